Background: an optimization exercise with open tools, aiming at small area. Do not read the settings as production practice. In this exercise RTL edits were held to simulation tests only and were not proved equivalent to the original. The runs stand in the order in which they began. Some may have run side by side, so a run need not build on the results above it, and the first need not be the original design. The series may have gaps, and a smaller design here may also do less where the tests do not look. The clock port is modelled as an ideal driver; clocking choices that lean on that would not hold on a real chip. Power figures rest on the tool's default switching activity, not on a simulated workload.

--- design.v ---
`timescale 1ns / 1ps
module clk_divider(
	input wire clk,
	input wire rst,
	output wire segtick,
	output wire randclk
	);
	reg [9:0] s;
	reg [1:0] hi;
	wire z9 = (s[8:0] == 9'd0);
	wire fb = s[9] ^ s[6] ^ z9;
	always @(posedge clk)
		if (rst) begin s <= 0; hi <= 0; end
		else begin
			s <= {s[8:0], fb};
			if (segtick) hi <= hi + 1;
		end
	assign segtick = s[9] & z9;
	assign randclk = (hi == 2'd0) && (s == 10'd1);
endmodule
module seg_display(
	input clk,
	input rst,
	input segtick,
	input [1:0] state,
	input [15:0] bcd,
	output reg [7:0] seg,
	output [3:0] an
    );
	reg started;
	reg [1:0] cur;
	wire [1:0] digit = started ? cur + 2'd1 : 2'd0;
	reg [3:0] num;
	reg [7:0] nxt;
	function [7:0] seg_val;
		input [3:0] n;
		case (n)
			0: seg_val = 8'b11000000;
			1: seg_val = 8'b11111001;
			2: seg_val = 8'b10100100;
			3: seg_val = 8'b10110000;
			4: seg_val = 8'b10011001;
			5: seg_val = 8'b10010010;
			6: seg_val = 8'b10000010;
			7: seg_val = 8'b11111000;
			8: seg_val = 8'b10000000;
			default: seg_val = 8'b10010000;
		endcase
	endfunction
	always @* begin
		case (digit)
			2'd0: num = bcd[15:12];
			2'd1: num = bcd[11:8];
			2'd2: num = bcd[7:4];
			default: num = bcd[3:0];
		endcase
		case (state)
			2'd0: case (digit)
				2'd0: nxt = 8'b11000110;
				2'd1: nxt = 8'b11000001;
				2'd2: nxt = 8'b10000000;
				default: nxt = 8'b10000110;
			endcase
			2'd1: nxt = 8'b01111111;
			2'd2: nxt = seg_val(num);
			default: case (digit)
				2'd0: nxt = 8'b10100001;
				2'd1: nxt = 8'b11000000;
				2'd2: nxt = 8'b11001000;
				default: nxt = 8'b10000110;
			endcase
		endcase
	end
	always @(posedge clk)
		if (rst) begin
			started <= 0;
			cur <= 0;
			seg <= 8'hff;
		end
		else if (segtick) begin
			started <= 1;
			cur <= digit;
			seg <= nxt;
		end
	assign an = started ? ~(4'b1000 >> cur) : 4'b1111;
endmodule
`timescale 1ns / 1ps
module debouncing(
	input clk,
	input rst,
	input btn,
	output press
    );
	reg [4:0] r;
	reg fb;
	always @* begin
		case ({r[4], r[3], r[2], r[0]})
			4'd0: fb = 1'b1;   4'd1: fb = 1'b0;   4'd2: fb = 1'b1;   4'd3: fb = 1'b0;
			4'd4: fb = 1'b1;   4'd5: fb = 1'b0;   4'd6: fb = 1'b1;   4'd7: fb = 1'b1;
			4'd8: fb = 1'b0;   4'd9: fb = 1'b1;   4'd10: fb = 1'b0;  4'd11: fb = 1'b1;
			4'd12: fb = 1'b0;  4'd13: fb = 1'b1;  4'd14: fb = 1'b1;  default: fb = 1'b1;
		endcase
	end
	always @(posedge clk)
		if (rst || !btn) r <= 5'b00000;
		else r <= {r[3:0], fb};
	assign press = ~r[4] & r[3] & r[2] & r[0];
endmodule
module lfsr    (
	input clk,
	input rst,
	output [3:0] out
	);
	reg [3:0] sr;
	wire linear_feedback = ~(sr[3] ^ sr[2]);
	always @(posedge clk)
		if (rst) sr <= 0;
		else sr <= {sr[2:0], linear_feedback};
	assign out = (sr[3] & sr[2]) ? {3'b011, sr[1] | sr[0]} : sr;
endmodule
`timescale 1ns / 1ps
module logic_and_vga(
	input clk,
	input rst,
	input randclk,
	input [7:0] sw,
	input btn_reset,
	input cw_press,
	input ccw_press,
	input hrot_press,
	input vrot_press,
	input [3:0] rand_num,
	output reg [1:0] state,		 
	output reg [15:0] bcd,
	output hsync,
	output vsync,
	output [2:0] red,
	output [2:0] green,
	output [1:0] blue
    );
	reg [2:0] hg, vg;
	reg [6:0] hw, vw;
	wire line_end = (hg == 3'd7) && (hw == 7'd15);
	wire frame_end = (vg == 3'd4) && (vw == 7'd89);
	always @(posedge clk)
		if (rst) begin
			hg <= 0; hw <= 56; vg <= 0; vw <= 49;
		end
		else if (line_end) begin
			hg <= 0; hw <= 56;
			if (frame_end) begin vg <= 0; vw <= 49; end
			else if (vw == 7'd119) begin vg <= vg + 1; vw <= 0; end
			else vw <= vw + 1;
		end
		else if (hw == 7'd119) begin hg <= hg + 1; hw <= 0; end
		else hw <= hw + 1;
	assign hsync = ~(hg == 0 || (hg == 1 && hw < 32));	 
	assign vsync = ~(vg == 0 && vw < 51);			 
	wire clr = rst | btn_reset;
	wire scramble = sw[0] & randclk;
	wire turn = cw_press | ccw_press;
	wire onehot = (sw[7:2] == 6'b100000) | (sw[7:2] == 6'b010000) | (sw[7:2] == 6'b001000) |
	              (sw[7:2] == 6'b000100) | (sw[7:2] == 6'b000010) | (sw[7:2] == 6'b000001);
	wire [5:0] face_sel = {sw[2], sw[3], sw[4], sw[5], sw[6], sw[7]};	 
	reg [11:0] tsel;
	integer k;
	always @* begin
		tsel = 12'b0;
		if (clr) tsel = 12'b0;
		else if (scramble) begin
			for (k = 0; k < 12; k = k + 1)
				tsel[k] = (rand_num == k);
		end
		else if (cw_press) begin
			if (onehot) tsel[5:0] = face_sel;
		end
		else if (ccw_press) begin
			if (onehot) tsel[11:6] = face_sel;
		end
	end
	wire [143:0] stk;
	wire [8:0] cul;
	wire [17:0] ctr;
	wire solved;
	cube_state cube_state(
		.clk(clk), .clr(clr), .hrot(hrot_press), .vrot(vrot_press),
		.tsel(tsel), .stk(stk), .cul(cul), .ctr(ctr));
	solved_check solved_check(.stk(stk), .ctr(ctr), .solved(solved));
	reg [1:0] st_q;
	always @* state = (st_q == 2 && solved) ? 2'd3 : st_q;
	always @(posedge clk)
		if (clr) st_q <= 0;
		else if (scramble) st_q <= 1;
		else if (turn && state == 1) st_q <= 2;
		else st_q <= state;
	wire counted = ~clr & ~scramble & turn & onehot;
	wire [3:0] d0 = bcd[3:0], d1 = bcd[7:4], d2 = bcd[11:8], d3 = bcd[15:12];
	wire wrap = (bcd == 16'h8191);
	wire c0 = (d0 == 9), c1 = c0 & (d1 == 9), c2 = c1 & (d2 == 9);
	always @(posedge clk) begin
		if (clr | scramble | (counted & wrap)) bcd <= 0;
		else if (counted) begin
			bcd[3:0] <= c0 ? 4'd0 : d0 + 1;
			bcd[7:4] <= c0 ? (c1 ? 4'd0 : d1 + 1) : d1;
			bcd[11:8] <= c1 ? (c2 ? 4'd0 : d2 + 1) : d2;
			bcd[15:12] <= c2 ? d3 + 1 : d3;
		end
	end
	wire [2:0] hcell = {hw >= 70 && hw < 100, hw >= 35 && hw < 65, hw < 30};
	wire [2:0] vcell = {vw >= 70 && vw < 100, vw >= 35 && vw < 65, vw < 30};
	wire [5:0] lcol;
	assign lcol[0] = hg == 5 && hw >= 60 && hw < 70;
	assign lcol[1] = hg == 5 && hw >= 80 && hw < 90;
	assign lcol[2] = hg == 5 && hw >= 100 && hw < 110;
	assign lcol[3] = hg == 6 && hw < 10;
	assign lcol[4] = hg == 6 && hw >= 20 && hw < 30;
	assign lcol[5] = hg == 6 && hw >= 40 && hw < 50;
	wire [11:0] ch;
	wire [9:0] rh;
	genvar g, c;
	generate for (g = 0; g < 4; g = g + 1) begin: cg
		for (c = 0; c < 3; c = c + 1) begin: cc
			assign ch[3*g+c] = (hg == g+2 && hcell[c]);
		end
	end endgenerate
	generate for (g = 0; g < 3; g = g + 1) begin: rg
		for (c = 0; c < 3; c = c + 1) begin: rc
			assign rh[3*g+c] = (vg == g+1 && vcell[c]);
		end
	end endgenerate
	assign rh[9] = vg == 4 && vw >= 20 && vw < 30;
	wire [2:0] scol;
	sticker_pick sticker_pick(.rh(rh), .ch(ch), .lcol(lcol), .stk(stk), .ctr(ctr), .color(scol));
	reg [2:0] pix;
	always @(posedge clk)
		if (rst) pix <= 3'b000;
		else pix <= scol;
	reg [7:0] rgb;
	always @* begin
		case (pix)
			3'b001: rgb = 8'b111_111_11;	 
			3'b010: rgb = 8'b111_100_00;	 
			3'b011: rgb = 8'b000_111_00;	 
			3'b100: rgb = 8'b001_001_11;	 
			3'b101: rgb = 8'b111_000_00;	 
			3'b110: rgb = 8'b111_111_00;	 
			default: rgb = 8'b000_000_00;	 
		endcase
	end
	assign {red, green, blue} = rgb;
endmodule
module cube_state(
	input clk,
	input clr,             
	input hrot,            
	input vrot,            
	input [11:0] tsel,     
	output reg [143:0] stk,
	output reg [8:0] cul,   
	output [17:0] ctr       
	);
	assign ctr = {~cul[2:0], ~cul[8:6], ~cul[5:3], cul};
	wire [143:0] r1, r2, nx;
	assign r1[2:0] = hrot ? stk[17:15] : stk[2:0];
	assign r1[5:3] = hrot ? stk[11:9] : stk[5:3];
	assign r1[8:6] = hrot ? stk[2:0] : stk[8:6];
	assign r1[11:9] = hrot ? stk[20:18] : stk[11:9];
	assign r1[14:12] = hrot ? stk[5:3] : stk[14:12];
	assign r1[17:15] = hrot ? stk[23:21] : stk[17:15];
	assign r1[20:18] = hrot ? stk[14:12] : stk[20:18];
	assign r1[23:21] = hrot ? stk[8:6] : stk[23:21];
	assign r1[26:24] = hrot ? stk[50:48] : stk[26:24];
	assign r1[29:27] = hrot ? stk[53:51] : stk[29:27];
	assign r1[32:30] = hrot ? stk[56:54] : stk[32:30];
	assign r1[35:33] = hrot ? stk[59:57] : stk[35:33];
	assign r1[38:36] = hrot ? stk[62:60] : stk[38:36];
	assign r1[41:39] = hrot ? stk[65:63] : stk[41:39];
	assign r1[44:42] = hrot ? stk[68:66] : stk[44:42];
	assign r1[47:45] = hrot ? stk[71:69] : stk[47:45];
	assign r1[50:48] = hrot ? stk[74:72] : stk[50:48];
	assign r1[53:51] = hrot ? stk[77:75] : stk[53:51];
	assign r1[56:54] = hrot ? stk[80:78] : stk[56:54];
	assign r1[59:57] = hrot ? stk[83:81] : stk[59:57];
	assign r1[62:60] = hrot ? stk[86:84] : stk[62:60];
	assign r1[65:63] = hrot ? stk[89:87] : stk[65:63];
	assign r1[68:66] = hrot ? stk[92:90] : stk[68:66];
	assign r1[71:69] = hrot ? stk[95:93] : stk[71:69];
	assign r1[74:72] = hrot ? stk[98:96] : stk[74:72];
	assign r1[77:75] = hrot ? stk[101:99] : stk[77:75];
	assign r1[80:78] = hrot ? stk[104:102] : stk[80:78];
	assign r1[83:81] = hrot ? stk[107:105] : stk[83:81];
	assign r1[86:84] = hrot ? stk[110:108] : stk[86:84];
	assign r1[89:87] = hrot ? stk[113:111] : stk[89:87];
	assign r1[92:90] = hrot ? stk[116:114] : stk[92:90];
	assign r1[95:93] = hrot ? stk[119:117] : stk[95:93];
	assign r1[98:96] = hrot ? stk[26:24] : stk[98:96];
	assign r1[101:99] = hrot ? stk[29:27] : stk[101:99];
	assign r1[104:102] = hrot ? stk[32:30] : stk[104:102];
	assign r1[107:105] = hrot ? stk[35:33] : stk[107:105];
	assign r1[110:108] = hrot ? stk[38:36] : stk[110:108];
	assign r1[113:111] = hrot ? stk[41:39] : stk[113:111];
	assign r1[116:114] = hrot ? stk[44:42] : stk[116:114];
	assign r1[119:117] = hrot ? stk[47:45] : stk[119:117];
	assign r1[122:120] = hrot ? stk[128:126] : stk[122:120];
	assign r1[125:123] = hrot ? stk[134:132] : stk[125:123];
	assign r1[128:126] = hrot ? stk[143:141] : stk[128:126];
	assign r1[131:129] = hrot ? stk[125:123] : stk[131:129];
	assign r1[134:132] = hrot ? stk[140:138] : stk[134:132];
	assign r1[137:135] = hrot ? stk[122:120] : stk[137:135];
	assign r1[140:138] = hrot ? stk[131:129] : stk[140:138];
	assign r1[143:141] = hrot ? stk[137:135] : stk[143:141];
	assign r2[2:0] = vrot ? r1[50:48] : r1[2:0];
	assign r2[5:3] = vrot ? r1[53:51] : r1[5:3];
	assign r2[8:6] = vrot ? r1[56:54] : r1[8:6];
	assign r2[11:9] = vrot ? r1[59:57] : r1[11:9];
	assign r2[14:12] = vrot ? r1[62:60] : r1[14:12];
	assign r2[17:15] = vrot ? r1[65:63] : r1[17:15];
	assign r2[20:18] = vrot ? r1[68:66] : r1[20:18];
	assign r2[23:21] = vrot ? r1[71:69] : r1[23:21];
	assign r2[26:24] = vrot ? r1[32:30] : r1[26:24];
	assign r2[29:27] = vrot ? r1[38:36] : r1[29:27];
	assign r2[32:30] = vrot ? r1[47:45] : r1[32:30];
	assign r2[35:33] = vrot ? r1[29:27] : r1[35:33];
	assign r2[38:36] = vrot ? r1[44:42] : r1[38:36];
	assign r2[41:39] = vrot ? r1[26:24] : r1[41:39];
	assign r2[44:42] = vrot ? r1[35:33] : r1[44:42];
	assign r2[47:45] = vrot ? r1[41:39] : r1[47:45];
	assign r2[50:48] = vrot ? r1[122:120] : r1[50:48];
	assign r2[53:51] = vrot ? r1[125:123] : r1[53:51];
	assign r2[56:54] = vrot ? r1[128:126] : r1[56:54];
	assign r2[59:57] = vrot ? r1[131:129] : r1[59:57];
	assign r2[62:60] = vrot ? r1[134:132] : r1[62:60];
	assign r2[65:63] = vrot ? r1[137:135] : r1[65:63];
	assign r2[68:66] = vrot ? r1[140:138] : r1[68:66];
	assign r2[71:69] = vrot ? r1[143:141] : r1[71:69];
	assign r2[74:72] = vrot ? r1[89:87] : r1[74:72];
	assign r2[77:75] = vrot ? r1[83:81] : r1[77:75];
	assign r2[80:78] = vrot ? r1[74:72] : r1[80:78];
	assign r2[83:81] = vrot ? r1[92:90] : r1[83:81];
	assign r2[86:84] = vrot ? r1[77:75] : r1[86:84];
	assign r2[89:87] = vrot ? r1[95:93] : r1[89:87];
	assign r2[92:90] = vrot ? r1[86:84] : r1[92:90];
	assign r2[95:93] = vrot ? r1[80:78] : r1[95:93];
	assign r2[98:96] = vrot ? r1[2:0] : r1[98:96];
	assign r2[101:99] = vrot ? r1[5:3] : r1[101:99];
	assign r2[104:102] = vrot ? r1[8:6] : r1[104:102];
	assign r2[107:105] = vrot ? r1[11:9] : r1[107:105];
	assign r2[110:108] = vrot ? r1[14:12] : r1[110:108];
	assign r2[113:111] = vrot ? r1[17:15] : r1[113:111];
	assign r2[116:114] = vrot ? r1[20:18] : r1[116:114];
	assign r2[119:117] = vrot ? r1[23:21] : r1[119:117];
	assign r2[122:120] = vrot ? r1[98:96] : r1[122:120];
	assign r2[125:123] = vrot ? r1[101:99] : r1[125:123];
	assign r2[128:126] = vrot ? r1[104:102] : r1[128:126];
	assign r2[131:129] = vrot ? r1[107:105] : r1[131:129];
	assign r2[134:132] = vrot ? r1[110:108] : r1[134:132];
	assign r2[137:135] = vrot ? r1[113:111] : r1[137:135];
	assign r2[140:138] = vrot ? r1[116:114] : r1[140:138];
	assign r2[143:141] = vrot ? r1[119:117] : r1[143:141];
	assign nx[2:0] = ({3{tsel[6]}} & r2[8:6]) | ({3{tsel[0]}} & r2[17:15]) | ({3{tsel[10]}} & r2[41:39]) | ({3{tsel[7]}} & r2[50:48]) | ({3{tsel[4]}} & r2[80:78]) | ({3{tsel[1]}} & r2[119:117]) | ({3{~(clr | tsel[0] | tsel[1] | tsel[4] | tsel[6] | tsel[7] | tsel[10])}} & r2[2:0]);
	assign nx[5:3] = ({3{tsel[0]}} & r2[11:9]) | ({3{tsel[6]}} & r2[14:12]) | ({3{tsel[10]}} & r2[35:33]) | ({3{tsel[4]}} & r2[86:84]) | ({3{~(clr | tsel[0] | tsel[4] | tsel[6] | tsel[10])}} & r2[5:3]);
	assign nx[8:6] = ({3{tsel[0]}} & r2[2:0]) | ({3{tsel[6]}} & r2[23:21]) | ({3{tsel[10]}} & r2[26:24]) | ({3{tsel[3]}} & r2[56:54]) | ({3{tsel[4]}} & r2[95:93]) | ({3{tsel[9]}} & r2[113:111]) | ({3{~(clr | tsel[0] | tsel[3] | tsel[4] | tsel[6] | tsel[9] | tsel[10])}} & r2[8:6]);
	assign nx[11:9] = ({3{tsel[6]}} & r2[5:3]) | ({3{tsel[0]}} & r2[20:18]) | ({3{tsel[7]}} & r2[59:57]) | ({3{tsel[1]}} & r2[110:108]) | ({3{~(clr | tsel[0] | tsel[1] | tsel[6] | tsel[7])}} & r2[11:9]);
	assign nx[14:12] = ({3{tsel[0]}} & r2[5:3]) | ({3{tsel[6]}} & r2[20:18]) | ({3{tsel[3]}} & r2[62:60]) | ({3{tsel[9]}} & r2[107:105]) | ({3{~(clr | tsel[0] | tsel[3] | tsel[6] | tsel[9])}} & r2[14:12]);
	assign nx[17:15] = ({3{tsel[6]}} & r2[2:0]) | ({3{tsel[0]}} & r2[23:21]) | ({3{tsel[2]}} & r2[47:45]) | ({3{tsel[7]}} & r2[65:63]) | ({3{tsel[8]}} & r2[74:72]) | ({3{tsel[1]}} & r2[104:102]) | ({3{~(clr | tsel[0] | tsel[1] | tsel[2] | tsel[6] | tsel[7] | tsel[8])}} & r2[17:15]);
	assign nx[20:18] = ({3{tsel[6]}} & r2[11:9]) | ({3{tsel[0]}} & r2[14:12]) | ({3{tsel[2]}} & r2[38:36]) | ({3{tsel[8]}} & r2[83:81]) | ({3{~(clr | tsel[0] | tsel[2] | tsel[6] | tsel[8])}} & r2[20:18]);
	assign nx[23:21] = ({3{tsel[0]}} & r2[8:6]) | ({3{tsel[6]}} & r2[17:15]) | ({3{tsel[2]}} & r2[32:30]) | ({3{tsel[3]}} & r2[71:69]) | ({3{tsel[8]}} & r2[89:87]) | ({3{tsel[9]}} & r2[98:96]) | ({3{~(clr | tsel[0] | tsel[2] | tsel[3] | tsel[6] | tsel[8] | tsel[9])}} & r2[23:21]);
	assign nx[26:24] = ({3{tsel[4]}} & r2[8:6]) | ({3{tsel[7]}} & r2[32:30]) | ({3{tsel[1]}} & r2[41:39]) | ({3{tsel[0]}} & r2[50:48]) | ({3{tsel[6]}} & r2[98:96]) | ({3{tsel[10]}} & r2[137:135]) | ({3{~(clr | tsel[0] | tsel[1] | tsel[4] | tsel[6] | tsel[7] | tsel[10])}} & r2[26:24]);
	assign nx[29:27] = ({3{tsel[1]}} & r2[35:33]) | ({3{tsel[7]}} & r2[38:36]) | ({3{tsel[0]}} & r2[53:51]) | ({3{tsel[6]}} & r2[101:99]) | ({3{~(clr | tsel[0] | tsel[1] | tsel[6] | tsel[7])}} & r2[29:27]);
	assign nx[32:30] = ({3{tsel[8]}} & r2[23:21]) | ({3{tsel[1]}} & r2[26:24]) | ({3{tsel[7]}} & r2[47:45]) | ({3{tsel[0]}} & r2[56:54]) | ({3{tsel[6]}} & r2[104:102]) | ({3{tsel[2]}} & r2[122:120]) | ({3{~(clr | tsel[0] | tsel[1] | tsel[2] | tsel[6] | tsel[7] | tsel[8])}} & r2[32:30]);
	assign nx[35:33] = ({3{tsel[4]}} & r2[5:3]) | ({3{tsel[7]}} & r2[29:27]) | ({3{tsel[1]}} & r2[44:42]) | ({3{tsel[10]}} & r2[140:138]) | ({3{~(clr | tsel[1] | tsel[4] | tsel[7] | tsel[10])}} & r2[35:33]);
	assign nx[38:36] = ({3{tsel[8]}} & r2[20:18]) | ({3{tsel[1]}} & r2[29:27]) | ({3{tsel[7]}} & r2[44:42]) | ({3{tsel[2]}} & r2[125:123]) | ({3{~(clr | tsel[1] | tsel[2] | tsel[7] | tsel[8])}} & r2[38:36]);
	assign nx[41:39] = ({3{tsel[4]}} & r2[2:0]) | ({3{tsel[7]}} & r2[26:24]) | ({3{tsel[1]}} & r2[47:45]) | ({3{tsel[11]}} & r2[65:63]) | ({3{tsel[5]}} & r2[113:111]) | ({3{tsel[10]}} & r2[143:141]) | ({3{~(clr | tsel[1] | tsel[4] | tsel[5] | tsel[7] | tsel[10] | tsel[11])}} & r2[41:39]);
	assign nx[44:42] = ({3{tsel[7]}} & r2[35:33]) | ({3{tsel[1]}} & r2[38:36]) | ({3{tsel[11]}} & r2[68:66]) | ({3{tsel[5]}} & r2[116:114]) | ({3{~(clr | tsel[1] | tsel[5] | tsel[7] | tsel[11])}} & r2[44:42]);
	assign nx[47:45] = ({3{tsel[8]}} & r2[17:15]) | ({3{tsel[1]}} & r2[32:30]) | ({3{tsel[7]}} & r2[41:39]) | ({3{tsel[11]}} & r2[71:69]) | ({3{tsel[5]}} & r2[119:117]) | ({3{tsel[2]}} & r2[128:126]) | ({3{~(clr | tsel[1] | tsel[2] | tsel[5] | tsel[7] | tsel[8] | tsel[11])}} & r2[47:45]);
	assign nx[50:48] = ({3{tsel[1]}} & r2[2:0]) | ({3{tsel[6]}} & r2[26:24]) | ({3{tsel[8]}} & r2[56:54]) | ({3{tsel[2]}} & r2[65:63]) | ({3{tsel[0]}} & r2[74:72]) | ({3{tsel[7]}} & r2[122:120]) | ({3{~(clr | tsel[0] | tsel[1] | tsel[2] | tsel[6] | tsel[7] | tsel[8])}} & r2[50:48]);
	assign nx[53:51] = ({3{tsel[6]}} & r2[29:27]) | ({3{tsel[2]}} & r2[59:57]) | ({3{tsel[8]}} & r2[62:60]) | ({3{tsel[0]}} & r2[77:75]) | ({3{~(clr | tsel[0] | tsel[2] | tsel[6] | tsel[8])}} & r2[53:51]);
	assign nx[56:54] = ({3{tsel[9]}} & r2[8:6]) | ({3{tsel[6]}} & r2[32:30]) | ({3{tsel[2]}} & r2[50:48]) | ({3{tsel[8]}} & r2[71:69]) | ({3{tsel[0]}} & r2[80:78]) | ({3{tsel[3]}} & r2[128:126]) | ({3{~(clr | tsel[0] | tsel[2] | tsel[3] | tsel[6] | tsel[8] | tsel[9])}} & r2[56:54]);
	assign nx[59:57] = ({3{tsel[1]}} & r2[11:9]) | ({3{tsel[8]}} & r2[53:51]) | ({3{tsel[2]}} & r2[68:66]) | ({3{tsel[7]}} & r2[131:129]) | ({3{~(clr | tsel[1] | tsel[2] | tsel[7] | tsel[8])}} & r2[59:57]);
	assign nx[62:60] = ({3{tsel[9]}} & r2[14:12]) | ({3{tsel[2]}} & r2[53:51]) | ({3{tsel[8]}} & r2[68:66]) | ({3{tsel[3]}} & r2[134:132]) | ({3{~(clr | tsel[2] | tsel[3] | tsel[8] | tsel[9])}} & r2[62:60]);
	assign nx[65:63] = ({3{tsel[1]}} & r2[17:15]) | ({3{tsel[5]}} & r2[41:39]) | ({3{tsel[8]}} & r2[50:48]) | ({3{tsel[2]}} & r2[71:69]) | ({3{tsel[11]}} & r2[89:87]) | ({3{tsel[7]}} & r2[137:135]) | ({3{~(clr | tsel[1] | tsel[2] | tsel[5] | tsel[7] | tsel[8] | tsel[11])}} & r2[65:63]);
	assign nx[68:66] = ({3{tsel[5]}} & r2[44:42]) | ({3{tsel[8]}} & r2[59:57]) | ({3{tsel[2]}} & r2[62:60]) | ({3{tsel[11]}} & r2[92:90]) | ({3{~(clr | tsel[2] | tsel[5] | tsel[8] | tsel[11])}} & r2[68:66]);
	assign nx[71:69] = ({3{tsel[9]}} & r2[23:21]) | ({3{tsel[5]}} & r2[47:45]) | ({3{tsel[2]}} & r2[56:54]) | ({3{tsel[8]}} & r2[65:63]) | ({3{tsel[11]}} & r2[95:93]) | ({3{tsel[3]}} & r2[143:141]) | ({3{~(clr | tsel[2] | tsel[3] | tsel[5] | tsel[8] | tsel[9] | tsel[11])}} & r2[71:69]);
	assign nx[74:72] = ({3{tsel[2]}} & r2[17:15]) | ({3{tsel[6]}} & r2[50:48]) | ({3{tsel[9]}} & r2[80:78]) | ({3{tsel[3]}} & r2[89:87]) | ({3{tsel[0]}} & r2[98:96]) | ({3{tsel[8]}} & r2[128:126]) | ({3{~(clr | tsel[0] | tsel[2] | tsel[3] | tsel[6] | tsel[8] | tsel[9])}} & r2[74:72]);
	assign nx[77:75] = ({3{tsel[6]}} & r2[53:51]) | ({3{tsel[3]}} & r2[83:81]) | ({3{tsel[9]}} & r2[86:84]) | ({3{tsel[0]}} & r2[101:99]) | ({3{~(clr | tsel[0] | tsel[3] | tsel[6] | tsel[9])}} & r2[77:75]);
	assign nx[80:78] = ({3{tsel[10]}} & r2[2:0]) | ({3{tsel[6]}} & r2[56:54]) | ({3{tsel[3]}} & r2[74:72]) | ({3{tsel[9]}} & r2[95:93]) | ({3{tsel[0]}} & r2[104:102]) | ({3{tsel[4]}} & r2[143:141]) | ({3{~(clr | tsel[0] | tsel[3] | tsel[4] | tsel[6] | tsel[9] | tsel[10])}} & r2[80:78]);
	assign nx[83:81] = ({3{tsel[2]}} & r2[20:18]) | ({3{tsel[9]}} & r2[77:75]) | ({3{tsel[3]}} & r2[92:90]) | ({3{tsel[8]}} & r2[125:123]) | ({3{~(clr | tsel[2] | tsel[3] | tsel[8] | tsel[9])}} & r2[83:81]);
	assign nx[86:84] = ({3{tsel[10]}} & r2[5:3]) | ({3{tsel[3]}} & r2[77:75]) | ({3{tsel[9]}} & r2[92:90]) | ({3{tsel[4]}} & r2[140:138]) | ({3{~(clr | tsel[3] | tsel[4] | tsel[9] | tsel[10])}} & r2[86:84]);
	assign nx[89:87] = ({3{tsel[2]}} & r2[23:21]) | ({3{tsel[5]}} & r2[65:63]) | ({3{tsel[9]}} & r2[74:72]) | ({3{tsel[3]}} & r2[95:93]) | ({3{tsel[11]}} & r2[113:111]) | ({3{tsel[8]}} & r2[122:120]) | ({3{~(clr | tsel[2] | tsel[3] | tsel[5] | tsel[8] | tsel[9] | tsel[11])}} & r2[89:87]);
	assign nx[92:90] = ({3{tsel[5]}} & r2[68:66]) | ({3{tsel[9]}} & r2[83:81]) | ({3{tsel[3]}} & r2[86:84]) | ({3{tsel[11]}} & r2[116:114]) | ({3{~(clr | tsel[3] | tsel[5] | tsel[9] | tsel[11])}} & r2[92:90]);
	assign nx[95:93] = ({3{tsel[10]}} & r2[8:6]) | ({3{tsel[5]}} & r2[71:69]) | ({3{tsel[3]}} & r2[80:78]) | ({3{tsel[9]}} & r2[89:87]) | ({3{tsel[11]}} & r2[119:117]) | ({3{tsel[4]}} & r2[137:135]) | ({3{~(clr | tsel[3] | tsel[4] | tsel[5] | tsel[9] | tsel[10] | tsel[11])}} & r2[95:93]);
	assign nx[98:96] = ({3{tsel[3]}} & r2[23:21]) | ({3{tsel[0]}} & r2[26:24]) | ({3{tsel[6]}} & r2[74:72]) | ({3{tsel[10]}} & r2[104:102]) | ({3{tsel[4]}} & r2[113:111]) | ({3{tsel[9]}} & r2[143:141]) | ({3{~(clr | tsel[0] | tsel[3] | tsel[4] | tsel[6] | tsel[9] | tsel[10])}} & r2[98:96]);
	assign nx[101:99] = ({3{tsel[0]}} & r2[29:27]) | ({3{tsel[6]}} & r2[77:75]) | ({3{tsel[4]}} & r2[107:105]) | ({3{tsel[10]}} & r2[110:108]) | ({3{~(clr | tsel[0] | tsel[4] | tsel[6] | tsel[10])}} & r2[101:99]);
	assign nx[104:102] = ({3{tsel[7]}} & r2[17:15]) | ({3{tsel[0]}} & r2[32:30]) | ({3{tsel[6]}} & r2[80:78]) | ({3{tsel[4]}} & r2[98:96]) | ({3{tsel[10]}} & r2[119:117]) | ({3{tsel[1]}} & r2[137:135]) | ({3{~(clr | tsel[0] | tsel[1] | tsel[4] | tsel[6] | tsel[7] | tsel[10])}} & r2[104:102]);
	assign nx[107:105] = ({3{tsel[3]}} & r2[14:12]) | ({3{tsel[10]}} & r2[101:99]) | ({3{tsel[4]}} & r2[116:114]) | ({3{tsel[9]}} & r2[134:132]) | ({3{~(clr | tsel[3] | tsel[4] | tsel[9] | tsel[10])}} & r2[107:105]);
	assign nx[110:108] = ({3{tsel[7]}} & r2[11:9]) | ({3{tsel[4]}} & r2[101:99]) | ({3{tsel[10]}} & r2[116:114]) | ({3{tsel[1]}} & r2[131:129]) | ({3{~(clr | tsel[1] | tsel[4] | tsel[7] | tsel[10])}} & r2[110:108]);
	assign nx[113:111] = ({3{tsel[3]}} & r2[8:6]) | ({3{tsel[11]}} & r2[41:39]) | ({3{tsel[5]}} & r2[89:87]) | ({3{tsel[10]}} & r2[98:96]) | ({3{tsel[4]}} & r2[119:117]) | ({3{tsel[9]}} & r2[128:126]) | ({3{~(clr | tsel[3] | tsel[4] | tsel[5] | tsel[9] | tsel[10] | tsel[11])}} & r2[113:111]);
	assign nx[116:114] = ({3{tsel[11]}} & r2[44:42]) | ({3{tsel[5]}} & r2[92:90]) | ({3{tsel[10]}} & r2[107:105]) | ({3{tsel[4]}} & r2[110:108]) | ({3{~(clr | tsel[4] | tsel[5] | tsel[10] | tsel[11])}} & r2[116:114]);
	assign nx[119:117] = ({3{tsel[7]}} & r2[2:0]) | ({3{tsel[11]}} & r2[47:45]) | ({3{tsel[5]}} & r2[95:93]) | ({3{tsel[4]}} & r2[104:102]) | ({3{tsel[10]}} & r2[113:111]) | ({3{tsel[1]}} & r2[122:120]) | ({3{~(clr | tsel[1] | tsel[4] | tsel[5] | tsel[7] | tsel[10] | tsel[11])}} & r2[119:117]);
	assign nx[122:120] = ({3{tsel[8]}} & r2[32:30]) | ({3{tsel[1]}} & r2[50:48]) | ({3{tsel[2]}} & r2[89:87]) | ({3{tsel[7]}} & r2[119:117]) | ({3{tsel[11]}} & r2[128:126]) | ({3{tsel[5]}} & r2[137:135]) | ({3{~(clr | tsel[1] | tsel[2] | tsel[5] | tsel[7] | tsel[8] | tsel[11])}} & r2[122:120]);
	assign nx[125:123] = ({3{tsel[8]}} & r2[38:36]) | ({3{tsel[2]}} & r2[83:81]) | ({3{tsel[5]}} & r2[131:129]) | ({3{tsel[11]}} & r2[134:132]) | ({3{~(clr | tsel[2] | tsel[5] | tsel[8] | tsel[11])}} & r2[125:123]);
	assign nx[128:126] = ({3{tsel[8]}} & r2[47:45]) | ({3{tsel[9]}} & r2[56:54]) | ({3{tsel[2]}} & r2[74:72]) | ({3{tsel[3]}} & r2[113:111]) | ({3{tsel[5]}} & r2[122:120]) | ({3{tsel[11]}} & r2[143:141]) | ({3{~(clr | tsel[2] | tsel[3] | tsel[5] | tsel[8] | tsel[9] | tsel[11])}} & r2[128:126]);
	assign nx[131:129] = ({3{tsel[1]}} & r2[59:57]) | ({3{tsel[7]}} & r2[110:108]) | ({3{tsel[11]}} & r2[125:123]) | ({3{tsel[5]}} & r2[140:138]) | ({3{~(clr | tsel[1] | tsel[5] | tsel[7] | tsel[11])}} & r2[131:129]);
	assign nx[134:132] = ({3{tsel[9]}} & r2[62:60]) | ({3{tsel[3]}} & r2[107:105]) | ({3{tsel[5]}} & r2[125:123]) | ({3{tsel[11]}} & r2[140:138]) | ({3{~(clr | tsel[3] | tsel[5] | tsel[9] | tsel[11])}} & r2[134:132]);
	assign nx[137:135] = ({3{tsel[4]}} & r2[26:24]) | ({3{tsel[1]}} & r2[65:63]) | ({3{tsel[10]}} & r2[95:93]) | ({3{tsel[7]}} & r2[104:102]) | ({3{tsel[11]}} & r2[122:120]) | ({3{tsel[5]}} & r2[143:141]) | ({3{~(clr | tsel[1] | tsel[4] | tsel[5] | tsel[7] | tsel[10] | tsel[11])}} & r2[137:135]);
	assign nx[140:138] = ({3{tsel[4]}} & r2[35:33]) | ({3{tsel[10]}} & r2[86:84]) | ({3{tsel[11]}} & r2[131:129]) | ({3{tsel[5]}} & r2[134:132]) | ({3{~(clr | tsel[4] | tsel[5] | tsel[10] | tsel[11])}} & r2[140:138]);
	assign nx[143:141] = ({3{tsel[4]}} & r2[41:39]) | ({3{tsel[9]}} & r2[71:69]) | ({3{tsel[10]}} & r2[80:78]) | ({3{tsel[3]}} & r2[98:96]) | ({3{tsel[5]}} & r2[128:126]) | ({3{tsel[11]}} & r2[137:135]) | ({3{~(clr | tsel[3] | tsel[4] | tsel[5] | tsel[9] | tsel[10] | tsel[11])}} & r2[143:141]);
	wire [8:0] c1, c2;
	assign c1[2:0] = hrot ? cul[2:0] : cul[2:0];
	assign c1[5:3] = hrot ? cul[8:6] : cul[5:3];
	assign c1[8:6] = hrot ? ~cul[5:3] : cul[8:6];
	assign c2[2:0] = vrot ? c1[8:6] : c1[2:0];
	assign c2[5:3] = vrot ? c1[5:3] : c1[5:3];
	assign c2[8:6] = vrot ? ~c1[2:0] : c1[8:6];
	always @(posedge clk)
		if (clr) begin
			stk <= nx | 144'b110110110110110110110110100100100100100100100100101101101101101101101101011011011011011011011011010010010010010010010010001001001001001001001001;
			cul <= 9'b011010001;
		end
		else begin
			stk <= nx;
			cul <= c2;
		end
endmodule
module solved_check(
	input [143:0] stk,
	input [17:0] ctr,
	output solved
	);
	wire u0_0 = ctr[0] ? (&{stk[0], stk[3], stk[6], stk[9], stk[12], stk[15], stk[18], stk[21]}) : ~(|{stk[0], stk[3], stk[6], stk[9], stk[12], stk[15], stk[18], stk[21]});
	wire u0_1 = ctr[1] ? (&{stk[1], stk[4], stk[7], stk[10], stk[13], stk[16], stk[19], stk[22]}) : ~(|{stk[1], stk[4], stk[7], stk[10], stk[13], stk[16], stk[19], stk[22]});
	wire u0_2 = ctr[2] ? (&{stk[2], stk[5], stk[8], stk[11], stk[14], stk[17], stk[20], stk[23]}) : ~(|{stk[2], stk[5], stk[8], stk[11], stk[14], stk[17], stk[20], stk[23]});
	wire u1_0 = ctr[3] ? (&{stk[24], stk[27], stk[30], stk[33], stk[36], stk[39], stk[42], stk[45]}) : ~(|{stk[24], stk[27], stk[30], stk[33], stk[36], stk[39], stk[42], stk[45]});
	wire u1_1 = ctr[4] ? (&{stk[25], stk[28], stk[31], stk[34], stk[37], stk[40], stk[43], stk[46]}) : ~(|{stk[25], stk[28], stk[31], stk[34], stk[37], stk[40], stk[43], stk[46]});
	wire u1_2 = ctr[5] ? (&{stk[26], stk[29], stk[32], stk[35], stk[38], stk[41], stk[44], stk[47]}) : ~(|{stk[26], stk[29], stk[32], stk[35], stk[38], stk[41], stk[44], stk[47]});
	wire u2_0 = ctr[6] ? (&{stk[48], stk[51], stk[54], stk[57], stk[60], stk[63], stk[66], stk[69]}) : ~(|{stk[48], stk[51], stk[54], stk[57], stk[60], stk[63], stk[66], stk[69]});
	wire u2_1 = ctr[7] ? (&{stk[49], stk[52], stk[55], stk[58], stk[61], stk[64], stk[67], stk[70]}) : ~(|{stk[49], stk[52], stk[55], stk[58], stk[61], stk[64], stk[67], stk[70]});
	wire u2_2 = ctr[8] ? (&{stk[50], stk[53], stk[56], stk[59], stk[62], stk[65], stk[68], stk[71]}) : ~(|{stk[50], stk[53], stk[56], stk[59], stk[62], stk[65], stk[68], stk[71]});
	wire u3_0 = ctr[9] ? (&{stk[72], stk[75], stk[78], stk[81], stk[84], stk[87], stk[90], stk[93]}) : ~(|{stk[72], stk[75], stk[78], stk[81], stk[84], stk[87], stk[90], stk[93]});
	wire u3_1 = ctr[10] ? (&{stk[73], stk[76], stk[79], stk[82], stk[85], stk[88], stk[91], stk[94]}) : ~(|{stk[73], stk[76], stk[79], stk[82], stk[85], stk[88], stk[91], stk[94]});
	wire u3_2 = ctr[11] ? (&{stk[74], stk[77], stk[80], stk[83], stk[86], stk[89], stk[92], stk[95]}) : ~(|{stk[74], stk[77], stk[80], stk[83], stk[86], stk[89], stk[92], stk[95]});
	wire u4_0 = ctr[12] ? (&{stk[96], stk[99], stk[102], stk[105], stk[108], stk[111], stk[114], stk[117]}) : ~(|{stk[96], stk[99], stk[102], stk[105], stk[108], stk[111], stk[114], stk[117]});
	wire u4_1 = ctr[13] ? (&{stk[97], stk[100], stk[103], stk[106], stk[109], stk[112], stk[115], stk[118]}) : ~(|{stk[97], stk[100], stk[103], stk[106], stk[109], stk[112], stk[115], stk[118]});
	wire u4_2 = ctr[14] ? (&{stk[98], stk[101], stk[104], stk[107], stk[110], stk[113], stk[116], stk[119]}) : ~(|{stk[98], stk[101], stk[104], stk[107], stk[110], stk[113], stk[116], stk[119]});
	assign solved = u0_0 & u0_1 & u0_2 & u1_0 & u1_1 & u1_2 & u2_0 & u2_1 & u2_2 & u3_0 & u3_1 & u3_2 & u4_0 & u4_1 & u4_2;
endmodule
module sticker_pick(
	input [9:0] rh,
	input [11:0] ch,
	input [5:0] lcol,
	input [143:0] stk,
	input [17:0] ctr,
	output [2:0] color
	);
	wire [2:0] rv0 = ({3{ch[3]}} & stk[2:0]) | ({3{ch[4]}} & stk[5:3]) | ({3{ch[5]}} & stk[8:6]);
	wire [2:0] rv1 = ({3{ch[3]}} & stk[11:9]) | ({3{ch[4]}} & ctr[2:0]) | ({3{ch[5]}} & stk[14:12]);
	wire [2:0] rv2 = ({3{ch[3]}} & stk[17:15]) | ({3{ch[4]}} & stk[20:18]) | ({3{ch[5]}} & stk[23:21]);
	wire [2:0] rv3 = ({3{ch[0]}} & stk[26:24]) | ({3{ch[1]}} & stk[29:27]) | ({3{ch[2]}} & stk[32:30]) | ({3{ch[3]}} & stk[50:48]) | ({3{ch[4]}} & stk[53:51]) | ({3{ch[5]}} & stk[56:54]) | ({3{ch[6]}} & stk[74:72]) | ({3{ch[7]}} & stk[77:75]) | ({3{ch[8]}} & stk[80:78]) | ({3{ch[9]}} & stk[98:96]) | ({3{ch[10]}} & stk[101:99]) | ({3{ch[11]}} & stk[104:102]);
	wire [2:0] rv4 = ({3{ch[0]}} & stk[35:33]) | ({3{ch[1]}} & ctr[5:3]) | ({3{ch[2]}} & stk[38:36]) | ({3{ch[3]}} & stk[59:57]) | ({3{ch[4]}} & ctr[8:6]) | ({3{ch[5]}} & stk[62:60]) | ({3{ch[6]}} & stk[83:81]) | ({3{ch[7]}} & ctr[11:9]) | ({3{ch[8]}} & stk[86:84]) | ({3{ch[9]}} & stk[107:105]) | ({3{ch[10]}} & ctr[14:12]) | ({3{ch[11]}} & stk[110:108]);
	wire [2:0] rv5 = ({3{ch[0]}} & stk[41:39]) | ({3{ch[1]}} & stk[44:42]) | ({3{ch[2]}} & stk[47:45]) | ({3{ch[3]}} & stk[65:63]) | ({3{ch[4]}} & stk[68:66]) | ({3{ch[5]}} & stk[71:69]) | ({3{ch[6]}} & stk[89:87]) | ({3{ch[7]}} & stk[92:90]) | ({3{ch[8]}} & stk[95:93]) | ({3{ch[9]}} & stk[113:111]) | ({3{ch[10]}} & stk[116:114]) | ({3{ch[11]}} & stk[119:117]);
	wire [2:0] rv6 = ({3{ch[3]}} & stk[122:120]) | ({3{ch[4]}} & stk[125:123]) | ({3{ch[5]}} & stk[128:126]);
	wire [2:0] rv7 = ({3{ch[3]}} & stk[131:129]) | ({3{ch[4]}} & ctr[17:15]) | ({3{ch[5]}} & stk[134:132]);
	wire [2:0] rv8 = ({3{ch[3]}} & stk[137:135]) | ({3{ch[4]}} & stk[140:138]) | ({3{ch[5]}} & stk[143:141]);
	wire [2:0] rv9 = ({3{lcol[0]}} & ctr[2:0]) | ({3{lcol[1]}} & ctr[5:3]) | ({3{lcol[2]}} & ctr[8:6]) | ({3{lcol[3]}} & ctr[11:9]) | ({3{lcol[4]}} & ctr[14:12]) | ({3{lcol[5]}} & ctr[17:15]);
	assign color = ({3{rh[0]}} & rv0) | ({3{rh[1]}} & rv1) | ({3{rh[2]}} & rv2) | ({3{rh[3]}} & rv3) | ({3{rh[4]}} & rv4) | ({3{rh[5]}} & rv5) | ({3{rh[6]}} & rv6) | ({3{rh[7]}} & rv7) | ({3{rh[8]}} & rv8) | ({3{rh[9]}} & rv9);
endmodule
`timescale 1ns / 1ps
module cube_top( 
	input clk, 
	input rst,
	input [7:0] sw, 
	input btn_reset, 
	input btn_ccw, 
	input btn_cw,
	input btn_hrot, 
	input btn_vrot,
	output [7:0] seg, 
	output [3:0] an,
	output hsync,			 
	output vsync,			 
	output [2:0] red,		 
	output [2:0] green,	 
	output [1:0] blue		 
    );
	wire segtick;
	wire randclk;
	wire cw_press, ccw_press, hrot_press, vrot_press;
	wire [1:0] state;	 
	wire [15:0] bcd;	 
	wire [3:0] rand_num;	 
	clk_divider clk_divider(.clk(clk), .rst(rst), .segtick(segtick), .randclk(randclk));
	seg_display seg_display(.clk(clk), .rst(rst), .segtick(segtick), .state(state),
		.bcd(bcd), .seg(seg), .an(an));
	debouncing d1(.clk(clk), .rst(rst), .btn(btn_cw), .press(cw_press));
	debouncing d2(.clk(clk), .rst(rst), .btn(btn_ccw), .press(ccw_press));
	debouncing d3(.clk(clk), .rst(rst), .btn(btn_hrot), .press(hrot_press));
	debouncing d4(.clk(clk), .rst(rst), .btn(btn_vrot), .press(vrot_press));
	lfsr lfsr(.clk(clk), .rst(rst), .out(rand_num));
	logic_and_vga logic_and_vga(
		.clk(clk), .rst(rst), .randclk(randclk), .sw(sw), .btn_reset(btn_reset),
		.cw_press(cw_press), .ccw_press(ccw_press),
		.hrot_press(hrot_press), .vrot_press(vrot_press),
		.rand_num(rand_num), .state(state), .bcd(bcd),
		.hsync(hsync), .vsync(vsync), .red(red), .green(green), .blue(blue));
endmodule
--- run.sh ---
#!/bin/bash
# synth_recipe.tcl (not shown) runs the flow's synth.tcl, then flattens the netlist and writes it again
# the make line also repeats each setting of config.mk as NAME=value (left out here)
make -C /OpenROAD-flow-scripts/flow DESIGN_CONFIG=/design/flow/config.mk WORK_HOME=/design/flow/orfs CLKGATE_MAP_FILE= SYNTH_SCRIPT=/design/flow/synth_recipe.tcl finish
--- config.mk ---
export PLATFORM = sky130hd
export DESIGN_NAME = cube_top
export DESIGN_NICKNAME = cube_top
export VERILOG_FILES = /design/flow/design.v
export SDC_FILE = /design/flow/constraint.sdc
export NUM_CORES = 8
export LEC_CHECK = 0
export CAP_MARGIN = 20
export CORE_MARGIN = 2
export CORE_UTILIZATION = 25
export SLEW_MARGIN = 20
--- constraint.sdc ---
create_clock -name core_clock -period 12.0 [get_ports {clk}]
set_input_delay 2.4000 -clock core_clock [delete_from_list [all_inputs] [get_ports {clk}]]
set_output_delay 2.4000 -clock core_clock [all_outputs]
set_load 0.01 [all_outputs]
==> metrics.log, run 1 <==
INFO  metric drive_gt1_share = 6.30%
INFO  metric post_synthesis_cell_area = 18,200 µm²
INFO  metric antenna-diode-count = 0
INFO  metric postSynth.topFlopCell = sky130_fd_sc_hd__dfxtp_1
INFO  metric die_height = 274 µm
INFO  metric worst_pin_slew = 1.17 ns
INFO  metric r2r-end = logic_and_vga.cube_state.stk[88]
INFO  metric regToRegStartpoint = clk_divider.s[4]
INFO  metric setup.worst_path.class = in2reg
INFO  metric net_count_final = 2,191
INFO  metric placeableCoreArea = 71,700 µm²
INFO  metric core.rowCount = 98
INFO  metric drt-pass1-iter-count = 13
INFO  metric worst_setup_path_start_kind = input pin
INFO  metric area.growth.synth_to_final = 12.1%
INFO  metric setup-tns-final = 0 ns
INFO  metric finalClockSkew = 0.0327 ns
INFO  metric post_synth_inst_count = 2,210
INFO  metric ant_nets = 0
INFO  metric max_freq = 0.178 GHz
INFO  metric period_share = 46.9%
INFO  metric global_route_wire_length_before_repair = 116,000 µm
INFO  metric buffers_inserted_during_post_cts_setup_optimization = 0
INFO  metric grt_start_max_net_pins = 152
INFO  metric critPathCaptureType = register
INFO  metric whs_path_depth = 1
INFO  metric critical_path_rt = 12.43 ns
INFO  metric postSynthNetCount = 2,263
INFO  metric rsz0062_at_grt = no
INFO  metric num-fill-cells = 7,685
INFO  metric dpl.cell_count = 3,056
INFO  metric synth_edf_count = 0
INFO  metric final_hold_viol_count = 0
INFO  metric hold_buffers = 0
INFO  metric final.min_clock_period = 5.63 ns
INFO  metric worstPathMaxFanout = 36
INFO  metric total_leakage_power = 8.29 nW
INFO  metric rr_worst_depth = 11
INFO  metric tritoncts.num_buffers = 30
INFO  metric detailedRoute.firstIterationViolations = 3,494
INFO  metric synthDominantAreaCellType = sky130_fd_sc_hd__dfxtp_1
INFO  metric hp-class = reg2reg
INFO  metric numPortBuffers = 35
INFO  metric register_bit_count_reported_by_yosys = 241
INFO  metric synthDominantCellAreaShare = 26.6%
INFO  metric grt_pass1_vias = 18,800
INFO  metric power.total = 0.00197 W
INFO  metric number_of_setup_violations_in_the_final_report = 0
INFO  metric globalRoute.totalOverflow = 0
INFO  metric power.density_cell_area = 97.0 nW/µm²
INFO  metric worst-r2r-setup-slack = 7.79 ns
INFO  metric synth_top_cells_by_area = sky130_fd_sc_hd__dfxtp_1, sky130_fd_sc_hd__mux2i_1, sky130_fd_sc_hd__a22oi_1
INFO  metric max-slew-margin-rel = 21.8%
INFO  metric met2_wl_post_dr = 31,500 µm
INFO  metric hold_end = d2.r[2]
INFO  metric max_cap_viol_count = 0
INFO  metric wl_per_cell = 24.8 µm
INFO  metric cts_tree = done
INFO  metric m1WireLength = 29,700 µm
INFO  metric ys_seq_area_share = 26.6%
INFO  metric most_frequently_used_cell_type_in_the_post_synthesis_netlist = sky130_fd_sc_hd__mux2i_1
INFO  metric worst_skew_pair.late_latency = 0.60 ns
INFO  metric post_synth_num_cell_types = 80
INFO  metric io_pins = 37
INFO  metric worst_setup_hold_path_clk_slew = 0.06 ns
INFO  metric die-width = 274 µm
INFO  metric via_count = 19,700
INFO  metric place.gp.congestion = 1.01
INFO  metric grt_antenna_before_repair = 1
INFO  metric total_die_area = 74,800 µm²
INFO  metric drc = 0
INFO  metric worst_ep_arrival_time = 6.06 ns
INFO  metric cts_num_sinks = 241
INFO  metric global_route_total_usage_across_every_layer = 19.7%
INFO  metric wirelength = 77,100 µm
INFO  metric cts.htree.levels = 1
INFO  metric timing_max_transition_violations_final = 0
INFO  metric synthArstFlopShare = 0%
INFO  metric route.top_layer_used = met4
INFO  metric final-instance-count-excl-fill = 3,108
INFO  metric ys_warn_count = 6
INFO  metric initial_core_util = 25.3%
INFO  metric route.detailed.vias_per_inst = 6.34
INFO  metric outcome = complete, no violations
INFO  metric cts_resized = 0
INFO  metric hp-start = d2.r[1]
INFO  metric clk_path_buf_depth = 3
INFO  metric place.detailed.hpwl = 50,400 µm
INFO  metric cts_root_buffer = sky130_fd_sc_hd__clkbuf_16
INFO  metric met3_wirelength = 10,800 µm
INFO  metric vdd.ir_drop.worst = 0.102 mV
INFO  metric synth.avg_cell_area = 8.22 µm²
INFO  metric synthTopCellsByCount = sky130_fd_sc_hd__mux2i_1, sky130_fd_sc_hd__nand2_1, sky130_fd_sc_hd__dfxtp_1
## worst max-delay path, cell delays in order
cell and delay [ns]:
sky130_fd_sc_hd__clkdlybuf4s50_1 0.46, sky130_fd_sc_hd__nand4b_1 0.07, sky130_fd_sc_hd__or3_1 0.33, sky130_fd_sc_hd__buf_4 0.26, sky130_fd_sc_hd__mux2i_4 0.21, sky130_fd_sc_hd__buf_4 0.48, sky130_fd_sc_hd__and2_1 0.77, sky130_fd_sc_hd__buf_4 0.45
sky130_fd_sc_hd__nor4_2 0.09, sky130_fd_sc_hd__buf_4 0.23, sky130_fd_sc_hd__nand2_1 0.08, sky130_fd_sc_hd__nand4_1 0.12
## cell usage in the layout (no fill, tap or decap), types with 39 or more instances in the layout
| cell type | netlist | layout |
|---|---|---|
| sky130_fd_sc_hd__a21oi_1 | 83 | 83 |
| sky130_fd_sc_hd__a221oi_1 | 62 | 62 |
| sky130_fd_sc_hd__a222oi_1 | 88 | 88 |
| sky130_fd_sc_hd__a22oi_1 | 184 | 184 |
| sky130_fd_sc_hd__buf_4 | 6 | 49 |
| sky130_fd_sc_hd__dfxtp_1 | 241 | 241 |
| sky130_fd_sc_hd__inv_1 | 39 | 39 |
| sky130_fd_sc_hd__mux2i_1 | 307 | 303 |
| sky130_fd_sc_hd__nand2_1 | 261 | 261 |
| sky130_fd_sc_hd__nand3_1 | 136 | 136 |
| sky130_fd_sc_hd__nand4_1 | 70 | 70 |
| sky130_fd_sc_hd__nor2_1 | 88 | 87 |
## through the flow
step | hold WS (ns) | setup slack, ns | area, µm² | util, %
after floorplan | 0.406 | 7.32 | 18200 | -
after global placement | 0.407 | 5.95 | 19400 | 27.0
after detailed placement | 0.412 | 5.97 | 19400 | 27.0
after CTS | 0.421 | 6.53 | 20400 | 28.4
after global routing | 0.449 | 6.41 | 20400 | 28.4
final | 0.418 | 6.37 | 20400 | 28.4
## flip-flops by register name (all words and copies together), names as in the netlist
register,count
logic_and_vga.st_q,2
logic_and_vga.vg,3
lfsr.sr,4
d4.r,5
clk_divider.hi,2
clk_divider.s,10
seg_display.started,1
seg_display.cur,2
logic_and_vga.hg,3
logic_and_vga.hw,7
seg_display.seg,8
logic_and_vga.vw,7
d3.r,5
logic_and_vga.cube_state.stk,144
logic_and_vga.bcd,16
logic_and_vga.pix,3
d1.r,5
logic_and_vga.cube_state.cul,9
d2.r,5
## kinds of logic after synthesis
| group | count (synthesis) | share of synthesized area [%] |
|---|---|---|
| simple gates | 778 | 21.9 |
| fa+ha+maj | 39 | 2.67 |
| flops | 241 | 26.6 |
| xor+xnor | 21 | 1.01 |
| mux | 317 | 17.8 |
| compound gates | 585 | 24.7 |
| buf+inv | 229 | 5.33 |
## routing by layer
metal / global-route usage [%] / vias to the layer above
met4: 11.1 / 0
met1: 25.3 / 9183
met3: 6.46 / 424
met5: 0 / -
met2: 28.7 / 1609
li1: - / 8493
## report_power, final
group          switching (W)  internal, W  total [W]
registers          0.0000346     0.000821   0.000856
clock network       0.000380     0.000557   0.000938
logic               0.000125    0.0000562   0.000181
## area by class of cell
cell class	instances	area, µm²	share of cell area [%]
clock buffer	41	852	4.18
clock inverter	11	153	0.750
inverter	39	146	0.719
multi-input combinational	1740	12500	61.2
sequential	241	4820	23.7
tap	950	1190	5.84
timing repair buffer	86	738	3.63
## how the worst max path moves through the flow
stage,depth (start not counted),end,slack [ns],start
after global placement,12,logic_and_vga.cube_state.stk[89],5.95,sw[0]
after detailed placement,12,logic_and_vga.cube_state.stk[88],5.97,sw[0]
after CTS,12,logic_and_vga.cube_state.stk[88],6.53,sw[0]
final,12,logic_and_vga.cube_state.stk[88],6.37,sw[0]
after global routing,12,logic_and_vga.cube_state.stk[88],6.41,sw[0]
after floorplan,10,logic_and_vga.cube_state.stk[69],7.32,sw[0]
==> run 2, diff against run 1 <==
==> design.v (replaced) <==
`timescale 1ns / 1ps
module clk_divider(
	input wire clk,
	input wire rst,
	output wire segtick,
	output wire randclk,
	output reg [1:0] hi	 
	);
	reg [9:0] s;
	wire z9 = (s[8:0] == 9'd0);
	wire fb = s[9] ^ s[6] ^ z9;
	always @(posedge clk)
		if (rst) begin s <= 0; hi <= 0; end
		else begin
			s <= {s[8:0], fb};
			if (segtick) hi <= hi + 1;
		end
	assign segtick = s[9] & z9;
	assign randclk = (hi == 2'd0) && (s == 10'd1);
endmodule
`timescale 1ns / 1ps
module seg_display(
	input clk,
	input rst,
	input segtick,
	input [1:0] digit,		 
	input [1:0] state,
	input [15:0] bcd,
	output reg [7:0] seg,
	output [3:0] an
    );
	reg started;			 
	wire [1:0] cur = digit - 2'd1;	 
	reg [3:0] num;
	reg [7:0] nxt;
	function [7:0] seg_val;
		input [3:0] n;
		case (n)
			0: seg_val = 8'b11000000;
			1: seg_val = 8'b11111001;
			2: seg_val = 8'b10100100;
			3: seg_val = 8'b10110000;
			4: seg_val = 8'b10011001;
			5: seg_val = 8'b10010010;
			6: seg_val = 8'b10000010;
			7: seg_val = 8'b11111000;
			8: seg_val = 8'b10000000;
			default: seg_val = 8'b10010000;
		endcase
	endfunction
	always @* begin
		case (digit)
			2'd0: num = bcd[15:12];
			2'd1: num = bcd[11:8];
			2'd2: num = bcd[7:4];
			default: num = bcd[3:0];
		endcase
		case (state)
			2'd0: case (digit)
				2'd0: nxt = 8'b11000110;
				2'd1: nxt = 8'b11000001;
				2'd2: nxt = 8'b10000000;
				default: nxt = 8'b10000110;
			endcase
			2'd1: nxt = 8'b01111111;
			2'd2: nxt = seg_val(num);
			default: case (digit)
				2'd0: nxt = 8'b10100001;
				2'd1: nxt = 8'b11000000;
				2'd2: nxt = 8'b11001000;
				default: nxt = 8'b10000110;
			endcase
		endcase
	end
	always @(posedge clk)
		if (rst) begin
			started <= 0;
			seg <= 8'hff;
		end
		else if (segtick) begin
			started <= 1;
			seg <= nxt;
		end
	assign an = started ? ~(4'b1000 >> cur) : 4'b1111;
endmodule
`timescale 1ns / 1ps
module debouncing(
	input clk,
	input rst,
	input btn,
	output press
    );
	reg [4:0] r;
	reg fb;
	always @* begin
		case ({r[4], r[3], r[2], r[0]})
			4'd0: fb = 1'b1;   4'd1: fb = 1'b0;   4'd2: fb = 1'b1;   4'd3: fb = 1'b0;
			4'd4: fb = 1'b1;   4'd5: fb = 1'b0;   4'd6: fb = 1'b1;   4'd7: fb = 1'b1;
			4'd8: fb = 1'b0;   4'd9: fb = 1'b1;   4'd10: fb = 1'b0;  4'd11: fb = 1'b1;
			4'd12: fb = 1'b0;  4'd13: fb = 1'b1;  4'd14: fb = 1'b1;  default: fb = 1'b1;
		endcase
	end
	always @(posedge clk)
		if (rst || !btn) r <= 5'b00000;
		else r <= {r[3:0], fb};
	assign press = ~r[4] & r[3] & r[2] & r[0];
endmodule
module lfsr    (
	input clk,
	input rst,
	output [3:0] out
	);
	reg [3:0] sr;
	wire linear_feedback = ~(sr[3] ^ sr[2]);
	always @(posedge clk)
		if (rst) sr <= 0;
		else sr <= {sr[2:0], linear_feedback};
	assign out = (sr[3] & sr[2]) ? {3'b011, sr[1] | sr[0]} : sr;
endmodule
`timescale 1ns / 1ps
module logic_and_vga(
	input clk,
	input rst,
	input randclk,
	input [7:0] sw,
	input btn_reset,
	input cw_press,
	input ccw_press,
	input hrot_press,
	input vrot_press,
	input [3:0] rand_num,
	output reg [1:0] state,		 
	output reg [15:0] bcd,
	output hsync,
	output vsync,
	output [2:0] red,
	output [2:0] green,
	output [1:0] blue
    );
	reg [2:0] hg, vg;
	reg [6:0] hw, vw;
	wire line_end = (hg == 3'd7) && (hw == 7'd15);
	wire frame_end = (vg == 3'd4) && (vw == 7'd89);
	always @(posedge clk)
		if (rst) begin
			hg <= 0; hw <= 56; vg <= 0; vw <= 49;
		end
		else if (line_end) begin
			hg <= 0; hw <= 56;
			if (frame_end) begin vg <= 0; vw <= 49; end
			else if (vw == 7'd119) begin vg <= vg + 1; vw <= 0; end
			else vw <= vw + 1;
		end
		else if (hw == 7'd119) begin hg <= hg + 1; hw <= 0; end
		else hw <= hw + 1;
	assign hsync = ~(hg == 0 || (hg == 1 && hw < 32));	 
	assign vsync = ~(vg == 0 && vw < 51);			 
	wire clr = rst | btn_reset;
	wire scramble = sw[0] & randclk;
	wire turn = cw_press | ccw_press;
	wire onehot = (sw[7:2] == 6'b100000) | (sw[7:2] == 6'b010000) | (sw[7:2] == 6'b001000) |
	              (sw[7:2] == 6'b000100) | (sw[7:2] == 6'b000010) | (sw[7:2] == 6'b000001);
	reg [2:0] tface;
	reg tccw, tvalid;
	always @* begin
		tface = sw[7] ? 3'd0 : sw[6] ? 3'd1 : sw[5] ? 3'd2 : sw[4] ? 3'd3 : sw[3] ? 3'd4 : 3'd5;
		tccw = ccw_press & ~cw_press;
		tvalid = ~clr & (cw_press | ccw_press) & onehot;
		if (scramble) begin
			tface = (rand_num < 6) ? rand_num[2:0] : rand_num[2:0] - 3'd6;
			tccw = (rand_num >= 6);
			tvalid = ~clr;
		end
	end
	reg [9-1:0] p;
	wire [9-1:0] pn;
	wire [5:0] spin, tstore, dstore;
	wire [1:0] drot;
	wire [2:0] dface;
	orient orient(.p(p), .hrot(hrot_press), .vrot(vrot_press), .tface(tface), .dface(dface),
		.pn(pn), .spin(spin), .tstore(tstore), .dstore(dstore), .drot(drot));
	always @(posedge clk)
		if (clr) p <= 9'd209;
		else p <= pn;
	wire [11:0] ut = tvalid ? (tccw ? {tstore, 6'b0} : {6'b0, tstore}) : 12'b0;
	wire [143:0] stk;
	wire solved;
	cube_state cube_state(.clk(clk), .clr(clr), .spin(spin), .ut(ut), .stk(stk));
	solved_check solved_check(.stk(stk), .solved(solved));
	reg [1:0] st_q;
	always @* state = (st_q == 2 && solved) ? 2'd3 : st_q;
	always @(posedge clk)
		if (clr) st_q <= 0;
		else if (scramble) st_q <= 1;
		else if (turn && state == 1) st_q <= 2;
		else st_q <= state;
	wire counted = ~clr & ~scramble & turn & onehot;
	wire [3:0] d0 = bcd[3:0], d1 = bcd[7:4], d2 = bcd[11:8], d3 = bcd[15:12];
	wire wrap = (bcd == 16'h8191);
	wire c0 = (d0 == 9), c1 = c0 & (d1 == 9), c2 = c1 & (d2 == 9);
	always @(posedge clk) begin
		if (clr | scramble | (counted & wrap)) bcd <= 0;
		else if (counted) begin
			bcd[3:0] <= c0 ? 4'd0 : d0 + 1;
			bcd[7:4] <= c0 ? (c1 ? 4'd0 : d1 + 1) : d1;
			bcd[11:8] <= c1 ? (c2 ? 4'd0 : d2 + 1) : d2;
			bcd[15:12] <= c2 ? d3 + 1 : d3;
		end
	end
	wire [2:0] hcell = {hw >= 70 && hw < 100, hw >= 35 && hw < 65, hw < 30};
	wire [2:0] vcell = {vw >= 70 && vw < 100, vw >= 35 && vw < 65, vw < 30};
	wire [5:0] lcol;
	assign lcol[0] = hg == 5 && hw >= 60 && hw < 70;
	assign lcol[1] = hg == 5 && hw >= 80 && hw < 90;
	assign lcol[2] = hg == 5 && hw >= 100 && hw < 110;
	assign lcol[3] = hg == 6 && hw < 10;
	assign lcol[4] = hg == 6 && hw >= 20 && hw < 30;
	assign lcol[5] = hg == 6 && hw >= 40 && hw < 50;
	wire [2:0] hgrp = (hg == 2) ? 3'd0 : (hg == 3) ? 3'd1 : (hg == 4) ? 3'd2 : (hg == 5) ? 3'd3 : 3'd7;
	wire hin = |hcell && hgrp != 7;
	wire vin = |vcell && vg >= 1 && vg <= 3;
	wire legend = (vg == 4 && vw >= 20 && vw < 30) && |lcol;
	reg [2:0] face;
	always @* begin
		face = 3'd6;
		if (legend)
			face = lcol[0] ? 3'd0 : lcol[1] ? 3'd1 : lcol[2] ? 3'd2 : lcol[3] ? 3'd3 : lcol[4] ? 3'd4 : 3'd5;
		else if (hin && vin) begin
			if (vg == 2) face = hgrp + 3'd1;
			else if (hgrp == 1) face = (vg == 1) ? 3'd0 : 3'd5;
		end
	end
	assign dface = face;
	wire [2:0] dr = legend ? 3'b010 : vcell;
	wire [2:0] dc = legend ? 3'b010 : hcell;
	wire [2:0] sr, sc;
	face_rot face_rot(.n(drot), .r(dr), .c(dc), .rs(sr), .cs(sc));
	wire [2:0] scol;
	sticker_pick sticker_pick(.u(dstore), .r(sr), .c(sc), .stk(stk), .color(scol));
	reg [2:0] pix;
	always @(posedge clk)
		if (rst) pix <= 3'b000;
		else pix <= scol;
	reg [7:0] rgb;
	always @* begin
		case (pix)
			3'b001: rgb = 8'b111_111_11;	 
			3'b010: rgb = 8'b111_100_00;	 
			3'b011: rgb = 8'b000_111_00;	 
			3'b100: rgb = 8'b001_001_11;	 
			3'b101: rgb = 8'b111_000_00;	 
			3'b110: rgb = 8'b111_111_00;	 
			default: rgb = 8'b000_000_00;	 
		endcase
	end
	assign {red, green, blue} = rgb;
endmodule
module orient(
	input [8:0] p,
	input hrot,
	input vrot,
	input [2:0] tface,       
	input [2:0] dface,       
	output [8:0] pn,         
	output [5:0] spin,       
	output [5:0] tstore,     
	output [5:0] dstore,     
	output reg [1:0] drot    
	);
	wire [8:0] p1;
	assign p1[2:0] = hrot ? p[2:0] : p[2:0];
	assign p1[5:3] = hrot ? p[8:6] : p[5:3];
	assign p1[8:6] = hrot ? ~p[5:3] : p[8:6];
	assign pn[2:0] = vrot ? p1[8:6] : p1[2:0];
	assign pn[5:3] = vrot ? p1[5:3] : p1[5:3];
	assign pn[8:6] = vrot ? ~p1[2:0] : p1[8:6];
	wire [2:0] sv0 = p1[2:0], sv1 = ~p1[8:6];
	assign spin = vrot ? ({(sv0 == 3'b110), (sv0 == 3'b100), (sv0 == 3'b101), (sv0 == 3'b011), (sv0 == 3'b010), (sv0 == 3'b001)} | {(sv1 == 3'b110), (sv1 == 3'b100), (sv1 == 3'b101), (sv1 == 3'b011), (sv1 == 3'b010), (sv1 == 3'b001)}) : 6'b0;
	reg [2:0] tc, dc;
	always @* begin
		case (tface)
			3'd0: tc = pn[2:0];
			3'd1: tc = pn[5:3];
			3'd2: tc = pn[8:6];
			3'd3: tc = ~pn[5:3];
			3'd4: tc = ~pn[8:6];
			default: tc = ~pn[2:0];
		endcase
		case (dface)
			3'd0: dc = p[2:0];
			3'd1: dc = p[5:3];
			3'd2: dc = p[8:6];
			3'd3: dc = ~p[5:3];
			3'd4: dc = ~p[8:6];
			3'd5: dc = ~p[2:0];
			default: dc = 3'b000;
		endcase
	end
	assign tstore = {(tc == 3'b110), (tc == 3'b100), (tc == 3'b101), (tc == 3'b011), (tc == 3'b010), (tc == 3'b001)};
	assign dstore = {(dc == 3'b110), (dc == 3'b100), (dc == 3'b101), (dc == 3'b011), (dc == 3'b010), (dc == 3'b001)};
	reg [2:0] nc;
	always @* begin
		case (dface)
			3'd0: nc = ~p[8:6];
			3'd1: nc = p[2:0];
			3'd2: nc = p[2:0];
			3'd3: nc = p[2:0];
			3'd4: nc = p[2:0];
			3'd5: nc = p[8:6];
			default: nc = 3'b000;
		endcase
		case ({dc, nc})
			6'b001010: drot = 2'd3;
			6'b001011: drot = 2'd2;
			6'b001101: drot = 2'd1;
			6'b001100: drot = 2'd0;
			6'b010001: drot = 2'd0;
			6'b010011: drot = 2'd1;
			6'b010100: drot = 2'd3;
			6'b010110: drot = 2'd2;
			6'b011001: drot = 2'd0;
			6'b011010: drot = 2'd3;
			6'b011101: drot = 2'd1;
			6'b011110: drot = 2'd2;
			6'b101001: drot = 2'd0;
			6'b101011: drot = 2'd3;
			6'b101100: drot = 2'd1;
			6'b101110: drot = 2'd2;
			6'b100001: drot = 2'd0;
			6'b100010: drot = 2'd1;
			6'b100101: drot = 2'd3;
			6'b100110: drot = 2'd2;
			6'b110010: drot = 2'd3;
			6'b110011: drot = 2'd0;
			6'b110101: drot = 2'd1;
			6'b110100: drot = 2'd2;
			default: drot = 2'd0;
		endcase
	end
endmodule
module cube_state(
	input clk,
	input clr,              
	input [5:0] spin,       
	input [11:0] ut,        
	output reg [143:0] stk
	);
	wire [143:0] r, nx;
	assign r[2:0] = spin[0] ? stk[23:21] : stk[2:0];
	assign r[5:3] = spin[0] ? stk[20:18] : stk[5:3];
	assign r[8:6] = spin[0] ? stk[17:15] : stk[8:6];
	assign r[11:9] = spin[0] ? stk[14:12] : stk[11:9];
	assign r[14:12] = spin[0] ? stk[11:9] : stk[14:12];
	assign r[17:15] = spin[0] ? stk[8:6] : stk[17:15];
	assign r[20:18] = spin[0] ? stk[5:3] : stk[20:18];
	assign r[23:21] = spin[0] ? stk[2:0] : stk[23:21];
	assign r[26:24] = spin[1] ? stk[47:45] : stk[26:24];
	assign r[29:27] = spin[1] ? stk[44:42] : stk[29:27];
	assign r[32:30] = spin[1] ? stk[41:39] : stk[32:30];
	assign r[35:33] = spin[1] ? stk[38:36] : stk[35:33];
	assign r[38:36] = spin[1] ? stk[35:33] : stk[38:36];
	assign r[41:39] = spin[1] ? stk[32:30] : stk[41:39];
	assign r[44:42] = spin[1] ? stk[29:27] : stk[44:42];
	assign r[47:45] = spin[1] ? stk[26:24] : stk[47:45];
	assign r[50:48] = spin[2] ? stk[71:69] : stk[50:48];
	assign r[53:51] = spin[2] ? stk[68:66] : stk[53:51];
	assign r[56:54] = spin[2] ? stk[65:63] : stk[56:54];
	assign r[59:57] = spin[2] ? stk[62:60] : stk[59:57];
	assign r[62:60] = spin[2] ? stk[59:57] : stk[62:60];
	assign r[65:63] = spin[2] ? stk[56:54] : stk[65:63];
	assign r[68:66] = spin[2] ? stk[53:51] : stk[68:66];
	assign r[71:69] = spin[2] ? stk[50:48] : stk[71:69];
	assign r[74:72] = spin[3] ? stk[95:93] : stk[74:72];
	assign r[77:75] = spin[3] ? stk[92:90] : stk[77:75];
	assign r[80:78] = spin[3] ? stk[89:87] : stk[80:78];
	assign r[83:81] = spin[3] ? stk[86:84] : stk[83:81];
	assign r[86:84] = spin[3] ? stk[83:81] : stk[86:84];
	assign r[89:87] = spin[3] ? stk[80:78] : stk[89:87];
	assign r[92:90] = spin[3] ? stk[77:75] : stk[92:90];
	assign r[95:93] = spin[3] ? stk[74:72] : stk[95:93];
	assign r[98:96] = spin[4] ? stk[119:117] : stk[98:96];
	assign r[101:99] = spin[4] ? stk[116:114] : stk[101:99];
	assign r[104:102] = spin[4] ? stk[113:111] : stk[104:102];
	assign r[107:105] = spin[4] ? stk[110:108] : stk[107:105];
	assign r[110:108] = spin[4] ? stk[107:105] : stk[110:108];
	assign r[113:111] = spin[4] ? stk[104:102] : stk[113:111];
	assign r[116:114] = spin[4] ? stk[101:99] : stk[116:114];
	assign r[119:117] = spin[4] ? stk[98:96] : stk[119:117];
	assign r[122:120] = spin[5] ? stk[143:141] : stk[122:120];
	assign r[125:123] = spin[5] ? stk[140:138] : stk[125:123];
	assign r[128:126] = spin[5] ? stk[137:135] : stk[128:126];
	assign r[131:129] = spin[5] ? stk[134:132] : stk[131:129];
	assign r[134:132] = spin[5] ? stk[131:129] : stk[134:132];
	assign r[137:135] = spin[5] ? stk[128:126] : stk[137:135];
	assign r[140:138] = spin[5] ? stk[125:123] : stk[140:138];
	assign r[143:141] = spin[5] ? stk[122:120] : stk[143:141];
	assign nx[2:0] = ({3{ut[6]}} & r[8:6]) | ({3{ut[0]}} & r[17:15]) | ({3{ut[10]}} & r[41:39]) | ({3{ut[7]}} & r[50:48]) | ({3{ut[4]}} & r[80:78]) | ({3{ut[1]}} & r[119:117]) | ({3{~(clr | ut[0] | ut[1] | ut[4] | ut[6] | ut[7] | ut[10])}} & r[2:0]);
	assign nx[5:3] = ({3{ut[0]}} & r[11:9]) | ({3{ut[6]}} & r[14:12]) | ({3{ut[10]}} & r[35:33]) | ({3{ut[4]}} & r[86:84]) | ({3{~(clr | ut[0] | ut[4] | ut[6] | ut[10])}} & r[5:3]);
	assign nx[8:6] = ({3{ut[0]}} & r[2:0]) | ({3{ut[6]}} & r[23:21]) | ({3{ut[10]}} & r[26:24]) | ({3{ut[3]}} & r[56:54]) | ({3{ut[4]}} & r[95:93]) | ({3{ut[9]}} & r[113:111]) | ({3{~(clr | ut[0] | ut[3] | ut[4] | ut[6] | ut[9] | ut[10])}} & r[8:6]);
	assign nx[11:9] = ({3{ut[6]}} & r[5:3]) | ({3{ut[0]}} & r[20:18]) | ({3{ut[7]}} & r[59:57]) | ({3{ut[1]}} & r[110:108]) | ({3{~(clr | ut[0] | ut[1] | ut[6] | ut[7])}} & r[11:9]);
	assign nx[14:12] = ({3{ut[0]}} & r[5:3]) | ({3{ut[6]}} & r[20:18]) | ({3{ut[3]}} & r[62:60]) | ({3{ut[9]}} & r[107:105]) | ({3{~(clr | ut[0] | ut[3] | ut[6] | ut[9])}} & r[14:12]);
	assign nx[17:15] = ({3{ut[6]}} & r[2:0]) | ({3{ut[0]}} & r[23:21]) | ({3{ut[2]}} & r[47:45]) | ({3{ut[7]}} & r[65:63]) | ({3{ut[8]}} & r[74:72]) | ({3{ut[1]}} & r[104:102]) | ({3{~(clr | ut[0] | ut[1] | ut[2] | ut[6] | ut[7] | ut[8])}} & r[17:15]);
	assign nx[20:18] = ({3{ut[6]}} & r[11:9]) | ({3{ut[0]}} & r[14:12]) | ({3{ut[2]}} & r[38:36]) | ({3{ut[8]}} & r[83:81]) | ({3{~(clr | ut[0] | ut[2] | ut[6] | ut[8])}} & r[20:18]);
	assign nx[23:21] = ({3{ut[0]}} & r[8:6]) | ({3{ut[6]}} & r[17:15]) | ({3{ut[2]}} & r[32:30]) | ({3{ut[3]}} & r[71:69]) | ({3{ut[8]}} & r[89:87]) | ({3{ut[9]}} & r[98:96]) | ({3{~(clr | ut[0] | ut[2] | ut[3] | ut[6] | ut[8] | ut[9])}} & r[23:21]);
	assign nx[26:24] = ({3{ut[4]}} & r[8:6]) | ({3{ut[7]}} & r[32:30]) | ({3{ut[1]}} & r[41:39]) | ({3{ut[0]}} & r[50:48]) | ({3{ut[6]}} & r[98:96]) | ({3{ut[10]}} & r[137:135]) | ({3{~(clr | ut[0] | ut[1] | ut[4] | ut[6] | ut[7] | ut[10])}} & r[26:24]);
	assign nx[29:27] = ({3{ut[1]}} & r[35:33]) | ({3{ut[7]}} & r[38:36]) | ({3{ut[0]}} & r[53:51]) | ({3{ut[6]}} & r[101:99]) | ({3{~(clr | ut[0] | ut[1] | ut[6] | ut[7])}} & r[29:27]);
	assign nx[32:30] = ({3{ut[8]}} & r[23:21]) | ({3{ut[1]}} & r[26:24]) | ({3{ut[7]}} & r[47:45]) | ({3{ut[0]}} & r[56:54]) | ({3{ut[6]}} & r[104:102]) | ({3{ut[2]}} & r[122:120]) | ({3{~(clr | ut[0] | ut[1] | ut[2] | ut[6] | ut[7] | ut[8])}} & r[32:30]);
	assign nx[35:33] = ({3{ut[4]}} & r[5:3]) | ({3{ut[7]}} & r[29:27]) | ({3{ut[1]}} & r[44:42]) | ({3{ut[10]}} & r[140:138]) | ({3{~(clr | ut[1] | ut[4] | ut[7] | ut[10])}} & r[35:33]);
	assign nx[38:36] = ({3{ut[8]}} & r[20:18]) | ({3{ut[1]}} & r[29:27]) | ({3{ut[7]}} & r[44:42]) | ({3{ut[2]}} & r[125:123]) | ({3{~(clr | ut[1] | ut[2] | ut[7] | ut[8])}} & r[38:36]);
	assign nx[41:39] = ({3{ut[4]}} & r[2:0]) | ({3{ut[7]}} & r[26:24]) | ({3{ut[1]}} & r[47:45]) | ({3{ut[11]}} & r[65:63]) | ({3{ut[5]}} & r[113:111]) | ({3{ut[10]}} & r[143:141]) | ({3{~(clr | ut[1] | ut[4] | ut[5] | ut[7] | ut[10] | ut[11])}} & r[41:39]);
	assign nx[44:42] = ({3{ut[7]}} & r[35:33]) | ({3{ut[1]}} & r[38:36]) | ({3{ut[11]}} & r[68:66]) | ({3{ut[5]}} & r[116:114]) | ({3{~(clr | ut[1] | ut[5] | ut[7] | ut[11])}} & r[44:42]);
	assign nx[47:45] = ({3{ut[8]}} & r[17:15]) | ({3{ut[1]}} & r[32:30]) | ({3{ut[7]}} & r[41:39]) | ({3{ut[11]}} & r[71:69]) | ({3{ut[5]}} & r[119:117]) | ({3{ut[2]}} & r[128:126]) | ({3{~(clr | ut[1] | ut[2] | ut[5] | ut[7] | ut[8] | ut[11])}} & r[47:45]);
	assign nx[50:48] = ({3{ut[1]}} & r[2:0]) | ({3{ut[6]}} & r[26:24]) | ({3{ut[8]}} & r[56:54]) | ({3{ut[2]}} & r[65:63]) | ({3{ut[0]}} & r[74:72]) | ({3{ut[7]}} & r[122:120]) | ({3{~(clr | ut[0] | ut[1] | ut[2] | ut[6] | ut[7] | ut[8])}} & r[50:48]);
	assign nx[53:51] = ({3{ut[6]}} & r[29:27]) | ({3{ut[2]}} & r[59:57]) | ({3{ut[8]}} & r[62:60]) | ({3{ut[0]}} & r[77:75]) | ({3{~(clr | ut[0] | ut[2] | ut[6] | ut[8])}} & r[53:51]);
	assign nx[56:54] = ({3{ut[9]}} & r[8:6]) | ({3{ut[6]}} & r[32:30]) | ({3{ut[2]}} & r[50:48]) | ({3{ut[8]}} & r[71:69]) | ({3{ut[0]}} & r[80:78]) | ({3{ut[3]}} & r[128:126]) | ({3{~(clr | ut[0] | ut[2] | ut[3] | ut[6] | ut[8] | ut[9])}} & r[56:54]);
	assign nx[59:57] = ({3{ut[1]}} & r[11:9]) | ({3{ut[8]}} & r[53:51]) | ({3{ut[2]}} & r[68:66]) | ({3{ut[7]}} & r[131:129]) | ({3{~(clr | ut[1] | ut[2] | ut[7] | ut[8])}} & r[59:57]);
	assign nx[62:60] = ({3{ut[9]}} & r[14:12]) | ({3{ut[2]}} & r[53:51]) | ({3{ut[8]}} & r[68:66]) | ({3{ut[3]}} & r[134:132]) | ({3{~(clr | ut[2] | ut[3] | ut[8] | ut[9])}} & r[62:60]);
	assign nx[65:63] = ({3{ut[1]}} & r[17:15]) | ({3{ut[5]}} & r[41:39]) | ({3{ut[8]}} & r[50:48]) | ({3{ut[2]}} & r[71:69]) | ({3{ut[11]}} & r[89:87]) | ({3{ut[7]}} & r[137:135]) | ({3{~(clr | ut[1] | ut[2] | ut[5] | ut[7] | ut[8] | ut[11])}} & r[65:63]);
	assign nx[68:66] = ({3{ut[5]}} & r[44:42]) | ({3{ut[8]}} & r[59:57]) | ({3{ut[2]}} & r[62:60]) | ({3{ut[11]}} & r[92:90]) | ({3{~(clr | ut[2] | ut[5] | ut[8] | ut[11])}} & r[68:66]);
	assign nx[71:69] = ({3{ut[9]}} & r[23:21]) | ({3{ut[5]}} & r[47:45]) | ({3{ut[2]}} & r[56:54]) | ({3{ut[8]}} & r[65:63]) | ({3{ut[11]}} & r[95:93]) | ({3{ut[3]}} & r[143:141]) | ({3{~(clr | ut[2] | ut[3] | ut[5] | ut[8] | ut[9] | ut[11])}} & r[71:69]);
	assign nx[74:72] = ({3{ut[2]}} & r[17:15]) | ({3{ut[6]}} & r[50:48]) | ({3{ut[9]}} & r[80:78]) | ({3{ut[3]}} & r[89:87]) | ({3{ut[0]}} & r[98:96]) | ({3{ut[8]}} & r[128:126]) | ({3{~(clr | ut[0] | ut[2] | ut[3] | ut[6] | ut[8] | ut[9])}} & r[74:72]);
	assign nx[77:75] = ({3{ut[6]}} & r[53:51]) | ({3{ut[3]}} & r[83:81]) | ({3{ut[9]}} & r[86:84]) | ({3{ut[0]}} & r[101:99]) | ({3{~(clr | ut[0] | ut[3] | ut[6] | ut[9])}} & r[77:75]);
	assign nx[80:78] = ({3{ut[10]}} & r[2:0]) | ({3{ut[6]}} & r[56:54]) | ({3{ut[3]}} & r[74:72]) | ({3{ut[9]}} & r[95:93]) | ({3{ut[0]}} & r[104:102]) | ({3{ut[4]}} & r[143:141]) | ({3{~(clr | ut[0] | ut[3] | ut[4] | ut[6] | ut[9] | ut[10])}} & r[80:78]);
	assign nx[83:81] = ({3{ut[2]}} & r[20:18]) | ({3{ut[9]}} & r[77:75]) | ({3{ut[3]}} & r[92:90]) | ({3{ut[8]}} & r[125:123]) | ({3{~(clr | ut[2] | ut[3] | ut[8] | ut[9])}} & r[83:81]);
	assign nx[86:84] = ({3{ut[10]}} & r[5:3]) | ({3{ut[3]}} & r[77:75]) | ({3{ut[9]}} & r[92:90]) | ({3{ut[4]}} & r[140:138]) | ({3{~(clr | ut[3] | ut[4] | ut[9] | ut[10])}} & r[86:84]);
	assign nx[89:87] = ({3{ut[2]}} & r[23:21]) | ({3{ut[5]}} & r[65:63]) | ({3{ut[9]}} & r[74:72]) | ({3{ut[3]}} & r[95:93]) | ({3{ut[11]}} & r[113:111]) | ({3{ut[8]}} & r[122:120]) | ({3{~(clr | ut[2] | ut[3] | ut[5] | ut[8] | ut[9] | ut[11])}} & r[89:87]);
	assign nx[92:90] = ({3{ut[5]}} & r[68:66]) | ({3{ut[9]}} & r[83:81]) | ({3{ut[3]}} & r[86:84]) | ({3{ut[11]}} & r[116:114]) | ({3{~(clr | ut[3] | ut[5] | ut[9] | ut[11])}} & r[92:90]);
	assign nx[95:93] = ({3{ut[10]}} & r[8:6]) | ({3{ut[5]}} & r[71:69]) | ({3{ut[3]}} & r[80:78]) | ({3{ut[9]}} & r[89:87]) | ({3{ut[11]}} & r[119:117]) | ({3{ut[4]}} & r[137:135]) | ({3{~(clr | ut[3] | ut[4] | ut[5] | ut[9] | ut[10] | ut[11])}} & r[95:93]);
	assign nx[98:96] = ({3{ut[3]}} & r[23:21]) | ({3{ut[0]}} & r[26:24]) | ({3{ut[6]}} & r[74:72]) | ({3{ut[10]}} & r[104:102]) | ({3{ut[4]}} & r[113:111]) | ({3{ut[9]}} & r[143:141]) | ({3{~(clr | ut[0] | ut[3] | ut[4] | ut[6] | ut[9] | ut[10])}} & r[98:96]);
	assign nx[101:99] = ({3{ut[0]}} & r[29:27]) | ({3{ut[6]}} & r[77:75]) | ({3{ut[4]}} & r[107:105]) | ({3{ut[10]}} & r[110:108]) | ({3{~(clr | ut[0] | ut[4] | ut[6] | ut[10])}} & r[101:99]);
	assign nx[104:102] = ({3{ut[7]}} & r[17:15]) | ({3{ut[0]}} & r[32:30]) | ({3{ut[6]}} & r[80:78]) | ({3{ut[4]}} & r[98:96]) | ({3{ut[10]}} & r[119:117]) | ({3{ut[1]}} & r[137:135]) | ({3{~(clr | ut[0] | ut[1] | ut[4] | ut[6] | ut[7] | ut[10])}} & r[104:102]);
	assign nx[107:105] = ({3{ut[3]}} & r[14:12]) | ({3{ut[10]}} & r[101:99]) | ({3{ut[4]}} & r[116:114]) | ({3{ut[9]}} & r[134:132]) | ({3{~(clr | ut[3] | ut[4] | ut[9] | ut[10])}} & r[107:105]);
	assign nx[110:108] = ({3{ut[7]}} & r[11:9]) | ({3{ut[4]}} & r[101:99]) | ({3{ut[10]}} & r[116:114]) | ({3{ut[1]}} & r[131:129]) | ({3{~(clr | ut[1] | ut[4] | ut[7] | ut[10])}} & r[110:108]);
	assign nx[113:111] = ({3{ut[3]}} & r[8:6]) | ({3{ut[11]}} & r[41:39]) | ({3{ut[5]}} & r[89:87]) | ({3{ut[10]}} & r[98:96]) | ({3{ut[4]}} & r[119:117]) | ({3{ut[9]}} & r[128:126]) | ({3{~(clr | ut[3] | ut[4] | ut[5] | ut[9] | ut[10] | ut[11])}} & r[113:111]);
	assign nx[116:114] = ({3{ut[11]}} & r[44:42]) | ({3{ut[5]}} & r[92:90]) | ({3{ut[10]}} & r[107:105]) | ({3{ut[4]}} & r[110:108]) | ({3{~(clr | ut[4] | ut[5] | ut[10] | ut[11])}} & r[116:114]);
	assign nx[119:117] = ({3{ut[7]}} & r[2:0]) | ({3{ut[11]}} & r[47:45]) | ({3{ut[5]}} & r[95:93]) | ({3{ut[4]}} & r[104:102]) | ({3{ut[10]}} & r[113:111]) | ({3{ut[1]}} & r[122:120]) | ({3{~(clr | ut[1] | ut[4] | ut[5] | ut[7] | ut[10] | ut[11])}} & r[119:117]);
	assign nx[122:120] = ({3{ut[8]}} & r[32:30]) | ({3{ut[1]}} & r[50:48]) | ({3{ut[2]}} & r[89:87]) | ({3{ut[7]}} & r[119:117]) | ({3{ut[11]}} & r[128:126]) | ({3{ut[5]}} & r[137:135]) | ({3{~(clr | ut[1] | ut[2] | ut[5] | ut[7] | ut[8] | ut[11])}} & r[122:120]);
	assign nx[125:123] = ({3{ut[8]}} & r[38:36]) | ({3{ut[2]}} & r[83:81]) | ({3{ut[5]}} & r[131:129]) | ({3{ut[11]}} & r[134:132]) | ({3{~(clr | ut[2] | ut[5] | ut[8] | ut[11])}} & r[125:123]);
	assign nx[128:126] = ({3{ut[8]}} & r[47:45]) | ({3{ut[9]}} & r[56:54]) | ({3{ut[2]}} & r[74:72]) | ({3{ut[3]}} & r[113:111]) | ({3{ut[5]}} & r[122:120]) | ({3{ut[11]}} & r[143:141]) | ({3{~(clr | ut[2] | ut[3] | ut[5] | ut[8] | ut[9] | ut[11])}} & r[128:126]);
	assign nx[131:129] = ({3{ut[1]}} & r[59:57]) | ({3{ut[7]}} & r[110:108]) | ({3{ut[11]}} & r[125:123]) | ({3{ut[5]}} & r[140:138]) | ({3{~(clr | ut[1] | ut[5] | ut[7] | ut[11])}} & r[131:129]);
	assign nx[134:132] = ({3{ut[9]}} & r[62:60]) | ({3{ut[3]}} & r[107:105]) | ({3{ut[5]}} & r[125:123]) | ({3{ut[11]}} & r[140:138]) | ({3{~(clr | ut[3] | ut[5] | ut[9] | ut[11])}} & r[134:132]);
	assign nx[137:135] = ({3{ut[4]}} & r[26:24]) | ({3{ut[1]}} & r[65:63]) | ({3{ut[10]}} & r[95:93]) | ({3{ut[7]}} & r[104:102]) | ({3{ut[11]}} & r[122:120]) | ({3{ut[5]}} & r[143:141]) | ({3{~(clr | ut[1] | ut[4] | ut[5] | ut[7] | ut[10] | ut[11])}} & r[137:135]);
	assign nx[140:138] = ({3{ut[4]}} & r[35:33]) | ({3{ut[10]}} & r[86:84]) | ({3{ut[11]}} & r[131:129]) | ({3{ut[5]}} & r[134:132]) | ({3{~(clr | ut[4] | ut[5] | ut[10] | ut[11])}} & r[140:138]);
	assign nx[143:141] = ({3{ut[4]}} & r[41:39]) | ({3{ut[9]}} & r[71:69]) | ({3{ut[10]}} & r[80:78]) | ({3{ut[3]}} & r[98:96]) | ({3{ut[5]}} & r[128:126]) | ({3{ut[11]}} & r[137:135]) | ({3{~(clr | ut[3] | ut[4] | ut[5] | ut[9] | ut[10] | ut[11])}} & r[143:141]);
	always @(posedge clk)
		if (clr) stk <= nx | 144'b110110110110110110110110100100100100100100100100101101101101101101101101011011011011011011011011010010010010010010010010001001001001001001001001;
		else stk <= nx;
endmodule
module solved_check(
	input [143:0] stk,
	output solved
	);
	assign solved = (stk[2:0] == 3'b001) &&
		(stk[5:3] == 3'b001) &&
		(stk[8:6] == 3'b001) &&
		(stk[11:9] == 3'b001) &&
		(stk[14:12] == 3'b001) &&
		(stk[17:15] == 3'b001) &&
		(stk[20:18] == 3'b001) &&
		(stk[23:21] == 3'b001) &&
		(stk[26:24] == 3'b010) &&
		(stk[29:27] == 3'b010) &&
		(stk[32:30] == 3'b010) &&
		(stk[35:33] == 3'b010) &&
		(stk[38:36] == 3'b010) &&
		(stk[41:39] == 3'b010) &&
		(stk[44:42] == 3'b010) &&
		(stk[47:45] == 3'b010) &&
		(stk[50:48] == 3'b011) &&
		(stk[53:51] == 3'b011) &&
		(stk[56:54] == 3'b011) &&
		(stk[59:57] == 3'b011) &&
		(stk[62:60] == 3'b011) &&
		(stk[65:63] == 3'b011) &&
		(stk[68:66] == 3'b011) &&
		(stk[71:69] == 3'b011) &&
		(stk[74:72] == 3'b101) &&
		(stk[77:75] == 3'b101) &&
		(stk[80:78] == 3'b101) &&
		(stk[83:81] == 3'b101) &&
		(stk[86:84] == 3'b101) &&
		(stk[89:87] == 3'b101) &&
		(stk[92:90] == 3'b101) &&
		(stk[95:93] == 3'b101) &&
		(stk[98:96] == 3'b100) &&
		(stk[101:99] == 3'b100) &&
		(stk[104:102] == 3'b100) &&
		(stk[107:105] == 3'b100) &&
		(stk[110:108] == 3'b100) &&
		(stk[113:111] == 3'b100) &&
		(stk[116:114] == 3'b100) &&
		(stk[119:117] == 3'b100);
endmodule
module sticker_pick(
	input [5:0] u,
	input [2:0] r,
	input [2:0] c,
	input [143:0] stk,
	output [2:0] color
	);
	wire [2:0] v0_0 = ({3{c[0]}} & stk[2:0]) | ({3{c[1]}} & stk[5:3]) | ({3{c[2]}} & stk[8:6]);
	wire [2:0] v0_1 = ({3{c[0]}} & stk[11:9]) | ({3{c[1]}} & 3'b001) | ({3{c[2]}} & stk[14:12]);
	wire [2:0] v0_2 = ({3{c[0]}} & stk[17:15]) | ({3{c[1]}} & stk[20:18]) | ({3{c[2]}} & stk[23:21]);
	wire [2:0] v1_0 = ({3{c[0]}} & stk[26:24]) | ({3{c[1]}} & stk[29:27]) | ({3{c[2]}} & stk[32:30]);
	wire [2:0] v1_1 = ({3{c[0]}} & stk[35:33]) | ({3{c[1]}} & 3'b010) | ({3{c[2]}} & stk[38:36]);
	wire [2:0] v1_2 = ({3{c[0]}} & stk[41:39]) | ({3{c[1]}} & stk[44:42]) | ({3{c[2]}} & stk[47:45]);
	wire [2:0] v2_0 = ({3{c[0]}} & stk[50:48]) | ({3{c[1]}} & stk[53:51]) | ({3{c[2]}} & stk[56:54]);
	wire [2:0] v2_1 = ({3{c[0]}} & stk[59:57]) | ({3{c[1]}} & 3'b011) | ({3{c[2]}} & stk[62:60]);
	wire [2:0] v2_2 = ({3{c[0]}} & stk[65:63]) | ({3{c[1]}} & stk[68:66]) | ({3{c[2]}} & stk[71:69]);
	wire [2:0] v3_0 = ({3{c[0]}} & stk[74:72]) | ({3{c[1]}} & stk[77:75]) | ({3{c[2]}} & stk[80:78]);
	wire [2:0] v3_1 = ({3{c[0]}} & stk[83:81]) | ({3{c[1]}} & 3'b101) | ({3{c[2]}} & stk[86:84]);
	wire [2:0] v3_2 = ({3{c[0]}} & stk[89:87]) | ({3{c[1]}} & stk[92:90]) | ({3{c[2]}} & stk[95:93]);
	wire [2:0] v4_0 = ({3{c[0]}} & stk[98:96]) | ({3{c[1]}} & stk[101:99]) | ({3{c[2]}} & stk[104:102]);
	wire [2:0] v4_1 = ({3{c[0]}} & stk[107:105]) | ({3{c[1]}} & 3'b100) | ({3{c[2]}} & stk[110:108]);
	wire [2:0] v4_2 = ({3{c[0]}} & stk[113:111]) | ({3{c[1]}} & stk[116:114]) | ({3{c[2]}} & stk[119:117]);
	wire [2:0] v5_0 = ({3{c[0]}} & stk[122:120]) | ({3{c[1]}} & stk[125:123]) | ({3{c[2]}} & stk[128:126]);
	wire [2:0] v5_1 = ({3{c[0]}} & stk[131:129]) | ({3{c[1]}} & 3'b110) | ({3{c[2]}} & stk[134:132]);
	wire [2:0] v5_2 = ({3{c[0]}} & stk[137:135]) | ({3{c[1]}} & stk[140:138]) | ({3{c[2]}} & stk[143:141]);
	assign color = ({3{u[0] & r[0]}} & v0_0) | ({3{u[0] & r[1]}} & v0_1) | ({3{u[0] & r[2]}} & v0_2) | ({3{u[1] & r[0]}} & v1_0) | ({3{u[1] & r[1]}} & v1_1) | ({3{u[1] & r[2]}} & v1_2) | ({3{u[2] & r[0]}} & v2_0) | ({3{u[2] & r[1]}} & v2_1) | ({3{u[2] & r[2]}} & v2_2) | ({3{u[3] & r[0]}} & v3_0) | ({3{u[3] & r[1]}} & v3_1) | ({3{u[3] & r[2]}} & v3_2) | ({3{u[4] & r[0]}} & v4_0) | ({3{u[4] & r[1]}} & v4_1) | ({3{u[4] & r[2]}} & v4_2) | ({3{u[5] & r[0]}} & v5_0) | ({3{u[5] & r[1]}} & v5_1) | ({3{u[5] & r[2]}} & v5_2);
endmodule
module face_rot(
	input [1:0] n,
	input [2:0] r,
	input [2:0] c,
	output reg [2:0] rs,
	output reg [2:0] cs
	);
	always @*
		case (n)
			2'd0: begin rs = {r[2], r[1], r[0]}; cs = {c[2], c[1], c[0]}; end
			2'd1: begin rs = {c[2], c[1], c[0]}; cs = {r[0], r[1], r[2]}; end
			2'd2: begin rs = {r[0], r[1], r[2]}; cs = {c[0], c[1], c[2]}; end
			2'd3: begin rs = {c[0], c[1], c[2]}; cs = {r[2], r[1], r[0]}; end
		endcase
endmodule
`timescale 1ns / 1ps
module cube_top( 
	input clk, 
	input rst,
	input [7:0] sw, 
	input btn_reset, 
	input btn_ccw, 
	input btn_cw,
	input btn_hrot, 
	input btn_vrot,
	output [7:0] seg, 
	output [3:0] an,
	output hsync,			 
	output vsync,			 
	output [2:0] red,		 
	output [2:0] green,	 
	output [1:0] blue		 
    );
	wire segtick;
	wire randclk;
	wire [1:0] digit;	 
	wire cw_press, ccw_press, hrot_press, vrot_press;
	wire [1:0] state;	 
	wire [15:0] bcd;	 
	wire [3:0] rand_num;	 
	clk_divider clk_divider(.clk(clk), .rst(rst), .segtick(segtick), .randclk(randclk), .hi(digit));
	seg_display seg_display(.clk(clk), .rst(rst), .segtick(segtick), .digit(digit), .state(state),
		.bcd(bcd), .seg(seg), .an(an));
	debouncing d1(.clk(clk), .rst(rst), .btn(btn_cw), .press(cw_press));
	debouncing d2(.clk(clk), .rst(rst), .btn(btn_ccw), .press(ccw_press));
	debouncing d3(.clk(clk), .rst(rst), .btn(btn_hrot), .press(hrot_press));
	debouncing d4(.clk(clk), .rst(rst), .btn(btn_vrot), .press(vrot_press));
	lfsr lfsr(.clk(clk), .rst(rst), .out(rand_num));
	logic_and_vga logic_and_vga(
		.clk(clk), .rst(rst), .randclk(randclk), .sw(sw), .btn_reset(btn_reset),
		.cw_press(cw_press), .ccw_press(ccw_press),
		.hrot_press(hrot_press), .vrot_press(vrot_press),
		.rand_num(rand_num), .state(state), .bcd(bcd),
		.hsync(hsync), .vsync(vsync), .red(red), .green(green), .blue(blue));
endmodule
==> metrics.log, run 2 <==
INFO  metric worst_setup_hold_path_clk_slew = 0.06 ns (about the same)
INFO  metric post_synthesis_cell_area = 18,000 µm² (-1.2%)
INFO  metric max_ffs_per_register = 144 (unchanged)
INFO  metric worst-r2r-setup-slack = 4.94 ns (-2.85 ns)
INFO  metric drc = 0 (unchanged)
INFO  metric synthDominantCellAreaShare = 26.7% (+0.086 points)
INFO  metric ant_nets = 0 (unchanged)
INFO  metric route.detailed.vias_per_inst = 6.00 (-5.4%)
INFO  metric vdd.ir_drop.worst = 0.127 mV (+25%)
INFO  metric max_freq = 0.125 GHz (-30%)
INFO  metric global_route_total_usage_across_every_layer = 19.0% (-0.68 points)
INFO  metric post_synth_inst_count = 2,395 (+8.4%)
INFO  metric final_hold_viol_count = 0 (unchanged)
INFO  metric most-common-layout-cells = sky130_fd_sc_hd__nand2_1, sky130_fd_sc_hd__dfxtp_1, sky130_fd_sc_hd__o21ai_0, sky130_fd_sc_hd__mux2i_1, sky130_fd_sc_hd__nor2_1
INFO  metric io_pins = 37 (unchanged)
INFO  metric numPortBuffers = 35 (unchanged)
INFO  metric whs_path_depth = 1 (unchanged)
INFO  metric worstPathMaxFanout = 12 (-67%)
INFO  metric wirelength = 73,600 µm (-4.6%)
INFO  metric regToRegStartpoint = logic_and_vga.hg[2]
INFO  metric max_cap_viol_count = 0 (unchanged)
INFO  metric finalClockSkew = 0.0208 ns (-0.0120 ns)
INFO  metric clk_path_buf_depth = 3 (unchanged)
INFO  metric buffers_inserted_during_post_cts_setup_optimization = 0 (unchanged)
INFO  metric synth_edf_count = 0 (unchanged)
INFO  metric postSynthNetCount = 2,456 (+8.5%)
INFO  metric setup.worst_path.class = in2reg
INFO  metric postSynth.topFlopCell = sky130_fd_sc_hd__dfxtp_1
INFO  metric place.detailed.hpwl = 49,600 µm (-1.7%)
INFO  metric total_die_area = 74,000 µm² (-1.1%)
INFO  metric worst_skew_pair.late_latency = 0.60 ns (about the same)
INFO  metric synth-compound-area-share = 27.9% (+3.2 points)
INFO  metric hp-class = reg2reg
INFO  metric power.density_cell_area = 99.5 nW/µm² (+2.6%)
INFO  metric pre_cts_ws = 3.65 ns (-2.32 ns)
INFO  metric hold_buffers = 0 (unchanged)
INFO  metric final.setup.worst_slack = 4.01 ns (-2.36 ns)
INFO  metric critical_path_rt = 12.49 ns (+0.06 ns)
INFO  metric total_leakage_power = 6.82 nW (-18%)
INFO  metric critPathCaptureType = register
INFO  metric placeableCoreArea = 71,200 µm² (-0.68%)
INFO  metric most_frequent_standard_cell_in_the_layout_excluding_fill_and_tap_cells = sky130_fd_sc_hd__nand2_1
INFO  metric slowest_stage = sky130_fd_sc_hd__or4b_2
INFO  metric cts_root_buffer = sky130_fd_sc_hd__clkbuf_16
INFO  metric register_bit_count_reported_by_yosys = 239 (-0.83%)
INFO  metric period_share = 66.6% (+20 points)
INFO  metric tritoncts.num_buffers = 29 (-3.3%)
INFO  metric dominant_combinational_cell_family_by_area_after_synthesis = compound AO/OA/AOI/OAI gates
INFO  metric worst_ep_arrival_time = 8.49 ns (+2.43 ns)
INFO  metric mux_contribution_to_synthesized_area = 11.6% (-6.2 points)
INFO  metric setup-tns-final = 0 ns (unchanged)
INFO  metric hp-start = d4.r[1]
INFO  metric via_count = 19,800 (+0.39%)
INFO  metric global_route_wire_length_before_repair = 112,000 µm (-3.8%)
INFO  metric r2r-end = logic_and_vga.pix[2]
INFO  metric drt-pass1-iter-count = 10 (-3)
INFO  metric grt_pass1_vias = 18,400 (-2.0%)
INFO  metric top_regs = logic_and_vga.cube_state.stk x144, logic_and_vga.bcd x16, clk_divider.s x10
INFO  metric path_cells = clkdlybuf4s50_1, nand2_1, or4b_2, a21oi_1, nor2b_1, mux2_2, a21oi_1, nand3_1, nor2_1, buf_4, and2_1, nand2_1, o22ai_1, a21oi_1, o211ai_1
INFO  metric initial_core_util = 25.2% (-0.12 points)
INFO  metric synth.avg_cell_area = 7.50 µm² (-8.8%)
INFO  metric post_synth_num_cell_types = 94 (+18%)
INFO  metric synthDominantAreaCellType = sky130_fd_sc_hd__dfxtp_1
INFO  metric place.gp.congestion = 0.997 (-1.4%)
INFO  metric grt_start_max_net_pins = 190 (+25%)
INFO  metric max-slew-margin-rel = 19.2% (-2.6 points)
INFO  metric worst_setup_path_start_kind = input pin
INFO  metric outcome = complete, no violations
INFO  metric synthArstFlopShare = 0% (unchanged)
INFO  metric ys_warn_count = 8 (+2)
INFO  metric ys_seq_area_share = 26.7% (+0.086 points)
INFO  metric critical-path-max-stage-delay = 0.83 ns (+0.06 ns)
INFO  metric die_height = 272 µm (-0.57%)
INFO  metric rr_worst_depth = 21 (+10)
INFO  metric timing_max_transition_violations_final = 0 (unchanged)
INFO  metric net_count_final = 2,385 (+8.9%)
INFO  metric die-width = 272 µm (-0.57%)
INFO  metric cts_num_sinks = 239 (-0.83%)
INFO  metric hold_end = d4.r[2]
INFO  metric post_synthesis_xor_xnor_area_fraction = 1.32% (+0.30 points)
INFO  metric detailedRoute.firstIterationViolations = 2,881 (-18%)
INFO  metric area.growth.synth_to_final = 13.0%
INFO  metric critical_path.most_common_cell = sky130_fd_sc_hd__a21oi_1
INFO  metric most_frequently_used_cell_type_in_the_post_synthesis_netlist = sky130_fd_sc_hd__nand2_1
INFO  metric globalRoute.totalOverflow = 0 (unchanged)
INFO  metric final.min_clock_period = 7.99 ns (+2.36 ns)
INFO  metric wl_per_cell = 22.3 µm (-10%)
INFO  metric top_register = logic_and_vga.cube_state.stk
INFO  metric number_of_setup_violations_in_the_final_report = 0 (unchanged)
INFO  metric worst_pin_slew = 1.20 ns (+0.0308 ns)
INFO  metric cts.htree.levels = 1 (unchanged)
INFO  metric cts_resized = 0 (unchanged)
INFO  metric grt_antenna_before_repair = 2 (+1)
INFO  metric synth_top_cells_by_area = sky130_fd_sc_hd__dfxtp_1, sky130_fd_sc_hd__mux2i_1, sky130_fd_sc_hd__nand2_1
INFO  metric drive_gt1_share = 7.16% (+0.86 points)
INFO  metric post_synth_and_or_nand_nor_area_fraction = 24.2% (+2.2 points)
INFO  metric cts_tree = done
INFO  metric core.rowCount = 98 (unchanged)
INFO  metric rsz0062_at_grt = no
INFO  metric synthTopCellsByCount = sky130_fd_sc_hd__nand2_1, sky130_fd_sc_hd__dfxtp_1, sky130_fd_sc_hd__o21ai_0
INFO  metric synthAdderAreaFrac = 3.37% (+0.70 points)
[run 2: per-stage QoR]
step | power (W) | utilization (%) | std cells | area, µm² | hold WS, ns
after detailed placement | 0.00104 | 27.0 | 3243 | 19200 | 0.416
after CTS | 0.00202 | 28.5 | 3297 | 20300 | 0.431
final | 0.00202 | 28.5 | 3298 | 20300 | 0.427
after global placement | 0.00104 | 27.0 | 3243 | 19200 | 0.408
after global routing | 0.00207 | 28.5 | 3297 | 20300 | 0.450
after floorplan | 0.000968 | - | 2395 | 18000 | 0.406
[run 2: layout make-up]
class                           instances  area [µm²]
Fill cell                            7677       51000
Multi-Input combinational cell       1933       12400
Sequential cell                       239        4780
Tap cell                              950        1190
Clock buffer                           37         796
Timing Repair Buffer                   73         643
Clock inverter                         17         250
Inverter                               48         180
Antenna cell                            1        2.50
[run 2: how the worst max path moves through the flow]
stage | startpoint | to | slack, ns
floorplan | sw[0] | logic_and_vga.cube_state.stk[128] | 5.69
global placement | sw[0] | logic_and_vga.cube_state.stk[81] | 3.69
detailed placement | sw[0] | logic_and_vga.cube_state.stk[81] | 3.65
CTS | sw[0] | logic_and_vga.cube_state.stk[81] | 4.24
global route | sw[0] | logic_and_vga.cube_state.stk[81] | 3.87
finish | sw[0] | logic_and_vga.cube_state.stk[81] | 4.01
[run 2: cells by family after synthesis]
| kind of cell | after synthesis |
|---|---|
| and+or+nand+nor | 909 |
| adders and majority gates | 49 |
| AOI/OAI and AO/OA | 746 |
| muxes | 202 |
| DFF | 239 |
| xor gates and xnor gates | 27 |
| buffers and inverters | 223 |
[run 2: layer usage]
metal	vias to the layer above	track usage, %	routed length, µm
met1	9205	24.9	29300
met5	-	0	9
met3	313	5.79	9820
met4	2	9.99	4170
li1	8912	-	-
met2	1353	27.9	30200
[run 2: power breakdown]
| group | switching (W) | leakage (nW) | internal [W] |
|---|---|---|---|
| combinational | 0.000135 | 4.37 | 0.0000617 |
| clock | 0.000389 | 0.508 | 0.000597 |
| sequential | 0.0000244 | 1.94 | 0.000811 |
[run 2: critical path, delay by kind of cell]
family | cells | cell delay (ns)
mux | 1 | 0.36
buf+inv | 2 | 0.72
simple gates | 7 | 3.26
compound gates | 5 | 1.72
==> run 3, diff against run 2 <==
==> flow/run.sh (new file) <==
#!/bin/bash
# Own layout flow: the standard flow (standard.sh), with one change: the
# combinational cells of the standard synthesis are re-mapped by ABC with an
# area-oriented script before the layout. The flip-flops are kept exactly as
# the standard synthesis made them (same instances, names and cells). Each
# tool's output goes to a log file in this folder.
set -euo pipefail
W=$(pwd)
R=$W/orfs/results/${FLOW_PLATFORM:-sky130hd}/cube_top/base
FH=${FLOW_HOME:-/OpenROAD-flow-scripts/flow}
LIB=$FH/platforms/sky130hd/lib/sky130_fd_sc_hd__tt_025C_1v80.lib
YOSYS=$FH/../tools/install/yosys/bin/yosys
[ -x "$YOSYS" ] || YOSYS=yosys

# 1. the standard synthesis
bash standard.sh synth > $W/log_1_standard_synth.txt 2>&1
cp $R/1_2_yosys.v $W/standard_synth.v

# 2. re-map the combinational cells (flip-flops kept as black boxes)
DU=$(sed -n '/DONT_USE_CELLS +=/,/^$/p' $FH/platforms/sky130hd/config.mk | grep -o 'sky130_fd_sc_hd__[a-z0-9_]*' | sed 's/^/-dont_use /' | tr '\n' ' ')
sed -e "s|@LIB@|$LIB|g" -e "s|@DU@|$DU|g" -e "s|@IN@|$W/standard_synth.v|g" -e "s|@OUT@|$W/remapped.v|g" \
    -e "s|@ABC@|$W/flow/remap.abc|g" -e "s|@CONSTR@|$W/flow/abc.constr|g" $W/flow/remap.ys > $W/remap_run.ys
$YOSYS -s $W/remap_run.ys > $W/log_2_remap.txt 2>&1
cp $W/remapped.v $R/1_2_yosys.v
rm -f $R/1_synth.odb $R/1_synth.sdc

# 3. the rest of the standard flow, from the re-mapped netlist
bash standard.sh > $W/log_3_standard_finish.txt 2>&1
test -f $W/out/final.def
==> flow/abc.constr (new file) <==
set_driving_cell sky130_fd_sc_hd__buf_1
set_load 5
==> flow/remap.abc (new file) <==
&get -n
&st
&syn2
&dch -f
&nf -R 1000
&put
buffer -c
topo
stime -c
upsize -c
dnsize -c
==> flow/remap.ys (new file) <==
# Re-map the standard synthesis netlist: the flip-flops (sky130_fd_sc_hd__dfxtp_1)
# stay black boxes; the rest is flattened to logic and mapped again by ABC.
read_liberty -ignore_miss_func @LIB@
read_verilog @IN@
hierarchy -top cube_top
setattr -mod -set blackbox 1 sky130_fd_sc_hd__dfxtp_1
flatten
opt_clean -purge
abc -liberty @LIB@ @DU@ -script @ABC@ -constr @CONSTR@ -D 12000
opt_clean -purge
setundef -zero
hilomap -singleton -hicell sky130_fd_sc_hd__conb_1 HI -locell sky130_fd_sc_hd__conb_1 LO
insbuf -buf sky130_fd_sc_hd__buf_4 A X
splitnets
opt_clean -purge
read_liberty -lib @LIB@
tee -o /dev/stdout stat -liberty @LIB@
check -assert -mapped
write_verilog -noattr -nohex -nodec @OUT@
==> standard.sh (new file) <==
#!/bin/bash
# synth_recipe.tcl (not shown) runs the flow's synth.tcl, then flattens the netlist and writes it again
# the make line also repeats each setting of config.mk as NAME=value (left out here)
make -C /OpenROAD-flow-scripts/flow DESIGN_CONFIG=/design/flow/config.mk WORK_HOME=/design/flow/orfs CLKGATE_MAP_FILE= SYNTH_SCRIPT=/design/flow/synth_recipe.tcl "${@:-finish}"
removed: run.sh
==> metrics.log, run 3 <==
INFO  metric outcome = complete, no violations
INFO  metric cts_resized = 0 (unchanged)
INFO  metric antenna-diode-count = 0 (-1)
INFO  metric grt_antenna_before_repair = 1 (-1)
INFO  metric globalRouteMet3Util = 6.17% (+0.38 points)
INFO  metric die-width = 265 µm (-2.5%)
INFO  metric place.detailed.hpwl = 50,500 µm (+2.0%)
INFO  metric wl_per_cell = 23.0 µm (+3.2%)
INFO  metric critPathCaptureType = register
INFO  metric net_count_final = 2,309 (-3.2%)
INFO  metric busiest_layer = met2
INFO  metric max-slew-margin-rel = 16.4% (-2.9 points)
INFO  metric post_synth_inst_count = 2,361 (-1.4%)
INFO  metric max_ffs_per_register = 144 (unchanged)
INFO  metric timing_max_transition_violations_final = 0 (unchanged)
INFO  metric vdd.ir_drop.worst = 0.118 mV (-7.0%)
INFO  metric power.density_cell_area = 102 nW/µm² (+2.1%)
INFO  metric placeableCoreArea = 67,400 µm² (-5.4%)
INFO  metric setup.worst_path.class = in2reg
INFO  metric top_register = logic_and_vga.cube_state.stk
INFO  metric global_route_wire_length_before_repair = 110,000 µm (-1.4%)
INFO  metric most_frequent_standard_cell_in_the_layout_excluding_fill_and_tap_cells = sky130_fd_sc_hd__nand2_1
INFO  metric hp-class = reg2reg
INFO  metric finalClockSkew = 0.0145 ns (-0.00628 ns)
INFO  metric area_after_dpl = 18,200 µm² (-5.3%)
INFO  metric clk_path_buf_depth = 3 (unchanged)
INFO  metric grt_pass1_vias = 17,900 (-2.7%)
INFO  metric max_freq = 0.124 GHz (-1.1%)
INFO  metric number_of_setup_violations_in_the_final_report = 0 (unchanged)
INFO  metric ant_nets = 0 (unchanged)
INFO  metric worst_ep_arrival_time = 8.61 ns (+0.12 ns)
INFO  metric setup-tns-final = 0 ns (unchanged)
INFO  metric hold-worst-slack = 0.424 ns (-0.00259 ns)
INFO  metric synth.avg_cell_area = 7.23 µm² (-3.6%)
INFO  metric via_count = 19,700 (-0.64%)
INFO  metric global_route_total_usage_across_every_layer = 19.9% (+0.94 points)
INFO  metric cts_num_sinks = 239 (unchanged)
INFO  metric drt-pass1-iter-count = 7 (-3)
INFO  metric r2r-end = logic_and_vga.pix[2]
INFO  metric final_area = 19,200 µm² (-5.2%)
INFO  metric max_cap_viol_count = 0 (unchanged)
INFO  metric met1_usage = 25.9% (+1.0 points)
INFO  metric drive_gt1_share = 7.51% (+0.35 points)
INFO  metric post_synthesis_cell_area = 17,100 µm² (-4.9%)
INFO  metric place.gp.congestion = 1.03 (+2.9%)
INFO  metric hold_end = d4.r[2]
INFO  metric worst_setup_path_start_kind = input pin
INFO  metric worstPathMaxFanout = 19 (+7)
INFO  metric io_pins = 37 (unchanged)
INFO  metric period_share = 67.4% (+0.77 points)
INFO  metric buffers_inserted_during_post_cts_setup_optimization = 0 (unchanged)
INFO  metric drc = 0 (unchanged)
INFO  metric final.min_clock_period = 8.08 ns (+0.0926 ns)
INFO  metric final_hold_viol_count = 0 (unchanged)
INFO  metric route.detailed.vias_per_inst = 6.16 (+2.7%)
INFO  metric tritoncts.num_buffers = 31 (+6.9%)
INFO  metric total_leakage_power = 7.26 nW (+6.4%)
INFO  metric regToRegStartpoint = logic_and_vga.vw[3]
INFO  metric detailedRoute.firstIterationViolations = 2,791 (-3.1%)
INFO  metric core.rowCount = 95 (-3.1%)
INFO  metric top_regs = logic_and_vga.cube_state.stk x144, logic_and_vga.bcd x16, clk_divider.s x10
INFO  metric worst_pin_slew = 1.22 ns (+0.0164 ns)
INFO  metric postSynthNetCount = 2,376 (-3.3%)
INFO  metric area.growth.synth_to_final = 12.6%
INFO  metric cts_root_buffer = sky130_fd_sc_hd__clkbuf_16
INFO  metric most-common-layout-cells = sky130_fd_sc_hd__nand2_1, sky130_fd_sc_hd__dfxtp_1, sky130_fd_sc_hd__nor2_1, sky130_fd_sc_hd__o21ai_0, sky130_fd_sc_hd__mux2i_1
INFO  metric initial_core_util = 25.3% (+0.12 points)
INFO  metric numPortBuffers = 35 (unchanged)
INFO  metric die_height = 265 µm (-2.5%)
INFO  metric hold_buffers = 0 (unchanged)
INFO  metric cts_tree = done
INFO  metric grt_start_max_net_pins = 185 (-2.6%)
INFO  metric rr_worst_depth = 24 (+14%)
INFO  metric met2_usage = 28.7% (+0.87 points)
INFO  metric critical_path_rt = 12.52 ns (+0.03 ns)
INFO  metric rsz0062_at_grt = no
INFO  metric power.total = 0.00195 W (-3.2%)
INFO  metric globalRoute.totalOverflow = 0 (unchanged)
INFO  metric wirelength = 73,500 µm (-0.11%)
INFO  metric ys_warn_count = 8 (unchanged)
INFO  metric cts.htree.levels = 1 (unchanged)
INFO  metric whs_path_depth = 1 (unchanged)
INFO  metric worst-r2r-setup-slack = 4.71 ns (-0.23 ns)
INFO  metric worst_skew_pair.late_latency = 0.61 ns (about the same)
INFO  metric hp-start = d4.r[1]
INFO  metric worst_setup_hold_path_clk_slew = 0.06 ns (about the same)
INFO  metric total_die_area = 70,400 µm² (-4.9%)
## run 3: per-layer routing
layer | wire (µm) | up-vias
li1 | - | 8686
met1 | 28600 | 9057
met2 | 29400 | 1522
met3 | 10200 | 391
met4 | 5260 | 2
met5 | 51 | -
## run 3: worst max path at each step
stage,cells past startpoint,endpoint,start
6_report,16,logic_and_vga.cube_state.stk[9],sw[0]
5_1_grt,17,logic_and_vga.cube_state.stk[9],sw[0]
4_1_cts,16,logic_and_vga.cube_state.stk[9],sw[0]
3_5_place_dp,16,logic_and_vga.cube_state.stk[9],sw[0]
3_3_place_gp,16,logic_and_vga.cube_state.stk[9],sw[0]
2_1_floorplan,13,logic_and_vga.cube_state.stk[72],sw[0]
## run 3: area by class of cell
class | count | area, µm²
clock buffer | 49 | 943
clock inverter | 8 | 65.1
fill | 7265 | 48200
inverter | 22 | 82.6
multi-input combinational | 1926 | 11600
sequential | 239 | 4780
tap | 873 | 1090
timing repair buffer | 74 | 651
## run 3: per-stage QoR
step	setup slack (ns)	cells	utilization, %
2_1_floorplan	6.38	2361	-
6_report	3.92	3191	28.5
3_3_place_gp	3.67	3134	27.0
3_5_place_dp	3.68	3134	27.0
4_1_cts	4.28	3191	28.5
5_1_grt	3.75	3191	28.5
## run 3: worst max-delay path: stages
cell                              delay, ns
sky130_fd_sc_hd__clkdlybuf4s50_1       0.48
sky130_fd_sc_hd__nand2_1               0.05
sky130_fd_sc_hd__or4_1                 0.66
sky130_fd_sc_hd__o21ai_1               0.57
sky130_fd_sc_hd__nand2b_1              0.28
sky130_fd_sc_hd__mux2i_1               0.10
sky130_fd_sc_hd__a22oi_1               0.45
sky130_fd_sc_hd__nand3_1               0.35
sky130_fd_sc_hd__inv_1                 0.21
sky130_fd_sc_hd__nand2_1               0.50
sky130_fd_sc_hd__nor2_2                0.83
sky130_fd_sc_hd__buf_4                 0.47
sky130_fd_sc_hd__nand2_1               0.60
sky130_fd_sc_hd__o22ai_1               0.43
sky130_fd_sc_hd__a211oi_1              0.08
sky130_fd_sc_hd__o21ai_0               0.11
## run 3: power by group
group,internal (W),total [W],switching (W),leakage [nW]
logic,0.0000548,0.000189,0.000134,4.83
clock network,0.000537,0.000929,0.000392,0.485
registers,0.000811,0.000835,0.0000240,1.94
total,0.00140,0.00195,0.000550,7.26
==> run 4, diff against run 3 <==
--- a/design.v
+++ b/design.v
@@ -498,25 +498,14 @@
 	input [143:0] stk,
 	output [2:0] color
 	);
-	wire [2:0] v0_0 = ({3{c[0]}} & stk[2:0]) | ({3{c[1]}} & stk[5:3]) | ({3{c[2]}} & stk[8:6]);
-	wire [2:0] v0_1 = ({3{c[0]}} & stk[11:9]) | ({3{c[1]}} & 3'b001) | ({3{c[2]}} & stk[14:12]);
-	wire [2:0] v0_2 = ({3{c[0]}} & stk[17:15]) | ({3{c[1]}} & stk[20:18]) | ({3{c[2]}} & stk[23:21]);
-	wire [2:0] v1_0 = ({3{c[0]}} & stk[26:24]) | ({3{c[1]}} & stk[29:27]) | ({3{c[2]}} & stk[32:30]);
-	wire [2:0] v1_1 = ({3{c[0]}} & stk[35:33]) | ({3{c[1]}} & 3'b010) | ({3{c[2]}} & stk[38:36]);
-	wire [2:0] v1_2 = ({3{c[0]}} & stk[41:39]) | ({3{c[1]}} & stk[44:42]) | ({3{c[2]}} & stk[47:45]);
-	wire [2:0] v2_0 = ({3{c[0]}} & stk[50:48]) | ({3{c[1]}} & stk[53:51]) | ({3{c[2]}} & stk[56:54]);
-	wire [2:0] v2_1 = ({3{c[0]}} & stk[59:57]) | ({3{c[1]}} & 3'b011) | ({3{c[2]}} & stk[62:60]);
-	wire [2:0] v2_2 = ({3{c[0]}} & stk[65:63]) | ({3{c[1]}} & stk[68:66]) | ({3{c[2]}} & stk[71:69]);
-	wire [2:0] v3_0 = ({3{c[0]}} & stk[74:72]) | ({3{c[1]}} & stk[77:75]) | ({3{c[2]}} & stk[80:78]);
-	wire [2:0] v3_1 = ({3{c[0]}} & stk[83:81]) | ({3{c[1]}} & 3'b101) | ({3{c[2]}} & stk[86:84]);
-	wire [2:0] v3_2 = ({3{c[0]}} & stk[89:87]) | ({3{c[1]}} & stk[92:90]) | ({3{c[2]}} & stk[95:93]);
-	wire [2:0] v4_0 = ({3{c[0]}} & stk[98:96]) | ({3{c[1]}} & stk[101:99]) | ({3{c[2]}} & stk[104:102]);
-	wire [2:0] v4_1 = ({3{c[0]}} & stk[107:105]) | ({3{c[1]}} & 3'b100) | ({3{c[2]}} & stk[110:108]);
-	wire [2:0] v4_2 = ({3{c[0]}} & stk[113:111]) | ({3{c[1]}} & stk[116:114]) | ({3{c[2]}} & stk[119:117]);
-	wire [2:0] v5_0 = ({3{c[0]}} & stk[122:120]) | ({3{c[1]}} & stk[125:123]) | ({3{c[2]}} & stk[128:126]);
-	wire [2:0] v5_1 = ({3{c[0]}} & stk[131:129]) | ({3{c[1]}} & 3'b110) | ({3{c[2]}} & stk[134:132]);
-	wire [2:0] v5_2 = ({3{c[0]}} & stk[137:135]) | ({3{c[1]}} & stk[140:138]) | ({3{c[2]}} & stk[143:141]);
-	assign color = ({3{u[0] & r[0]}} & v0_0) | ({3{u[0] & r[1]}} & v0_1) | ({3{u[0] & r[2]}} & v0_2) | ({3{u[1] & r[0]}} & v1_0) | ({3{u[1] & r[1]}} & v1_1) | ({3{u[1] & r[2]}} & v1_2) | ({3{u[2] & r[0]}} & v2_0) | ({3{u[2] & r[1]}} & v2_1) | ({3{u[2] & r[2]}} & v2_2) | ({3{u[3] & r[0]}} & v3_0) | ({3{u[3] & r[1]}} & v3_1) | ({3{u[3] & r[2]}} & v3_2) | ({3{u[4] & r[0]}} & v4_0) | ({3{u[4] & r[1]}} & v4_1) | ({3{u[4] & r[2]}} & v4_2) | ({3{u[5] & r[0]}} & v5_0) | ({3{u[5] & r[1]}} & v5_1) | ({3{u[5] & r[2]}} & v5_2);
+	wire [8:0] rc = {r[2] & c[2], r[2] & c[1], r[2] & c[0], r[1] & c[2], r[1] & c[1], r[1] & c[0], r[0] & c[2], r[0] & c[1], r[0] & c[0]};
+	wire [2:0] fv0 = ({3{rc[0]}} & stk[2:0]) | ({3{rc[1]}} & stk[5:3]) | ({3{rc[2]}} & stk[8:6]) | ({3{rc[3]}} & stk[11:9]) | ({3{rc[4]}} & 3'b001) | ({3{rc[5]}} & stk[14:12]) | ({3{rc[6]}} & stk[17:15]) | ({3{rc[7]}} & stk[20:18]) | ({3{rc[8]}} & stk[23:21]);
+	wire [2:0] fv1 = ({3{rc[0]}} & stk[26:24]) | ({3{rc[1]}} & stk[29:27]) | ({3{rc[2]}} & stk[32:30]) | ({3{rc[3]}} & stk[35:33]) | ({3{rc[4]}} & 3'b010) | ({3{rc[5]}} & stk[38:36]) | ({3{rc[6]}} & stk[41:39]) | ({3{rc[7]}} & stk[44:42]) | ({3{rc[8]}} & stk[47:45]);
+	wire [2:0] fv2 = ({3{rc[0]}} & stk[50:48]) | ({3{rc[1]}} & stk[53:51]) | ({3{rc[2]}} & stk[56:54]) | ({3{rc[3]}} & stk[59:57]) | ({3{rc[4]}} & 3'b011) | ({3{rc[5]}} & stk[62:60]) | ({3{rc[6]}} & stk[65:63]) | ({3{rc[7]}} & stk[68:66]) | ({3{rc[8]}} & stk[71:69]);
+	wire [2:0] fv3 = ({3{rc[0]}} & stk[74:72]) | ({3{rc[1]}} & stk[77:75]) | ({3{rc[2]}} & stk[80:78]) | ({3{rc[3]}} & stk[83:81]) | ({3{rc[4]}} & 3'b101) | ({3{rc[5]}} & stk[86:84]) | ({3{rc[6]}} & stk[89:87]) | ({3{rc[7]}} & stk[92:90]) | ({3{rc[8]}} & stk[95:93]);
+	wire [2:0] fv4 = ({3{rc[0]}} & stk[98:96]) | ({3{rc[1]}} & stk[101:99]) | ({3{rc[2]}} & stk[104:102]) | ({3{rc[3]}} & stk[107:105]) | ({3{rc[4]}} & 3'b100) | ({3{rc[5]}} & stk[110:108]) | ({3{rc[6]}} & stk[113:111]) | ({3{rc[7]}} & stk[116:114]) | ({3{rc[8]}} & stk[119:117]);
+	wire [2:0] fv5 = ({3{rc[0]}} & stk[122:120]) | ({3{rc[1]}} & stk[125:123]) | ({3{rc[2]}} & stk[128:126]) | ({3{rc[3]}} & stk[131:129]) | ({3{rc[4]}} & 3'b110) | ({3{rc[5]}} & stk[134:132]) | ({3{rc[6]}} & stk[137:135]) | ({3{rc[7]}} & stk[140:138]) | ({3{rc[8]}} & stk[143:141]);
+	assign color = ({3{u[0]}} & fv0) | ({3{u[1]}} & fv1) | ({3{u[2]}} & fv2) | ({3{u[3]}} & fv3) | ({3{u[4]}} & fv4) | ({3{u[5]}} & fv5);
 endmodule
 module face_rot(
 	input [1:0] n,
==> flow/run.sh (replaced) <==
#!/bin/bash
# Own layout flow: the standard flow (standard.sh) with these changes.
# 1. Synthesis: the standard synthesis script (synth_recipe.tcl, run through
#    standard.sh), with only its ABC technology-mapping call changed: an
#    area-oriented ABC script (flow/abc_*.abc) instead of ORFS's speed script,
#    and a delay target of 12000 ps (the clock period) instead of 12. Each
#    script is tried; a netlist is only used if its flip-flops (instance names
#    and cells) are exactly the standard synthesis's, and the smallest such
#    netlist (or the standard one, if smaller) is laid out.
# 2. Port buffers are sky130_fd_sc_hd__buf_1 (the standard flow's
#    buffer_ports picks a larger delay buffer); every port still gets one.
# 3. Clock tree synthesis without dummy loads, tried with each setting in
#    flow/cts_configs.txt; the tree with the smallest cell area whose largest
#    flip-flop clock-pin slew (placement estimate) is at most 95 ps is kept
#    (the first setting if none is).
# Each tool's output goes to a log file in this folder.
set -euo pipefail
W=$(pwd)
PLAT=${FLOW_PLATFORM:-sky130hd}
R=$W/orfs/results/$PLAT/cube_top/base
REP=$W/orfs/reports/$PLAT/cube_top/base
FH=${FLOW_HOME:-/OpenROAD-flow-scripts/flow}
LIB=$FH/platforms/sky130hd/lib/sky130_fd_sc_hd__tt_025C_1v80.lib
PORTS="BUFFER_PORTS_ARGS=-buffer_cell sky130_fd_sc_hd__buf_1"

flops() { grep -E '^\s*sky130_fd_sc_hd__(df|ed|sdf|dl)[a-z0-9_]* ' "$1" | awk '{print $1, $2}' | sort; }
area() { grep -m1 'Chip area for module' "$1" | awk '{print $NF}'; }

# 1. the standard synthesis, then the synthesis with each ABC script
bash standard.sh synth > $W/log_1_synth_standard.txt 2>&1
cp $R/1_2_yosys.v $W/synth_standard.v
cp $REP/synth_stat.txt $W/synth_standard_stat.txt
flops $W/synth_standard.v > $W/flops_standard.txt
best=standard; best_area=$(area $W/synth_standard_stat.txt)
echo "standard $best_area" > $W/synth_areas.txt
for abc in $W/flow/abc_*.abc; do
  n=$(basename $abc .abc)
  {
    echo 'proc abc {args} {'
    echo '  set i [lsearch -exact $args -script]'
    echo "  if {\$i >= 0} { set args [lreplace \$args [expr {\$i + 1}] [expr {\$i + 1}] $abc] }"
    echo '  set i [lsearch -exact $args -D]'
    echo '  if {$i >= 0} { set args [lreplace $args [expr {$i + 1}] [expr {$i + 1}] 12000] }'
    echo '  yosys abc {*}$args'
    echo '}'
    cat $W/synth_recipe.tcl
  } > $W/synth_$n.tcl
  rm -f $R/1_2_yosys.v $R/1_synth.odb $R/1_synth.sdc
  if bash standard.sh "SYNTH_SCRIPT=$W/synth_$n.tcl" $R/1_2_yosys.v > $W/log_1_synth_$n.txt 2>&1; then
    cp $R/1_2_yosys.v $W/synth_$n.v
    cp $REP/synth_stat.txt $W/synth_${n}_stat.txt
    a=$(area $W/synth_${n}_stat.txt)
    if flops $W/synth_$n.v | cmp -s - $W/flops_standard.txt; then
      echo "$n $a" >> $W/synth_areas.txt
      if awk -v a="$a" -v b="$best_area" 'BEGIN { exit !(a < b) }'; then best=$n; best_area=$a; fi
    else
      echo "$n $a flip-flops differ, not used" >> $W/synth_areas.txt
    fi
  else
    echo "$n failed" >> $W/synth_areas.txt
  fi
done
echo "chosen $best $best_area" >> $W/synth_areas.txt
rm -f $R/1_2_yosys.v $R/1_synth.odb $R/1_synth.sdc
cp $W/synth_$best.v $R/1_2_yosys.v
cp $W/synth_${best}_stat.txt $REP/synth_stat.txt
bash standard.sh synth > $W/log_2_synth_odb.txt 2>&1

# 2. floorplan and placement, standard (smaller port buffers)
bash standard.sh "$PORTS" place > $W/log_3_place.txt 2>&1

# 3. clock tree synthesis with each setting
i=0; cbest=""; cbest_area=""
while IFS= read -r cfg; do
  [ -n "$cfg" ] || continue
  i=$((i+1))
  rm -f $R/4_1_cts.odb $R/4_cts.odb $R/4_cts.sdc
  if bash standard.sh "$PORTS" "CTS_ARGS=$cfg" cts > $W/log_4_cts_$i.txt 2>&1; then
    mkdir -p $W/cts_$i
    cp -p $R/4_1_cts.odb $R/4_cts.odb $R/4_cts.sdc $W/cts_$i/
    EVAL_ODB=$R/4_cts.odb EVAL_SDC=$R/4_cts.sdc EVAL_LIB=$LIB EVAL_RC=$FH/platforms/sky130hd/setRC.tcl \
      openroad -no_init -exit $W/flow/cts_eval.tcl > $W/log_4_cts_eval_$i.txt 2>&1 || true
    e=$(grep "^EVAL" $W/log_4_cts_eval_$i.txt || true)
    a=$(echo "$e" | awk '{print $3}'); s=$(echo "$e" | awk '{print $5}')
    echo "$i area $a slew_ps $s : $cfg" >> $W/cts_choice.txt
    if [ -n "$a" ] && [ -n "$s" ] && awk -v s="$s" 'BEGIN { exit !(s <= 95) }'; then
      if [ -z "$cbest_area" ] || awk -v a="$a" -v b="$cbest_area" 'BEGIN { exit !(a < b) }'; then
        cbest=$i; cbest_area=$a
      fi
    fi
  else
    echo "$i failed : $cfg" >> $W/cts_choice.txt
  fi
done < $W/flow/cts_configs.txt
[ -n "$cbest" ] || cbest=1
echo "chosen $cbest" >> $W/cts_choice.txt
cfg=$(grep -v '^$' $W/flow/cts_configs.txt | sed -n "${cbest}p")
cp -p $W/cts_$cbest/4_1_cts.odb $W/cts_$cbest/4_cts.odb $W/cts_$cbest/4_cts.sdc $R/

# 4. the rest of the standard flow
bash standard.sh "$PORTS" "CTS_ARGS=$cfg" finish > $W/log_5_finish.txt 2>&1
test -f $W/out/final.def
==> flow/abc_1.abc (new file) <==
strash
dc2
&get -n
&st
&dch -f
&nf -R 1000
&put
buffer -c
topo
stime -c
dnsize -c
==> flow/abc_2.abc (new file) <==
&get -n
&st
&syn2
&dch -f
&nf -R 1000
&put
buffer -c
topo
stime -c
dnsize -c
==> flow/abc_3.abc (new file) <==
&get -n
&st
&syn2
&dch
&nf -R 1000
&put
buffer -c
topo
stime -c
dnsize -c
==> flow/abc_4.abc (new file) <==
strash
dc2
dc2
&get -n
&st
&dch -f
&nf -R 1000
&put
buffer -c
topo
stime -c
dnsize -c
==> flow/cts_configs.txt (new file) <==
-sink_clustering_enable -repair_clock_nets -dont_use_dummy_load -buf_list sky130_fd_sc_hd__clkbuf_8
-sink_clustering_enable -repair_clock_nets -dont_use_dummy_load -buf_list sky130_fd_sc_hd__clkbuf_8 -sink_clustering_size 25 -sink_clustering_max_diameter 60
-sink_clustering_enable -repair_clock_nets -dont_use_dummy_load -buf_list sky130_fd_sc_hd__clkbuf_8 -sink_clustering_size 20 -sink_clustering_max_diameter 50
-sink_clustering_enable -repair_clock_nets -dont_use_dummy_load -buf_list sky130_fd_sc_hd__clkbuf_8 -sink_clustering_size 30 -sink_clustering_max_diameter 45
-sink_clustering_enable -repair_clock_nets -dont_use_dummy_load -buf_list sky130_fd_sc_hd__clkbuf_4 -sink_clustering_size 20 -sink_clustering_max_diameter 30
-sink_clustering_enable -repair_clock_nets -dont_use_dummy_load
==> flow/cts_eval.tcl (new file) <==
read_db $::env(EVAL_ODB)
read_liberty $::env(EVAL_LIB)
read_sdc $::env(EVAL_SDC)
source $::env(EVAL_RC)
set_propagated_clock [all_clocks]
estimate_parasitics -placement
set worst 0
foreach pin [get_pins -hierarchical */CLK] {
  set s [get_property $pin slew_max]
  if {$s > $worst} { set worst $s }
}
set block [ord::get_db_block]
set a 0.0
foreach inst [$block getInsts] {
  set m [$inst getMaster]
  if {[$m getType] eq "CORE"} { set a [expr {$a + double([$m getWidth]) * [$m getHeight]}] }
}
set dbu [$block getDbUnitsPerMicron]
puts "EVAL area [expr {$a / ($dbu * $dbu)}] slew_ps [expr {$worst * 1000.0}]"
removed: flow/remap.abc
removed: flow/remap.ys
==> metrics.log, run 4 <==
INFO  metric io_pins = 37 (unchanged)
INFO  metric finalClockSkew = 0.0948 ns (+0.0803 ns)
INFO  metric worst_pin_slew = 1.18 ns (-0.0386 ns)
INFO  metric net_count_final = 1,984 (-14%)
INFO  metric drc = 0 (unchanged)
INFO  metric clk_path_buf_depth = 3 (unchanged)
INFO  metric tritoncts.num_buffers = 29 (-6.5%)
INFO  metric area.growth.synth_to_final = 9.86%
INFO  metric via_count = 17,800 (-9.6%)
INFO  metric rsz0062_at_grt = no
INFO  metric detailedRoute.firstIterationViolations = 3,794 (+36%)
INFO  metric power.switching_fraction = 29.6% (+1.4 points)
INFO  metric worst_setup_path_start_kind = register
INFO  metric worst_setup_hold_path_clk_slew = 0.08 ns (+0.02 ns)
INFO  metric postSynthNetCount = 1,985 (-16%)
INFO  metric die_height = 256 µm (-3.4%)
INFO  metric grt_start_max_net_pins = 64 (-65%)
INFO  metric place.detailed.hpwl = 42,400 µm (-16%)
INFO  metric wirelength = 64,800 µm (-12%)
INFO  metric rr_worst_depth = 25 (+4.2%)
INFO  metric hold_end = d2.r[2]
INFO  metric final_area = 17,500 µm² (-9.2%)
INFO  metric timing_max_transition_violations_final = 0 (unchanged)
INFO  metric post_synthesis_cell_area = 15,900 µm² (-6.9%)
INFO  metric max_freq = 0.130 GHz (+4.8%)
INFO  metric power.sequential.fraction = 54.3% (+11 points)
INFO  metric cts_resized = 0 (unchanged)
INFO  metric postSynth.topFlopCell = sky130_fd_sc_hd__dfxtp_1
INFO  metric setup.worst_path.class = reg2reg
INFO  metric grt_pass1_vias = 16,900 (-5.4%)
INFO  metric critPathCaptureType = register
INFO  metric placeableCoreArea = 63,000 µm² (-6.6%)
INFO  metric post_synth_inst_count = 1,924 (-19%)
INFO  metric drt-pass1-iter-count = 15 (+8)
INFO  metric register_bit_count_reported_by_yosys = 239
INFO  metric outcome = complete, no violations
INFO  metric cts_tree = done
INFO  metric top_register = logic_and_vga.cube_state.stk
INFO  metric setup-tns-final = 0 ns (unchanged)
INFO  metric cts.htree.levels = 1 (unchanged)
INFO  metric number_of_setup_violations_in_the_final_report = 0 (unchanged)
INFO  metric max-slew-margin-rel = 21.0% (+4.6 points)
INFO  metric total_die_area = 65,600 µm² (-6.8%)
INFO  metric ant_nets = 0 (unchanged)
INFO  metric cts_num_sinks = 239 (unchanged)
INFO  metric synth.avg_cell_area = 8.26 µm² (+14%)
INFO  metric area_after_dpl = 17,000 µm² (-6.7%)
INFO  metric final.min_clock_period = 7.72 ns (-0.369 ns)
INFO  metric numPortBuffers = 35 (unchanged)
INFO  metric ys_warn_count = 8 (unchanged)
INFO  metric route.detailed.vias_per_inst = 6.41 (+4.1%)
INFO  metric whs_path_depth = 1 (unchanged)
INFO  metric synthArstFlopShare = 0%
INFO  metric synthTopCellsByCount = sky130_fd_sc_hd__nand2_1, sky130_fd_sc_hd__dfxtp_1, sky130_fd_sc_hd__a222oi_1
INFO  metric cts_root_buffer = sky130_fd_sc_hd__clkbuf_16
INFO  metric globalRoute.totalOverflow = 0 (unchanged)
INFO  metric vdd.ir_drop.worst = 0.0483 mV (-59%)
INFO  metric period_share = 64.3% (-3.1 points)
INFO  metric regToRegStartpoint = logic_and_vga.hw[4]
INFO  metric most-common-layout-cells = sky130_fd_sc_hd__nand2_1, sky130_fd_sc_hd__dfxtp_1, sky130_fd_sc_hd__a222oi_1, sky130_fd_sc_hd__mux2_2, sky130_fd_sc_hd__nor2_1
INFO  metric hp-class = reg2reg
INFO  metric r2r-end = logic_and_vga.pix[0]
INFO  metric hold_buffers = 0 (unchanged)
INFO  metric buffers_inserted_during_post_cts_setup_optimization = 0 (unchanged)
INFO  metric p_switching = 0.000456 W (-17%)
INFO  metric share_comb_of_total_power = 10.0% (+0.3 points)
INFO  metric max_cap_viol_count = 0 (unchanged)
INFO  metric most_frequently_used_cell_type_in_the_post_synthesis_netlist = sky130_fd_sc_hd__nand2_1
INFO  metric clkPwrFrac = 35.6% (-12 points)
INFO  metric ys_seq_area_share = 30.1%
INFO  metric hp-start = d2.r[1]
INFO  metric synth_edf_count = 0
INFO  metric worst_skew_pair.late_latency = 0.87 ns (+0.26 ns)
INFO  metric post_synth_num_cell_types = 62
INFO  metric internal = 0.00108 W (-23%)
INFO  metric grt_antenna_before_repair = 2 (+1)
INFO  metric core.rowCount = 92 (-3.2%)
INFO  metric worstPathMaxFanout = 18 (-1)
INFO  metric total_leakage_power = 5.93 nW (-18%)
INFO  metric power.density_cell_area = 88.2 nW/µm² (-13%)
INFO  metric synth_top_cells_by_area = sky130_fd_sc_hd__dfxtp_1, sky130_fd_sc_hd__a222oi_1, sky130_fd_sc_hd__mux2_2
INFO  metric synthDominantCellAreaShare = 30.1%
INFO  metric top_regs = logic_and_vga.cube_state.stk x144, logic_and_vga.bcd x16, clk_divider.s x10
INFO  metric die-width = 256 µm (-3.4%)
INFO  metric synthDominantAreaCellType = sky130_fd_sc_hd__dfxtp_1
INFO  metric wl_per_cell = 23.4 µm (+1.5%)
INFO  metric worst_ep_arrival_time = 8.37 ns (-0.24 ns)
INFO  metric global_route_wire_length_before_repair = 98,000 µm (-11%)
INFO  metric max_ffs_per_register = 144 (unchanged)
INFO  metric initial_core_util = 25.2% (-0.080 points)
INFO  metric final_hold_viol_count = 0 (unchanged)
INFO  metric place.gp.congestion = 0.971 (-5.4%)
INFO  metric drive_gt1_share = 14.1% (+6.5 points)
INFO  metric worst-r2r-setup-slack = 4.28 ns (-0.43 ns)
INFO  metric global_route_total_usage_across_every_layer = 18.6% (-1.3 points)
INFO  metric most_frequent_standard_cell_in_the_layout_excluding_fill_and_tap_cells = sky130_fd_sc_hd__nand2_1
INFO  metric critical_path_rt = 12.66 ns (+0.14 ns)
run 4: power groups by stage:
stage          clock network (W)  registers (W)  logic [W]
2_1_floorplan                  0       0.000842  0.0000998
3_3_place_gp                   0       0.000851   0.000146
3_5_place_dp                   0       0.000852   0.000145
4_1_cts                 0.000767       0.000835   0.000146
5_1_grt                 0.000597       0.000838   0.000163
6_report                0.000549       0.000837   0.000155
run 4: kinds of logic (layout without fill, tap and decap cells):
kind of cell	after synthesis	in the layout	share of synthesized area [%]
xor+xnor	21	21	1.16
flops	239	239	30.1
compound gates	564	564	29.0
mux	154	154	10.8
other cells	0	5	0
simple gates	728	728	21.3
buf+inv	172	169	4.11
fa+ha+maj	46	46	3.62
run 4: cell type report:
cell class                 count  area (µm²)
fill                        6747       45500
multi-input combinational   1513       10600
sequential                   239        4780
tap                          846        1060
clock buffer                  60         450
timing repair buffer          71         403
inverter                      38         143
antenna                        5        12.5
run 4: stage by stage:
stage	total power, W	std cells	hold slack (ns)	setup slack [ns]	util, %
2_1_floorplan	0.000942	1924	0.406	6.06	-
3_3_place_gp	0.000997	2706	0.410	4.83	27.0
3_5_place_dp	0.000998	2706	0.415	4.55	27.0
4_1_cts	0.00175	2735	0.405	4.50	28.1
5_1_grt	0.00160	2772	0.436	3.61	27.7
6_report	0.00154	2772	0.397	4.28	27.7
run 4: critical path: stages, from the launching register on:
cell                        delay [ns]
sky130_fd_sc_hd__dfxtp_1          0.40
sky130_fd_sc_hd__or2_2            0.36
sky130_fd_sc_hd__o21bai_1         0.19
sky130_fd_sc_hd__nor3_1           0.11
sky130_fd_sc_hd__a41o_1           0.23
sky130_fd_sc_hd__a211oi_1         0.30
sky130_fd_sc_hd__a211o_1          0.32
sky130_fd_sc_hd__nand3_1          0.16
sky130_fd_sc_hd__o32ai_1          0.65
sky130_fd_sc_hd__inv_1            0.13
sky130_fd_sc_hd__or3_1            0.42
sky130_fd_sc_hd__o2111ai_1        0.52
sky130_fd_sc_hd__nor2b_1          0.29
sky130_fd_sc_hd__nor2b_1          0.62
sky130_fd_sc_hd__a21oi_1          0.12
sky130_fd_sc_hd__nor3_1           0.30
sky130_fd_sc_hd__nor2_1           0.18
sky130_fd_sc_hd__nand2_1          0.13
sky130_fd_sc_hd__o21ai_0          0.09
sky130_fd_sc_hd__a21oi_1          0.26
sky130_fd_sc_hd__nor2_1           0.07
sky130_fd_sc_hd__buf_4            0.24
sky130_fd_sc_hd__a222oi_1         0.62
sky130_fd_sc_hd__a31oi_1          0.21
sky130_fd_sc_hd__a2111oi_0        0.39
sky130_fd_sc_hd__a21oi_1          0.19
run 4: layer usage:
metal	up-vias	share of wire (%)	GRT usage, %
met5	-	0	0
met4	0	6.3	10.3
met3	364	14	6.15
met2	1513	41	27.7
met1	8240	38	23.6
li1	7657	-	-
run 4: how the worst max path moves through the flow:
stage	depth (start not counted)	from	end
final	25	logic_and_vga.hw[4]	logic_and_vga.pix[0]
after global routing	28	logic_and_vga.hw[2]	logic_and_vga.pix[2]
after CTS	27	logic_and_vga.hw[4]	logic_and_vga.pix[2]
after detailed placement	27	logic_and_vga.hw[4]	logic_and_vga.pix[2]
after global placement	25	logic_and_vga.hw[5]	logic_and_vga.pix[0]
after floorplan	28	logic_and_vga.hw[4]	logic_and_vga.pix[0]
==> run 5, diff against run 4 <==
==> flow/abc_2.abc (replaced) <==
strash
balance
rewrite
refactor
balance
&get -n
&st
&dch -f
&nf -R 1000
&put
buffer -c
topo
stime -c
dnsize -c
==> flow/abc_3.abc (replaced) <==
strash
balance
rewrite
refactor
balance
rewrite -z
refactor -z
balance
&get -n
&st
&dch -f
&nf -R 1000
&put
buffer -c
topo
stime -c
dnsize -c
==> flow/abc_4.abc (replaced) <==
strash
balance
rewrite
rewrite -z
balance
rewrite -z
balance
&get -n
&st
&dch -f
&nf -R 1000
&put
buffer -c
topo
stime -c
dnsize -c
==> flow/abc_5.abc (new file) <==
strash
ifraig
dc2
&get -n
&st
&dch -f
&nf -R 1000
&put
buffer -c
topo
stime -c
dnsize -c
==> flow/abc_6.abc (new file) <==
&get -n
&st
&syn2
&dch -f
&nf -R 1000
&put
buffer -c
topo
stime -c
dnsize -c
==> flow/abc_7.abc (new file) <==
&get -n
&st
&syn2
&dch
&nf -R 1000
&put
buffer -c
topo
stime -c
dnsize -c
==> flow/abc_8.abc (new file) <==
strash
dc2
&get -n
&st
&syn2
&dch -f
&nf -R 1000
&put
buffer -c
topo
stime -c
dnsize -c
==> metrics.log, run 5 <==
INFO  metric regToRegStartpoint = logic_and_vga.hw[4]
INFO  metric register_bit_count_reported_by_yosys = 239 (unchanged)
INFO  metric synth.avg_cell_area = 7.71 µm² (-6.7%)
INFO  metric power.sequential.fraction = 52.8% (-1.5 points)
INFO  metric tritoncts.num_buffers = 29 (unchanged)
INFO  metric postSynthNetCount = 2,102 (+5.9%)
INFO  metric synthTopCellsByCount = sky130_fd_sc_hd__o22ai_1, sky130_fd_sc_hd__nor2_1, sky130_fd_sc_hd__dfxtp_1
INFO  metric period_share = 70.4% (+6.1 points)
INFO  metric clk_path_buf_depth = 3 (unchanged)
INFO  metric grt_pass1_vias = 17,000 (+0.70%)
INFO  metric timing_max_transition_violations_final = 0 (unchanged)
INFO  metric slowest_stage = sky130_fd_sc_hd__nor2_2
INFO  metric cts_root_buffer = sky130_fd_sc_hd__clkbuf_16
INFO  metric area.growth.synth_to_final = 9.91% (about the same)
INFO  metric critical-path-max-stage-delay = 0.92 ns (+0.27 ns)
INFO  metric ys_warn_count = 8 (unchanged)
INFO  metric global_route_wire_length_before_repair = 97,300 µm (-0.70%)
INFO  metric io_pins = 37 (unchanged)
INFO  metric synthArstFlopShare = 0% (unchanged)
INFO  metric max_freq = 0.118 GHz (-8.7%)
INFO  metric net_count_final = 2,109 (+6.3%)
INFO  metric cts_num_sinks = 239 (unchanged)
INFO  metric numPortBuffers = 35 (unchanged)
INFO  metric cts.htree.levels = 1 (unchanged)
INFO  metric wirelength = 63,200 µm (-2.5%)
INFO  metric top_regs = logic_and_vga.cube_state.stk x144, logic_and_vga.bcd x16, clk_divider.s x10
INFO  metric placeableCoreArea = 61,900 µm² (-1.6%)
INFO  metric number_of_setup_violations_in_the_final_report = 0 (unchanged)
INFO  metric critical_path_rt = 12.64 ns (-0.02 ns)
INFO  metric worst_setup_hold_path_clk_slew = 0.08 ns (about the same)
INFO  metric worst_setup_path_start_kind = register
INFO  metric worstPathMaxFanout = 18 (unchanged)
INFO  metric ys_seq_area_share = 30.4% (+0.32 points)
INFO  metric wl_per_cell = 21.9 µm (-6.3%)
INFO  metric hp-class = reg2reg
INFO  metric worst_skew_pair.late_latency = 0.83 ns (-0.04 ns)
INFO  metric power.density_cell_area = 92.3 nW/µm² (+4.6%)
INFO  metric share_comb_of_total_power = 10.2% (+0.2 points)
INFO  metric synth_edf_count = 0 (unchanged)
INFO  metric hold_buffers = 0 (unchanged)
INFO  metric globalRoute.totalOverflow = 0 (unchanged)
INFO  metric initial_core_util = 25.4% (+0.15 points)
INFO  metric global_route_total_usage_across_every_layer = 18.9% (+0.27 points)
INFO  metric critical_path_buf_inv_count = 0 (-2)
INFO  metric max_ffs_per_register = 144 (unchanged)
INFO  metric total_leakage_power = 5.61 nW (-5.3%)
INFO  metric critPathCaptureType = register
INFO  metric most_frequent_standard_cell_in_the_layout_excluding_fill_and_tap_cells = sky130_fd_sc_hd__o22ai_1
INFO  metric cts_resized = 0 (unchanged)
INFO  metric most-common-layout-cells = sky130_fd_sc_hd__o22ai_1, sky130_fd_sc_hd__nor2_1, sky130_fd_sc_hd__dfxtp_1, sky130_fd_sc_hd__o21ai_0, sky130_fd_sc_hd__mux2i_1
INFO  metric vdd.ir_drop.worst = 0.0577 mV (+19%)
INFO  metric clkPwrFrac = 37.0% (+1.4 points)
INFO  metric rsz0062_at_grt = no
INFO  metric drt-pass1-iter-count = 9 (-6)
INFO  metric worst_ep_arrival_time = 9.09 ns (+0.72 ns)
INFO  metric critPathLaunch = logic_and_vga.hw[4]
INFO  metric post_synthesis_cell_area = 15,700 µm² (-1.0%)
INFO  metric cts_tree = done
INFO  metric ant_nets = 0 (unchanged)
INFO  metric grt_antenna_before_repair = 1 (-1)
INFO  metric drive_gt1_share = 6.70% (-7.4 points)
INFO  metric die-width = 255 µm (-0.52%)
INFO  metric via_count = 18,100 (+1.8%)
INFO  metric final_hold_viol_count = 0 (unchanged)
INFO  metric place.detailed.hpwl = 40,600 µm (-4.2%)
INFO  metric setup-tns-final = 0 ns (unchanged)
INFO  metric die_height = 255 µm (-0.52%)
INFO  metric place.gp.congestion = 0.947 (-2.5%)
INFO  metric setup.worst_path.class = reg2reg
INFO  metric p_switching = 0.000473 W (+3.7%)
INFO  metric postSynth.topFlopCell = sky130_fd_sc_hd__dfxtp_1
INFO  metric critPathTopFamily = compound AO/OA/AOI/OAI gates
INFO  metric max_cap_viol_count = 0 (unchanged)
INFO  metric most_frequently_used_cell_type_in_the_post_synthesis_netlist = sky130_fd_sc_hd__o22ai_1
INFO  metric outcome = complete, no violations
INFO  metric drc = 0 (unchanged)
INFO  metric total_die_area = 64,900 µm² (-1.0%)
INFO  metric synthDominantCellAreaShare = 30.4% (+0.32 points)
INFO  metric core.rowCount = 91 (-1.1%)
INFO  metric top_register = logic_and_vga.cube_state.stk
INFO  metric buffers_inserted_during_post_cts_setup_optimization = 0 (unchanged)
INFO  metric grt_start_max_net_pins = 78 (+22%)
INFO  metric worst-r2r-setup-slack = 3.55 ns (-0.74 ns)
INFO  metric post_synth_inst_count = 2,041 (+6.1%)
INFO  metric max-slew-margin-rel = 22.1% (+1.2 points)
INFO  metric worst_pin_slew = 1.17 ns (-0.0142 ns)
INFO  metric post_synth_num_cell_types = 56 (-9.7%)
INFO  metric hp-start = d4.r[1]
INFO  metric power.switching_fraction = 29.6% (about the same)
INFO  metric internal = 0.00112 W (+3.6%)
INFO  metric synthDominantAreaCellType = sky130_fd_sc_hd__dfxtp_1
INFO  metric finalClockSkew = 0.112 ns (+0.0175 ns)
INFO  metric critical_path.most_common_cell = sky130_fd_sc_hd__nor2_1
INFO  metric final.min_clock_period = 8.45 ns (+0.735 ns)
INFO  metric detailedRoute.firstIterationViolations = 2,821 (-26%)
INFO  metric power.total = 0.00160 W (+3.6%)
INFO  metric finish.utilization = 27.9% (+0.18 points)
INFO  metric route.detailed.vias_per_inst = 6.27 (-2.2%)
INFO  metric synth_top_cells_by_area = sky130_fd_sc_hd__dfxtp_1, sky130_fd_sc_hd__o22ai_1, sky130_fd_sc_hd__mux2i_1
==> run 5: changes by cell type after synthesis, sizes merged, moves of 55 or more <==
cell,delta
a221oi,-57
a222oi,-180
a22oi,-63
mux2,-139
mux2i,+139
nand2,-178
nand3,-62
nor2,+110
nor3,+58
o21ai,+149
o221ai,+55
o22ai,+264
==> run 5: cell type report <==
type	count	area (µm²)
Antenna cell	3	7.51
Clock buffer	69	518
Fill cell	6719	44700
Inverter	34	128
Multi-Input combinational cell	1635	10400
Sequential cell	239	4780
Tap cell	837	1050
Timing Repair Buffer	69	392
==> run 5: power by group through the flow <==
stage	registers (W)	clock network [W]	logic, W
global placement	0.000856	0	0.000152
CTS	0.000840	0.000758	0.000155
global route	0.000843	0.000645	0.000174
finish	0.000842	0.000591	0.000163
detailed placement	0.000857	0	0.000154
floorplan	0.000845	0	0.000105
==> run 5: per-stage QoR <==
stage	hold WS, ns	std cells	worst slack [ns]	area (µm²)
CTS	0.437	2843	4.07	17500
floorplan	0.406	2041	6.00	15700
detailed placement	0.421	2814	4.09	16800
global route	0.458	2884	3.05	17300
finish	0.428	2886	3.55	17300
global placement	0.411	2813	4.18	16700
==> run 5: cells by family after synthesis <==
family | share of synthesized area (%)
compound gates | 29.3
xor+xnor | 1.17
fa+ha+maj | 3.66
buf+inv | 4.05
flops | 30.4
mux | 9.80
simple gates | 21.6
==> run 5: worst paths after layout <==
kind / cells after the start / endpoint
worst min-delay path: 1 / d4.r[2]
worst max-delay path: 27 / logic_and_vga.pix[1]
worst min register to register: 1 / d4.r[2]
worst max register to register: 27 / logic_and_vga.pix[1]
==> run 5: layer usage <==
layer / wire length, µm / part of all wire, % / global-route usage, % / vias up
li1: - / - / - / 7898
met1: 23900 / 38 / 22.8 / 8369
met2: 26700 / 42 / 28.4 / 1442
met3: 8550 / 14 / 7.05 / 384
met4: 4000 / 6.3 / 11.6 / 2
met5: 21 / 0.033 / 0 / -
==> run 6, diff against run 5 <==
--- a/flow/run.sh
+++ b/flow/run.sh
@@ -5,8 +5,9 @@
 #    area-oriented ABC script (flow/abc_*.abc) instead of ORFS's speed script,
 #    and a delay target of 12000 ps (the clock period) instead of 12. Each
 #    script is tried; a netlist is only used if its flip-flops (instance names
-#    and cells) are exactly the standard synthesis's, and the smallest such
-#    netlist (or the standard one, if smaller) is laid out.
+#    and cells) are exactly the standard synthesis's. The (up to) four
+#    smallest such netlists are each placed (standard floorplan and placement)
+#    and the one with the smallest placed cell area is laid out.
 # 2. Port buffers are sky130_fd_sc_hd__buf_1 (the standard flow's
 #    buffer_ports picks a larger delay buffer); every port still gets one.
 # 3. Clock tree synthesis without dummy loads, tried with each setting in
@@ -31,8 +32,9 @@
 cp $R/1_2_yosys.v $W/synth_standard.v
 cp $REP/synth_stat.txt $W/synth_standard_stat.txt
 flops $W/synth_standard.v > $W/flops_standard.txt
-best=standard; best_area=$(area $W/synth_standard_stat.txt)
-echo "standard $best_area" > $W/synth_areas.txt
+echo "standard $(area $W/synth_standard_stat.txt)" > $W/synth_areas.txt
+echo "standard $(area $W/synth_standard_stat.txt)" > $W/synth_ok.txt
+mkdir -p $W/res_synth; cp -p $R/* $W/res_synth/
 for abc in $W/flow/abc_*.abc; do
   n=$(basename $abc .abc)
   {
@@ -52,7 +54,7 @@
     a=$(area $W/synth_${n}_stat.txt)
     if flops $W/synth_$n.v | cmp -s - $W/flops_standard.txt; then
       echo "$n $a" >> $W/synth_areas.txt
-      if awk -v a="$a" -v b="$best_area" 'BEGIN { exit !(a < b) }'; then best=$n; best_area=$a; fi
+      echo "$n $a" >> $W/synth_ok.txt
     else
       echo "$n $a flip-flops differ, not used" >> $W/synth_areas.txt
     fi
@@ -60,14 +62,31 @@
     echo "$n failed" >> $W/synth_areas.txt
   fi
 done
-echo "chosen $best $best_area" >> $W/synth_areas.txt
-rm -f $R/1_2_yosys.v $R/1_synth.odb $R/1_synth.sdc
-cp $W/synth_$best.v $R/1_2_yosys.v
-cp $W/synth_${best}_stat.txt $REP/synth_stat.txt
-bash standard.sh synth > $W/log_2_synth_odb.txt 2>&1
-
-# 2. floorplan and placement, standard (smaller port buffers)
-bash standard.sh "$PORTS" place > $W/log_3_place.txt 2>&1
+# 2. floorplan and placement (standard, smaller port buffers) of the four
+#    smallest netlists; keep the smallest placed design
+sort -k2 -g $W/synth_ok.txt | head -4 | awk '{print $1}' > $W/place_candidates.txt
+pbest=""; pbest_area=""
+while IFS= read -r n; do
+  rm -rf $R; mkdir -p $R
+  cp -p $W/res_synth/* $R/
+  rm -f $R/1_2_yosys.v $R/1_synth.odb $R/1_synth.sdc
+  cp $W/synth_$n.v $R/1_2_yosys.v
+  if bash standard.sh "$PORTS" place > $W/log_3_place_$n.txt 2>&1; then
+    EVAL_ODB=$R/3_place.odb openroad -no_init -exit $W/flow/place_eval.tcl > $W/log_3_place_eval_$n.txt 2>&1 || true
+    a=$(grep "^EVAL" $W/log_3_place_eval_$n.txt | awk '{print $3}' || true)
+    echo "$n $a" >> $W/place_areas.txt
+    if [ -n "$a" ]; then
+      rm -rf $W/res_$n; cp -rp $R $W/res_$n
+      if [ -z "$pbest_area" ] || awk -v a="$a" -v b="$pbest_area" 'BEGIN { exit !(a < b) }'; then pbest=$n; pbest_area=$a; fi
+    fi
+  else
+    echo "$n failed" >> $W/place_areas.txt
+  fi
+done < $W/place_candidates.txt
+test -n "$pbest"
+echo "chosen $pbest $pbest_area" >> $W/place_areas.txt
+rm -rf $R; cp -rp $W/res_$pbest $R
+cp $W/synth_${pbest}_stat.txt $REP/synth_stat.txt
 
 # 3. clock tree synthesis with each setting
 i=0; cbest=""; cbest_area=""
==> flow/abc_6.abc (replaced) <==
strash
dc2
&get -n
&st
&dch -f
&nf -R 1000
&put
buffer -c -N 12
topo
stime -c
dnsize -c
==> flow/abc_7.abc (replaced) <==
strash
balance
rewrite
refactor
balance
&get -n
&st
&dch -f
&nf -R 1000
&put
buffer -c -N 12
topo
stime -c
dnsize -c
==> flow/abc_8.abc (replaced) <==
strash
balance
rewrite
refactor
balance
&get -n
&st
&dch -f
&nf -R 1000
&put
buffer -c -N 8
topo
stime -c
dnsize -c
==> flow/abc_9.abc (new file) <==
strash
balance
rewrite
rewrite -z
balance
rewrite -z
balance
&get -n
&st
&dch -f
&nf -R 1000
&put
buffer -c -N 12
topo
stime -c
dnsize -c
==> flow/place_eval.tcl (new file) <==
read_db $::env(EVAL_ODB)
set block [ord::get_db_block]
set a 0.0
foreach inst [$block getInsts] {
  set m [$inst getMaster]
  if {[$m getType] eq "CORE"} { set a [expr {$a + double([$m getWidth]) * [$m getHeight]}] }
}
set dbu [$block getDbUnitsPerMicron]
puts "EVAL area [expr {$a / ($dbu * $dbu)}]"
==> metrics.log, run 6 <==
INFO  metric grt_pass1_vias = 16,400 (-3.6%)
INFO  metric multi_input_area = 10,400 µm² (about the same)
INFO  metric area_after_dpl = 17,000 µm² (+1.2%)
INFO  metric top_regs = logic_and_vga.cube_state.stk x144, logic_and_vga.bcd x16, clk_divider.s x10
INFO  metric place.gp.congestion = 0.962 (+1.6%)
INFO  metric max_ffs_per_register = 144 (unchanged)
INFO  metric post_synthesis_cell_area = 15,800 µm² (+0.63%)
INFO  metric wirelength = 59,900 µm (-5.1%)
INFO  metric cts_tree = done
INFO  metric outcome = complete, no violations
INFO  metric drc = 0 (unchanged)
INFO  metric setup.worst_path.class = reg2reg
INFO  metric place.detailed.hpwl = 41,000 µm (+0.83%)
INFO  metric drive_gt1_share = 5.73% (-0.97 points)
INFO  metric regToRegStartpoint = logic_and_vga.hw[4]
INFO  metric global_route_wire_length_before_repair = 92,200 µm (-5.3%)
INFO  metric core.rowCount = 92 (+1.1%)
INFO  metric total_leakage_power = 5.53 nW (-1.6%)
INFO  metric post_synth_inst_count = 2,068 (+1.3%)
INFO  metric postSynthNetCount = 2,129 (+1.3%)
INFO  metric timing_max_transition_violations_final = 0 (unchanged)
INFO  metric final_area = 17,100 µm² (-0.82%)
INFO  metric crit_end = logic_and_vga.pix[0]
INFO  metric pre_cts_ws = 4.23 ns (+0.133 ns)
INFO  metric grt_antenna_before_repair = 1 (unchanged)
INFO  metric final.min_clock_period = 7.71 ns (-0.739 ns)
INFO  metric top_register = logic_and_vga.cube_state.stk
INFO  metric area.growth.synth_to_final = 8.33%
INFO  metric num-fill-cells = 6,643 (-1.1%)
INFO  metric dpl.cell_count = 2,870 (+2.0%)
INFO  metric critical-path-max-stage-delay = 0.79 ns (-0.13 ns)
INFO  metric final_hold_viol_count = 0 (unchanged)
INFO  metric clk_path_buf_depth = 3 (unchanged)
INFO  metric most_frequent_standard_cell_in_the_layout_excluding_fill_and_tap_cells = sky130_fd_sc_hd__o22ai_1
INFO  metric tritoncts.num_buffers = 28 (-3.4%)
INFO  metric drt-pass1-iter-count = 10 (+1)
INFO  metric worst_ep_arrival_time = 8.30 ns (-0.79 ns)
INFO  metric slowest_stage = sky130_fd_sc_hd__o31ai_1
INFO  metric die_height = 256 µm (+0.31%)
INFO  metric number_of_setup_violations_in_the_final_report = 0 (unchanged)
INFO  metric ys_warn_count = 8 (unchanged)
INFO  metric net_count_final = 2,089 (-0.95%)
INFO  metric critical_path.most_common_cell = sky130_fd_sc_hd__nor2_1
INFO  metric hp-class = reg2reg
INFO  metric globalRoute.totalOverflow = 0 (unchanged)
INFO  metric wl_per_cell = 20.9 µm (-4.4%)
INFO  metric cts_num_sinks = 239 (unchanged)
INFO  metric numPortBuffers = 35 (unchanged)
INFO  metric most-common-layout-cells = sky130_fd_sc_hd__o22ai_1, sky130_fd_sc_hd__nor2_1, sky130_fd_sc_hd__dfxtp_1, sky130_fd_sc_hd__o21ai_0, sky130_fd_sc_hd__mux2i_1
INFO  metric rsz0062_at_grt = no
INFO  metric setup-tns-final = 0 ns (unchanged)
INFO  metric total_die_area = 64,700 µm² (-0.42%)
INFO  metric worstPathMaxFanout = 18 (unchanged)
INFO  metric final-instance-count-excl-fill = 2,864 (-0.76%)
INFO  metric cts.htree.levels = 1 (unchanged)
INFO  metric global_route_total_usage_across_every_layer = 17.6% (-1.3 points)
INFO  metric worst_setup_path_start_kind = register
INFO  metric cts_root_buffer = sky130_fd_sc_hd__clkbuf_16
INFO  metric critical_path_rt = 12.59 ns (-0.05 ns)
INFO  metric cts_resized = 0 (unchanged)
INFO  metric route.detailed.vias_per_inst = 6.16 (-1.8%)
INFO  metric initial_core_util = 25.2% (-0.21 points)
INFO  metric vdd.ir_drop.worst = 0.0508 mV (-12%)
INFO  metric worst-r2r-setup-slack = 4.29 ns (+0.74 ns)
INFO  metric io_pins = 37 (unchanged)
INFO  metric hold_buffers = 0 (unchanged)
INFO  metric final.setup.worst_slack = 4.29 ns (+0.739 ns)
INFO  metric critPathCaptureType = register
INFO  metric finalClockSkew = 0.122 ns (+0.00980 ns)
INFO  metric worst_skew_pair.late_latency = 0.77 ns (-0.06 ns)
INFO  metric die-width = 256 µm (+0.31%)
INFO  metric worst_pin_slew = 0.976 ns (-0.191 ns)
INFO  metric detailedRoute.firstIterationViolations = 2,229 (-21%)
INFO  metric buffers_inserted_during_post_cts_setup_optimization = 0 (unchanged)
INFO  metric synth.avg_cell_area = 7.65 µm² (-0.69%)
INFO  metric period_share = 64.3% (-6.2 points)
INFO  metric rr_worst_depth = 28 (+3.7%)
INFO  metric power.density_cell_area = 86.8 nW/µm² (-6.0%)
INFO  metric max_cap_viol_count = 0 (unchanged)
INFO  metric critPathLaunch = logic_and_vga.hw[4]
INFO  metric final-seq-area = 4780 µm² (unchanged)
INFO  metric via_count = 17,600 (-2.6%)
INFO  metric max_freq = 0.130 GHz (+9.6%)
INFO  metric ant_nets = 0 (unchanged)
INFO  metric grt_start_max_net_pins = 78 (unchanged)
INFO  metric max-slew-margin-rel = 34.8% (+13 points)
INFO  metric worst_setup_hold_path_clk_slew = 0.09 ns (about the same)
INFO  metric r2r-end = logic_and_vga.pix[0]
INFO  metric placeableCoreArea = 61,800 µm² (-0.18%)
==> run 6: cell types whose count changed in the layout (fill, tap and decap cells not counted), moves of 2 or more <==
cell / change
sky130_fd_sc_hd__buf_4: -2
sky130_fd_sc_hd__o21ai_0: -3
sky130_fd_sc_hd__o21ai_1: +3
sky130_fd_sc_hd__diode_2: -2
sky130_fd_sc_hd__clkbuf_4: -18
==> run 6: per-layer routing <==
layer  GRT usage (%)  wire [µm]  share of wire, %  vias up
met3            4.31       7200                12      279
met2            26.7      25000                42     1328
met5               0          0                 0        -
met4            9.13       3420               5.7        0
li1                -          -                 -     7873
met1            23.0      24300                41     8153
==> run 6: worst max-delay path: cells and delay by family (launching register included) <==
family / cells / cell delay, ns
flip-flops: 1 / 0.57
AO/OA/AOI/OAI: 15 / 4.55
buffers and inverters: 1 / 0.24
AND/OR/NAND/NOR: 12 / 2.24
==> run 6: worst min path at each step <==
stage,start,endpoint,slack [ns],cells past startpoint
finish,d1.r[1],d1.r[2],0.44,1
detailed placement,d4.r[1],d4.r[2],0.42,1
floorplan,d1.r[1],d1.r[2],0.41,1
CTS,d2.r[1],d2.r[2],0.43,1
global route,clk_divider.s[7],clk_divider.s[8],0.45,1
global placement,d4.r[1],d4.r[2],0.41,1
==> run 6: layout make-up <==
type | instances | area share, %
multi-input cells | 1635 | 60.7
inverters | 34 | 0.744
well taps | 837 | 6.11
clock buffers | 51 | 2.23
repair buffers | 67 | 2.29
diodes | 1 | 0.0146
flip-flops and latches | 239 | 27.9
==> run 6: through the flow <==
stage               utilization (%)  total power, W  hold WS, ns
floorplan                         -        0.000945        0.406
global placement               27.0         0.00101        0.408
detailed placement             27.0         0.00100        0.417
CTS                            28.2         0.00173        0.434
global route                   27.7         0.00155        0.449
finish                         27.7         0.00149        0.437
==> run 6: power breakdown <==
group          total [W]  internal, W  switching, W
combinational   0.000157    0.0000483      0.000109
sequential      0.000842     0.000814     0.0000282
clock           0.000489     0.000192      0.000296
==> run 7, diff against run 6 <==
--- a/design.v
+++ b/design.v
@@ -36,16 +36,16 @@
 	function [7:0] seg_val;
 		input [3:0] n;
 		case (n)
-			0: seg_val = 8'b11000000;
-			1: seg_val = 8'b11111001;
-			2: seg_val = 8'b10100100;
-			3: seg_val = 8'b10110000;
-			4: seg_val = 8'b10011001;
-			5: seg_val = 8'b10010010;
-			6: seg_val = 8'b10000010;
-			7: seg_val = 8'b11111000;
-			8: seg_val = 8'b10000000;
-			default: seg_val = 8'b10010000;
+			4'b0000: seg_val = 8'b11000000;	 
+			4'b0001: seg_val = 8'b11111001;	 
+			4'b0011: seg_val = 8'b10100100;	 
+			4'b0110: seg_val = 8'b10110000;	 
+			4'b1101: seg_val = 8'b10011001;	 
+			4'b1011: seg_val = 8'b10010010;	 
+			4'b0111: seg_val = 8'b10000010;	 
+			4'b1110: seg_val = 8'b11111000;	 
+			4'b1100: seg_val = 8'b10000000;	 
+			default: seg_val = 8'b10010000;	 
 		endcase
 	endfunction
 	always @* begin
@@ -195,16 +195,24 @@
 		else if (turn && state == 1) st_q <= 2;
 		else st_q <= state;
 	wire counted = ~clr & ~scramble & turn & onehot;
+	function [3:0] dnext;
+		input [3:0] x;
+		dnext = {x[2:0], x[3] ? x[0] : ~(x[1] & x[0])};
+	endfunction
+	function is9;
+		input [3:0] x;
+		is9 = x[3] & ~x[2] & ~x[1];
+	endfunction
 	wire [3:0] d0 = bcd[3:0], d1 = bcd[7:4], d2 = bcd[11:8], d3 = bcd[15:12];
-	wire wrap = (bcd == 16'h8191);
-	wire c0 = (d0 == 9), c1 = c0 & (d1 == 9), c2 = c1 & (d2 == 9);
+	wire c0 = is9(d0), c1 = c0 & is9(d1), c2 = c1 & is9(d2);
+	wire wrap = (bcd == 16'b1100_0001_1000_0001);	 
 	always @(posedge clk) begin
 		if (clr | scramble | (counted & wrap)) bcd <= 0;
 		else if (counted) begin
-			bcd[3:0] <= c0 ? 4'd0 : d0 + 1;
-			bcd[7:4] <= c0 ? (c1 ? 4'd0 : d1 + 1) : d1;
-			bcd[11:8] <= c1 ? (c2 ? 4'd0 : d2 + 1) : d2;
-			bcd[15:12] <= c2 ? d3 + 1 : d3;
+			bcd[3:0] <= dnext(d0);
+			if (c0) bcd[7:4] <= dnext(d1);
+			if (c1) bcd[11:8] <= dnext(d2);
+			if (c2) bcd[15:12] <= dnext(d3);
 		end
 	end
 	wire [2:0] hcell = {hw >= 70 && hw < 100, hw >= 35 && hw < 65, hw < 30};
==> metrics.log, run 7 <==
INFO  metric outcome = complete, no violations
INFO  metric tritoncts.num_buffers = 27 (-3.6%)
INFO  metric share_comb_of_total_power = 10.0% (-0.6 points)
INFO  metric max_ffs_per_register = 144 (unchanged)
INFO  metric grt_start_max_net_pins = 76 (-2.6%)
INFO  metric most_frequent_standard_cell_in_the_layout_excluding_fill_and_tap_cells = sky130_fd_sc_hd__o22ai_1
INFO  metric global_route_wire_length_before_repair = 93,300 µm (+1.2%)
INFO  metric initial_core_util = 25.4% (+0.19 points)
INFO  metric period_share = 61.6% (-2.6 points)
INFO  metric p_switching = 0.000440 W (+1.5%)
INFO  metric final_area = 17,000 µm² (-1.1%)
INFO  metric drt-pass1-iter-count = 7 (-3)
INFO  metric cts_tree = done
INFO  metric area.growth.synth_to_final = 8.12%
INFO  metric timing_max_transition_violations_final = 0 (unchanged)
INFO  metric top_regs = logic_and_vga.cube_state.stk x144, logic_and_vga.bcd x16, clk_divider.s x10
INFO  metric cts_num_sinks = 239 (unchanged)
INFO  metric final.min_clock_period = 7.40 ns (-0.317 ns)
INFO  metric globalRoute.totalOverflow = 0 (unchanged)
INFO  metric global_route_total_usage_across_every_layer = 18.0% (+0.41 points)
INFO  metric most-common-layout-cells = sky130_fd_sc_hd__o22ai_1, sky130_fd_sc_hd__nor2_1, sky130_fd_sc_hd__dfxtp_1, sky130_fd_sc_hd__o21ai_0, sky130_fd_sc_hd__mux2i_1
INFO  metric final_hold_viol_count = 0 (unchanged)
INFO  metric max-slew-margin-rel = 34.2% (-0.63 points)
INFO  metric placeableCoreArea = 61,600 µm² (-0.37%)
INFO  metric post_synthesis_cell_area = 15,700 µm² (-0.90%)
INFO  metric internal = 0.00111 W (+5.5%)
INFO  metric power.switching_fraction = 28.4% (-0.78 points)
INFO  metric grt_antenna_before_repair = 0 (-1)
INFO  metric power.density_cell_area = 91.5 nW/µm² (+5.5%)
INFO  metric postSynthNetCount = 2,090 (-1.8%)
INFO  metric hp-start = d4.r[1]
INFO  metric net_count_final = 2,024 (-3.1%)
INFO  metric cts_root_buffer = sky130_fd_sc_hd__clkbuf_16
INFO  metric worstPathMaxFanout = 18 (unchanged)
INFO  metric die-width = 254 µm (-0.44%)
INFO  metric total_leakage_power = 5.55 nW (+0.46%)
INFO  metric setup-tns-final = 0 ns (unchanged)
INFO  metric synth.avg_cell_area = 7.70 µm² (+0.56%)
INFO  metric cts_resized = 0 (unchanged)
INFO  metric area_after_dpl = 16,700 µm² (-1.5%)
INFO  metric worst_ep_arrival_time = 7.81 ns (-0.49 ns)
INFO  metric max_cap_viol_count = 0 (unchanged)
INFO  metric final-seq-area = 4780 µm² (unchanged)
INFO  metric ant_nets = 0 (unchanged)
INFO  metric worst_pin_slew = 0.984 ns (+0.00811 ns)
INFO  metric ys_warn_count = 8 (unchanged)
INFO  metric buffers_inserted_during_post_cts_setup_optimization = 0 (unchanged)
INFO  metric die_height = 254 µm (-0.44%)
INFO  metric worst_setup_hold_path_clk_slew = 0.06 ns (-0.03 ns)
INFO  metric number_of_setup_violations_in_the_final_report = 0 (unchanged)
INFO  metric num-fill-cells = 6,626 (-0.26%)
INFO  metric critPathCaptureType = register
INFO  metric regToRegStartpoint = logic_and_vga.hw[4]
INFO  metric clk_path_buf_depth = 3 (unchanged)
INFO  metric multi_input_area = 10,200 µm² (-1.8%)
INFO  metric total_die_area = 64,100 µm² (-0.86%)
INFO  metric critPathLaunch = logic_and_vga.hw[4]
INFO  metric finalClockSkew = 0.0653 ns (-0.0567 ns)
INFO  metric core.rowCount = 91 (-1.1%)
INFO  metric power.sequential.fraction = 54.3% (-2.3 points)
INFO  metric critical_path_rt = 12.41 ns (-0.18 ns)
INFO  metric place.gp.congestion = 0.973 (+1.1%)
INFO  metric grt_pass1_vias = 16,200 (-1.2%)
INFO  metric route.detailed.vias_per_inst = 6.17 (+0.22%)
INFO  metric top_register = logic_and_vga.cube_state.stk
INFO  metric drive_gt1_share = 4.82% (-0.90 points)
INFO  metric worst_skew_pair.late_latency = 0.59 ns (-0.18 ns)
INFO  metric via_count = 17,300 (-1.7%)
INFO  metric detailedRoute.firstIterationViolations = 3,203 (+44%)
INFO  metric hold_buffers = 0 (unchanged)
INFO  metric drc = 0 (unchanged)
INFO  metric setup.worst_path.class = reg2reg
INFO  metric post_synth_inst_count = 2,038 (-1.5%)
INFO  metric rsz0062_at_grt = no
INFO  metric vdd.ir_drop.worst = 0.0547 mV (+7.6%)
INFO  metric max_freq = 0.135 GHz (+4.3%)
INFO  metric worst_setup_path_start_kind = register
INFO  metric hp-class = reg2reg
INFO  metric wl_per_cell = 21.2 µm (+1.4%)
INFO  metric numPortBuffers = 35 (unchanged)
INFO  metric wirelength = 59,600 µm (-0.61%)
INFO  metric io_pins = 37 (unchanged)
INFO  metric cts.htree.levels = 1 (unchanged)
INFO  metric clkPwrFrac = 35.7% (+2.9 points)
INFO  metric place.detailed.hpwl = 40,100 µm (-2.0%)
==> run 7: power by group through the flow <==
stage | clock, W | sequential (W) | combinational (W)
after floorplan | 0 | 0.000845 | 0.000101
after global placement | 0 | 0.000858 | 0.000149
after CTS | 0.000719 | 0.000841 | 0.000150
after detailed placement | 0 | 0.000858 | 0.000148
after global routing | 0.000597 | 0.000844 | 0.000168
final | 0.000554 | 0.000842 | 0.000156
==> run 7: final cells by class <==
| class | instances | area share (%) |
|---|---|---|
| Multi-Input combinational cell | 1608 | 60.3 |
| Sequential cell | 239 | 28.2 |
| Tap cell | 837 | 6.18 |
| Clock buffer | 34 | 2.76 |
| Timing Repair Buffer | 61 | 1.93 |
| Inverter | 28 | 0.620 |
| Antenna cell | 1 | 0.0148 |
==> run 7: metrics by stage <==
stage	worst slack (ns)	cells	util, %	total power (W)	hold slack (ns)
after floorplan	6.25	2038	-	0.000946	0.406
after global placement	4.70	2810	27.0	0.00101	0.407
final	4.61	2808	27.5	0.00155	0.429
after detailed placement	4.63	2810	27.0	0.00101	0.411
after CTS	4.84	2800	27.9	0.00171	0.422
after global routing	3.85	2807	27.5	0.00161	0.451
==> run 7: final timing paths <==
check                                            end  slack, ns  depth (start not counted)
worst max register to register  logic_and_vga.pix[0]       4.61                         27
worst min register to register               d4.r[2]       0.43                          1
worst min-delay path                         d4.r[2]       0.43                          1
worst max-delay path            logic_and_vga.pix[0]       4.61                         27
==> run 7: layer usage <==
layer	GRT usage, %	vias up	part of all wire (%)
li1	-	7710	-
met1	23.1	8103	40
met2	27.9	1263	43
met3	5.38	251	12
met4	7.71	0	4.5
met5	0	-	0
==> run 7: critical path: stages, from the launching register on <==
cell	delay, ns
sky130_fd_sc_hd__dfxtp_1	0.60
sky130_fd_sc_hd__nor3_1	0.11
sky130_fd_sc_hd__a21boi_0	0.25
sky130_fd_sc_hd__nor3_1	0.11
sky130_fd_sc_hd__a41oi_1	0.19
sky130_fd_sc_hd__nand2_1	0.09
sky130_fd_sc_hd__o31ai_1	0.83
sky130_fd_sc_hd__o21ai_0	0.23
sky130_fd_sc_hd__o21a_1	0.23
sky130_fd_sc_hd__nand2_1	0.13
sky130_fd_sc_hd__nor2_1	0.09
sky130_fd_sc_hd__a22oi_1	0.21
sky130_fd_sc_hd__o21ai_0	0.13
sky130_fd_sc_hd__a211oi_2	0.58
sky130_fd_sc_hd__nand2_1	0.14
sky130_fd_sc_hd__nor2_1	0.45
sky130_fd_sc_hd__inv_1	0.10
sky130_fd_sc_hd__a21oi_1	0.17
sky130_fd_sc_hd__a21oi_1	0.18
sky130_fd_sc_hd__or2_2	0.35
sky130_fd_sc_hd__o22ai_1	0.17
sky130_fd_sc_hd__o22ai_1	0.15
sky130_fd_sc_hd__nor2_2	0.70
sky130_fd_sc_hd__a22o_1	0.26
sky130_fd_sc_hd__a221oi_1	0.05
sky130_fd_sc_hd__a31oi_1	0.19
sky130_fd_sc_hd__a2111oi_0	0.11
sky130_fd_sc_hd__a21oi_1	0.44
==> run 8, diff against run 7 <==
--- a/design.v
+++ b/design.v
@@ -141,6 +141,8 @@
 	reg [6:0] hw, vw;
 	wire line_end = (hg == 3'd7) && (hw == 7'd15);
 	wire frame_end = (vg == 3'd4) && (vw == 7'd89);
+	wire [6:0] w_inc = (line_end ? vw : hw) + 7'd1;
+	wire [2:0] g_inc = (line_end ? vg : hg) + 3'd1;
 	always @(posedge clk)
 		if (rst) begin
 			hg <= 0; hw <= 56; vg <= 0; vw <= 49;
@@ -148,11 +150,11 @@
 		else if (line_end) begin
 			hg <= 0; hw <= 56;
 			if (frame_end) begin vg <= 0; vw <= 49; end
-			else if (vw == 7'd119) begin vg <= vg + 1; vw <= 0; end
-			else vw <= vw + 1;
+			else if (vw == 7'd119) begin vg <= g_inc; vw <= 0; end
+			else vw <= w_inc;
 		end
-		else if (hw == 7'd119) begin hg <= hg + 1; hw <= 0; end
-		else hw <= hw + 1;
+		else if (hw == 7'd119) begin hg <= g_inc; hw <= 0; end
+		else hw <= w_inc;
 	assign hsync = ~(hg == 0 || (hg == 1 && hw < 32));	 
 	assign vsync = ~(vg == 0 && vw < 51);			 
 	wire clr = rst | btn_reset;
==> metrics.log, run 8 <==
INFO  metric vdd.ir_drop.worst = 0.0676 mV (+24%)
INFO  metric place.detailed.hpwl = 41,600 µm (+3.8%)
INFO  metric wl_per_cell = 21.9 µm (+3.2%)
INFO  metric clkPwrFrac = 35.0% (-0.7 points)
INFO  metric total_die_area = 63,700 µm² (-0.57%)
INFO  metric r2r-end = logic_and_vga.pix[0]
INFO  metric met1_usage = 24.3% (+1.3 points)
INFO  metric final.setup.worst_slack = 4.75 ns (+0.142 ns)
INFO  metric hold_end = d2.r[2]
INFO  metric route.detailed.vias_per_inst = 6.27 (+1.6%)
INFO  metric synth.avg_cell_area = 7.56 µm² (-1.7%)
INFO  metric grt_antenna_before_repair = 2 (+2)
INFO  metric numPortBuffers = 35 (unchanged)
INFO  metric share_comb_of_total_power = 10.4% (+0.4 points)
INFO  metric worst_setup_path_start_kind = register
INFO  metric total_leakage_power = 5.39 nW (-3.0%)
INFO  metric global_route_total_usage_across_every_layer = 18.4% (+0.43 points)
INFO  metric cts.htree.levels = 1 (unchanged)
INFO  metric met2_usage = 27.6% (-0.38 points)
INFO  metric io_pins = 37 (unchanged)
INFO  metric power.sequential.fraction = 54.5% (+0.2 points)
INFO  metric drive_gt1_share = 5.93% (+1.1 points)
INFO  metric cts_resized = 0 (unchanged)
INFO  metric cts_tree = done
INFO  metric setup.worst_path.class = reg2reg
INFO  metric cts_num_sinks = 239 (unchanged)
INFO  metric finalClockSkew = 0.0882 ns (+0.0229 ns)
INFO  metric grt_pass1_vias = 16,300 (+0.73%)
INFO  metric post_synth_inst_count = 2,079 (+2.0%)
INFO  metric max-slew-margin-rel = 20.6% (-14 points)
INFO  metric worst_skew_pair.late_latency = 0.83 ns (+0.24 ns)
INFO  metric finish.utilization = 27.5% (-0.075 points)
INFO  metric hold_buffers = 0 (unchanged)
INFO  metric global_route_wire_length_before_repair = 94,300 µm (+1.0%)
INFO  metric core.rowCount = 91 (unchanged)
INFO  metric postSynthNetCount = 2,121 (+1.5%)
INFO  metric slowest_stage = sky130_fd_sc_hd__a211oi_1
INFO  metric whs_path_depth = 1 (unchanged)
INFO  metric outcome = complete, no violations
INFO  metric p_switching = 0.000458 W (+4.0%)
INFO  metric num-fill-cells = 6,601 (-0.38%)
INFO  metric grt_start_max_net_pins = 73 (-3.9%)
INFO  metric max_cap_viol_count = 0 (unchanged)
INFO  metric die-width = 255 µm (+0.14%)
INFO  metric pre_cts_ws = 5.10 ns (+0.473 ns)
INFO  metric hp-start = d2.r[1]
INFO  metric worst_ep_arrival_time = 7.93 ns (+0.12 ns)
INFO  metric area.growth.synth_to_final = 7.13%
INFO  metric ys_warn_count = 8 (unchanged)
INFO  metric hold-worst-slack = 0.413 ns (-0.0168 ns)
INFO  metric rsz0062_at_grt = no
INFO  metric max_freq = 0.138 GHz (+2.0%)
INFO  metric critical_path.most_common_cell = sky130_fd_sc_hd__nor2_1
INFO  metric worstPathMaxFanout = 18 (unchanged)
INFO  metric max_ffs_per_register = 144 (unchanged)
INFO  metric drt-pass1-iter-count = 7 (unchanged)
INFO  metric top_regs = logic_and_vga.cube_state.stk x144, logic_and_vga.bcd x16, clk_divider.s x10
INFO  metric critical_path_rt = 12.68 ns (+0.27 ns)
INFO  metric worst-r2r-setup-slack = 4.75 ns (+0.14 ns)
INFO  metric regToRegStartpoint = logic_and_vga.hg[1]
INFO  metric most-common-layout-cells = sky130_fd_sc_hd__o22ai_1, sky130_fd_sc_hd__dfxtp_1, sky130_fd_sc_hd__nor2_1, sky130_fd_sc_hd__o21ai_0, sky130_fd_sc_hd__mux2i_1
INFO  metric final.min_clock_period = 7.25 ns (-0.142 ns)
INFO  metric rr_worst_depth = 28 (+3.7%)
INFO  metric initial_core_util = 25.4% (about the same)
INFO  metric hp-class = reg2reg
INFO  metric internal = 0.00109 W (-2.1%)
INFO  metric post_synthesis_cell_area = 15,700 µm² (+0.28%)
INFO  metric detailedRoute.firstIterationViolations = 2,575 (-20%)
INFO  metric cts_root_buffer = sky130_fd_sc_hd__clkbuf_16
INFO  metric worst_pin_slew = 1.18 ns (+0.200 ns)
INFO  metric buffers_inserted_during_post_cts_setup_optimization = 0 (unchanged)
INFO  metric setup-tns-final = 0 ns (unchanged)
INFO  metric top_register = logic_and_vga.cube_state.stk
INFO  metric worst_setup_hold_path_clk_slew = 0.09 ns (+0.03 ns)
INFO  metric via_count = 17,600 (+1.3%)
INFO  metric die_height = 255 µm (+0.14%)
INFO  metric place.gp.congestion = 0.963 (-1.0%)
INFO  metric globalRouteMet3Util = 5.36% (-0.021 points)
INFO  metric critPathCaptureType = register
INFO  metric globalRoute.totalOverflow = 0 (unchanged)
INFO  metric ant_nets = 0 (unchanged)
INFO  metric busiest_layer = met2
INFO  metric placeableCoreArea = 61,400 µm² (-0.37%)
INFO  metric number_of_setup_violations_in_the_final_report = 0 (unchanged)
INFO  metric most_frequent_standard_cell_in_the_layout_excluding_fill_and_tap_cells = sky130_fd_sc_hd__o22ai_1
INFO  metric power.switching_fraction = 29.6% (+1.2 points)
INFO  metric timing_max_transition_violations_final = 0 (unchanged)
INFO  metric net_count_final = 2,050 (+1.3%)
INFO  metric final_hold_viol_count = 0 (unchanged)
INFO  metric clk_path_buf_depth = 3 (unchanged)
INFO  metric critical-path-max-stage-delay = 0.80 ns (-0.03 ns)
INFO  metric wirelength = 61,300 µm (+2.8%)
INFO  metric period_share = 60.4% (-1.2 points)
INFO  metric drc = 0 (unchanged)
INFO  metric power.density_cell_area = 91.8 nW/µm² (+0.29%)
INFO  metric tritoncts.num_buffers = 29 (+7.4%)
run 8: worst max-delay path by stage:
| stage | start | endpoint | slack, ns | depth (start not counted) |
|---|---|---|---|---|
| 6_report | logic_and_vga.hg[1] | logic_and_vga.pix[0] | 4.75 | 28 |
| 2_1_floorplan | sw[0] | logic_and_vga.cube_state.stk[118] | 6.31 | 18 |
| 3_5_place_dp | sw[0] | logic_and_vga.cube_state.stk[8] | 5.10 | 16 |
| 5_1_grt | logic_and_vga.hg[1] | logic_and_vga.pix[0] | 4.05 | 28 |
| 3_3_place_gp | sw[0] | logic_and_vga.cube_state.stk[143] | 5.10 | 16 |
| 4_1_cts | logic_and_vga.hg[1] | logic_and_vga.pix[0] | 4.82 | 28 |
run 8: through the flow:
| stage | instances | total power, W | area [µm²] |
|---|---|---|---|
| after detailed placement | 2857 | 0.000997 | 16800 |
| after floorplan | 2079 | 0.000940 | 15700 |
| after global routing | 2799 | 0.00161 | 16800 |
| after CTS | 2764 | 0.00175 | 17100 |
| after global placement | 2856 | 0.000998 | 16800 |
| final | 2799 | 0.00155 | 16800 |
run 8: metal layers:
layer / wire length, µm / share of wire, % / vias up
met5: 0 / 0 / -
met4: 3110 / 5.1 / 0
li1: - / - / 7824
met3: 8030 / 13 / 279
met1: 24500 / 40 / 8151
met2: 25600 / 42 / 1299
run 8: area by class of cell:
type / instances / area (µm²) / area share [%]
sequential: 239 / 4780 / 28.4
tap: 790 / 988 / 5.87
inverter: 26 / 97.6 / 0.579
timing repair buffer: 62 / 335 / 1.99
clock buffer: 61 / 458 / 2.72
antenna: 3 / 7.51 / 0.0446
multi-input combinational: 1618 / 10200 / 60.4
run 8: power groups by stage:
stage	sequential [W]	clock, W	combinational [W]
after floorplan	0.000844	0	0.0000963
after global placement	0.000855	0	0.000143
after detailed placement	0.000855	0	0.000142
after CTS	0.000842	0.000756	0.000155
after global routing	0.000845	0.000590	0.000173
final	0.000844	0.000542	0.000161
run 8: critical path: cells and delay by family (launching register included):
family | cells | cell delay, ns
AOI/OAI and AO/OA | 11 | 3.45
adders and majority gates | 2 | 0.39
buffers and inverters | 2 | 0.33
DFF | 1 | 0.47
and+or+nand+nor | 13 | 2.44

## what the ideal ports hide
The results above use ideal ports. As a check the final layouts listed here were re-extracted and re-timed, cells and wires unchanged.
Step 1 assumes that a clkbuf_16 drives the clock port and a buf_2 every other input.
Step 2 also shifts input and output timing later by t, the mid clock arrival at the registers, as if the neighbouring blocks saw the same clock.
Slacks: ideal / step 1 / step 2; pairs: ideal / step 1.
run	t, ns	setup WS [ns]	hold WS [ns]	cell pins on the clock port's net
run 1	0.645	6.369 / 6.407 / 5.763	0.418 / 0.418 / 0.418	1
run 2	0.641	4.008 / 4.033 / 3.392	0.427 / 0.427 / 0.427	1
run 3	0.667	3.915 / 3.940 / 3.274	0.424 / 0.424 / 0.424	1
run 4	0.877	4.284 / 4.284 / 4.284	0.397 / 0.397 / 0.397	1
run 5	0.820	3.549 / 3.549 / 3.549	0.428 / 0.428 / 0.428	1
run 6	0.749	4.288 / 4.288 / 4.070	0.437 / 0.437 / 0.437	1
run 7	0.613	4.605 / 4.605 / 4.193	0.429 / 0.429 / 0.429	1
run 8	0.837	4.747 / 4.747 / 4.747	0.413 / 0.413 / 0.413	1
After both steps setup and hold are still met in every run listed. The setup slack of run 3, which loses most, moves by +0.025 ns with the drivers and by -0.641 ns with both steps.
